Source: an optimization exercise on an open RTL-to-GDS flow (aim: small area and a short achievable clock period). Production flows keep margins and buffers that such runs may drop.
At most, simulation tests tie the RTL to the original design; equivalence was not proved.
The runs stand in the order in which they began. Some may have run side by side, so a run need not build on the results above it, and the first need not be the original design.
Not every run is shown, and edits may drop behaviour that the tests do not exercise.
Only the layout flow was run in runs 1 to 3; the RTL was not checked for function there.
No activity file was given, so power comes from the tool's default toggle rates.

<file path="design/flow/run.sh">
#!/bin/bash
# synth_recipe.tcl (not shown) runs the flow's synth.tcl, then flattens the netlist and writes it again
# the make line also repeats each setting of config.mk as NAME=value (left out here)
make -C /OpenROAD-flow-scripts/flow DESIGN_CONFIG=/design/flow/config.mk WORK_HOME=/design/flow/orfs CLKGATE_MAP_FILE= SYNTH_SCRIPT=/design/flow/synth_recipe.tcl finish
</file>
<file path="design/flow/config.mk">
export PLATFORM = sky130hd
export DESIGN_NAME = top_level
export DESIGN_NICKNAME = top_level
export VERILOG_FILES = /design/flow/design.v
export SDC_FILE = /design/flow/constraint.sdc
export NUM_CORES = 4
export LEC_CHECK = 0
export CAP_MARGIN = 20
export CORE_MARGIN = 2
export CORE_UTILIZATION = 40
export SLEW_MARGIN = 20
</file>
<file path="design/flow/design.v">
module zero_cross 
						(input clk,
						input reset,
						input enable,
						input signed [11:0] x,
						output reg flag
						);
	reg signed [11:0] x_anterior, x_atual;
	always @ (posedge clk ) begin
		if (enable)begin 
			x_atual <= x;
			if((x_atual[11] == 1) &(x_anterior[11] == 0)) begin
				flag <= 1'b1;
			end else begin 
				flag <= 1'b0;
				end
			x_anterior <= x_atual;
		end else begin
					flag <= 1'b0;
					end
	end
endmodule
module top_level (input clk,
						input reset,
						input signed [11:0] entrada,
						input amostra_pronta,
						output flag,
						output reg ctrl,
						output reg [15:0] cnt,
						output reg [15:0] contagem_final,
						output [24:0] freq
						);
	zero_cross  cruza_zero     (.clk(clk),
										 .reset(reset),
										 .enable(amostra_pronta),
										 .x(entrada),
										 .flag(flag)
										);
	always @ (posedge clk) begin
	if(reset)begin
		if(flag) ctrl <= ~ctrl;
		if(ctrl) cnt <= cnt + 16'd1;
		else cnt <= 16'd0;
	end else  begin 
					ctrl <= 1'b0;
					cnt <= 16'd0; 
				end
	end
		always @ (posedge clk) begin
			if(reset) begin
				if(ctrl & flag) contagem_final <= cnt + 16'd1;
			end
			else contagem_final <= 16'd0;
		end
	wire [24:0] contagem_ext;
	assign contagem_ext = contagem_final;
	assign freq = (contagem_ext == 25'd0) ? (25'd1)  : (25'd2000000 / contagem_ext);	
endmodule
</file>
<file path="design/flow/constraint.sdc">
create_clock -name core_clock -period 90.0 [get_ports {clk}]
set_input_delay 18.0000 -clock core_clock [delete_from_list [all_inputs] [get_ports {clk}]]
set_output_delay 18.0000 -clock core_clock [all_outputs]
set_load 0.01 [all_outputs]
</file>
==> results of run 1 <==
[kinds of logic after synthesis]
logic type,after synthesis,synth area share [%]
multiplexers,112,7.35
XOR/XNOR,184,9.30
other,1,0.0217
adder cells (fa/ha/maj),256,18.5
buffers and inverters,144,3.37
flip-flops,36,4.28
AO/OA/AOI/OAI,816,32.3
AND/OR/NAND/NOR,886,24.9
[stage by stage]
stage | hold WS (ns) | util [%] | instance area [um2] | worst slack [ns]
after floorplan | 0.419 | - | 17300 | 19.99
final | 0.449 | 43.8 | 18800 | 10.17
after CTS | 0.456 | 43.8 | 18800 | 10.94
after global routing | 0.470 | 43.8 | 18800 | 4.86
after detailed placement | 0.444 | 43.4 | 18600 | 11.50
after global placement | 0.433 | 43.4 | 18600 | 12.10
[cells in the mapped netlist (all sizes together) (16+ instances only)]
cell      n  area [um2]
and2     21         131
o21bai   16         120
inv      76         285
and3     29         181
o21ai   160         801
buf      24         133
nand3    68         353
mux2     86        1010
nor2    258         973
a211oi   25         210
nor3     73         388
clkbuf   43         161
or2      20         125
o21a     63         473
xor2     58         508
o211a    21         210
nand2   226         851
or3      18         113
a21o     86         646
xnor2   126        1100
a21oi   198         995
o211ai   26         195
o31ai    31         248
mux2i    26         268
a31oi    31         200
ha      256        3200
nor2b    36         225
nand2b   52         325
nor4     22         153
dfxtp    34         681
nand4    22         138
[state kept, by name, summed over array words and instances, names as in the netlist]
| register | flops |
|---|---|
| cnt | 16 |
| contagem_final | 16 |
| cruza_zero.flag | 1 |
| cruza_zero.x_anterior | 1 |
| cruza_zero.x_atual | 1 |
| ctrl | 1 |
[critical path, delay by kind of cell, from the launching register on]
| family | cells | cell delay, ns |
|---|---|---|
| AO/OA/AOI/OAI | 138 | 34.82 |
| adder cells (fa/ha/maj) | 23 | 7.50 |
| buffers and inverters | 11 | 3.47 |
| flip-flops | 1 | 0.71 |
| multiplexers | 3 | 0.91 |
| AND/OR/NAND/NOR | 68 | 13.96 |
[how the worst max path moves through the flow]
stage                                   start  endpoint  slack, ns  cells after the start
2_1_floorplan  contagem_final[1]$_SDFFE_PN0P_   freq[0]      19.99                    259
3_3_place_gp   contagem_final[1]$_SDFFE_PN0P_   freq[0]      12.10                    244
3_5_place_dp   contagem_final[1]$_SDFFE_PN0P_   freq[0]      11.50                    244
4_1_cts        contagem_final[1]$_SDFFE_PN0P_   freq[0]      10.94                    244
5_1_grt        contagem_final[1]$_SDFFE_PN0P_   freq[0]       4.86                    246
6_report       contagem_final[1]$_SDFFE_PN0P_   freq[0]      10.17                    243
[area by class of cell]
| type | count | share of cell area [%] |
|---|---|---|
| flip-flops and latches | 36 | 3.95 |
| clock buffers | 6 | 0.686 |
| well taps | 585 | 3.90 |
| inverters | 77 | 1.54 |
| clock inverters | 2 | 0.186 |
| repair buffers | 93 | 4.53 |
| multi-input cells | 2256 | 85.2 |
[layer usage]
metal,vias up,GRT usage (%),share of wire (%)
met5,-,0,0
met4,0,5.78,2.2
met3,91,1.79,5.1
met2,455,41.1,45
met1,8628,33.2,47
li1,9226,-,-
==> flow_metrics.env, run 1 <==
export IMPL_outcome="no timing/DRC/antenna violations"
export IMPL_first_pass_iters=5
export IMPL_row_count=76
export IMPL_drv_slew=0
export IMPL_max_cap_violations=0
export IMPL_skew_ns=0.00610
export IMPL_synth_area_mm2=0.0173
export IMPL_place_gp_congestion=0.923
export IMPL_io_pin_count=74
export IMPL_min_path_type="flop to flop"
export IMPL_clkTransAtPathRegs_ns=0.06
export IMPL_final_hold_violation_count=0
export IMPL_cts_buffers=5
export IMPL_wirelength_mm=55.1
export IMPL_ys_flop_type="dfxtp_1"
export IMPL_drtIter0Drc=1175
export IMPL_final_setup_tns_ns=0
export IMPL_fillCellCount=4470
export IMPL_nNetsFinal=2740
export IMPL_antenna_cells=0
export IMPL_max_freq_mhz=12.5
export IMPL_arrival_ns=61.83
export IMPL_port_buffers=61
export IMPL_final_cell_mix="256 x nor2_1, 256 x ha_1, 225 x nand2_1"
export IMPL_stdcell_count=3055
export IMPL_coreArea_mm2=0.0429
export IMPL_synth_edf_count=2
export IMPL_vias=18400
export IMPL_clk_latency_ns=0.28
export IMPL_reg2reg_depth=9
export IMPL_crit_path_max_incr_delay_ns=0.94
export IMPL_ys_seq_area_share_pct=4.28
export IMPL_holdPathStages=0
export IMPL_die_h_um=212
export IMPL_cpMostUsedCell="o21ai_0"
export IMPL_postSynthAreaPerCell_um2=7.11
export IMPL_ant_nets=0
export IMPL_drc=0
export IMPL_synth_seq_cells=36
export IMPL_slew_headroom_pct=23.5
export IMPL_grtUsageTotal_pct=24.2
export IMPL_start_util_pct=40.4
export IMPL_worstSetupPathType="flop to primary output"
export IMPL_hold_buffers=0
export IMPL_crit_required_ns=72.00
export IMPL_die_w_um=212
export IMPL_post_cts_resized=0
export IMPL_rsz0062_at_grt="false"
export IMPL_vias_per_cell=6.02
export IMPL_r2r_slack_ns=87.96
export IMPL_areaGrowthSynthToFinish_pct=8.50
export IMPL_placed_cells=3047
export IMPL_setup_viol=0
export IMPL_worstMarginPinSlew_ns=1.15
export IMPL_cts_root_buf="clkbuf_16"
export IMPL_grt_max_degree=67
export IMPL_ys_async_sr_fraction_pct=0
export IMPL_finalCriticalPeriod_ns=79.83
export IMPL_start_kind="flop"
export IMPL_drive_above_1_share_pct=7.94
export IMPL_clockBufferDepth=2
export IMPL_hold_start="cruza_zero.x_atual[11]$_DFFE_PP_"
export IMPL_dpl_hpwl_mm=43.0
export IMPL_hold_end="cruza_zero.x_anterior[11]$_DFFE_PP_"
export IMPL_multi_input_area_mm2=0.0160
export IMPL_antenna_found_initial=0
export IMPL_grt_pass1_vias=17568
export IMPL_worstPathMaxFanout=28
export IMPL_clock_sinks=36
export IMPL_postCtsSetupRepairBufs=0
export IMPL_syn_inst=2435
export IMPL_die_area_mm2=0.0450
export IMPL_regArea_um2=742
export IMPL_r2r_end="contagem_final[14]$_SDFFE_PN0P_"
export IMPL_detail_route_wl_per_cell_um=18.0
export IMPL_cts_tree="built"
export IMPL_ys_types=112
export IMPL_grt_pass1_wl_mm=89.8
export IMPL_grt_overflow=0
export IMPL_cts_htree_levels=2
export IMPL_min_period_over_period_pct=88.7
export IMPL_yosys_warnings=2
export IMPL_cp_slowest_cell="a21oi_1"
export IMPL_worst_setup_path_end_kind="primary output"
export IMPL_timing_rr_start="cnt[0]$_SDFF_PN0_"
Power of run 1 is not shown: default switching activity piles up to over one toggle a cycle in this logic, so the estimate is an artifact.
==> inputs of run 2 (changes only) <==
==> design/flow/design.v (replaced) <==
module zero_cross 
						(input clk,
						input reset,
						input enable,
						input signed [11:0] x,
						output reg flag
						);
	reg s_anterior, s_atual;
	always @ (posedge clk) begin
		if (enable) begin
			s_atual    <= x[11];
			s_anterior <= s_atual;
			flag       <= s_atual & ~s_anterior;
		end else begin
			flag <= 1'b0;
		end
	end
endmodule
module top_level (input clk,
						input reset,
						input signed [11:0] entrada,
						input amostra_pronta,
						output flag,
						output reg ctrl,
						output reg [15:0] cnt,
						output reg [15:0] contagem_final,
						output [24:0] freq
						);
	zero_cross  cruza_zero     (.clk(clk),
										 .reset(reset),
										 .enable(amostra_pronta),
										 .x(entrada),
										 .flag(flag)
										);
	wire [15:0] cnt_inc = cnt + 16'd1;
	always @ (posedge clk) begin
		if (reset) begin
			if (flag) ctrl <= ~ctrl;
			if (ctrl) cnt <= cnt_inc;
			else cnt <= 16'd0;
		end else begin
			ctrl <= 1'b0;
			cnt <= 16'd0;
		end
	end
	always @ (posedge clk) begin
		if (reset) begin
			if (ctrl & flag) contagem_final <= cnt_inc;
		end
		else contagem_final <= 16'd0;
	end
	reg [15:0] Q, R;
	reg [9:0]  D;
	reg [10:0] S;
	reg [4:0]  E;
	reg [6:0]  T;
	wire [15:0] m1 = cnt + 16'd2;    
	wire [15:0] m2 = cnt + 16'd3;    
	wire [15:0] m3 = cnt + 16'd4;    
	wire        c1 = (R[15:11] == 5'd0) && (R[10:0] < S);
	wire [15:0] Qn = Q - {6'd0, D} - {15'd0, c1};
	wire [15:0] Rn = R - {5'd0, S} + (c1 ? m1 : 16'd0);
	wire signed [12:0] Y2  = $signed({2'b00, S}) - $signed({5'b00000, T, 1'b0}) - $signed({12'd0, c1});
	wire signed [12:0] Y2a = Y2 + $signed({4'd0, m2[8:0]});
	wire        c2a = Y2[12];
	wire        c2b = c2a && (m2[15:9] == 7'd0) && Y2a[12];
	wire [1:0]  c2  = {c2b, c2a & ~c2b};
	wire [10:0] S1  = Y2[10:0] + m2[10:0];
	wire [10:0] Sn  = c2b ? (S1 + m2[10:0]) : (c2a ? S1 : Y2[10:0]);
	wire [9:0]  Dn  = D - {4'd0, E, 1'b0} - {8'd0, c2};
	wire signed [8:0] Y3 = $signed({2'b00, T}) - $signed({4'd0, E}) - $signed({3'd0, E, 1'b0}) - $signed({7'd0, c2});
	wire        c3 = Y3[8];
	wire [4:0]  En = E - {4'd0, c3};
	wire [6:0]  Tn = c3 ? (Y3[6:0] + m3[6:0]) : Y3[6:0];
	always @ (posedge clk) begin
		if (cnt == 16'd42) begin
			Q <= 16'd45454; R <= 16'd24; D <= 10'd1010; S <= 11'd4; E <= 5'd21; T <= 7'd44;
		end else begin
			Q <= Qn; R <= Rn; D <= Dn; S <= Sn; E <= En; T <= Tn;
		end
	end
	wire        wrap = (cnt == 16'hffff);
	reg  [20:0] f_next;
	always @* begin
		f_next = wrap ? 21'd1 : {5'd0, Q};
		if (cnt[15:6] == 10'd0) begin
			case (cnt[5:0])
				6'd0: f_next = 21'd2000000;
				6'd1: f_next = 21'd1000000;
				6'd2: f_next = 21'd666666;
				6'd3: f_next = 21'd500000;
				6'd4: f_next = 21'd400000;
				6'd5: f_next = 21'd333333;
				6'd6: f_next = 21'd285714;
				6'd7: f_next = 21'd250000;
				6'd8: f_next = 21'd222222;
				6'd9: f_next = 21'd200000;
				6'd10: f_next = 21'd181818;
				6'd11: f_next = 21'd166666;
				6'd12: f_next = 21'd153846;
				6'd13: f_next = 21'd142857;
				6'd14: f_next = 21'd133333;
				6'd15: f_next = 21'd125000;
				6'd16: f_next = 21'd117647;
				6'd17: f_next = 21'd111111;
				6'd18: f_next = 21'd105263;
				6'd19: f_next = 21'd100000;
				6'd20: f_next = 21'd95238;
				6'd21: f_next = 21'd90909;
				6'd22: f_next = 21'd86956;
				6'd23: f_next = 21'd83333;
				6'd24: f_next = 21'd80000;
				6'd25: f_next = 21'd76923;
				6'd26: f_next = 21'd74074;
				6'd27: f_next = 21'd71428;
				6'd28: f_next = 21'd68965;
				6'd29: f_next = 21'd66666;
				6'd30: f_next = 21'd64516;
				6'd31: f_next = 21'd62500;
				6'd32: f_next = 21'd60606;
				6'd33: f_next = 21'd58823;
				6'd34: f_next = 21'd57142;
				6'd35: f_next = 21'd55555;
				6'd36: f_next = 21'd54054;
				6'd37: f_next = 21'd52631;
				6'd38: f_next = 21'd51282;
				6'd39: f_next = 21'd50000;
				6'd40: f_next = 21'd48780;
				6'd41: f_next = 21'd47619;
				6'd42: f_next = 21'd46511;
				default: ;
			endcase
		end
	end
	reg [20:0] freq_r;
	always @ (posedge clk) begin
		if (reset) begin
			if (ctrl & flag) freq_r <= f_next;
		end
		else freq_r <= 21'd1;
	end
	assign freq = {4'd0, freq_r};
endmodule
--- a/design/flow/config.mk
+++ b/design/flow/config.mk
@@ -5,6 +5,7 @@
 export SDC_FILE = /design/flow/constraint.sdc
 export NUM_CORES = 4
 export LEC_CHECK = 0
+export ABC_AREA = 1
 export CAP_MARGIN = 20
 export CORE_MARGIN = 2
 export CORE_UTILIZATION = 40
==> flow_metrics.env, run 2 <==
export IMPL_outcome="no timing/DRC/antenna violations"
export IMPL_worstPathCellList="clkdlybuf4s50_1"
export IMPL_slew_headroom_pct=29.3
export IMPL_skew_ns=0.0158
export IMPL_first_pass_iters=6
export IMPL_grtUsageTotal_pct=23.6
export IMPL_cts_tree="built"
export IMPL_layout_commonest_cell="nand2_1"
export IMPL_critPathLaunch="cnt[3]$_SDFF_PN0_"
export IMPL_die_w_um=171
export IMPL_antenna_found_initial=0
export IMPL_clockBufferDepth=2
export IMPL_holdPathStages=1
export IMPL_r2r_end="T[6]$_SDFF_PN0_"
export IMPL_wirelength_mm=33.4
export IMPL_ys_seq_area_share_pct=22.2
export IMPL_ys_async_sr_fraction_pct=0
export IMPL_post_cts_resized=0
export IMPL_min_period_over_period_pct=22.2
export IMPL_coreArea_mm2=0.0271
export IMPL_cts_htree_levels=4
export IMPL_synth_edf_count=2
export IMPL_ys_flop_type="dfxtp_1"
export IMPL_detail_route_wl_per_cell_um=16.1
export IMPL_synth_top_area_share_pct=21.6
export IMPL_start_kind="flop"
export IMPL_postCtsSetupRepairBufs=0
export IMPL_grt_overflow=0
export IMPL_cp_endpoint="cnt[3]"
export IMPL_clk_latency_ns=0.43
export IMPL_clock_sinks=122
export IMPL_timing_rr_start="S[6]$_SDFF_PN0_"
export IMPL_crit_path_max_incr_delay_ns=0.84
export IMPL_cp_num_cells=1
export IMPL_hold_buffers=0
export IMPL_syn_inst=1643
export IMPL_top_register="freq_r"
export IMPL_row_count=60
export IMPL_worstMarginPinSlew_ns=1.06
export IMPL_nNetsFinal=1858
export IMPL_max_freq_mhz=50.1
export IMPL_grt_max_degree=30
export IMPL_start_util_pct=40.9
export IMPL_post_route_util_pct=46.4
export IMPL_port_buffers=58
export IMPL_yosys_top_cells_area="dfxtp_1 22%, ha_1 14%, nand2_1 11%"
export IMPL_final_cell_mix="328 x nand2_1, 286 x inv_1, 150 x nor2_1"
export IMPL_grt_pass1_vias=10439
export IMPL_rsz0062_at_grt="false"
export IMPL_synth_common_cells="328 x nand2_1, 286 x inv_1, 152 x nor2_1"
export IMPL_final_setup_tns_ns=0
export IMPL_post_synth_top_count_cell="nand2_1"
export IMPL_synth_seq_cells=122
export IMPL_vias=10671
export IMPL_grt_pass1_wl_mm=53.8
export IMPL_largest_reg_flops=21
export IMPL_ys_types=60
export IMPL_yosys_warnings=2
export IMPL_arrival_ns=1.97
export IMPL_clkTransAtPathRegs_ns=0.07
export IMPL_reg2reg_depth=40
export IMPL_io_pin_count=74
export IMPL_min_path_type="flop to flop"
export IMPL_placed_cells=2049
export IMPL_antenna_cells=0
export IMPL_dpl_hpwl_mm=26.6
export IMPL_worstPathMaxFanout=13
export IMPL_final_hold_violation_count=0
export IMPL_die_h_um=171
export IMPL_yosys_area_top_type="dfxtp_1"
export IMPL_stdcell_count=2079
export IMPL_cts_buffers=17
export IMPL_vias_per_cell=5.13
export IMPL_hold_start="cruza_zero.s_anterior$_DFFE_PP_"
export IMPL_cp_slowest_cell="dfxtp_1"
export IMPL_crit_family="flip-flops"
export IMPL_drtIter0Drc=890
export IMPL_areaGrowthSynthToFinish_pct=13.3
export IMPL_place_gp_congestion=0.947
export IMPL_worstSetupPathType="flop to primary output"
export IMPL_max_cap_violations=0
export IMPL_drc=0
export IMPL_postSynthAreaPerCell_um2=6.75
export IMPL_setup_viol=0
export IMPL_drv_slew=0
export IMPL_ant_nets=0
export IMPL_die_area_mm2=0.0291
export IMPL_worst_setup_path_end_kind="primary output"
export IMPL_finalCriticalPeriod_ns=19.97
export IMPL_synth_area_mm2=0.0111
export IMPL_cts_root_buf="clkbuf_16"
export IMPL_r2r_slack_ns=81.74
export IMPL_drive_above_1_share_pct=6.56
export IMPL_path_buf_inv=1
export IMPL_crit_required_ns=72.00
## run 2: cell type report
cell class | instances | area (um2)
Clock buffer | 19 | 443
Clock inverter | 11 | 124
Fill cell | 2793 | 14500
Inverter | 298 | 1130
Multi-Input combinational cell | 1192 | 7320
Sequential cell | 122 | 2460
Tap cell | 372 | 465
Timing Repair Buffer | 65 | 633
## run 2: worst register-to-register path, delay by kind of cell, from the launching register on
kind	cells	cell delay, ns
simple gates	14	1.82
xor+xnor	3	0.87
fa+ha+maj	8	2.33
flops	1	0.45
buf+inv	7	1.26
compound gates	8	1.44
## run 2: worst min-delay path by stage
| stage | endpoint | slack [ns] |
|---|---|---|
| after global placement | cruza_zero.flag$_SDFF_PN0_ | 0.39 |
| after detailed placement | cruza_zero.flag$_SDFF_PN0_ | 0.40 |
| after global routing | cruza_zero.flag$_SDFF_PN0_ | 0.44 |
| final | cruza_zero.flag$_SDFF_PN0_ | 0.42 |
| after floorplan | cruza_zero.flag$_SDFF_PN0_ | 0.38 |
| after CTS | cruza_zero.flag$_SDFF_PN0_ | 0.42 |
## run 2: cells by family (layout without fill, tap and decap cells)
kind of cell	count (synthesis)	count (layout)	share of synthesized area, %
AO/OA/AOI/OAI	243	243	12.3
XOR/XNOR	69	69	5.51
adder cells (fa/ha/maj)	147	147	17.9
buffers and inverters	332	393	12.0
flip-flops	122	122	22.2
other	1	4	0.0338
AND/OR/NAND/NOR	729	729	30.0
## run 2: per-stage QoR
stage	hold slack [ns]	instance area, um2	setup slack [ns]
floorplan	0.383	11100	71.10
global placement	0.393	12000	69.99
detailed placement	0.395	12000	70.01
CTS	0.417	12600	70.02
global route	0.440	12600	69.98
finish	0.415	12600	70.03
## run 2: metal layers
metal	GRT usage, %	routed length (um)	vias to the layer above
met5	0	0	-
met4	8.40	896	0
met3	3.26	1420	57
met2	40.8	15800	289
met1	30.0	15300	4911
li1	-	-	5414
Power of run 2 is not shown: the default activity estimate is doubtful for this run.
==> inputs of run 3 (changes only) <==
--- a/design/flow/design.v
+++ b/design/flow/design.v
@@ -32,7 +32,34 @@
 										 .x(entrada),
 										 .flag(flag)
 										);
-	wire [15:0] cnt_inc = cnt + 16'd1;
+	function [16:0] add16;    
+		input [15:0] a;
+		input [15:0] b;
+		input        ci;
+		integer i;
+		reg c;
+		begin
+			c = ci;
+			for (i = 0; i < 16; i = i + 1) begin
+				add16[i] = a[i] ^ b[i] ^ c;
+				c = (a[i] & b[i]) | (c & (a[i] ^ b[i]));
+			end
+			add16[16] = c;
+		end
+	endfunction
+	function [15:0] inc16;    
+		input [15:0] a;
+		integer i;
+		reg c;
+		begin
+			c = 1'b1;
+			for (i = 0; i < 16; i = i + 1) begin
+				inc16[i] = a[i] ^ c;
+				c = c & a[i];
+			end
+		end
+	endfunction
+	wire [15:0] cnt_inc = inc16(cnt);
 	always @ (posedge clk) begin
 		if (reset) begin
 			if (flag) ctrl <= ~ctrl;
@@ -54,29 +81,30 @@
 	reg [10:0] S;
 	reg [4:0]  E;
 	reg [6:0]  T;
-	wire [15:0] m1 = cnt + 16'd2;    
-	wire [15:0] m2 = cnt + 16'd3;    
-	wire [15:0] m3 = cnt + 16'd4;    
-	wire        c1 = (R[15:11] == 5'd0) && (R[10:0] < S);
-	wire [15:0] Qn = Q - {6'd0, D} - {15'd0, c1};
-	wire [15:0] Rn = R - {5'd0, S} + (c1 ? m1 : 16'd0);
-	wire signed [12:0] Y2  = $signed({2'b00, S}) - $signed({5'b00000, T, 1'b0}) - $signed({12'd0, c1});
-	wire signed [12:0] Y2a = Y2 + $signed({4'd0, m2[8:0]});
-	wire        c2a = Y2[12];
-	wire        c2b = c2a && (m2[15:9] == 7'd0) && Y2a[12];
-	wire [1:0]  c2  = {c2b, c2a & ~c2b};
-	wire [10:0] S1  = Y2[10:0] + m2[10:0];
-	wire [10:0] Sn  = c2b ? (S1 + m2[10:0]) : (c2a ? S1 : Y2[10:0]);
-	wire [9:0]  Dn  = D - {4'd0, E, 1'b0} - {8'd0, c2};
-	wire signed [8:0] Y3 = $signed({2'b00, T}) - $signed({4'd0, E}) - $signed({3'd0, E, 1'b0}) - $signed({7'd0, c2});
-	wire        c3 = Y3[8];
-	wire [4:0]  En = E - {4'd0, c3};
-	wire [6:0]  Tn = c3 ? (Y3[6:0] + m3[6:0]) : Y3[6:0];
+	wire [15:0] m1 = inc16(cnt_inc);                             
+	wire [15:0] m2 = inc16(m1);                                  
+	wire [15:0] m3 = inc16(m2);                                  
+	wire [16:0] t1 = add16({5'd0, R[10:0]}, ~{5'd0, S}, 1'b1);    
+	wire        c1 = ~t1[16] & (R[15:11] == 5'd0);                
+	wire [15:0] Qn = add16(Q, ~{6'd0, D}, ~c1);                   
+	wire [15:0] Rn = add16(c1 ? m1 : {R[15:11], 11'd0}, {{4{~t1[16]}}, t1[11:0]}, 1'b0);
+	wire [16:0] y2 = add16({5'd0, S}, ~{8'd0, T, 1'b0}, ~c1);     
+	wire [15:0] s1 = add16(y2[15:0], m2, 1'b0);                    
+	wire        c2a = y2[15];
+	wire        c2b = c2a & s1[15] & (cnt[15:8] == 8'd0);
+	wire [15:0] s2 = add16(s1, m2, 1'b0);                          
+	wire [10:0] Sn = c2b ? s2[10:0] : (c2a ? s1[10:0] : y2[10:0]);
+	wire [15:0] Dn = add16({6'd0, D}, ~{10'd0, E, c2b}, ~c2a);    
+	wire [15:0] y3a = add16({9'd0, T}, ~{10'd0, E, c2b}, ~c2a);    
+	wire [15:0] y3  = add16(y3a, ~{11'd0, E}, 1'b1);              
+	wire        c3  = y3[15];
+	wire [15:0] En  = add16({11'd0, E}, 16'hffff, ~c3);           
+	wire [15:0] Tn  = add16(y3, c3 ? m3 : 16'd0, 1'b0);
 	always @ (posedge clk) begin
 		if (cnt == 16'd42) begin
 			Q <= 16'd45454; R <= 16'd24; D <= 10'd1010; S <= 11'd4; E <= 5'd21; T <= 7'd44;
 		end else begin
-			Q <= Qn; R <= Rn; D <= Dn; S <= Sn; E <= En; T <= Tn;
+			Q <= Qn; R <= Rn; D <= Dn[9:0]; S <= Sn; E <= En[4:0]; T <= Tn[6:0];
 		end
 	end
 	wire        wrap = (cnt == 16'hffff);
==> flow_metrics.env, run 3 <==
export IMPL_layout_commonest_cell="nand2_1"
export IMPL_ys_flop_type="dfxtp_1"
export IMPL_worstPathCellList="clkdlybuf4s50_1"
export IMPL_cts_buffers=17
export IMPL_synth_edf_count=2
export IMPL_finalCriticalPeriod_ns=19.83
export IMPL_yosys_warnings=2
export IMPL_ir_drop_v=0.0000258
export IMPL_worstSetupPathType="flop to primary output"
export IMPL_cts_root_buf="clkbuf_16"
export IMPL_hold_buffers=0
export IMPL_grt_pass1_wl_mm=37.2
export IMPL_cts_tree="built"
export IMPL_fillCellCount=2056
export IMPL_crit_path_max_incr_delay_ns=0.75
export IMPL_place_gp_congestion=0.963
export IMPL_ant_nets=0
export IMPL_yosys_top_cells_area="dfxtp_1 28%, fa_1 19%, ha_1 11%"
export IMPL_synth_area_mm2=0.00862
export IMPL_clk_latency_ns=0.42
export IMPL_max_cap_violations=0
export IMPL_ys_async_sr_fraction_pct=0
export IMPL_p_switching_w=0.000145
export IMPL_post_route_util_pct=47.6
export IMPL_regArea_mm2=0.00246
export IMPL_areaGrowthSynthToFinish_pct=16.5
export IMPL_drc=0
export IMPL_max_freq_mhz=50.4
export IMPL_grt_overflow=0
export IMPL_postCtsSetupRepairBufs=0
export IMPL_post_cts_resized=0
export IMPL_rsz0062_at_grt="false"
export IMPL_cts_htree_levels=4
export IMPL_synth_top_family_by_area="adder cells"
export IMPL_drive_above_1_share_pct=6.44
export IMPL_arrival_ns=1.83
export IMPL_wirelength_mm=22.6
export IMPL_crit_family="flip-flops"
export IMPL_nNetsFinal=1293
export IMPL_worstMarginPinSlew_ns=0.745
export IMPL_die_h_um=151
export IMPL_start_kind="flop"
export IMPL_min_path_type="flop to flop"
export IMPL_row_count=53
export IMPL_start_util_pct=40.9
export IMPL_final_setup_tns_ns=0
export IMPL_setup_viol=0
export IMPL_largest_reg_flops=21
export IMPL_worstPathMaxFanout=11
export IMPL_ys_types=43
export IMPL_io_pin_count=74
export IMPL_vias_per_cell=4.95
export IMPL_detail_route_wl_per_cell_um=16.0
export IMPL_skew_ns=0.00988
export IMPL_first_pass_iters=5
export IMPL_drtIter0Drc=469
export IMPL_grt_pass1_vias=7040
export IMPL_p_sw_share_pct=41.3
export IMPL_port_buffers=58
export IMPL_clockBufferDepth=2
export IMPL_die_w_um=151
export IMPL_synth_common_cells="234 x nand2_1, 158 x inv_1, 139 x nor2_1"
export IMPL_clock_sinks=122
export IMPL_grtUsageTotal_pct=21.5
export IMPL_path_buf_inv=1
export IMPL_vias=6976
export IMPL_syn_inst=1071
export IMPL_clkTransAtPathRegs_ns=0.06
export IMPL_coreArea_mm2=0.0211
export IMPL_combPwrFrac_pct=55.3
export IMPL_postSynthAreaPerCell_um2=8.05
export IMPL_die_area_mm2=0.0227
export IMPL_p_seq_share_pct=24.2
export IMPL_worst_setup_path_end_kind="primary output"
export IMPL_dpl_hpwl_mm=17.4
export IMPL_final_cell_mix="234 x nand2_1, 158 x inv_1, 138 x nor2_1"
export IMPL_synth_seq_cells=122
export IMPL_drv_slew=0
export IMPL_multi_input_area_mm2=0.00536
export IMPL_yosys_area_top_type="dfxtp_1"
export IMPL_muxShareOfSynthArea_pct=0.116
export IMPL_ys_seq_area_share_pct=28.6
export IMPL_antenna_cells=0
export IMPL_final_hold_violation_count=0
export IMPL_synth_top_area_share_pct=27.9
export IMPL_crit_required_ns=72.00
export IMPL_r2r_slack_ns=74.21
export IMPL_synth_compound_area_share_pct=4.20
export IMPL_leakage_nw=5.31
export IMPL_whs_ns=0.404
export IMPL_p_int_w=0.000207
export IMPL_cp_slowest_cell="dfxtp_1"
export IMPL_yosys_area_share_xor_xnor_pct=1.32
export IMPL_grt_max_degree=35
export IMPL_slew_headroom_pct=50.3
export IMPL_min_period_over_period_pct=22.0
export IMPL_synthSimpleGateAreaFrac_pct=26.4
export IMPL_outcome="no timing/DRC/antenna violations"
export IMPL_top_register="freq_r"
export IMPL_antenna_found_initial=0
export IMPL_post_synth_top_count_cell="nand2_1"
export IMPL_synth_fa_ha_area_share_pct=29.9
export IMPL_powerDensity_mw_per_mm2=35.1
export IMPL_clkPwrFrac_pct=20.5
export IMPL_total_power_w=0.000352
[run 3: cell types whose count changed after synthesis, moves of 17 or more]
| cell | change |
|---|---|
| nand3_1 | -20 |
| nand2_1 | -94 |
| o21ai_0 | -43 |
| ha_1 | -51 |
| xor2_1 | -45 |
| fa_1 | +61 |
| nor3_1 | -17 |
| inv_1 | -128 |
| a21oi_1 | -105 |
[run 3: stage by stage]
stage	instance area, um2	worst slack, ns	cells
global route	10000	70.06	1409
finish	10000	70.17	1409
CTS	10000	70.12	1409
global placement	9410	70.13	1376
detailed placement	9420	70.16	1377
floorplan	8630	71.10	1074
[run 3: power groups by stage]
stage / registers [W] / logic, W / clock network (W)
after detailed placement: 0.0000868 / 0.000196 / 0
after global routing: 0.0000878 / 0.000237 / 0.0000761
after global placement: 0.0000864 / 0.000190 / 0
after CTS: 0.0000857 / 0.000200 / 0.0000740
final: 0.0000852 / 0.000195 / 0.0000722
after floorplan: 0.0000842 / 0.000160 / 0
[run 3: per-layer routing]
| layer | track usage, % | wire length (um) |
|---|---|---|
| met1 | 29.2 | 10500 |
| met2 | 34.9 | 10600 |
| met3 | 3.61 | 832 |
| met4 | 7.38 | 604 |
| met5 | 0 | 0 |
[run 3: final cells by class]
cell class	instances	area share, %
Sequential cell	122	24.5
Clock inverter	15	1.89
Inverter	163	6.10
Multi-Input combinational cell	751	53.4
Clock buffer	17	4.24
Timing Repair Buffer	66	6.42
Tap cell	275	3.43
[run 3: path summary, 6_finish.rpt]
| check | from | end | depth (start not counted) |
|---|---|---|---|
| hold / removal | cruza_zero.s_anterior$_DFFE_PP_ | cruza_zero.flag$_SDFF_PN0_ | 1 |
| setup / recovery | cnt[0]$_SDFF_PN0_ | cnt[0] | 1 |
| hold reg to reg | cruza_zero.s_anterior$_DFFE_PP_ | cruza_zero.flag$_SDFF_PN0_ | 1 |
| setup reg to reg | S[0]$_SDFF_PN0_ | T[6]$_SDFF_PN0_ | 59 |
[run 3: cells by family (layout without fill, tap and decap cells)]
family | Yosys count | after routing
muxes | 1 | 1
xor gates and xnor gates | 13 | 13
adders and majority gates | 157 | 157
and+or+nand+nor | 523 | 523
DFF | 122 | 122
buffers and inverters | 201 | 261
AOI/OAI and AO/OA | 53 | 53
other | 1 | 4
==> inputs of run 4 (changes only) <==
--- a/design/flow/design.v
+++ b/design/flow/design.v
@@ -81,30 +81,28 @@
 	reg [10:0] S;
 	reg [4:0]  E;
 	reg [6:0]  T;
-	wire [15:0] m1 = inc16(cnt_inc);                             
-	wire [15:0] m2 = inc16(m1);                                  
-	wire [15:0] m3 = inc16(m2);                                  
-	wire [16:0] t1 = add16({5'd0, R[10:0]}, ~{5'd0, S}, 1'b1);    
-	wire        c1 = ~t1[16] & (R[15:11] == 5'd0);                
-	wire [15:0] Qn = add16(Q, ~{6'd0, D}, ~c1);                   
-	wire [15:0] Rn = add16(c1 ? m1 : {R[15:11], 11'd0}, {{4{~t1[16]}}, t1[11:0]}, 1'b0);
-	wire [16:0] y2 = add16({5'd0, S}, ~{8'd0, T, 1'b0}, ~c1);     
-	wire [15:0] s1 = add16(y2[15:0], m2, 1'b0);                    
-	wire        c2a = y2[15];
-	wire        c2b = c2a & s1[15] & (cnt[15:8] == 8'd0);
-	wire [15:0] s2 = add16(s1, m2, 1'b0);                          
-	wire [10:0] Sn = c2b ? s2[10:0] : (c2a ? s1[10:0] : y2[10:0]);
-	wire [15:0] Dn = add16({6'd0, D}, ~{10'd0, E, c2b}, ~c2a);    
-	wire [15:0] y3a = add16({9'd0, T}, ~{10'd0, E, c2b}, ~c2a);    
-	wire [15:0] y3  = add16(y3a, ~{11'd0, E}, 1'b1);              
-	wire        c3  = y3[15];
-	wire [15:0] En  = add16({11'd0, E}, 16'hffff, ~c3);           
-	wire [15:0] Tn  = add16(y3, c3 ? m3 : 16'd0, 1'b0);
+	wire [11:0] m2 = {inc16({5'd0, cnt_inc[11:1]}), cnt_inc[0]};
+	wire [16:0] t1 = add16({4'd0, 1'b0, R[10:0]}, {4'd0, ~{1'b0, S}}, 1'b1);   
+	wire        c1 = ~t1[12] & (R[15:11] == 5'd0);                            
+	wire [16:0] Qn = add16(Q, ~{6'd0, D}, ~c1);                                 
+	wire [16:0] Rn = add16(c1 ? cnt_inc : {R[15:11], 11'd0}, {{4{t1[11]}}, t1[11:0]}, c1);
+	wire [16:0] y2 = add16({5'd0, S}, {3'd0, ~{5'd0, T, 1'b0}}, ~c1);          
+	wire        c2a = y2[12];
+	wire [16:0] s1 = add16({4'd0, y2[11:0]}, {4'd0, m2}, 1'b0);                 
+	wire        c2b = c2a & s1[11] & (cnt[15:8] == 8'd0);
+	wire [16:0] s2 = add16({8'd0, s1[7:0]}, {8'd0, m2[7:0]}, 1'b0);             
+	wire [10:0] Sn = c2b ? {3'd0, s2[7:0]} : (c2a ? s1[10:0] : y2[10:0]);
+	wire [16:0] Dn = add16({6'd0, D}, {6'd0, ~{4'd0, E, c2b}}, ~c2a);          
+	wire [16:0] y3a = add16({9'd0, T}, {8'd0, ~{2'd0, E, c2b}}, ~c2a);         
+	wire [16:0] y3  = add16({8'd0, y3a[7:0]}, {8'd0, ~{3'd0, E}}, 1'b1);        
+	wire        c3  = y3[7];
+	wire [16:0] En  = add16({11'd0, E}, {11'd0, 5'h1f}, ~c3);                   
+	wire [16:0] Tn  = add16({9'd0, y3[6:0]}, {9'd0, c3 ? m2[6:0] : 7'd0}, c3);  
 	always @ (posedge clk) begin
 		if (cnt == 16'd42) begin
 			Q <= 16'd45454; R <= 16'd24; D <= 10'd1010; S <= 11'd4; E <= 5'd21; T <= 7'd44;
 		end else begin
-			Q <= Qn; R <= Rn; D <= Dn[9:0]; S <= Sn; E <= En[4:0]; T <= Tn[6:0];
+			Q <= Qn[15:0]; R <= Rn[15:0]; D <= Dn[9:0]; S <= Sn; E <= En[4:0]; T <= Tn[6:0];
 		end
 	end
 	wire        wrap = (cnt == 16'hffff);
--- a/design/flow/config.mk
+++ b/design/flow/config.mk
@@ -8,5 +8,5 @@
 export ABC_AREA = 1
 export CAP_MARGIN = 20
 export CORE_MARGIN = 2
-export CORE_UTILIZATION = 40
+export CORE_UTILIZATION = 70
 export SLEW_MARGIN = 20
==> flow_metrics.env, run 4 <==
export IMPL_vias_per_cell=6.60
export IMPL_largest_reg_flops=21
export IMPL_fin_ws_ns=70.00
export IMPL_ys_flop_type="dfxtp_1"
export IMPL_grt_pass1_wl_mm=45.0
export IMPL_arrival_ns=2.00
export IMPL_setup_viol=0
export IMPL_drtIter0Drc=1048
export IMPL_yosys_warnings=2
export IMPL_coreArea_mm2=0.0110
export IMPL_ys_async_sr_fraction_pct=0
export IMPL_synth_top_area_share_pct=30.1
export IMPL_max_freq_mhz=50.0
export IMPL_max_cap_violations=0
export IMPL_worstSetupPathType="flop to primary output"
export IMPL_outcome="no timing/DRC/antenna violations"
export IMPL_areaGrowthSynthToFinish_pct=15.2
export IMPL_die_w_um=111
export IMPL_first_pass_iters=8
export IMPL_final_hold_violation_count=0
export IMPL_path_buf_inv=1
export IMPL_row_count=38
export IMPL_final_cell_mix="200 x nand2_1, 159 x inv_1, 139 x nor2_1"
export IMPL_crit_required_ns=72.00
export IMPL_drv_slew=0
export IMPL_postSynthAreaPerCell_um2=8.08
export IMPL_die_area_mm2=0.0123
export IMPL_drc=0
export IMPL_cts_tree="built"
export IMPL_place_ws_ns=70.07
export IMPL_clk_latency_ns=0.44
export IMPL_grtUsageTotal_pct=48.3
export IMPL_slew_headroom_pct=32.6
export IMPL_post_cts_resized=0
export IMPL_io_pin_count=74
export IMPL_finalCriticalPeriod_ns=20.00
export IMPL_cts_htree_levels=4
export IMPL_final_setup_tns_ns=0
export IMPL_layout_commonest_cell="nand2_1"
export IMPL_crit_family="flip-flops"
export IMPL_ys_seq_area_share_pct=30.9
export IMPL_drive_above_1_share_pct=4.77
export IMPL_dpl_hpwl_mm=18.3
export IMPL_ant_nets=0
export IMPL_wirelength_mm=28.6
export IMPL_synth_area_mm2=0.00798
export IMPL_place_gp_congestion=1.05
export IMPL_antenna_cells=0
export IMPL_synth_edf_count=2
export IMPL_min_path_type="flop to flop"
export IMPL_postCtsSetupRepairBufs=0
export IMPL_grt_pass1_vias=8256
export IMPL_rsz0062_at_grt="false"
export IMPL_antenna_found_initial=0
export IMPL_top_register="freq_r"
export IMPL_clock_sinks=122
export IMPL_min_period_over_period_pct=22.2
export IMPL_hold_buffers=0
export IMPL_detail_route_wl_per_cell_um=24.1
export IMPL_synth_common_cells="200 x nand2_1, 159 x inv_1, 141 x nor2_1"
export IMPL_port_buffers=58
export IMPL_yosys_top_cells_area="dfxtp_1 30%, fa_1 20%, nand2_1 9.4%"
export IMPL_crit_path_max_incr_delay_ns=0.88
export IMPL_synth_seq_cells=122
export IMPL_clockBufferDepth=2
export IMPL_post_synth_top_count_cell="nand2_1"
export IMPL_clkTransAtPathRegs_ns=0.05
export IMPL_cp_slowest_cell="dfxtp_1"
export IMPL_worstMarginPinSlew_ns=1.01
export IMPL_grt_max_degree=32
export IMPL_start_kind="flop"
export IMPL_die_h_um=111
export IMPL_vias=7848
export IMPL_worstPathMaxFanout=17
export IMPL_yosys_area_top_type="dfxtp_1"
export IMPL_nNetsFinal=1180
export IMPL_syn_inst=988
export IMPL_start_util_pct=72.7
export IMPL_grt_overflow=0
export IMPL_cts_buffers=17
export IMPL_skew_ns=0.0131
export IMPL_worstPathCellList="clkdlybuf4s50_1"
export IMPL_ys_types=38
export IMPL_worst_setup_path_end_kind="primary output"
export IMPL_cts_root_buf="clkbuf_16"
-- run 4: cell count changes in the layout (fill, tap and decap cells not counted), sizes merged, moves of 3 or more --
| cell | previous run | this run |
|---|---|---|
| nand2 | 236 | 201 |
| inv | 168 | 164 |
| nor3 | 15 | 6 |
| a21oi | 8 | 11 |
| nand4 | 14 | 23 |
| o21ai | 18 | 13 |
| nor2 | 152 | 146 |
| buf | 8 | 4 |
| a311oi | 0 | 5 |
| nand3 | 94 | 85 |
| ha | 76 | 47 |
| o21a | 1 | 4 |
-- run 4: final timing paths --
kind	from	to	slack, ns	cells after the start
worst max-delay path	cruza_zero.flag$_SDFF_PN0_	flag	70.00	1
worst min-delay path	cruza_zero.s_anterior$_DFFE_PP_	cruza_zero.flag$_SDFF_PN0_	0.41	1
worst max register to register	S[0]$_SDFF_PN0_	T[6]$_SDFF_PN0_	72.84	58
worst min register to register	cruza_zero.s_anterior$_DFFE_PP_	cruza_zero.flag$_SDFF_PN0_	0.41	1
-- run 4: logic make-up after synthesis --
logic type,after synthesis,share of synthesized area [%]
DFF,122,30.9
xor gates and xnor gates,12,1.32
AOI/OAI and AO/OA,60,5.22
adders and majority gates,128,27.7
buffers and inverters,197,10.0
and+or+nand+nor,468,24.8
other,1,0.0470
-- run 4: metal layers --
layer	vias up	share of wire [%]	GRT usage, %
li1	3180	-	-
met1	3628	32	52.8
met2	745	47	78.7
met3	295	11	12.6
met4	0	11	40.5
met5	-	0	0
-- run 4: layout make-up --
type | instances | area (um2)
well taps | 140 | 175
multi-input cells | 672 | 4740
fillers | 573 | 1790
clock inverters | 13 | 171
clock buffers | 18 | 429
flip-flops and latches | 122 | 2460
inverters | 162 | 608
repair buffers | 62 | 611
-- run 4: metrics by stage --
stage          cell area, um2  utilization [%]  cells  hold WS (ns)
2_1_floorplan            7990                -    991         0.383
3_3_place_gp             8590             78.2   1158         0.395
3_5_place_dp             8590             78.2   1158         0.410
4_1_cts                  9190             83.7   1189         0.422
5_1_grt                  9200             83.7   1189         0.428
6_report                 9200             83.7   1189         0.414
Power of run 4 is not shown: the default activity estimate is doubtful for this run.
==> inputs of run 5 (changes only) <==
==> design/flow/flow/run.sh (new file) <==
#!/bin/bash
# The standard layout (standard.sh: standard synthesis, floorplan, place,
# CTS, route, finish) with one change: the port buffers that global placement
# inserts are sky130_fd_sc_hd__buf_1 instead of the tool's default choice.
set -euo pipefail
export BUFFER_PORTS_ARGS="-buffer_cell sky130_fd_sc_hd__buf_1"
bash standard.sh finish > flow_standard.log 2>&1
==> design/flow/standard.sh (new file) <==
#!/bin/bash
# synth_recipe.tcl (not shown) runs the flow's synth.tcl, then flattens the netlist and writes it again
# the make line also repeats each setting of config.mk as NAME=value (left out here)
make -C /OpenROAD-flow-scripts/flow DESIGN_CONFIG=/design/flow/config.mk WORK_HOME=/design/flow/orfs CLKGATE_MAP_FILE= SYNTH_SCRIPT=/design/flow/synth_recipe.tcl "${@:-finish}"
removed: design/flow/run.sh
==> flow_metrics.env, run 5 <==
export IMPL_antenna_cells=0
export IMPL_worstSetupPathType="flop to primary output"
export IMPL_synth_edf_count=2
export IMPL_synth_common_cells="200 x nand2_1, 159 x inv_1, 141 x nor2_1"
export IMPL_timing_rr_start="R[0]$_SDFF_PN0_"
export IMPL_postCtsSetupRepairBufs=0
export IMPL_drv_slew=0
export IMPL_synth_area_mm2=0.00798
export IMPL_reg2reg_depth=59
export IMPL_min_path_type="flop to flop"
export IMPL_ys_types=38
export IMPL_max_freq_mhz=51.4
export IMPL_vias_per_cell=6.34
export IMPL_die_area_mm2=0.0123
export IMPL_final_setup_tns_ns=0
export IMPL_clkTransAtPathRegs_ns=0.05
export IMPL_synth_top_area_share_pct=30.1
export IMPL_start_kind="flop"
export IMPL_cts_tree="built"
export IMPL_grt_max_degree=31
export IMPL_io_pin_count=74
export IMPL_grt_overflow=0
export IMPL_top_register="freq_r"
export IMPL_wirelength_mm=26.7
export IMPL_cts_buffers=17
export IMPL_crit_path_max_incr_delay_ns=0.80
export IMPL_r2r_slack_ns=72.85
export IMPL_row_count=38
export IMPL_coreArea_mm2=0.0110
export IMPL_syn_inst=988
export IMPL_place_gp_congestion=0.989
export IMPL_antenna_found_initial=0
export IMPL_worst_setup_path_end_kind="primary output"
export IMPL_slew_headroom_pct=49.6
export IMPL_grt_pass1_wl_mm=42.0
export IMPL_detail_route_wl_per_cell_um=22.5
export IMPL_cts_root_buf="clkbuf_16"
export IMPL_worstMarginPinSlew_ns=0.755
export IMPL_postSynthAreaPerCell_um2=8.08
export IMPL_worstPathMaxFanout=17
export IMPL_worstPathCellList="buf_1"
export IMPL_yosys_warnings=2
export IMPL_synth_seq_cells=122
export IMPL_cts_htree_levels=4
export IMPL_vias=7551
export IMPL_ys_flop_type="dfxtp_1"
export IMPL_finalCriticalPeriod_ns=19.44
export IMPL_min_period_over_period_pct=21.6
export IMPL_dpl_hpwl_mm=18.2
export IMPL_setup_viol=0
export IMPL_drive_above_1_share_pct=5.04
export IMPL_die_w_um=111
export IMPL_skew_ns=0.0165
export IMPL_clockBufferDepth=2
export IMPL_max_cap_violations=0
export IMPL_post_cts_resized=0
export IMPL_crit_family="flip-flops"
export IMPL_largest_reg_flops=21
export IMPL_cp_slowest_cell="dfxtp_1"
export IMPL_clock_sinks=122
export IMPL_r2r_end="T[6]$_SDFF_PN0_"
export IMPL_grtUsageTotal_pct=44.7
export IMPL_outcome="no timing/DRC/antenna violations"
export IMPL_final_hold_violation_count=0
export IMPL_ant_nets=0
export IMPL_ys_seq_area_share_pct=30.9
export IMPL_die_h_um=111
export IMPL_rsz0062_at_grt="false"
export IMPL_post_synth_top_count_cell="nand2_1"
export IMPL_final_cell_mix="200 x nand2_1, 159 x inv_1, 139 x nor2_1"
export IMPL_ys_async_sr_fraction_pct=0
export IMPL_hold_start="cruza_zero.s_anterior$_DFFE_PP_"
export IMPL_first_pass_iters=10
export IMPL_layout_commonest_cell="nand2_1"
export IMPL_hold_end="cruza_zero.flag$_SDFF_PN0_"
export IMPL_path_buf_inv=1
export IMPL_crit_required_ns=72.00
export IMPL_areaGrowthSynthToFinish_pct=10.6
export IMPL_yosys_top_cells_area="dfxtp_1 30%, fa_1 20%, nand2_1 9.4%"
export IMPL_grt_pass1_vias=7926
export IMPL_yosys_area_top_type="dfxtp_1"
export IMPL_clk_latency_ns=0.44
export IMPL_drtIter0Drc=950
export IMPL_arrival_ns=1.44
export IMPL_hold_buffers=0
export IMPL_port_buffers=58
export IMPL_drc=0
export IMPL_start_util_pct=72.7
export IMPL_nNetsFinal=1181
export IMPL_holdPathStages=1
[run 5: layout make-up]
class	count	area (um2)
clock buffer	18	439
tap	140	175
clock inverter	14	146
multi-input combinational	672	4740
fill	650	2160
timing repair buffer	63	255
sequential	122	2460
inverter	162	608
[run 5: cell families after synthesis]
family          share of synthesized area [%]
simple gates                             24.8
xor+xnor                                 1.32
buf+inv                                  10.0
flops                                    30.9
other cells                            0.0470
fa+ha+maj                                27.7
compound gates                           5.22
[run 5: worst max-delay path by stage]
stage	startpoint	endpoint	slack [ns]	cells past startpoint
final	cruza_zero.flag$_SDFF_PN0_	flag	70.56	1
after global routing	cruza_zero.flag$_SDFF_PN0_	flag	70.52	1
after CTS	cruza_zero.flag$_SDFF_PN0_	flag	70.60	1
after detailed placement	reset	freq_r[18]$_SDFFE_PN0P_	70.59	6
after global placement	reset	freq_r[19]$_SDFFE_PN0P_	70.66	5
after floorplan	reset	contagem_final[10]$_SDFFE_PN0P_	71.14	4
[run 5: metrics by stage]
stage | std cells | hold WS (ns) | setup slack [ns] | instance area, um2 | util, %
floorplan | 991 | 0.383 | 71.14 | 7990 | -
global placement | 1159 | 0.395 | 70.66 | 8230 | 75.0
detailed placement | 1159 | 0.405 | 70.59 | 8230 | 75.0
CTS | 1191 | 0.410 | 70.60 | 8820 | 80.3
global route | 1191 | 0.429 | 70.52 | 8820 | 80.3
finish | 1191 | 0.406 | 70.56 | 8820 | 80.3
[run 5: metal layers]
| metal | wire length (um) | GRT usage [%] |
|---|---|---|
| met3 | 2750 | 10.8 |
| met1 | 8810 | 50.1 |
| met5 | 0 | 0 |
| met4 | 2410 | 34.8 |
| met2 | 12800 | 73.1 |
Power of run 5 is not shown: the default activity estimate is doubtful for this run.
==> inputs of run 6 (changes only) <==
--- a/design/flow/config.mk
+++ b/design/flow/config.mk
@@ -9,4 +9,5 @@
 export CAP_MARGIN = 20
 export CORE_MARGIN = 2
 export CORE_UTILIZATION = 70
+export CTS_BUF_LIST = sky130_fd_sc_hd__clkbuf_2 sky130_fd_sc_hd__clkbuf_4 sky130_fd_sc_hd__clkbuf_8
 export SLEW_MARGIN = 20
==> flow_metrics.env, run 6 <==
export IMPL_outcome="no timing/DRC/antenna violations"
export IMPL_areaGrowthSynthToFinish_pct=8.18
export IMPL_min_period_over_period_pct=21.7
export IMPL_grtUsageTotal_pct=44.1
export IMPL_first_pass_iters=6
export IMPL_finalCriticalPeriod_ns=19.50
export IMPL_post_synth_top_count_cell="nand2_1"
export IMPL_crit_family="flip-flops"
export IMPL_crit_required_ns=72.00
export IMPL_antenna_cells=0
export IMPL_die_w_um=111
export IMPL_layout_commonest_cell="nand2_1"
export IMPL_final_hold_violation_count=0
export IMPL_final_cell_mix="200 x nand2_1, 159 x inv_1, 139 x nor2_1"
export IMPL_min_path_type="flop to flop"
export IMPL_synth_area_mm2=0.00798
export IMPL_clk_latency_ns=0.47
export IMPL_row_count=38
export IMPL_grt_pass1_vias=7692
export IMPL_syn_inst=988
export IMPL_cts_root_buf="clkbuf_8"
export IMPL_start_kind="flop"
export IMPL_drive_above_1_share_pct=5.04
export IMPL_worstPathCellList="buf_1"
export IMPL_cp_slowest_cell="dfxtp_1"
export IMPL_synth_top_area_share_pct=30.1
export IMPL_dpl_hpwl_mm=18.2
export IMPL_worstSetupPathType="flop to primary output"
export IMPL_postSynthAreaPerCell_um2=8.08
export IMPL_ant_nets=0
export IMPL_worstMarginPinSlew_ns=0.779
export IMPL_fillCellCount=698
export IMPL_synth_common_cells="200 x nand2_1, 159 x inv_1, 141 x nor2_1"
export IMPL_top_register="freq_r"
export IMPL_start_util_pct=72.7
export IMPL_slew_headroom_pct=48.0
export IMPL_clockBufferDepth=2
export IMPL_yosys_area_top_type="dfxtp_1"
export IMPL_grt_max_degree=31
export IMPL_setup_viol=0
export IMPL_drtIter0Drc=944
export IMPL_arrival_ns=1.50
export IMPL_place_gp_congestion=0.989
export IMPL_ys_flop_type="dfxtp_1"
export IMPL_postCtsSetupRepairBufs=0
export IMPL_vias_per_cell=6.27
export IMPL_cts_htree_levels=4
export IMPL_ys_async_sr_fraction_pct=0
export IMPL_ys_seq_area_share_pct=30.9
export IMPL_antenna_found_initial=0
export IMPL_largest_reg_flops=21
export IMPL_io_pin_count=74
export IMPL_detail_route_wl_per_cell_um=21.9
export IMPL_cts_buffers=17
export IMPL_clkTransAtPathRegs_ns=0.07
export IMPL_die_h_um=111
export IMPL_final_setup_tns_ns=0
export IMPL_worst_setup_path_end_kind="primary output"
export IMPL_grt_overflow=0
export IMPL_path_buf_inv=1
export IMPL_die_area_mm2=0.0123
export IMPL_drv_slew=0
export IMPL_clock_sinks=122
export IMPL_ys_types=38
export IMPL_crit_path_max_incr_delay_ns=0.83
export IMPL_worstPathMaxFanout=17
export IMPL_synth_edf_count=2
export IMPL_rsz0062_at_grt="false"
export IMPL_grt_pass1_wl_mm=41.0
export IMPL_cts_tree="built"
export IMPL_multi_input_area_mm2=0.00474
export IMPL_skew_ns=0.0168
export IMPL_port_buffers=58
export IMPL_regArea_mm2=0.00246
export IMPL_nNetsFinal=1181
export IMPL_yosys_warnings=2
export IMPL_wirelength_mm=26.0
export IMPL_synth_seq_cells=122
export IMPL_coreArea_mm2=0.0110
export IMPL_yosys_top_cells_area="dfxtp_1 30%, fa_1 20%, nand2_1 9.4%"
export IMPL_drc=0
export IMPL_vias=7472
export IMPL_max_freq_mhz=51.3
export IMPL_hold_buffers=0
export IMPL_max_cap_violations=0
export IMPL_post_cts_resized=0
run 6: cell count changes in the layout (fill, tap and decap cells not counted):
cell       before  now
clkbuf_8        1   18
clkbuf_16      17    0
run 6: cell families after synthesis:
logic type | synth area share [%]
simple gates | 24.8
compound gates | 5.22
fa+ha+maj | 27.7
other cells | 0.0470
xor+xnor | 1.32
flops | 30.9
buf+inv | 10.0
run 6: per-stage QoR:
step	worst slack, ns	instances	instance area (um2)	util (%)	hold WS (ns)
6_report	70.50	1191	8630	78.6	0.409
5_1_grt	70.46	1191	8630	78.6	0.432
4_1_cts	70.54	1191	8630	78.6	0.412
3_5_place_dp	70.59	1159	8230	75.0	0.405
3_3_place_gp	70.66	1159	8230	75.0	0.395
2_1_floorplan	71.14	991	7990	-	0.383
run 6: worst paths after layout:
| kind | start | to | slack, ns | cells past startpoint |
|---|---|---|---|---|
| min | cruza_zero.s_anterior$_DFFE_PP_ | cruza_zero.flag$_SDFF_PN0_ | 0.41 | 1 |
| max | cruza_zero.flag$_SDFF_PN0_ | flag | 70.50 | 1 |
| max reg2reg | S[0]$_SDFF_PN0_ | T[6]$_SDFF_PN0_ | 73.02 | 58 |
| min reg2reg | cruza_zero.s_anterior$_DFFE_PP_ | cruza_zero.flag$_SDFF_PN0_ | 0.41 | 1 |
run 6: area by class of cell:
cell class                      count  area share, %
Clock buffer                       18           2.87
Clock inverter                     14           1.70
Timing Repair Buffer               63           2.96
Sequential cell                   122           28.5
Multi-Input combinational cell    672           54.9
Tap cell                          140           2.03
Inverter                          162           7.04
run 6: layer usage:
layer	wire length (um)	part of all wire (%)	global-route usage, %
met5	0	0	0
met4	2290	8.8	30.2
met3	2460	9.5	10.6
met2	12500	48	74.0
met1	8800	34	49.7
Power of run 6 is not shown: the default activity estimate is doubtful for this run.
==> inputs of run 7 (changes only) <==
==> design/flow/flow/run.sh (replaced) <==
#!/bin/bash
# The standard layout (standard.sh) with two changes:
#  1. after the standard synthesis, its combinational logic is re-mapped by
#     flow/resyn.tcl (ABC's default liberty script, cell don't-use list kept);
#     every flip-flop keeps its instance name and cell type;
#  2. the port buffers that global placement inserts are buf_1 cells.
# Each tool's output goes to a log file of its own in this folder.
set -euo pipefail
export BUFFER_PORTS_ARGS="-buffer_cell sky130_fd_sc_hd__buf_1"
RES=orfs/results/sky130hd/top_level/base
bash standard.sh synth > flow_1_synth.log 2>&1
cp $RES/1_2_yosys.v std_netlist.v
export LIB=$FLOW_HOME/platforms/sky130hd/lib/sky130_fd_sc_hd__tt_025C_1v80.lib
export IN_NETLIST=std_netlist.v OUT_NETLIST=resyn_netlist.v OUT_STAT=resyn_stat.txt TOP=$FLOW_TOP
export DONT_USE_LIST="$(grep -m1 '^abc -script' orfs/logs/sky130hd/top_level/base/1_2_yosys.log | grep -o -- '-dont_use [^ ]*' | sed 's/-dont_use //' | tr '\n' ' ')"
yosys -c flow/resyn.tcl > flow_2_resyn.log 2>&1
diff <(grep -oE 'sky130_fd_sc_hd__[a-z]*df[a-z]*_[0-9]+ +[^ ]+' std_netlist.v | sort) \
     <(grep -oE 'sky130_fd_sc_hd__[a-z]*df[a-z]*_[0-9]+ +[^ ]+' resyn_netlist.v | sort) > flow_3_ffcheck.log 2>&1
cp resyn_netlist.v $RES/1_2_yosys.v
rm -f $RES/1_synth.odb $RES/1_synth.sdc
bash standard.sh finish > flow_4_finish.log 2>&1
==> design/flow/flow/resyn.tcl (new file) <==
# Re-maps the combinational logic of the standard synthesis netlist with ABC's
# default liberty script. Every flip-flop instance (name and cell type) is kept
# as the standard synthesis made it.
yosys -import
set lib $::env(LIB)
read_liberty -ignore_miss_func $lib
read_verilog $::env(IN_NETLIST)
hierarchy -top $::env(TOP)
foreach m {sky130_fd_sc_hd__dfxtp_1 sky130_fd_sc_hd__dfxtp_2 sky130_fd_sc_hd__dfxtp_4 sky130_fd_sc_hd__edfxtp_1 sky130_fd_sc_hd__dfxbp_1 sky130_fd_sc_hd__dfxbp_2 sky130_fd_sc_hd__dfrtp_1 sky130_fd_sc_hd__dfstp_1 sky130_fd_sc_hd__dfrtp_2 sky130_fd_sc_hd__dfrtp_4} { catch { blackbox $m } }
flatten
opt_clean
set dont_use {}
foreach c $::env(DONT_USE_LIST) { lappend dont_use -dont_use $c }
abc -liberty $lib {*}$dont_use
opt_clean -purge
hilomap -hicell sky130_fd_sc_hd__conb_1 HI -locell sky130_fd_sc_hd__conb_1 LO
splitnets
yosys rename -hide w:*.*
opt_clean -purge
tee -o $::env(OUT_STAT) stat -liberty $lib
write_verilog -noattr -nohex -nodec $::env(OUT_NETLIST)
--- a/design/flow/config.mk
+++ b/design/flow/config.mk
@@ -9,5 +9,4 @@
 export CAP_MARGIN = 20
 export CORE_MARGIN = 2
 export CORE_UTILIZATION = 70
-export CTS_BUF_LIST = sky130_fd_sc_hd__clkbuf_2 sky130_fd_sc_hd__clkbuf_4 sky130_fd_sc_hd__clkbuf_8
 export SLEW_MARGIN = 20
==> flow_metrics.env, run 7 <==
export IMPL_post_cts_resized=0
export IMPL_worstSetupPathType="flop to primary output"
export IMPL_final_cell_mix="145 x nor2_1, 123 x nand2_1, 120 x dfxtp_1"
export IMPL_grt_use_met2_pct=78.0
export IMPL_antenna_cells=0
export IMPL_start_kind="flop"
export IMPL_grt_pass1_wl_mm=44.4
export IMPL_clk_latency_ns=0.56
export IMPL_place_gp_congestion=1.10
export IMPL_areaGrowthSynthToFinish_pct=14.4
export IMPL_synth_area_mm2=0.00772
export IMPL_worstPathCellList="buf_1"
export IMPL_vias=9151
export IMPL_outcome="no timing/DRC/antenna violations"
export IMPL_largest_reg_flops=21
export IMPL_row_count=38
export IMPL_crit_required_ns=72.00
export IMPL_crit_path_max_incr_delay_ns=0.69
export IMPL_clockBufferDepth=2
export IMPL_max_cap_violations=0
export IMPL_nNetsFinal=1147
export IMPL_start_util_pct=71.5
export IMPL_path_buf_inv=1
export IMPL_min_period_over_period_pct=21.6
export IMPL_wirelength_mm=28.5
export IMPL_die_area_mm2=0.0119
export IMPL_antenna_found_initial=0
export IMPL_postSynthAreaPerCell_um2=7.40
export IMPL_setup_viol=0
export IMPL_cts_buffers=17
export IMPL_layout_commonest_cell="nor2_1"
export IMPL_coreArea_mm2=0.0108
export IMPL_arrival_ns=1.47
export IMPL_ant_nets=0
export IMPL_clkTransAtPathRegs_ns=0.06
export IMPL_top_register="freq_r"
export IMPL_dpl_hpwl_mm=17.8
export IMPL_die_h_um=109
export IMPL_drc=0
export IMPL_vias_per_cell=7.12
export IMPL_grt_overflow=0
export IMPL_holdPathStages=1
export IMPL_detail_route_wl_per_cell_um=22.2
export IMPL_cts_htree_levels=4
export IMPL_drtIter0Drc=1449
export IMPL_globalRoute_busiestLayer="met2"
export IMPL_first_pass_iters=8
export IMPL_worst_setup_path_end_kind="primary output"
export IMPL_syn_inst=1044
export IMPL_final_setup_tns_ns=0
export IMPL_max_freq_mhz=51.4
export IMPL_grt_max_degree=37
export IMPL_port_buffers=58
export IMPL_cts_root_buf="clkbuf_8"
export IMPL_skew_ns=0.00980
export IMPL_grtUsageTotal_pct=48.9
export IMPL_slew_headroom_pct=30.2
export IMPL_multi_input_area_mm2=0.00518
export IMPL_yosys_warnings=2
export IMPL_crit_family="flip-flops"
export IMPL_fillCellCount=601
export IMPL_grt_pass1_vias=8794
export IMPL_grt_met1_usage_pct=54.0
export IMPL_cp_num_cells=1
export IMPL_hold_buffers=0
export IMPL_drv_slew=0
export IMPL_grtUsageMet3_pct=14.8
export IMPL_die_w_um=109
export IMPL_postCtsSetupRepairBufs=0
export IMPL_rsz0062_at_grt="false"
export IMPL_finalCriticalPeriod_ns=19.47
export IMPL_worstPathMaxFanout=15
export IMPL_clock_sinks=122
export IMPL_drive_above_1_share_pct=3.76
export IMPL_final_hold_violation_count=0
export IMPL_min_path_type="flop to flop"
export IMPL_worstMarginPinSlew_ns=1.04
export IMPL_cts_tree="built"
export IMPL_cp_slowest_cell="dfxtp_1"
export IMPL_reg2reg_depth=30
export IMPL_io_pin_count=74
export IMPL_regArea_mm2=0.00246
export IMPL_whs_ns=0.414
[run 7: per-stage QoR]
step / std cells / cell area, um2 / setup WS, ns / utilization (%)
after CTS: 1285 / 8840 / 70.60 / 81.9
after detailed placement: 1253 / 8200 / 70.19 / 76.0
final: 1285 / 8840 / 70.53 / 81.9
after global placement: 1253 / 8200 / 70.23 / 76.0
after floorplan: 1044 / 7720 / 70.70 / -
after global routing: 1285 / 8840 / 70.53 / 81.9
[run 7: final timing paths]
path	start	endpoint	slack [ns]
max	cnt[2]$_SDFF_PN0_	cnt[2]	70.53
min	cruza_zero.s_anterior$_DFFE_PP_	cruza_zero.flag$_SDFF_PN0_	0.41
max reg2reg	S[0]$_SDFF_PN0_	T[6]$_SDFF_PN0_	78.61
min reg2reg	cruza_zero.s_anterior$_DFFE_PP_	cruza_zero.flag$_SDFF_PN0_	0.41
[run 7: final cells by class]
cell class              instances  area share (%)
multi-input cells             900            58.6
flip-flops and latches        122            27.9
clock buffers                  20            5.04
repair buffers                 69            3.40
clock inverters                12            2.14
well taps                     140            1.98
inverters                      22           0.935
[run 7: per-layer routing]
metal / vias to the layer above / routed length [um]
met5: - / 0
met4: 0 / 2610
met3: 302 / 3540
met2: 897 / 12800
met1: 4084 / 9600
li1: 3868 / -
[run 7: worst reg2reg max path, delay by kind of cell (launching register included)]
family	cells	cell delay, ns
AO/OA/AOI/OAI	20	7.16
XOR/XNOR	3	1.00
adder cells (fa/ha/maj)	4	1.73
flip-flops	1	0.51
AND/OR/NAND/NOR	3	0.90
Power of run 7 is not shown: the default activity estimate is doubtful for this run.
==> inputs of run 8 (changes only) <==
==> design/flow/flow/run.sh (replaced) <==
#!/bin/bash
# The standard layout (standard.sh: standard synthesis, floorplan, place,
# CTS, route, finish) with one change: the port buffers that global placement
# inserts are sky130_fd_sc_hd__buf_1 instead of the tool's default choice.
set -euo pipefail
export BUFFER_PORTS_ARGS="-buffer_cell sky130_fd_sc_hd__buf_1"
bash standard.sh finish > flow_standard.log 2>&1
--- a/design/flow/config.mk
+++ b/design/flow/config.mk
@@ -9,4 +9,7 @@
 export CAP_MARGIN = 20
 export CORE_MARGIN = 2
 export CORE_UTILIZATION = 70
+export CTS_BUF_LIST = sky130_fd_sc_hd__clkbuf_8
+export CTS_CLUSTER_DIAMETER = 80
+export CTS_CLUSTER_SIZE = 30
 export SLEW_MARGIN = 20
removed: design/flow/flow/resyn.tcl
==> flow_metrics.env, run 8 <==
export IMPL_synth_top_area_share_pct=30.1
export IMPL_port_buffers=58
export IMPL_slew_headroom_pct=48.0
export IMPL_ys_seq_area_share_pct=30.9
export IMPL_postCtsSetupRepairBufs=0
export IMPL_post_route_util_pct=78.6
export IMPL_post_synth_top_count_cell="nand2_1"
export IMPL_coreArea_mm2=0.0110
export IMPL_ys_flop_type="dfxtp_1"
export IMPL_yosys_warnings=2
export IMPL_cp_slowest_cell="dfxtp_1"
export IMPL_final_area_mm2=0.00863
export IMPL_grt_max_degree=31
export IMPL_finalCriticalPeriod_ns=19.50
export IMPL_final_setup_tns_ns=0
export IMPL_hold_buffers=0
export IMPL_die_w_um=111
export IMPL_top_register="freq_r"
export IMPL_cts_buffers=17
export IMPL_place_gp_congestion=0.989
export IMPL_synth_common_cells="200 x nand2_1, 159 x inv_1, 141 x nor2_1"
export IMPL_die_h_um=111
export IMPL_rsz0062_at_grt="false"
export IMPL_min_path_type="flop to flop"
export IMPL_antenna_cells=0
export IMPL_setup_viol=0
export IMPL_layout_commonest_cell="nand2_1"
export IMPL_clockBufferDepth=2
export IMPL_synth_seq_cells=122
export IMPL_start_kind="flop"
export IMPL_nNetsFinal=1181
export IMPL_worstSetupPathType="flop to primary output"
export IMPL_wirelength_mm=26.0
export IMPL_first_pass_iters=6
export IMPL_largest_reg_flops=21
export IMPL_post_cts_resized=0
export IMPL_clkTransAtPathRegs_ns=0.07
export IMPL_synth_edf_count=2
export IMPL_dpl_hpwl_mm=18.2
export IMPL_drtIter0Drc=944
export IMPL_max_freq_mhz=51.3
export IMPL_syn_inst=988
export IMPL_clock_sinks=122
export IMPL_grt_pass1_vias=7692
export IMPL_ant_nets=0
export IMPL_row_count=38
export IMPL_skew_ns=0.0168
export IMPL_crit_path_max_incr_delay_ns=0.83
export IMPL_areaGrowthSynthToFinish_pct=8.18
export IMPL_grt_overflow=0
export IMPL_io_pin_count=74
export IMPL_min_period_over_period_pct=21.7
export IMPL_max_cap_violations=0
export IMPL_final_hold_violation_count=0
export IMPL_stdcell_count=1191
export IMPL_crit_family="flip-flops"
export IMPL_drive_above_1_share_pct=5.04
export IMPL_cts_root_buf="clkbuf_8"
export IMPL_postSynthAreaPerCell_um2=8.08
export IMPL_placed_area_mm2=0.00823
export IMPL_drv_slew=0
export IMPL_ys_types=38
export IMPL_worstMarginPinSlew_ns=0.779
export IMPL_grt_pass1_wl_mm=41.0
export IMPL_synth_area_mm2=0.00798
export IMPL_worstPathMaxFanout=17
export IMPL_yosys_top_cells_area="dfxtp_1 30%, fa_1 20%, nand2_1 9.4%"
export IMPL_cts_htree_levels=4
export IMPL_antenna_found_initial=0
export IMPL_vias=7472
export IMPL_outcome="no timing/DRC/antenna violations"
export IMPL_crit_required_ns=72.00
export IMPL_drc=0
export IMPL_final_cell_mix="200 x nand2_1, 159 x inv_1, 139 x nor2_1"
export IMPL_vias_per_cell=6.27
export IMPL_grtUsageTotal_pct=44.1
export IMPL_ys_async_sr_fraction_pct=0
export IMPL_yosys_area_top_type="dfxtp_1"
export IMPL_path_buf_inv=1
export IMPL_cts_tree="built"
export IMPL_start_util_pct=72.7
export IMPL_worst_setup_path_end_kind="primary output"
export IMPL_detail_route_wl_per_cell_um=21.9
export IMPL_clk_latency_ns=0.47
export IMPL_placed_cells=1159
export IMPL_worstPathCellList="buf_1"
export IMPL_arrival_ns=1.50
export IMPL_die_area_mm2=0.0123
==> run 8: path summary, 6_finish.rpt <==
kind | cells past startpoint | slack [ns] | from | end
worst max-delay path | 1 | 70.50 | cruza_zero.flag$_SDFF_PN0_ | flag
worst min register to register | 1 | 0.41 | cruza_zero.s_anterior$_DFFE_PP_ | cruza_zero.flag$_SDFF_PN0_
worst min-delay path | 1 | 0.41 | cruza_zero.s_anterior$_DFFE_PP_ | cruza_zero.flag$_SDFF_PN0_
worst max register to register | 58 | 73.02 | S[0]$_SDFF_PN0_ | T[6]$_SDFF_PN0_
==> run 8: routing by layer <==
layer	share of wire (%)	routed length [um]	GRT usage, %	vias to the layer above
met5	0	0	0	-
met4	8.8	2290	30.2	0
met3	9.5	2460	10.6	216
met2	48	12500	74.0	630
met1	34	8800	49.7	3449
li1	-	-	-	3177
==> run 8: layout make-up <==
| class | instances | area, um2 |
|---|---|---|
| multi-input combinational | 672 | 4740 |
| sequential | 122 | 2460 |
| fill | 698 | 2350 |
| inverter | 162 | 608 |
| timing repair buffer | 63 | 255 |
| clock buffer | 18 | 248 |
| tap | 140 | 175 |
| clock inverter | 14 | 146 |
==> run 8: stage by stage <==
stage               hold WS (ns)  worst slack, ns
finish                     0.409            70.50
global route               0.432            70.46
detailed placement         0.405            70.59
floorplan                  0.383            71.14
CTS                        0.412            70.54
global placement           0.395            70.66
==> run 8: cells by family after synthesis <==
kind of cell / after synthesis / synth area share (%)
fa+ha+maj: 128 / 27.7
flops: 122 / 30.9
compound gates: 60 / 5.22
buf+inv: 197 / 10.0
simple gates: 468 / 24.8
other cells: 1 / 0.0470
xor+xnor: 12 / 1.32
Power of run 8 is not shown: the default activity estimate is doubtful for this run.
==> inputs of run 9 (changes only) <==
--- a/design/flow/design.v
+++ b/design/flow/design.v
@@ -3,18 +3,23 @@
 						input reset,
 						input enable,
 						input signed [11:0] x,
-						output reg flag
+						output reg flag,
+						output     flag_int    
 						);
 	reg s_anterior, s_atual;
+	reg flag_n;
 	always @ (posedge clk) begin
 		if (enable) begin
 			s_atual    <= x[11];
 			s_anterior <= s_atual;
 			flag       <= s_atual & ~s_anterior;
+			flag_n     <= ~(s_atual & ~s_anterior);
 		end else begin
-			flag <= 1'b0;
+			flag   <= 1'b0;
+			flag_n <= 1'b1;
 		end
 	end
+	assign flag_int = ~flag_n;
 endmodule
 module top_level (input clk,
 						input reset,
@@ -26,11 +31,13 @@
 						output reg [15:0] contagem_final,
 						output [24:0] freq
 						);
+	wire flag_i;    
 	zero_cross  cruza_zero     (.clk(clk),
 										 .reset(reset),
 										 .enable(amostra_pronta),
 										 .x(entrada),
-										 .flag(flag)
+										 .flag(flag),
+										 .flag_int(flag_i)
 										);
 	function [16:0] add16;    
 		input [15:0] a;
@@ -62,7 +69,7 @@
 	wire [15:0] cnt_inc = inc16(cnt);
 	always @ (posedge clk) begin
 		if (reset) begin
-			if (flag) ctrl <= ~ctrl;
+			if (flag_i) ctrl <= ~ctrl;
 			if (ctrl) cnt <= cnt_inc;
 			else cnt <= 16'd0;
 		end else begin
@@ -72,7 +79,7 @@
 	end
 	always @ (posedge clk) begin
 		if (reset) begin
-			if (ctrl & flag) contagem_final <= cnt_inc;
+			if (ctrl & flag_i) contagem_final <= cnt_inc;
 		end
 		else contagem_final <= 16'd0;
 	end
@@ -161,7 +168,7 @@
 	reg [20:0] freq_r;
 	always @ (posedge clk) begin
 		if (reset) begin
-			if (ctrl & flag) freq_r <= f_next;
+			if (ctrl & flag_i) freq_r <= f_next;
 		end
 		else freq_r <= 21'd1;
 	end
==> design/flow/flow/run.sh (replaced) <==
#!/bin/bash
# The standard layout (standard.sh) with two changes:
#  1. after the standard synthesis, its combinational logic is re-mapped by
#     flow/resyn.tcl (ABC script flow/area.abc, the platform's don't-use cells
#     kept out); every flip-flop keeps its instance name and cell type, which is
#     checked, and flow/equiv.ys proves the new netlist equivalent to the
#     standard one before the layout goes on;
#  2. the port buffers that global placement inserts are buf_1 cells.
# Each tool's output goes to a log file of its own in this folder.
set -euo pipefail
export BUFFER_PORTS_ARGS="-buffer_cell sky130_fd_sc_hd__buf_1"
RES=orfs/results/sky130hd/top_level/base
bash standard.sh synth > flow_1_synth.log 2>&1
cp $RES/1_2_yosys.v std_netlist.v
export LIB=$FLOW_HOME/platforms/sky130hd/lib/sky130_fd_sc_hd__tt_025C_1v80.lib
export IN_NETLIST=std_netlist.v OUT_NETLIST=resyn_netlist.v OUT_STAT=resyn_stat.txt TOP=$FLOW_TOP
export ABC_SCRIPT=flow/area.abc
export DONT_USE_LIST="$(grep -m1 '^abc -script' orfs/logs/sky130hd/top_level/base/1_2_yosys.log | grep -o -- '-dont_use [^ ]*' | sed 's/-dont_use //' | tr '\n' ' ')"
yosys -c flow/resyn.tcl > flow_2_resyn.log 2>&1
diff <(grep -oE 'sky130_fd_sc_hd__[a-z]*df[a-z]*_[0-9]+ +[^ ]+' std_netlist.v | sort) \
     <(grep -oE 'sky130_fd_sc_hd__[a-z]*df[a-z]*_[0-9]+ +[^ ]+' resyn_netlist.v | sort) > flow_3_ffcheck.log 2>&1
sed -e "s#LIBFILE#$LIB#" -e "s#TOPNAME#$FLOW_TOP#g" flow/equiv.ys > equiv_run.ys
yosys equiv_run.ys > flow_4_equiv.log 2>&1
cp resyn_netlist.v $RES/1_2_yosys.v
rm -f $RES/1_synth.odb $RES/1_synth.sdc
bash standard.sh finish > flow_5_finish.log 2>&1
==> design/flow/flow/area.abc (new file) <==
strash; dc2; dc2; strash; &get -n; &dch -f; &nf -R 1000; &put; strash; dc2; dc2; &get -n; &dch -f; &nf -R 1000; &put; topo; buffer -N 10; dnsize -c
==> design/flow/flow/equiv.ys (new file) <==
# Proves that the re-mapped netlist does what the standard synthesis netlist does
# (registers paired by instance name); fails the flow otherwise.
read_liberty -ignore_miss_func LIBFILE
read_verilog std_netlist.v
rename TOPNAME gold
read_verilog resyn_netlist.v
rename TOPNAME gate
flatten gold gate
rename -hide w:_*_.*
rename -hide w:_*_
opt_clean -purge
equiv_make gold gate eq
hierarchy -top eq
equiv_simple -seq 1
equiv_induct
equiv_status -assert
==> design/flow/flow/resyn.tcl (new file) <==
# Re-maps the combinational logic of the standard synthesis netlist with ABC
# (flow/area.abc: two rounds of dc2/dch/&nf area recovery, then fanout buffering). Every flip-flop instance (name and cell type) is kept
# as the standard synthesis made it.
yosys -import
set lib $::env(LIB)
read_liberty -ignore_miss_func $lib
read_verilog $::env(IN_NETLIST)
hierarchy -top $::env(TOP)
foreach m {sky130_fd_sc_hd__dfxtp_1 sky130_fd_sc_hd__dfxtp_2 sky130_fd_sc_hd__dfxtp_4 sky130_fd_sc_hd__edfxtp_1 sky130_fd_sc_hd__dfxbp_1 sky130_fd_sc_hd__dfxbp_2 sky130_fd_sc_hd__dfrtp_1 sky130_fd_sc_hd__dfstp_1 sky130_fd_sc_hd__dfrtp_2 sky130_fd_sc_hd__dfrtp_4} { catch { blackbox $m } }
flatten
yosys rename -hide w:_*_.*
opt_clean
set dont_use {}
foreach c $::env(DONT_USE_LIST) { lappend dont_use -dont_use $c }
abc -script $::env(ABC_SCRIPT) -liberty $lib {*}$dont_use
opt_clean -purge
hilomap -hicell sky130_fd_sc_hd__conb_1 HI -locell sky130_fd_sc_hd__conb_1 LO
splitnets
yosys rename -hide w:_*_.*
opt_clean -purge
tee -o $::env(OUT_STAT) stat -liberty $lib
write_verilog -noattr -nohex -nodec $::env(OUT_NETLIST)
--- a/design/flow/config.mk
+++ b/design/flow/config.mk
@@ -10,6 +10,4 @@
 export CORE_MARGIN = 2
 export CORE_UTILIZATION = 70
 export CTS_BUF_LIST = sky130_fd_sc_hd__clkbuf_8
-export CTS_CLUSTER_DIAMETER = 80
-export CTS_CLUSTER_SIZE = 30
 export SLEW_MARGIN = 20
==> flow_metrics.env, run 9 <==
export IMPL_clockBufferDepth=2
export IMPL_first_pass_iters=6
export IMPL_worstPathCellList="buf_1, nand2_1, or2_2, nor2_1, a221o_1"
export IMPL_top_register="freq_r"
export IMPL_placed_area_mm2=0.00782
export IMPL_ant_nets=0
export IMPL_postCtsSetupRepairBufs=0
export IMPL_start_kind="input pin"
export IMPL_die_h_um=107
export IMPL_detail_route_wl_per_cell_um=18.0
export IMPL_vias=7910
export IMPL_place_gp_congestion=1.13
export IMPL_worst_setup_path_end_kind="flop"
export IMPL_worstSetupPathType="input pin to flop"
export IMPL_grt_overflow=0
export IMPL_areaGrowthSynthToFinish_pct=10.3
export IMPL_cts_tree="built"
export IMPL_setup_viol=0
export IMPL_drtIter0Drc=822
export IMPL_r2r_end="T[6]$_SDFF_PN0_"
export IMPL_io_pin_count=74
export IMPL_syn_inst=1026
export IMPL_grt_met1_usage_pct=47.0
export IMPL_outcome="no timing/DRC/antenna violations"
export IMPL_start_util_pct=72.3
export IMPL_final_setup_tns_ns=0
export IMPL_layout_commonest_cell="nor2_1"
export IMPL_cts_buffers=17
export IMPL_grt_pass1_wl_mm=35.7
export IMPL_arrival_ns=20.21
export IMPL_finalCriticalPeriod_ns=19.81
export IMPL_coreArea_mm2=0.0103
export IMPL_vias_per_cell=6.40
export IMPL_max_freq_mhz=50.5
export IMPL_min_period_over_period_pct=22.0
export IMPL_crit_required_ns=90.39
export IMPL_hold_end="contagem_final[5]$_SDFFE_PN0P_"
export IMPL_yosys_warnings=2
export IMPL_largest_reg_flops=21
export IMPL_cts_root_buf="clkbuf_8"
export IMPL_post_route_util_pct=79.7
export IMPL_drv_slew=0
export IMPL_final_cell_mix="149 x nor2_1, 130 x nand2_1, 121 x dfxtp_1"
export IMPL_final_area_mm2=0.00823
export IMPL_whs_ns=0.454
export IMPL_final_hold_violation_count=0
export IMPL_port_buffers=58
export IMPL_die_area_mm2=0.0115
export IMPL_cp_slowest_cell="nor2_1"
export IMPL_grt_pass1_vias=7557
export IMPL_skew_ns=0.0139
export IMPL_clkTransAtPathRegs_ns=0.07
export IMPL_crit_path_max_incr_delay_ns=0.81
export IMPL_rsz0062_at_grt="false"
export IMPL_hold_buffers=0
export IMPL_drive_above_1_share_pct=4.19
export IMPL_post_cts_resized=0
export IMPL_holdPathStages=2
export IMPL_globalRoute_busiestLayer="met2"
export IMPL_nNetsFinal=1101
export IMPL_reg2reg_depth=59
export IMPL_clk_latency_ns=0.46
export IMPL_timing_rr_start="S[0]$_SDFF_PN0_"
export IMPL_r2r_slack_ns=75.62
export IMPL_synth_area_mm2=0.00746
export IMPL_dpl_hpwl_mm=16.0
export IMPL_hold_start="contagem_final[5]$_SDFFE_PN0P_"
export IMPL_postSynthAreaPerCell_um2=7.27
export IMPL_row_count=37
export IMPL_worstMarginPinSlew_ns=1.00
export IMPL_wirelength_mm=22.3
export IMPL_cts_htree_levels=4
export IMPL_grtUsageMet3_pct=6.93
export IMPL_grt_max_degree=32
export IMPL_max_cap_violations=0
export IMPL_antenna_found_initial=0
export IMPL_drc=0
export IMPL_die_w_um=107
export IMPL_clock_sinks=123
export IMPL_worstPathMaxFanout=18
export IMPL_min_path_type="flop to flop"
export IMPL_slew_headroom_pct=33.1
export IMPL_grtUsageTotal_pct=39.3
export IMPL_grt_use_met2_pct=67.6
## run 9: how the worst max path moves through the flow
| stage | startpoint | cells after the start | endpoint | slack [ns] |
|---|---|---|---|---|
| 2_1_floorplan | reset | 6 | freq_r[10]$_SDFFE_PN0P_ | 70.70 |
| 3_3_place_gp | reset | 5 | freq_r[1]$_SDFFE_PN0P_ | 69.82 |
| 3_5_place_dp | reset | 5 | freq_r[7]$_SDFFE_PN0P_ | 69.81 |
| 4_1_cts | reset | 5 | freq_r[7]$_SDFFE_PN0P_ | 70.26 |
| 5_1_grt | reset | 5 | freq_r[1]$_SDFFE_PN0P_ | 70.09 |
| 6_report | reset | 5 | freq_r[7]$_SDFFE_PN0P_ | 70.19 |
## run 9: stage by stage
step | cells | setup slack [ns]
2_1_floorplan | 1026 | 70.70
3_3_place_gp | 1203 | 69.82
3_5_place_dp | 1203 | 69.81
4_1_cts | 1235 | 70.26
5_1_grt | 1235 | 70.09
6_report | 1236 | 70.19
## run 9: critical path, delay by kind of cell
kind	cells	cell delay (ns)
AO/OA/AOI/OAI	1	0.29
AND/OR/NAND/NOR	3	1.76
buffers and inverters	1	0.15
## run 9: area by class of cell
class | instances | area, um2
Timing Repair Buffer | 65 | 270
Sequential cell | 123 | 2480
Tap cell | 136 | 170
Clock buffer | 20 | 275
Fill cell | 690 | 2100
Inverter | 41 | 154
Antenna cell | 1 | 2.50
Multi-Input combinational cell | 838 | 4740
Clock inverter | 12 | 133
## run 9: per-layer routing
metal	up-vias	share of wire [%]	wire [um]
met1	3614	38	8450
met5	-	0	0
met4	0	4.8	1080
met2	504	48	10600
li1	3677	-	-
met3	115	9.6	2130
Power of run 9 is not shown: the default activity estimate is doubtful for this run.
==> inputs of run 10 (changes only) <==
--- a/design/flow/flow/run.sh
+++ b/design/flow/flow/run.sh
@@ -5,10 +5,13 @@
 #     kept out); every flip-flop keeps its instance name and cell type, which is
 #     checked, and flow/equiv.ys proves the new netlist equivalent to the
 #     standard one before the layout goes on;
-#  2. the port buffers that global placement inserts are buf_1 cells.
+#  2. the port buffers that global placement inserts are buf_1 cells;
+#  3. repair_timing aims at 71 ns of setup slack (a 19 ns period) instead of 0,
+#     so that it also speeds up the paths from the inputs and to the outputs.
 # Each tool's output goes to a log file of its own in this folder.
 set -euo pipefail
 export BUFFER_PORTS_ARGS="-buffer_cell sky130_fd_sc_hd__buf_1"
+export SETUP_SLACK_MARGIN=71
 RES=orfs/results/sky130hd/top_level/base
 bash standard.sh synth > flow_1_synth.log 2>&1
 cp $RES/1_2_yosys.v std_netlist.v
==> flow_metrics.env, run 10 <==
export IMPL_slew_headroom_pct=37.2
export IMPL_clkTransAtPathRegs_ns=0.07
export IMPL_worstSetupPathType="flop to primary output"
export IMPL_row_count=37
export IMPL_die_h_um=107
export IMPL_rsz0062_at_grt="true"
export IMPL_layout_commonest_cell="nor2_1"
export IMPL_coreArea_mm2=0.0103
export IMPL_hold_buffers=0
export IMPL_min_path_type="flop to flop"
export IMPL_max_freq_mhz=52.6
export IMPL_grt_pass1_vias=7925
export IMPL_detail_route_wl_per_cell_um=19.7
export IMPL_worstPathMaxFanout=2
export IMPL_top_register="freq_r"
export IMPL_start_util_pct=72.3
export IMPL_fillCellCount=650
export IMPL_timing_rr_start="S[0]$_SDFF_PN0_"
export IMPL_min_period_over_period_pct=21.1
export IMPL_die_area_mm2=0.0115
export IMPL_grt_overflow=0
export IMPL_nNetsFinal=1110
export IMPL_wirelength_mm=24.5
export IMPL_cts_root_buf="clkbuf_8"
export IMPL_r2r_end="T[6]$_SDFF_PN0_"
export IMPL_reg2reg_depth=59
export IMPL_io_pin_count=74
export IMPL_ant_nets=0
export IMPL_final_hold_violation_count=0
export IMPL_largest_reg_flops=21
export IMPL_skew_ns=0.0244
export IMPL_clk_latency_ns=0.47
export IMPL_drc=0
export IMPL_hold_start="cruza_zero.s_anterior$_DFFE_PP_"
export IMPL_first_pass_iters=7
export IMPL_synth_area_mm2=0.00746
export IMPL_cts_buffers=17
export IMPL_r2r_slack_ns=75.04
export IMPL_antenna_found_initial=1
export IMPL_dpl_hpwl_mm=15.8
export IMPL_cts_tree="built"
export IMPL_critPathLaunch="cnt[2]$_SDFF_PN0_"
export IMPL_hold_end="cruza_zero.flag_n$_SDFF_PN1_"
export IMPL_worstMarginPinSlew_ns=0.933
export IMPL_drv_slew=0
export IMPL_cts_htree_levels=4
export IMPL_finalCriticalPeriod_ns=19.00
export IMPL_setup_viol=0
export IMPL_worst_setup_path_end_kind="primary output"
export IMPL_final_cell_mix="147 x nor2_1, 128 x nand2_1, 110 x o21ai_0"
export IMPL_drtIter0Drc=930
export IMPL_postSynthAreaPerCell_um2=7.27
export IMPL_arrival_ns=1.00
export IMPL_max_cap_violations=0
export IMPL_syn_inst=1026
export IMPL_place_gp_congestion=1.06
export IMPL_start_kind="flop"
export IMPL_grt_pass1_wl_mm=38.6
export IMPL_drive_above_1_share_pct=9.49
export IMPL_grt_max_degree=38
export IMPL_clockBufferDepth=2
export IMPL_grtUsageTotal_pct=42.8
export IMPL_die_w_um=107
export IMPL_crit_required_ns=72.00
export IMPL_areaGrowthSynthToFinish_pct=11.9
export IMPL_clock_sinks=123
export IMPL_port_buffers=58
export IMPL_vias_per_cell=6.68
export IMPL_holdPathStages=1
export IMPL_yosys_warnings=2
export IMPL_vias=8308
export IMPL_outcome="no timing/DRC/antenna violations"
export IMPL_antenna_cells=0
export IMPL_final_setup_tns_ns=0
-- run 10: cell types whose count changed in the layout (fill, tap and decap cells not counted), moves of 6 or more --
cell / delta
buf_1: -29
clkbuf_2: +17
buf_4: +6
buf_2: +10
dfxtp_4: +9
dfxtp_1: -16
dfxtp_2: +7
-- run 10: cell type report --
cell class / count / area (um2) / area share, %
Multi-Input combinational cell: 838 / 4760 / 57.0
Sequential cell: 123 / 2520 / 30.2
Timing Repair Buffer: 74 / 407 / 4.87
Clock buffer: 20 / 275 / 3.30
Tap cell: 136 / 170 / 2.04
Inverter: 41 / 154 / 1.84
Clock inverter: 11 / 56.3 / 0.674
-- run 10: worst max-delay path by stage --
stage,endpoint,slack (ns),cells past startpoint
5_1_grt,cnt[2],70.96,2
4_1_cts,cnt[2],70.99,2
6_report,cnt[2],71.00,2
3_3_place_gp,freq_r[8]$_SDFFE_PN0P_,70.40,6
2_1_floorplan,freq_r[4]$_SDFFE_PN0P_,71.00,7
3_5_place_dp,freq_r[8]$_SDFFE_PN0P_,70.44,6
-- run 10: through the flow --
step                worst slack, ns  util (%)  instances  cell area [um2]  hold slack, ns
detailed placement            70.44      75.8       1203             7830           0.438
finish                        71.00      80.9       1243             8350           0.449
global route                  70.96      80.9       1243             8350           0.474
floorplan                     71.00         -       1026             7490           0.420
CTS                           70.99      80.2       1240             8280           0.453
global placement              70.40      75.8       1203             7830           0.432
-- run 10: repair_timing --
item / CTS / global route
gates resized for setup: 35 / 27
setup endpoints to repair: 30 / 33
pin swaps: 1 / 0
setup buffers: 6 / 3
gates cloned: 0 / 0
-- run 10: worst max-delay path: stages (launching register included) --
cell and delay (ns):
dfxtp_2 0.32, buf_6 0.12, buf_6 0.11
-- run 10: per-layer routing --
layer  GRT usage [%]  vias to the layer above  routed length (um)  share of wire (%)
li1                -                     3690                   -                  -
met1            48.5                     3792                8800                 36
met2            71.0                      649               11500                 47
met3            12.4                      175                2770                 11
met4            25.6                        2                1420                5.8
met5               0                        -                  19              0.077
Power of run 10 is not shown: the default activity estimate is doubtful for this run.
==> inputs of run 11 (changes only) <==
--- a/design/flow/design.v
+++ b/design/flow/design.v
@@ -83,39 +83,40 @@
 		end
 		else contagem_final <= 16'd0;
 	end
-	reg [15:0] Q, R;
+	reg [15:0] Qb, R;
 	reg [9:0]  D;
-	reg [10:0] S;
-	reg [4:0]  E;
+	reg [10:0] Sb;
+	reg [4:0]  Eb;
 	reg [6:0]  T;
-	wire [11:0] m2 = {inc16({5'd0, cnt_inc[11:1]}), cnt_inc[0]};
-	wire [16:0] t1 = add16({4'd0, 1'b0, R[10:0]}, {4'd0, ~{1'b0, S}}, 1'b1);   
-	wire        c1 = ~t1[12] & (R[15:11] == 5'd0);                            
-	wire [16:0] Qn = add16(Q, ~{6'd0, D}, ~c1);                                 
-	wire [16:0] Rn = add16(c1 ? cnt_inc : {R[15:11], 11'd0}, {{4{t1[11]}}, t1[11:0]}, c1);
-	wire [16:0] y2 = add16({5'd0, S}, {3'd0, ~{5'd0, T, 1'b0}}, ~c1);          
-	wire        c2a = y2[12];
-	wire [16:0] s1 = add16({4'd0, y2[11:0]}, {4'd0, m2}, 1'b0);                 
-	wire        c2b = c2a & s1[11] & (cnt[15:8] == 8'd0);
-	wire [16:0] s2 = add16({8'd0, s1[7:0]}, {8'd0, m2[7:0]}, 1'b0);             
-	wire [10:0] Sn = c2b ? {3'd0, s2[7:0]} : (c2a ? s1[10:0] : y2[10:0]);
-	wire [16:0] Dn = add16({6'd0, D}, {6'd0, ~{4'd0, E, c2b}}, ~c2a);          
-	wire [16:0] y3a = add16({9'd0, T}, {8'd0, ~{2'd0, E, c2b}}, ~c2a);         
-	wire [16:0] y3  = add16({8'd0, y3a[7:0]}, {8'd0, ~{3'd0, E}}, 1'b1);        
+	wire [11:0] m2  = {inc16({5'd0, cnt_inc[11:1]}), cnt_inc[0]};
+	wire [11:0] m2n = ~m2;
+	wire [16:0] t1  = add16({5'd0, R[10:0]}, {4'd0, 1'b1, Sb}, 1'b1);           
+	wire        c1  = ~t1[12] & (R[15:11] == 5'd0);                             
+	wire [16:0] Qbn = add16(Qb, {6'd0, D}, c1);                                 
+	wire [16:0] Rn  = add16(c1 ? cnt_inc : {R[15:11], 11'd0}, {{4{t1[11]}}, t1[11:0]}, c1);
+	wire [16:0] y2b = add16({3'd0, 2'b11, Sb}, {5'd0, T, 1'b0}, c1);           
+	wire        c2a = ~y2b[12];
+	wire [16:0] s1b = add16({4'd0, y2b[11:0]}, {4'd0, m2n}, 1'b1);             
+	wire        c2b = c2a & ~s1b[11] & (cnt[15:8] == 8'd0);
+	wire [16:0] s2b = add16({8'd0, s1b[7:0]}, {8'd0, m2n[7:0]}, 1'b1);         
+	wire [10:0] Sbn = c2b ? {3'b111, s2b[7:0]} : (c2a ? s1b[10:0] : y2b[10:0]);
+	wire [16:0] Dn  = add16({6'd0, D}, {6'd0, 4'b1111, Eb, ~c2b}, ~c2a);       
+	wire [16:0] y3a = add16({9'd0, T}, {8'd0, 2'b11, Eb, ~c2b}, ~c2a);         
+	wire [16:0] y3  = add16({8'd0, y3a[7:0]}, {8'd0, 3'b111, Eb}, 1'b1);       
 	wire        c3  = y3[7];
-	wire [16:0] En  = add16({11'd0, E}, {11'd0, 5'h1f}, ~c3);                   
+	wire [16:0] Ebn = add16({11'd0, Eb}, 16'd0, c3);                            
 	wire [16:0] Tn  = add16({9'd0, y3[6:0]}, {9'd0, c3 ? m2[6:0] : 7'd0}, c3);  
 	always @ (posedge clk) begin
 		if (cnt == 16'd42) begin
-			Q <= 16'd45454; R <= 16'd24; D <= 10'd1010; S <= 11'd4; E <= 5'd21; T <= 7'd44;
+			Qb <= ~16'd45454; R <= 16'd24; D <= 10'd1010; Sb <= ~11'd4; Eb <= ~5'd21; T <= 7'd44;
 		end else begin
-			Q <= Qn[15:0]; R <= Rn[15:0]; D <= Dn[9:0]; S <= Sn; E <= En[4:0]; T <= Tn[6:0];
+			Qb <= Qbn[15:0]; R <= Rn[15:0]; D <= Dn[9:0]; Sb <= Sbn; Eb <= Ebn[4:0]; T <= Tn[6:0];
 		end
 	end
 	wire        wrap = (cnt == 16'hffff);
 	reg  [20:0] f_next;
 	always @* begin
-		f_next = wrap ? 21'd1 : {5'd0, Q};
+		f_next = wrap ? 21'd1 : {5'd0, ~Qb};
 		if (cnt[15:6] == 10'd0) begin
 			case (cnt[5:0])
 				6'd0: f_next = 21'd2000000;
==> design/flow/flow/run.sh (replaced) <==
#!/bin/bash
# The standard layout (standard.sh) with three changes:
#  1. after the standard synthesis, its combinational logic is re-mapped by
#     flow/resyn.tcl with each ABC script in flow/abc/ (with and without the
#     standard netlist's adder cells kept), and the smallest result is used.
#     Every flip-flop keeps its instance name and cell type, which is checked,
#     and flow/equiv.ys proves the chosen netlist equivalent to the standard one
#     before the layout goes on;
#  2. the port buffers that global placement inserts are buf_1 cells;
#  3. repair_timing aims at 71 ns of setup slack (a 19 ns period) instead of 0,
#     so that it also speeds up the paths from the inputs and to the outputs.
# Each tool's output goes to a log file of its own in this folder.
set -euo pipefail
export BUFFER_PORTS_ARGS="-buffer_cell sky130_fd_sc_hd__buf_1"
export SETUP_SLACK_MARGIN=71
RES=orfs/results/sky130hd/top_level/base
bash standard.sh synth > flow_1_synth.log 2>&1
cp $RES/1_2_yosys.v std_netlist.v
export LIB=$FLOW_HOME/platforms/sky130hd/lib/sky130_fd_sc_hd__tt_025C_1v80.lib
export IN_NETLIST=std_netlist.v TOP=$FLOW_TOP
export DONT_USE_LIST="$(grep -m1 '^abc -script' orfs/logs/sky130hd/top_level/base/1_2_yosys.log | grep -o -- '-dont_use [^ ]*' | sed 's/-dont_use //' | tr '\n' ' ')"
ffs() { grep -oE 'sky130_fd_sc_hd__[a-z]*df[a-z]*_[0-9]+ +[^ ]+' "$1" | sort; }
ffs std_netlist.v > std_ffs.txt
: > resyn_areas.txt
for s in flow/abc/*.abc; do
  for k in 0 1; do
    n=resyn_$(basename $s .abc)_k$k
    if ABC_SCRIPT=$s KEEP_ADDERS=$k OUT_NETLIST=$n.v OUT_STAT=$n.stat yosys -c flow/resyn.tcl > flow_2_$n.log 2>&1 \
       && ffs $n.v | cmp -s - std_ffs.txt; then
      echo "$(grep 'Chip area' $n.stat | awk '{print $NF}') $n" >> resyn_areas.txt
    fi
  done
done
sort -g resyn_areas.txt > resyn_ranked.txt
chosen=""
while read -r area n; do
  sed -e "s#LIBFILE#$LIB#" -e "s#TOPNAME#$FLOW_TOP#g" -e "s#resyn_netlist.v#$n.v#" flow/equiv.ys > equiv_$n.ys
  if yosys equiv_$n.ys > flow_3_equiv_$n.log 2>&1; then chosen=$n; break; fi
done < resyn_ranked.txt
echo "chosen: ${chosen:-standard netlist}" > flow_4_choice.log
if [[ -n "$chosen" ]]; then
  cp $chosen.v $RES/1_2_yosys.v
  rm -f $RES/1_synth.odb $RES/1_synth.sdc
fi
bash standard.sh finish > flow_5_finish.log 2>&1
==> design/flow/flow/abc/s1.abc (new file) <==
strash; dc2; dc2; strash; &get -n; &dch -f; &nf -R 1000; &put; strash; dc2; dc2; &get -n; &dch -f; &nf -R 1000; &put; topo; buffer -N 10; dnsize -c
==> design/flow/flow/abc/s2.abc (new file) <==
strash; dc2; dc2; strash; &get -n; &dch -f; &nf -R 1000; &put; strash; dc2; dc2; &get -n; &dch -f; &nf -R 1000; &put; strash; dc2; dc2; &get -n; &dch -f; &nf -R 1000; &put; topo; buffer -N 10; dnsize -c
==> design/flow/flow/abc/s3.abc (new file) <==
strash; &get -n; &fraig -x; &put; scorr; dc2; dretime; strash; &get -n; &dch -f; &nf -R 1000; &put; strash; dc2; &get -n; &dch -f; &nf -R 1000; &put; topo; buffer -N 10; dnsize -c
==> design/flow/flow/abc/s4.abc (new file) <==
strash; dc2; dc2; strash; &get -n; &dch -f; &nf -R 1000 -F 4 -A 4; &put; strash; dc2; dc2; &get -n; &dch -f; &nf -R 1000 -F 4 -A 4; &put; topo; buffer -N 10; dnsize -c
==> design/flow/flow/abc/s5.abc (new file) <==
strash; dc2; dc2; strash; &get -n; &dch -f; &nf -R 2000; &put; strash; &get -n; &dch -f; &nf -R 2000; &put; topo; buffer -N 10; dnsize -c
==> design/flow/flow/resyn.tcl (replaced) <==
# Re-maps the combinational logic of the standard synthesis netlist with the
# ABC script $ABC_SCRIPT. Every flip-flop instance (name and cell type) is kept
# as the standard synthesis made it; with KEEP_ADDERS=1 its full and half
# adder cells are kept too.
yosys -import
set lib $::env(LIB)
read_liberty -ignore_miss_func $lib
read_verilog $::env(IN_NETLIST)
hierarchy -top $::env(TOP)
set keep {sky130_fd_sc_hd__dfxtp_1 sky130_fd_sc_hd__dfxtp_2 sky130_fd_sc_hd__dfxtp_4 sky130_fd_sc_hd__edfxtp_1 sky130_fd_sc_hd__dfxbp_1 sky130_fd_sc_hd__dfxbp_2 sky130_fd_sc_hd__dfrtp_1 sky130_fd_sc_hd__dfstp_1 sky130_fd_sc_hd__dfrtp_2 sky130_fd_sc_hd__dfrtp_4}
if { $::env(KEEP_ADDERS) } { lappend keep sky130_fd_sc_hd__fa_1 sky130_fd_sc_hd__ha_1 }
foreach m $keep { catch { blackbox $m } }
flatten
yosys rename -hide w:_*_.*
opt_clean
set dont_use {}
foreach c $::env(DONT_USE_LIST) { lappend dont_use -dont_use $c }
abc -script $::env(ABC_SCRIPT) -liberty $lib {*}$dont_use
opt_clean -purge
hilomap -hicell sky130_fd_sc_hd__conb_1 HI -locell sky130_fd_sc_hd__conb_1 LO
splitnets
yosys rename -hide w:_*_.*
opt_clean -purge
tee -o $::env(OUT_STAT) stat -liberty $lib
write_verilog -noattr -nohex -nodec $::env(OUT_NETLIST)
removed: design/flow/flow/area.abc
==> flow_metrics.env, run 11 <==
export IMPL_outcome="no timing/DRC/antenna violations"
export IMPL_grtUsageTotal_pct=41.0
export IMPL_slew_headroom_pct=47.8
export IMPL_nNetsFinal=1076
export IMPL_worstSetupPathType="flop to primary output"
export IMPL_largest_reg_flops=21
export IMPL_min_path_type="flop to flop"
export IMPL_worst_setup_path_end_kind="primary output"
export IMPL_vias=7931
export IMPL_grt_overflow=0
export IMPL_port_buffers=58
export IMPL_drv_slew=0
export IMPL_dpl_hpwl_mm=16.1
export IMPL_vias_per_cell=6.55
export IMPL_clock_sinks=123
export IMPL_die_area_mm2=0.0112
export IMPL_drive_above_1_share_pct=12.0
export IMPL_hold_buffers=0
export IMPL_drtIter0Drc=1130
export IMPL_layout_commonest_cell="nor2_1"
export IMPL_grt_pass1_vias=7247
export IMPL_multi_input_area_mm2=0.00469
export IMPL_syn_inst=981
export IMPL_worstPathMaxFanout=2
export IMPL_io_pin_count=74
export IMPL_rsz0062_at_grt="true"
export IMPL_arrival_ns=1.03
export IMPL_skew_ns=0.0189
export IMPL_cts_htree_levels=4
export IMPL_antenna_cells=0
export IMPL_top_register="freq_r"
export IMPL_synth_area_mm2=0.00728
export IMPL_grt_max_degree=38
export IMPL_max_cap_violations=0
export IMPL_areaGrowthSynthToFinish_pct=15.2
export IMPL_worstMarginPinSlew_ns=0.777
export IMPL_final_setup_tns_ns=0
export IMPL_ant_nets=0
export IMPL_yosys_warnings=2
export IMPL_clk_latency_ns=0.47
export IMPL_cp_endpoint="cnt[0]"
export IMPL_timing_rr_start="Sb[0]$_SDFF_PN1_"
export IMPL_post_route_util_pct=82.3
export IMPL_grt_pass1_wl_mm=35.9
export IMPL_place_gp_congestion=1.10
export IMPL_die_w_um=106
export IMPL_drc=0
export IMPL_coreArea_mm2=0.0102
export IMPL_die_h_um=106
export IMPL_fillCellCount=625
export IMPL_r2r_end="T[6]$_SDFF_PN0_"
export IMPL_finalCriticalPeriod_ns=19.03
export IMPL_cts_tree="built"
export IMPL_wirelength_mm=23.8
export IMPL_start_kind="flop"
export IMPL_crit_required_ns=72.00
export IMPL_postSynthAreaPerCell_um2=7.42
export IMPL_start_util_pct=71.4
export IMPL_first_pass_iters=12
export IMPL_cts_buffers=17
export IMPL_antenna_found_initial=0
export IMPL_detail_route_wl_per_cell_um=19.7
export IMPL_clkTransAtPathRegs_ns=0.08
export IMPL_critPathLaunch="cnt[0]$_SDFF_PN0_"
export IMPL_row_count=37
export IMPL_clockBufferDepth=2
export IMPL_regArea_mm2=0.00254
export IMPL_r2r_slack_ns=76.37
export IMPL_reg2reg_depth=58
export IMPL_cts_root_buf="clkbuf_8"
export IMPL_setup_viol=0
export IMPL_min_period_over_period_pct=21.1
export IMPL_final_cell_mix="139 x nor2_1, 126 x nand2_1, 102 x dfxtp_1"
export IMPL_final_hold_violation_count=0
export IMPL_max_freq_mhz=52.5
-- run 11: layer usage --
| layer | global-route usage [%] | wire length [um] |
|---|---|---|
| met1 | 49.8 | 9110 |
| met3 | 9.32 | 2470 |
| met2 | 67.9 | 10900 |
| met4 | 21.2 | 1300 |
| met5 | 0 | 0 |
-- run 11: worst max-delay path: stages, from the launching register on --
cell     delay, ns
dfxtp_4       0.35
buf_12        0.12
buf_6         0.11
-- run 11: layout make-up --
cell class	instances	area share, %
tap	136	2.03
timing repair buffer	84	5.97
multi-input combinational	821	56.0
sequential	123	30.3
clock inverter	15	2.25
inverter	14	0.627
clock buffer	17	2.79
-- run 11: through the flow --
stage | cells | worst slack, ns | area, um2 | hold slack, ns
floorplan | 981 | 71.08 | 7290 | 0.420
detailed placement | 1161 | 70.26 | 7660 | 0.435
global placement | 1161 | 70.30 | 7660 | 0.424
finish | 1210 | 70.97 | 8380 | 0.442
CTS | 1202 | 70.91 | 8270 | 0.446
global route | 1210 | 70.95 | 8380 | 0.461
-- run 11: how the worst min path moves through the flow --
stage                                    startpoint  depth (start not counted)                            to
floorplan           cruza_zero.s_anterior$_DFFE_PP_                          1  cruza_zero.flag_n$_SDFF_PN1_
global placement             freq_r[5]$_SDFFE_PN0P_                          2        freq_r[5]$_SDFFE_PN0P_
detailed placement          freq_r[16]$_SDFFE_PN0P_                          2       freq_r[16]$_SDFFE_PN0P_
CTS                         freq_r[16]$_SDFFE_PN0P_                          2       freq_r[16]$_SDFFE_PN0P_
global route                freq_r[16]$_SDFFE_PN0P_                          2       freq_r[16]$_SDFFE_PN0P_
finish                      freq_r[16]$_SDFFE_PN0P_                          2       freq_r[16]$_SDFFE_PN0P_
-- run 11: timing repair --
item	CTS	global route
gates cloned	1	0
endpoints found under the setup margin	33	35
buffers inserted	8	8
pin swaps	1	0
gates resized for setup	46	22
Power of run 11 is not shown: the default activity estimate is doubtful for this run.
==> inputs of run 12 (changes only) <==
--- a/design/flow/flow/run.sh
+++ b/design/flow/flow/run.sh
@@ -8,11 +8,13 @@
 #     before the layout goes on;
 #  2. the port buffers that global placement inserts are buf_1 cells;
 #  3. repair_timing aims at 71 ns of setup slack (a 19 ns period) instead of 0,
-#     so that it also speeds up the paths from the inputs and to the outputs.
+#     so that it also speeds up the paths from the inputs and to the outputs,
+#     by resizing cells and swapping pins only.
 # Each tool's output goes to a log file of its own in this folder.
 set -euo pipefail
 export BUFFER_PORTS_ARGS="-buffer_cell sky130_fd_sc_hd__buf_1"
 export SETUP_SLACK_MARGIN=71
+export SETUP_MOVE_SEQUENCE="sizeup,swap"
 RES=orfs/results/sky130hd/top_level/base
 bash standard.sh synth > flow_1_synth.log 2>&1
 cp $RES/1_2_yosys.v std_netlist.v
==> flow_metrics.env, run 12 <==
export IMPL_outcome="no timing/DRC/antenna violations"
export IMPL_clock_sinks=123
export IMPL_min_path_type="flop to flop"
export IMPL_skew_ns=0.0148
export IMPL_nNetsFinal=1059
export IMPL_rsz0062_at_grt="true"
export IMPL_drc=0
export IMPL_worst_setup_path_end_kind="primary output"
export IMPL_top_register="freq_r"
export IMPL_port_buffers=58
export IMPL_min_period_over_period_pct=21.2
export IMPL_max_cap_violations=0
export IMPL_ant_nets=0
export IMPL_cts_root_buf="clkbuf_8"
export IMPL_drv_slew=0
export IMPL_largest_reg_flops=21
export IMPL_antenna_cells=0
export IMPL_syn_inst=981
export IMPL_worstPathMaxFanout=25
export IMPL_grt_pass1_vias=7213
export IMPL_clkTransAtPathRegs_ns=0.08
export IMPL_clk_latency_ns=0.46
export IMPL_r2r_slack_ns=76.44
export IMPL_place_gp_congestion=1.10
export IMPL_detail_route_wl_per_cell_um=19.4
export IMPL_layout_commonest_cell="nor2_1"
export IMPL_critPathLaunch="cnt[0]$_SDFF_PN0_"
export IMPL_cts_htree_levels=4
export IMPL_start_kind="flop"
export IMPL_highest_layer="met4"
export IMPL_vias=7862
export IMPL_wirelength_mm=23.1
export IMPL_dpl_hpwl_mm=16.1
export IMPL_grt_max_degree=38
export IMPL_timing_rr_start="Sb[0]$_SDFF_PN1_"
export IMPL_arrival_ns=1.09
export IMPL_grt_pass1_wl_mm=35.5
export IMPL_drive_above_1_share_pct=11.1
export IMPL_row_count=37
export IMPL_cts_tree="built"
export IMPL_grtUsageTotal_pct=40.3
export IMPL_yosys_warnings=2
export IMPL_vias_per_cell=6.59
export IMPL_max_freq_mhz=52.4
export IMPL_hold_start="freq_r[16]$_SDFFE_PN0P_"
export IMPL_areaGrowthSynthToFinish_pct=13.6
export IMPL_antenna_found_initial=0
export IMPL_crit_required_ns=72.00
export IMPL_first_pass_iters=9
export IMPL_finalCriticalPeriod_ns=19.09
export IMPL_cts_buffers=17
export IMPL_postSynthAreaPerCell_um2=7.42
export IMPL_start_util_pct=71.4
export IMPL_coreArea_mm2=0.0102
export IMPL_final_cell_mix="139 x nor2_1, 126 x nand2_1, 102 x dfxtp_1"
export IMPL_worstSetupPathType="flop to primary output"
export IMPL_drtIter0Drc=1016
export IMPL_met3_wirelength_mm=2.27
export IMPL_slew_headroom_pct=46.7
export IMPL_m1WireLength_mm=8.98
export IMPL_final_hold_violation_count=0
export IMPL_die_area_mm2=0.0112
export IMPL_synth_area_mm2=0.00728
export IMPL_setup_viol=0
export IMPL_final_setup_tns_ns=0
export IMPL_clockBufferDepth=2
export IMPL_met2_length_mm=10.8
export IMPL_io_pin_count=74
export IMPL_postCtsSetupRepairBufs=0
export IMPL_die_h_um=106
export IMPL_worstMarginPinSlew_ns=0.794
export IMPL_die_w_um=106
export IMPL_grt_overflow=0
run 12: final cells by class:
class                      instances  area, um2
tap                              136        170
multi-input combinational        821       4690
clock buffer                      17        234
sequential                       123       2540
timing repair buffer              67        390
inverter                          14       52.6
clock inverter                    15        189
fill                             637       1920
run 12: metrics by stage:
step / area (um2) / util, % / std cells / hold slack, ns / setup slack, ns
3_5_place_dp: 7660 / 75.2 / 1161 / 0.435 / 70.26
4_1_cts: 8200 / 80.5 / 1193 / 0.446 / 70.91
6_report: 8270 / 81.2 / 1193 / 0.442 / 70.91
3_3_place_gp: 7660 / 75.2 / 1161 / 0.424 / 70.30
5_1_grt: 8270 / 81.2 / 1193 / 0.461 / 70.88
2_1_floorplan: 7290 / - / 981 / 0.420 / 71.08
run 12: path summary, 6_finish.rpt:
| path | endpoint | depth (start not counted) |
|---|---|---|
| setup / recovery | cnt[0] | 2 |
| hold reg to reg | freq_r[16]$_SDFFE_PN0P_ | 2 |
| hold / removal | freq_r[16]$_SDFFE_PN0P_ | 2 |
| setup reg to reg | T[6]$_SDFF_PN0_ | 58 |
run 12: per-layer routing:
metal  vias to the layer above  GRT usage, %
met5                         -             0
met4                         0          18.9
met3                       135          9.93
met2                       526          67.2
met1                      3637          48.9
li1                       3564             -
run 12: what timing repair did:
item,4_1_cts,5_1_grt
pin swaps,1,3
hold endpoints to repair,0,0
hold buffers,0,0
resized for setup,52,31
setup endpoints to repair,33,37
run 12: worst max-delay path: stages (launching register included):
cell and delay [ns]:
dfxtp_2 0.34, buf_12 0.17, buf_6 0.12
Power of run 12 is not shown: the default activity estimate is doubtful for this run.
==> inputs of run 13 (changes only) <==
--- a/design/flow/flow/run.sh
+++ b/design/flow/flow/run.sh
@@ -9,12 +9,14 @@
 #  2. the port buffers that global placement inserts are buf_1 cells;
 #  3. repair_timing aims at 71 ns of setup slack (a 19 ns period) instead of 0,
 #     so that it also speeds up the paths from the inputs and to the outputs,
-#     by resizing cells and swapping pins only.
+#     by resizing cells and swapping pins only;
+#  4. clock tree synthesis inserts no dummy load cells.
 # Each tool's output goes to a log file of its own in this folder.
 set -euo pipefail
 export BUFFER_PORTS_ARGS="-buffer_cell sky130_fd_sc_hd__buf_1"
 export SETUP_SLACK_MARGIN=71
 export SETUP_MOVE_SEQUENCE="sizeup,swap"
+export CTS_ARGS="-sink_clustering_enable -repair_clock_nets -buf_list sky130_fd_sc_hd__clkbuf_8 -dont_use_dummy_load"
 RES=orfs/results/sky130hd/top_level/base
 bash standard.sh synth > flow_1_synth.log 2>&1
 cp $RES/1_2_yosys.v std_netlist.v
--- a/design/flow/config.mk
+++ b/design/flow/config.mk
@@ -8,6 +8,6 @@
 export ABC_AREA = 1
 export CAP_MARGIN = 20
 export CORE_MARGIN = 2
-export CORE_UTILIZATION = 70
+export CORE_UTILIZATION = 55
 export CTS_BUF_LIST = sky130_fd_sc_hd__clkbuf_8
 export SLEW_MARGIN = 20
==> flow_metrics.env, run 13 <==
export IMPL_clockBufferDepth=2
export IMPL_max_cap_violations=0
export IMPL_skew_ns=0.0166
export IMPL_clk_latency_ns=0.44
export IMPL_fillCellCount=1243
export IMPL_wirelength_mm=20.4
export IMPL_outcome="no timing/DRC/antenna violations"
export IMPL_drive_above_1_share_pct=8.72
export IMPL_crit_path_max_incr_delay_ns=0.45
export IMPL_min_period_over_period_pct=21.1
export IMPL_top_register="freq_r"
export IMPL_start_util_pct=55.6
export IMPL_place_gp_congestion=0.990
export IMPL_slew_headroom_pct=54.4
export IMPL_drv_slew=0
export IMPL_cts_buffers=17
export IMPL_path_buf_inv=1
export IMPL_row_count=42
export IMPL_crit_family="flip-flops"
export IMPL_die_h_um=119
export IMPL_grt_overflow=0
export IMPL_nNetsFinal=1060
export IMPL_worst_setup_path_end_kind="primary output"
export IMPL_synth_area_mm2=0.00728
export IMPL_syn_inst=981
export IMPL_layout_commonest_cell="nor2_1"
export IMPL_setup_viol=0
export IMPL_cts_tree="built"
export IMPL_drtIter0Drc=584
export IMPL_drc=0
export IMPL_powerDensity_mw_per_mm2=43.3
export IMPL_max_freq_mhz=52.6
export IMPL_die_w_um=119
export IMPL_grt_max_degree=32
export IMPL_final_hold_violation_count=0
export IMPL_postSynthAreaPerCell_um2=7.42
export IMPL_leakage_nw=3.20
export IMPL_rsz0062_at_grt="true"
export IMPL_worstPathMaxFanout=15
export IMPL_areaGrowthSynthToFinish_pct=11.2
export IMPL_arrival_ns=1.02
export IMPL_cts_htree_levels=4
export IMPL_finalCriticalPeriod_ns=19.02
export IMPL_ant_nets=0
export IMPL_coreArea_mm2=0.0131
export IMPL_grt_pass1_vias=6541
export IMPL_vias_per_cell=5.87
export IMPL_vias=7152
export IMPL_cp_slowest_cell="dfxtp_4"
export IMPL_post_route_util_pct=61.8
export IMPL_dpl_hpwl_mm=15.2
export IMPL_detail_route_wl_per_cell_um=16.7
export IMPL_final_setup_tns_ns=0
export IMPL_largest_reg_flops=21
export IMPL_worstPathCellList="buf_6"
export IMPL_port_buffers=58
export IMPL_ir_drop_v=0.0000379
export IMPL_clock_sinks=123
export IMPL_postCtsSetupRepairBufs=0
export IMPL_yosys_warnings=2
export IMPL_antenna_cells=0
export IMPL_die_area_mm2=0.0142
export IMPL_antenna_found_initial=0
export IMPL_crit_required_ns=72.00
export IMPL_start_kind="flop"
export IMPL_grtUsageTotal_pct=29.2
export IMPL_clkTransAtPathRegs_ns=0.06
export IMPL_cts_root_buf="clkbuf_8"
export IMPL_first_pass_iters=6
export IMPL_grt_pass1_wl_mm=32.7
export IMPL_worstMarginPinSlew_ns=0.678
export IMPL_io_pin_count=74
export IMPL_hold_buffers=0
export IMPL_min_path_type="flop to flop"
export IMPL_final_cell_mix="139 x nor2_1, 126 x nand2_1, 104 x dfxtp_1"
export IMPL_worstSetupPathType="flop to primary output"
## run 13: area by class of cell
cell class                      count  area, um2  area share (%)
Tap cell                          176        220            2.72
Sequential cell                   123       2530            31.3
Clock buffer                       17        234            2.89
Timing Repair Buffer               68        353            4.36
Multi-Input combinational cell    821       4700            58.1
Inverter                           14       52.6           0.650
## run 13: what timing repair did
action / CTS / global route
cloned: 0 / 0
gates resized for setup: 41 / 20
setup endpoints to repair: 30 / 33
pin swaps: 0 / 3
## run 13: final timing paths
check	slack (ns)	depth (start not counted)	start	end
hold / removal	0.43	2	freq_r[7]$_SDFFE_PN0P_	freq_r[7]$_SDFFE_PN0P_
hold reg to reg	0.43	2	freq_r[7]$_SDFFE_PN0P_	freq_r[7]$_SDFFE_PN0P_
setup / recovery	70.98	1	cnt[1]$_SDFF_PN0_	cnt[1]
setup reg to reg	76.80	58	Sb[0]$_SDFF_PN1_	T[6]$_SDFF_PN0_
## run 13: stage by stage
step / setup slack (ns) / power, W / std cells / hold slack (ns) / cell area, um2
CTS: 70.84 / 0.000351 / 1219 / 0.438 / 8040
floorplan: 71.08 / 0.000279 / 981 / 0.420 / 7290
finish: 70.98 / 0.000350 / 1219 / 0.433 / 8090
global route: 70.94 / 0.000388 / 1219 / 0.472 / 8090
global placement: 70.30 / 0.000306 / 1202 / 0.423 / 7720
detailed placement: 70.32 / 0.000314 / 1202 / 0.429 / 7720
## run 13: per-layer routing
metal / vias to the layer above / routed length, um / GRT usage [%]
met1: 3253 / 9080 / 38.6
li1: 3553 / - / -
met3: 44 / 1570 / 6.37
met2: 302 / 9200 / 46.7
met5: - / 0 / 0
met4: 0 / 544 / 10.8
## run 13: report_power, final
group          leakage (nW)  total [W]  switching, W  internal (W)
combinational          2.04   0.000221      0.000120      0.000101
clock                 0.122  0.0000352     0.0000187     0.0000166
sequential             1.03  0.0000936     0.0000198     0.0000738
==> inputs of run 14 (changes only) <==
--- a/design/flow/flow/run.sh
+++ b/design/flow/flow/run.sh
@@ -1,5 +1,5 @@
 #!/bin/bash
-# The standard layout (standard.sh) with three changes:
+# The standard layout (standard.sh) with four changes:
 #  1. after the standard synthesis, its combinational logic is re-mapped by
 #     flow/resyn.tcl with each ABC script in flow/abc/ (with and without the
 #     standard netlist's adder cells kept), and the smallest result is used.
==> flow_metrics.env, run 14 <==
export IMPL_die_h_um=119
export IMPL_arrival_ns=1.02
export IMPL_cts_buffers=17
export IMPL_worstSetupPathType="flop to primary output"
export IMPL_wirelength_mm=20.4
export IMPL_hold_buffers=0
export IMPL_yosys_warnings=2
export IMPL_vias_per_cell=5.87
export IMPL_layout_commonest_cell="nor2_1"
export IMPL_postCtsSetupRepairBufs=0
export IMPL_total_power_w=0.000350
export IMPL_nNetsFinal=1060
export IMPL_grt_overflow=0
export IMPL_start_kind="flop"
export IMPL_post_route_util_pct=61.8
export IMPL_synth_area_mm2=0.00728
export IMPL_slew_headroom_pct=54.4
export IMPL_grt_max_degree=32
export IMPL_hold_end="freq_r[7]$_SDFFE_PN0P_"
export IMPL_timing_rr_start="Sb[0]$_SDFF_PN1_"
export IMPL_setup_viol=0
export IMPL_areaGrowthSynthToFinish_pct=11.2
export IMPL_crit_path_max_incr_delay_ns=0.45
export IMPL_cts_htree_levels=4
export IMPL_final_cell_mix="139 x nor2_1, 126 x nand2_1, 104 x dfxtp_1"
export IMPL_cp_slowest_cell="dfxtp_4"
export IMPL_worstMarginPinSlew_ns=0.678
export IMPL_skew_ns=0.0166
export IMPL_largest_reg_flops=21
export IMPL_powerDensity_mw_per_mm2=43.3
export IMPL_finalCriticalPeriod_ns=19.02
export IMPL_max_freq_mhz=52.6
export IMPL_hold_start="freq_r[7]$_SDFFE_PN0P_"
export IMPL_rsz0062_at_grt="true"
export IMPL_io_pin_count=74
export IMPL_min_period_over_period_pct=21.1
export IMPL_port_buffers=58
export IMPL_die_w_um=119
export IMPL_grtUsageTotal_pct=29.2
export IMPL_postSynthAreaPerCell_um2=7.42
export IMPL_clock_sinks=123
export IMPL_final_setup_tns_ns=0
export IMPL_worst_setup_path_end_kind="primary output"
export IMPL_placed_cells=1202
export IMPL_crit_required_ns=72.00
export IMPL_ir_drop_v=0.0000379
export IMPL_place_gp_congestion=0.990
export IMPL_worstPathCellList="buf_6"
export IMPL_path_buf_inv=1
export IMPL_crit_family="flip-flops"
export IMPL_ant_nets=0
export IMPL_drtIter0Drc=584
export IMPL_leakage_nw=3.20
export IMPL_clockBufferDepth=2
export IMPL_drc=0
export IMPL_final_hold_violation_count=0
export IMPL_reg2reg_depth=58
export IMPL_stdcell_count=1219
export IMPL_start_util_pct=55.6
export IMPL_clkTransAtPathRegs_ns=0.06
export IMPL_clk_latency_ns=0.44
export IMPL_dpl_hpwl_mm=15.2
export IMPL_antenna_found_initial=0
export IMPL_antenna_cells=0
export IMPL_drive_above_1_share_pct=8.72
export IMPL_coreArea_mm2=0.0131
export IMPL_max_cap_violations=0
export IMPL_r2r_end="T[6]$_SDFF_PN0_"
export IMPL_grt_pass1_vias=6541
export IMPL_die_area_mm2=0.0142
export IMPL_r2r_slack_ns=76.80
export IMPL_cts_tree="built"
export IMPL_top_register="freq_r"
export IMPL_row_count=42
export IMPL_syn_inst=981
export IMPL_min_path_type="flop to flop"
export IMPL_detail_route_wl_per_cell_um=16.7
export IMPL_cts_root_buf="clkbuf_8"
export IMPL_first_pass_iters=6
export IMPL_drv_slew=0
export IMPL_worstPathMaxFanout=15
export IMPL_outcome="no timing/DRC/antenna violations"
export IMPL_holdPathStages=2
export IMPL_vias=7152
export IMPL_grt_pass1_wl_mm=32.7
[run 14: worst max-delay path by stage]
stage	startpoint	end	cells past startpoint
floorplan	reset	freq_r[1]$_SDFFE_PN0P_	6
global placement	reset	freq_r[1]$_SDFFE_PN0P_	7
detailed placement	reset	freq_r[1]$_SDFFE_PN0P_	7
CTS	cnt[2]$_SDFF_PN0_	cnt[2]	1
global route	cnt[2]$_SDFF_PN0_	cnt[2]	1
finish	cnt[1]$_SDFF_PN0_	cnt[1]	1
[run 14: power breakdown]
part / leakage [nW] / switching, W / internal [W]
logic: 2.04 / 0.000120 / 0.000101
clock network: 0.122 / 0.0000187 / 0.0000166
registers: 1.03 / 0.0000198 / 0.0000738
[run 14: timing repair]
| item | 4_1_cts | 5_1_grt |
|---|---|---|
| pin swaps | 0 | 3 |
| endpoints found under the setup margin | 30 | 33 |
| resized for setup | 41 | 20 |
[run 14: cell type report]
| cell class | instances | area, um2 |
|---|---|---|
| sequential | 123 | 2530 |
| multi-input combinational | 821 | 4700 |
| fill | 1243 | 4990 |
| tap | 176 | 220 |
| inverter | 14 | 52.6 |
| timing repair buffer | 68 | 353 |
| clock buffer | 17 | 234 |
[run 14: routing by layer]
layer | part of all wire (%) | GRT usage [%] | vias to the layer above
li1 | - | - | 3553
met1 | 45 | 38.6 | 3253
met2 | 45 | 46.7 | 302
met3 | 7.7 | 6.37 | 44
met4 | 2.7 | 10.8 | 0
met5 | 0 | 0 | -
[run 14: per-stage QoR]
stage / hold WS (ns) / area [um2] / setup slack, ns
floorplan: 0.420 / 7290 / 71.08
global placement: 0.423 / 7720 / 70.30
detailed placement: 0.429 / 7720 / 70.32
CTS: 0.438 / 8040 / 70.84
global route: 0.472 / 8090 / 70.94
finish: 0.433 / 8090 / 70.98
==> inputs of run 15 (changes only) <==
--- a/design/flow/flow/run.sh
+++ b/design/flow/flow/run.sh
@@ -7,14 +7,14 @@
 #     and flow/equiv.ys proves the chosen netlist equivalent to the standard one
 #     before the layout goes on;
 #  2. the port buffers that global placement inserts are buf_1 cells;
-#  3. repair_timing aims at 71 ns of setup slack (a 19 ns period) instead of 0,
+#  3. repair_timing aims at 71.2 ns of setup slack (an 18.8 ns period) instead of 0,
 #     so that it also speeds up the paths from the inputs and to the outputs,
 #     by resizing cells and swapping pins only;
 #  4. clock tree synthesis inserts no dummy load cells.
 # Each tool's output goes to a log file of its own in this folder.
 set -euo pipefail
 export BUFFER_PORTS_ARGS="-buffer_cell sky130_fd_sc_hd__buf_1"
-export SETUP_SLACK_MARGIN=71
+export SETUP_SLACK_MARGIN=71.2
 export SETUP_MOVE_SEQUENCE="sizeup,swap"
 export CTS_ARGS="-sink_clustering_enable -repair_clock_nets -buf_list sky130_fd_sc_hd__clkbuf_8 -dont_use_dummy_load"
 RES=orfs/results/sky130hd/top_level/base
==> flow_metrics.env, run 15 <==
export IMPL_detail_route_wl_per_cell_um=16.9
export IMPL_worstMarginPinSlew_ns=0.910
export IMPL_drv_slew=0
export IMPL_die_area_mm2=0.0142
export IMPL_cts_htree_levels=4
export IMPL_final_cell_mix="139 x nor2_1, 126 x nand2_1, 93 x o21ai_0"
export IMPL_syn_inst=981
export IMPL_worstPathCellList="buf_6"
export IMPL_row_count=42
export IMPL_arrival_ns=1.04
export IMPL_grt_overflow=0
export IMPL_antenna_found_initial=0
export IMPL_holdPathStages=2
export IMPL_nNetsFinal=1058
export IMPL_final_hold_violation_count=0
export IMPL_reg2reg_depth=58
export IMPL_synth_area_mm2=0.00728
export IMPL_r2r_slack_ns=76.61
export IMPL_port_buffers=58
export IMPL_start_kind="flop"
export IMPL_antenna_cells=0
export IMPL_postCtsSetupRepairBufs=0
export IMPL_drtIter0Drc=600
export IMPL_clockBufferDepth=2
export IMPL_wirelength_mm=20.6
export IMPL_grt_pass1_wl_mm=32.8
export IMPL_first_pass_iters=7
export IMPL_die_h_um=119
export IMPL_crit_path_max_incr_delay_ns=0.46
export IMPL_worstPathMaxFanout=16
export IMPL_skew_ns=0.0277
export IMPL_rsz0062_at_grt="true"
export IMPL_clkTransAtPathRegs_ns=0.06
export IMPL_cts_root_buf="clkbuf_8"
export IMPL_crit_family="flip-flops"
export IMPL_areaGrowthSynthToFinish_pct=17.6
export IMPL_max_cap_violations=0
export IMPL_min_period_over_period_pct=21.2
export IMPL_grt_pass1_vias=6606
export IMPL_finalCriticalPeriod_ns=19.04
export IMPL_ant_nets=0
export IMPL_cts_tree="built"
export IMPL_drc=0
export IMPL_clock_sinks=123
export IMPL_hold_end="freq_r[7]$_SDFFE_PN0P_"
export IMPL_io_pin_count=74
export IMPL_r2r_end="T[6]$_SDFF_PN0_"
export IMPL_final_setup_tns_ns=0
export IMPL_powerDensity_mw_per_mm2=40.6
export IMPL_die_w_um=119
export IMPL_cp_slowest_cell="dfxtp_4"
export IMPL_postSynthAreaPerCell_um2=7.42
export IMPL_largest_reg_flops=21
export IMPL_hold_buffers=0
export IMPL_drive_above_1_share_pct=16.5
export IMPL_worst_setup_path_end_kind="primary output"
export IMPL_total_power_w=0.000348
export IMPL_hold_start="freq_r[7]$_SDFFE_PN0P_"
export IMPL_cts_buffers=17
export IMPL_path_buf_inv=1
export IMPL_slew_headroom_pct=38.7
export IMPL_grtUsageTotal_pct=29.2
export IMPL_grt_max_degree=38
export IMPL_layout_commonest_cell="nor2_1"
export IMPL_crit_required_ns=72.00
export IMPL_outcome="no timing/DRC/antenna violations"
export IMPL_start_util_pct=55.6
export IMPL_ir_drop_v=0.0000403
export IMPL_yosys_warnings=2
export IMPL_fin_ws_ns=70.96
export IMPL_dpl_hpwl_mm=14.6
export IMPL_worstSetupPathType="flop to primary output"
export IMPL_vias_per_cell=5.92
export IMPL_place_gp_congestion=1.03
export IMPL_min_path_type="flop to flop"
export IMPL_place_ws_ns=70.35
export IMPL_setup_viol=0
export IMPL_timing_rr_start="Sb[0]$_SDFF_PN1_"
export IMPL_max_freq_mhz=52.5
export IMPL_leakage_nw=3.40
export IMPL_whs_ns=0.445
export IMPL_top_register="freq_r"
export IMPL_vias=7203
export IMPL_post_route_util_pct=65.4
export IMPL_clk_latency_ns=0.46
export IMPL_coreArea_mm2=0.0131
-- run 15: how the worst max path moves through the flow --
| stage | startpoint | endpoint | depth (start not counted) |
|---|---|---|---|
| 5_1_grt | cnt[2]$_SDFF_PN0_ | cnt[2] | 1 |
| 4_1_cts | cnt[2]$_SDFF_PN0_ | cnt[2] | 1 |
| 3_5_place_dp | reset | freq_r[13]$_SDFFE_PN0P_ | 6 |
| 2_1_floorplan | reset | freq_r[6]$_SDFFE_PN0P_ | 6 |
| 3_3_place_gp | reset | freq_r[13]$_SDFFE_PN0P_ | 6 |
| 6_report | cnt[2]$_SDFF_PN0_ | cnt[2] | 1 |
-- run 15: stage by stage --
stage,instance area (um2),cells
floorplan,7330,981
global placement,7720,1200
detailed placement,7720,1200
CTS,8550,1217
global route,8560,1217
finish,8560,1217
-- run 15: per-layer routing --
layer / up-vias / global-route usage (%) / routed length (um)
li1: 3543 / - / -
met1: 3272 / 37.7 / 9050
met2: 313 / 45.9 / 9160
met3: 75 / 7.95 / 1590
met4: 0 / 12.6 / 786
met5: - / 0 / 0
-- run 15: cell type report --
type | instances | area [um2]
Multi-Input combinational cell | 821 | 4760
Fill cell | 1168 | 4530
Sequential cell | 123 | 2590
Timing Repair Buffer | 66 | 696
Clock buffer | 17 | 234
Tap cell | 176 | 220
Inverter | 14 | 52.6
-- run 15: tightest hold or removal path, cell delays in order, from the launching register on --
cell and delay [ns]:
dfxtp_2 0.32, nand2_1 0.05, nand2_1 0.04
-- run 15: repair_timing --
action / in CTS / in global routing
setup endpoints to repair: 75 / 70
endpoints found under the hold margin: 0 / 0
gates resized for setup: 197 / 3
pin swaps: 8 / 4
-- run 15: where the power goes --
part,switching (W),total (W),internal (W)
clock,0.0000191,0.0000357,0.0000166
combinational,0.000118,0.000220,0.000101
sequential,0.0000189,0.0000925,0.0000736
total,0.000156,0.000348,0.000191
==> inputs of run 16 (changes only) <==
--- a/design/flow/flow/run.sh
+++ b/design/flow/flow/run.sh
@@ -7,14 +7,14 @@
 #     and flow/equiv.ys proves the chosen netlist equivalent to the standard one
 #     before the layout goes on;
 #  2. the port buffers that global placement inserts are buf_1 cells;
-#  3. repair_timing aims at 71.2 ns of setup slack (an 18.8 ns period) instead of 0,
+#  3. repair_timing aims at 70.8 ns of setup slack (a 19.2 ns period) instead of 0,
 #     so that it also speeds up the paths from the inputs and to the outputs,
 #     by resizing cells and swapping pins only;
 #  4. clock tree synthesis inserts no dummy load cells.
 # Each tool's output goes to a log file of its own in this folder.
 set -euo pipefail
 export BUFFER_PORTS_ARGS="-buffer_cell sky130_fd_sc_hd__buf_1"
-export SETUP_SLACK_MARGIN=71.2
+export SETUP_SLACK_MARGIN=70.8
 export SETUP_MOVE_SEQUENCE="sizeup,swap"
 export CTS_ARGS="-sink_clustering_enable -repair_clock_nets -buf_list sky130_fd_sc_hd__clkbuf_8 -dont_use_dummy_load"
 RES=orfs/results/sky130hd/top_level/base
==> flow_metrics.env, run 16 <==
export IMPL_drc=0
export IMPL_cts_root_buf="clkbuf_8"
export IMPL_r2r_end="T[6]$_SDFF_PN0_"
export IMPL_cts_buffers=17
export IMPL_cp_slowest_cell="dfxtp_1"
export IMPL_start_kind="flop"
export IMPL_postSynthAreaPerCell_um2=7.42
export IMPL_outcome="no timing/DRC/antenna violations"
export IMPL_grt_max_degree=38
export IMPL_slew_headroom_pct=55.3
export IMPL_clk_latency_ns=0.44
export IMPL_multi_input_area_mm2=0.00468
export IMPL_clkTransAtPathRegs_ns=0.06
export IMPL_worstSetupPathType="flop to primary output"
export IMPL_grt_overflow=0
export IMPL_layout_commonest_cell="nor2_1"
export IMPL_vias_per_cell=5.92
export IMPL_dpl_hpwl_mm=14.4
export IMPL_top_register="freq_r"
export IMPL_place_ws_ns=69.52
export IMPL_fin_ws_ns=70.86
export IMPL_areaGrowthSynthToFinish_pct=9.66
export IMPL_cts_tree="built"
export IMPL_first_pass_iters=8
export IMPL_grtUsageTotal_pct=28.3
export IMPL_clockBufferDepth=2
export IMPL_ant_nets=0
export IMPL_start_util_pct=55.6
export IMPL_die_h_um=119
export IMPL_worstPathMaxFanout=25
export IMPL_worstMarginPinSlew_ns=0.669
export IMPL_p_sw_share_pct=44.8
export IMPL_crit_path_max_incr_delay_ns=0.34
export IMPL_place_gp_congestion=1.03
export IMPL_drv_slew=0
export IMPL_timing_rr_start="Sb[0]$_SDFF_PN1_"
export IMPL_holdPathStages=2
export IMPL_min_path_type="flop to flop"
export IMPL_drive_above_1_share_pct=5.56
export IMPL_antenna_cells=0
export IMPL_grt_pass1_vias=6476
export IMPL_p_switching_w=0.000156
export IMPL_p_seq_share_pct=26.8
export IMPL_detail_route_wl_per_cell_um=16.3
export IMPL_wirelength_mm=19.8
export IMPL_antenna_found_initial=0
export IMPL_final_cell_mix="139 x nor2_1, 126 x nand2_1, 117 x dfxtp_1"
export IMPL_cts_htree_levels=4
export IMPL_arrival_ns=1.14
export IMPL_rsz0062_at_grt="false"
export IMPL_synth_area_mm2=0.00728
export IMPL_max_freq_mhz=52.3
export IMPL_die_area_mm2=0.0142
export IMPL_finalCriticalPeriod_ns=19.14
export IMPL_coreArea_mm2=0.0131
export IMPL_regArea_mm2=0.00249
export IMPL_min_period_over_period_pct=21.3
export IMPL_drtIter0Drc=648
export IMPL_final_hold_violation_count=0
export IMPL_critPathLaunch="cnt[0]$_SDFF_PN0_"
export IMPL_port_buffers=58
export IMPL_skew_ns=0.0266
export IMPL_reg2reg_depth=58
export IMPL_io_pin_count=74
export IMPL_postCtsSetupRepairBufs=0
export IMPL_p_int_w=0.000192
export IMPL_powerDensity_mw_per_mm2=43.5
export IMPL_yosys_warnings=2
export IMPL_clkPwrFrac_pct=10.2
export IMPL_setup_viol=0
export IMPL_combPwrFrac_pct=63.1
export IMPL_nNetsFinal=1060
export IMPL_r2r_slack_ns=76.96
export IMPL_crit_required_ns=72.00
export IMPL_fillCellCount=1224
export IMPL_hold_buffers=0
export IMPL_largest_reg_flops=21
export IMPL_die_w_um=119
export IMPL_worstPathCellList="buf_8, buf_1"
export IMPL_grt_pass1_wl_mm=32.0
export IMPL_row_count=42
export IMPL_clock_sinks=123
export IMPL_ir_drop_v=0.0000390
export IMPL_leakage_nw=3.11
export IMPL_cp_endpoint="cnt[0]"
export IMPL_max_cap_violations=0
export IMPL_final_setup_tns_ns=0
export IMPL_worst_setup_path_end_kind="primary output"
export IMPL_syn_inst=981
export IMPL_vias=7221
==> run 16: layout make-up <==
cell class	instances	area share [%]
multi-input cells	821	58.7
flip-flops and latches	123	31.2
repair buffers	68	3.76
clock buffers	17	2.93
well taps	176	2.76
inverters	14	0.659
==> run 16: critical path: cells and delay by family (launching register included) <==
kind                   cells  cell delay (ns)
DFF                        1             0.34
buffers and inverters      2             0.37
==> run 16: power groups by stage <==
stage	clock [W]	combinational, W	sequential (W)
after CTS	0.0000358	0.000218	0.0000930
after global routing	0.0000382	0.000252	0.0000960
after detailed placement	0	0.000216	0.0000941
after floorplan	0	0.000190	0.0000891
final	0.0000353	0.000219	0.0000930
after global placement	0	0.000211	0.0000931
==> run 16: metal layers <==
layer	GRT usage (%)	part of all wire [%]	up-vias
met5	0	0	-
met4	11.3	3.5	0
met1	37.4	45	3271
met2	43.8	43	327
li1	-	-	3542
met3	7.90	8.5	81
==> run 16: worst min-delay path by stage <==
stage	start	endpoint	slack [ns]
4_1_cts	freq_r[16]$_SDFFE_PN0P_	freq_r[16]$_SDFFE_PN0P_	0.44
3_5_place_dp	freq_r[16]$_SDFFE_PN0P_	freq_r[16]$_SDFFE_PN0P_	0.43
6_report	freq_r[7]$_SDFFE_PN0P_	freq_r[7]$_SDFFE_PN0P_	0.44
2_1_floorplan	cruza_zero.s_anterior$_DFFE_PP_	cruza_zero.flag_n$_SDFF_PN1_	0.42
5_1_grt	freq_r[5]$_SDFFE_PN0P_	freq_r[5]$_SDFFE_PN0P_	0.47
3_3_place_gp	freq_r[7]$_SDFFE_PN0P_	freq_r[7]$_SDFFE_PN0P_	0.42
==> run 16: what timing repair did <==
action                                 in CTS  in global routing
pin swaps                                   1                  1
endpoints found under the hold margin       0                  0
resized for setup                          11                  3
setup endpoints to repair                  25                 13
==> run 16: stage by stage <==
stage                     util [%]  hold WS (ns)  instances  total power (W)  instance area (um2)
after floorplan                  -         0.420        981         0.000279                 7280
after global placement        58.9         0.425       1202         0.000304                 7700
after detailed placement      58.9         0.429       1202         0.000311                 7700
after CTS                     60.9         0.440       1219         0.000347                 7970
after global routing          61.0         0.466       1219         0.000386                 7980
final                         61.0         0.435       1219         0.000347                 7980
==> inputs of run 17 (changes only) <==
--- a/design/flow/flow/run.sh
+++ b/design/flow/flow/run.sh
@@ -7,14 +7,14 @@
 #     and flow/equiv.ys proves the chosen netlist equivalent to the standard one
 #     before the layout goes on;
 #  2. the port buffers that global placement inserts are buf_1 cells;
-#  3. repair_timing aims at 70.8 ns of setup slack (a 19.2 ns period) instead of 0,
+#  3. repair_timing aims at 70.5 ns of setup slack (a 19.5 ns period) instead of 0,
 #     so that it also speeds up the paths from the inputs and to the outputs,
 #     by resizing cells and swapping pins only;
 #  4. clock tree synthesis inserts no dummy load cells.
 # Each tool's output goes to a log file of its own in this folder.
 set -euo pipefail
 export BUFFER_PORTS_ARGS="-buffer_cell sky130_fd_sc_hd__buf_1"
-export SETUP_SLACK_MARGIN=70.8
+export SETUP_SLACK_MARGIN=70.5
 export SETUP_MOVE_SEQUENCE="sizeup,swap"
 export CTS_ARGS="-sink_clustering_enable -repair_clock_nets -buf_list sky130_fd_sc_hd__clkbuf_8 -dont_use_dummy_load"
 RES=orfs/results/sky130hd/top_level/base
==> flow_metrics.env, run 17 <==
export IMPL_wirelength_mm=20.0
export IMPL_multi_input_area_mm2=0.00467
export IMPL_cts_tree="built"
export IMPL_whs_ns=0.434
export IMPL_p_sw_share_pct=44.9
export IMPL_synth_area_mm2=0.00728
export IMPL_p_int_w=0.000192
export IMPL_final_setup_tns_ns=0
export IMPL_combPwrFrac_pct=63.1
export IMPL_detail_route_wl_per_cell_um=16.4
export IMPL_final_hold_violation_count=0
export IMPL_worstPathMaxFanout=18
export IMPL_die_h_um=119
export IMPL_place_gp_congestion=1.02
export IMPL_die_w_um=119
export IMPL_cts_htree_levels=4
export IMPL_cts_root_buf="clkbuf_8"
export IMPL_grtUsageTotal_pct=28.8
export IMPL_clockBufferDepth=2
export IMPL_path_buf_inv=1
export IMPL_start_kind="input pin"
export IMPL_worstSetupPathType="input pin to flop"
export IMPL_worstMarginPinSlew_ns=0.668
export IMPL_postSynthAreaPerCell_um2=7.42
export IMPL_drc=0
export IMPL_io_pin_count=74
export IMPL_grt_max_degree=38
export IMPL_outcome="no timing/DRC/antenna violations"
export IMPL_slew_headroom_pct=55.2
export IMPL_nNetsFinal=1061
export IMPL_largest_reg_flops=21
export IMPL_row_count=42
export IMPL_hold_buffers=0
export IMPL_powerDensity_mw_per_mm2=43.7
export IMPL_start_util_pct=55.6
export IMPL_arrival_ns=19.74
export IMPL_leakage_nw=3.11
export IMPL_grt_overflow=0
export IMPL_vias=7268
export IMPL_coreArea_mm2=0.0131
export IMPL_cts_buffers=17
export IMPL_dpl_hpwl_mm=14.9
export IMPL_syn_inst=981
export IMPL_worst_setup_path_end_kind="flop"
export IMPL_final_cell_mix="140 x nor2_1, 126 x nand2_1, 121 x dfxtp_1"
export IMPL_max_cap_violations=0
export IMPL_rsz0062_at_grt="false"
export IMPL_port_buffers=58
export IMPL_antenna_cells=0
export IMPL_grt_pass1_vias=6599
export IMPL_finalCriticalPeriod_ns=19.40
export IMPL_stdcell_count=1220
export IMPL_skew_ns=0.0299
export IMPL_min_path_type="flop to flop"
export IMPL_min_period_over_period_pct=21.6
export IMPL_layout_commonest_cell="nor2_1"
export IMPL_areaGrowthSynthToFinish_pct=9.39
export IMPL_clkTransAtPathRegs_ns=0.06
export IMPL_drtIter0Drc=513
export IMPL_max_freq_mhz=51.6
export IMPL_cp_slowest_cell="or2_2"
export IMPL_worstPathCellList="buf_1, nand2_2, or2_2, nor2_1, o21ai_0, o211ai_1"
export IMPL_ant_nets=0
export IMPL_postCtsSetupRepairBufs=0
export IMPL_top_register="freq_r"
export IMPL_fillCellCount=1243
export IMPL_placed_cells=1203
export IMPL_setup_viol=0
export IMPL_first_pass_iters=5
export IMPL_yosys_warnings=2
export IMPL_die_area_mm2=0.0142
export IMPL_clock_sinks=123
export IMPL_crit_required_ns=90.35
export IMPL_drive_above_1_share_pct=5.08
export IMPL_crit_path_max_incr_delay_ns=0.50
export IMPL_vias_per_cell=5.96
export IMPL_regArea_mm2=0.00248
export IMPL_p_seq_share_pct=26.8
export IMPL_clk_latency_ns=0.45
export IMPL_antenna_found_initial=0
export IMPL_ir_drop_v=0.0000424
export IMPL_clkPwrFrac_pct=10.2
export IMPL_crit_family="simple AND/OR/NAND/NOR gates"
export IMPL_drv_slew=0
export IMPL_grt_pass1_wl_mm=32.5
export IMPL_p_switching_w=0.000156
==> run 17: changes by cell type in the layout (fill, tap and decap cells not counted) <==
cell     before  now
buf_4         9   11
buf_8         1    0
dfxtp_1     117  121
dfxtp_2       4    0
nand2_2       0    1
nand2_4       1    0
nand3_1      31   32
nand3_2       1    0
nor2_1      139  140
nor2_2        3    2
or2_2        19   20
or2_4         1    0
==> run 17: cell type report <==
| class | instances | area share, % |
|---|---|---|
| Multi-Input combinational cell | 821 | 58.7 |
| Sequential cell | 123 | 31.2 |
| Timing Repair Buffer | 69 | 3.77 |
| Clock buffer | 17 | 2.94 |
| Tap cell | 176 | 2.77 |
| Inverter | 14 | 0.660 |
==> run 17: routing by layer <==
layer / global-route usage (%) / part of all wire, % / up-vias
met5: 0 / 0 / -
met4: 11.2 / 3.0 / 0
met1: 38.4 / 45 / 3365
li1: - / - / 3552
met2: 45.2 / 44 / 299
met3: 6.51 / 7.3 / 52
==> run 17: through the flow <==
stage | power [W] | area (um2) | setup WS [ns] | utilization (%)
after floorplan | 0.000279 | 7280 | 70.76 | -
after global placement | 0.000305 | 7710 | 69.40 | 58.9
after detailed placement | 0.000312 | 7710 | 69.53 | 58.9
after CTS | 0.000348 | 7960 | 70.63 | 60.8
after global routing | 0.000388 | 7960 | 70.57 | 60.8
final | 0.000348 | 7960 | 70.60 | 60.8
==> run 17: worst min-delay path, cell delays in order (launching register included) <==
cell	delay [ns]
dfxtp_1	0.31
nand2_1	0.05
nand2_1	0.04
==> run 17: repair_timing <==
action,CTS,global route
setup endpoints to repair,18,0
hold endpoints to repair,0,0
resized for setup,4,0
==> run 17: worst paths after layout <==
check	slack, ns	cells after the start	from	end
hold reg to reg	0.43	2	freq_r[5]$_SDFFE_PN0P_	freq_r[5]$_SDFFE_PN0P_
setup / recovery	70.60	6	reset	freq_r[9]$_SDFFE_PN0P_
hold / removal	0.43	2	freq_r[5]$_SDFFE_PN0P_	freq_r[5]$_SDFFE_PN0P_
setup reg to reg	76.84	58	Sb[0]$_SDFF_PN1_	T[6]$_SDFF_PN0_
==> run 17: power groups by stage <==
stage | Sequential [W] | Clock (W) | Combinational [W]
floorplan | 0.0000891 | 0 | 0.000190
global placement | 0.0000932 | 0 | 0.000211
detailed placement | 0.0000943 | 0 | 0.000217
CTS | 0.0000931 | 0.0000365 | 0.000219
global route | 0.0000962 | 0.0000383 | 0.000253
finish | 0.0000931 | 0.0000354 | 0.000219
==> inputs of run 18 (changes only) <==
--- a/design/flow/flow/run.sh
+++ b/design/flow/flow/run.sh
@@ -7,14 +7,14 @@
 #     and flow/equiv.ys proves the chosen netlist equivalent to the standard one
 #     before the layout goes on;
 #  2. the port buffers that global placement inserts are buf_1 cells;
-#  3. repair_timing aims at 70.5 ns of setup slack (a 19.5 ns period) instead of 0,
+#  3. repair_timing aims at 70 ns of setup slack (a 20 ns period) instead of 0,
 #     so that it also speeds up the paths from the inputs and to the outputs,
 #     by resizing cells and swapping pins only;
 #  4. clock tree synthesis inserts no dummy load cells.
 # Each tool's output goes to a log file of its own in this folder.
 set -euo pipefail
 export BUFFER_PORTS_ARGS="-buffer_cell sky130_fd_sc_hd__buf_1"
-export SETUP_SLACK_MARGIN=70.5
+export SETUP_SLACK_MARGIN=70
 export SETUP_MOVE_SEQUENCE="sizeup,swap"
 export CTS_ARGS="-sink_clustering_enable -repair_clock_nets -buf_list sky130_fd_sc_hd__clkbuf_8 -dont_use_dummy_load"
 RES=orfs/results/sky130hd/top_level/base
==> flow_metrics.env, run 18 <==
export IMPL_outcome="no timing/DRC/antenna violations"
export IMPL_synth_area_mm2=0.00728
export IMPL_detail_route_wl_per_cell_um=16.4
export IMPL_p_switching_w=0.000156
export IMPL_final_cell_mix="141 x nor2_1, 127 x nand2_1, 121 x dfxtp_1"
export IMPL_arrival_ns=20.06
export IMPL_grt_max_degree=38
export IMPL_die_h_um=119
export IMPL_crit_path_max_incr_delay_ns=0.58
export IMPL_wirelength_mm=20.0
export IMPL_r2r_slack_ns=76.85
export IMPL_clockBufferDepth=2
export IMPL_cts_root_buf="clkbuf_8"
export IMPL_final_hold_violation_count=0
export IMPL_drv_slew=0
export IMPL_vias=7270
export IMPL_post_route_util_pct=60.7
export IMPL_vias_per_cell=5.96
export IMPL_yosys_warnings=2
export IMPL_grt_pass1_wl_mm=32.6
export IMPL_slew_headroom_pct=56.3
export IMPL_cp_slowest_cell="or2_2"
export IMPL_p_seq_share_pct=26.8
export IMPL_io_pin_count=74
export IMPL_finalCriticalPeriod_ns=19.71
export IMPL_cts_buffers=17
export IMPL_crit_required_ns=90.35
export IMPL_postCtsSetupRepairBufs=0
export IMPL_areaGrowthSynthToFinish_pct=9.25
export IMPL_worstSetupPathType="input pin to flop"
export IMPL_final_setup_tns_ns=0
export IMPL_antenna_found_initial=0
export IMPL_worstMarginPinSlew_ns=0.650
export IMPL_die_w_um=119
export IMPL_clkTransAtPathRegs_ns=0.07
export IMPL_drive_above_1_share_pct=4.89
export IMPL_largest_reg_flops=21
export IMPL_setup_viol=0
export IMPL_port_buffers=58
export IMPL_final_area_mm2=0.00795
export IMPL_grtUsageTotal_pct=28.8
export IMPL_place_gp_congestion=1.02
export IMPL_drtIter0Drc=557
export IMPL_max_freq_mhz=50.7
export IMPL_cts_tree="built"
export IMPL_worst_setup_path_end_kind="flop"
export IMPL_drc=0
export IMPL_start_kind="input pin"
export IMPL_ant_nets=0
export IMPL_r2r_end="T[6]$_SDFF_PN0_"
export IMPL_combPwrFrac_pct=63.1
export IMPL_min_path_type="flop to flop"
export IMPL_postSynthAreaPerCell_um2=7.42
export IMPL_grt_pass1_vias=6595
export IMPL_clock_sinks=123
export IMPL_holdPathStages=2
export IMPL_worstPathMaxFanout=18
export IMPL_hold_end="freq_r[5]$_SDFFE_PN0P_"
export IMPL_skew_ns=0.0274
export IMPL_nNetsFinal=1061
export IMPL_worstPathCellList="buf_1, nand2_1, or2_2, nor2_2, o21ai_0, o211ai_1"
export IMPL_coreArea_mm2=0.0131
export IMPL_hold_start="freq_r[5]$_SDFFE_PN0P_"
export IMPL_syn_inst=981
export IMPL_min_period_over_period_pct=21.9
export IMPL_hold_buffers=0
export IMPL_clk_latency_ns=0.44
export IMPL_placed_area_mm2=0.00771
export IMPL_start_util_pct=55.6
export IMPL_antenna_cells=0
export IMPL_first_pass_iters=5
export IMPL_p_int_w=0.000192
export IMPL_p_sw_share_pct=44.9
export IMPL_rsz0062_at_grt="false"
export IMPL_cts_htree_levels=4
export IMPL_reg2reg_depth=58
export IMPL_row_count=42
export IMPL_leakage_nw=3.11
export IMPL_timing_rr_start="Sb[0]$_SDFF_PN1_"
export IMPL_max_cap_violations=0
export IMPL_ir_drop_v=0.0000424
export IMPL_die_area_mm2=0.0142
export IMPL_top_register="freq_r"
export IMPL_layout_commonest_cell="nor2_1"
export IMPL_powerDensity_mw_per_mm2=43.8
export IMPL_dpl_hpwl_mm=14.9
export IMPL_grt_overflow=0
export IMPL_clkPwrFrac_pct=10.1
==> run 18: cell count changes in the layout (fill, tap and decap cells not counted) <==
cell	previous run	this run
nor2_1	140	141
nand2_1	126	127
nand2_2	1	0
nor2_4	1	0
==> run 18: worst max path at each step <==
stage	cells after the start	to	start	slack [ns]
3_3_place_gp	6	freq_r[10]$_SDFFE_PN0P_	reset	69.40
5_1_grt	6	freq_r[12]$_SDFFE_PN0P_	reset	70.16
6_report	6	freq_r[10]$_SDFFE_PN0P_	reset	70.29
3_5_place_dp	6	freq_r[10]$_SDFFE_PN0P_	reset	69.53
4_1_cts	6	freq_r[10]$_SDFFE_PN0P_	reset	70.31
2_1_floorplan	6	freq_r[10]$_SDFFE_PN0P_	reset	70.76
==> run 18: layout make-up <==
cell class | count | area (um2)
fillers | 1242 | 5140
multi-input cells | 821 | 4660
flip-flops and latches | 123 | 2480
repair buffers | 69 | 300
clock buffers | 17 | 234
well taps | 176 | 220
inverters | 14 | 52.6
==> run 18: through the flow <==
stage	hold slack, ns	power [W]	instances	setup slack (ns)
after detailed placement	0.431	0.000312	1203	69.53
final	0.434	0.000348	1220	70.29
after floorplan	0.420	0.000279	981	70.76
after global routing	0.468	0.000388	1220	70.16
after global placement	0.422	0.000305	1203	69.40
after CTS	0.440	0.000348	1220	70.31
==> run 18: power groups by stage <==
stage	combinational [W]	sequential, W	clock [W]
floorplan	0.000190	0.0000891	0
global placement	0.000211	0.0000932	0
detailed placement	0.000217	0.0000943	0
CTS	0.000219	0.0000931	0.0000365
global route	0.000253	0.0000962	0.0000383
finish	0.000219	0.0000931	0.0000353
==> run 18: routing by layer <==
metal	vias to the layer above	GRT usage [%]	routed length (um)
met5	-	0	0
met4	0	11.2	627
met3	65	6.37	1380
met2	302	45.3	8900
met1	3349	38.5	9050
li1	3554	-	-
==> run 18: critical path, delay by kind of cell <==
| kind | cells | cell delay, ns |
|---|---|---|
| AOI/OAI and AO/OA | 2 | 0.43 |
| and+or+nand+nor | 3 | 1.51 |
| buffers and inverters | 1 | 0.10 |
==> run 18: repair_timing <==
item / CTS / global route
setup endpoints to repair: 3 / 0
endpoints found under the hold margin: 0 / 0
gates resized for setup: 1 / 0
==> inputs of run 19 (changes only) <==
--- a/design/flow/flow/run.sh
+++ b/design/flow/flow/run.sh
@@ -7,14 +7,14 @@
 #     and flow/equiv.ys proves the chosen netlist equivalent to the standard one
 #     before the layout goes on;
 #  2. the port buffers that global placement inserts are buf_1 cells;
-#  3. repair_timing aims at 70 ns of setup slack (a 20 ns period) instead of 0,
+#  3. repair_timing aims at 70.8 ns of setup slack (a 19.2 ns period) instead of 0,
 #     so that it also speeds up the paths from the inputs and to the outputs,
 #     by resizing cells and swapping pins only;
 #  4. clock tree synthesis inserts no dummy load cells.
 # Each tool's output goes to a log file of its own in this folder.
 set -euo pipefail
 export BUFFER_PORTS_ARGS="-buffer_cell sky130_fd_sc_hd__buf_1"
-export SETUP_SLACK_MARGIN=70
+export SETUP_SLACK_MARGIN=70.8
 export SETUP_MOVE_SEQUENCE="sizeup,swap"
 export CTS_ARGS="-sink_clustering_enable -repair_clock_nets -buf_list sky130_fd_sc_hd__clkbuf_8 -dont_use_dummy_load"
 RES=orfs/results/sky130hd/top_level/base
==> design/flow/flow/abc/s6.abc (new file) <==
strash; &get -n; &deepsyn -T 60; &put; strash; &get -n; &dch -f; &nf -R 1000; &put; strash; dc2; &get -n; &dch -f; &nf -R 1000; &put; topo; buffer -N 10; dnsize -c
==> design/flow/flow/abc/s7.abc (new file) <==
strash; dc2; &get -n; &deepsyn -T 20 -S 2; &put; strash; &get -n; &dch -f; &nf -R 1000; &put; topo; buffer -N 10; dnsize -c
==> flow_metrics.env, run 19 <==
export IMPL_yosys_warnings=2
export IMPL_total_power_w=0.000328
export IMPL_outcome="no timing/DRC/antenna violations"
export IMPL_p_seq_share_pct=28.4
export IMPL_min_path_type="flop to flop"
export IMPL_setup_viol=0
export IMPL_io_pin_count=74
export IMPL_cts_root_buf="clkbuf_8"
export IMPL_dpl_hpwl_mm=15.0
export IMPL_max_freq_mhz=52.2
export IMPL_drive_above_1_share_pct=5.21
export IMPL_drc=0
export IMPL_clkTransAtPathRegs_ns=0.07
export IMPL_reg2reg_depth=41
export IMPL_worst_setup_path_end_kind="primary output"
export IMPL_cts_htree_levels=4
export IMPL_largest_reg_flops=21
export IMPL_start_kind="flop"
export IMPL_placed_area_mm2=0.00745
export IMPL_final_area_mm2=0.00775
export IMPL_hold_buffers=0
export IMPL_slew_headroom_pct=41.6
export IMPL_worstPathCellList="buf_6, buf_1"
export IMPL_areaGrowthSynthToFinish_pct=10.7
export IMPL_skew_ns=0.0227
export IMPL_final_cell_mix="118 x dfxtp_1, 110 x nand2_1, 107 x o21ai_0"
export IMPL_grt_pass1_vias=6482
export IMPL_place_gp_congestion=0.942
export IMPL_cp_num_cells=2
export IMPL_holdPathStages=1
export IMPL_drtIter0Drc=576
export IMPL_port_buffers=58
export IMPL_cts_tree="built"
export IMPL_layout_commonest_cell="dfxtp_1"
export IMPL_detail_route_wl_per_cell_um=17.7
export IMPL_grt_pass1_wl_mm=32.0
export IMPL_ir_drop_v=0.0000442
export IMPL_finalCriticalPeriod_ns=19.16
export IMPL_start_util_pct=55.9
export IMPL_clkPwrFrac_pct=10.8
export IMPL_powerDensity_mw_per_mm2=42.4
export IMPL_syn_inst=918
export IMPL_clk_latency_ns=0.45
export IMPL_combPwrFrac_pct=60.8
export IMPL_row_count=41
export IMPL_r2r_slack_ns=78.03
export IMPL_p_switching_w=0.000149
export IMPL_synth_area_mm2=0.00700
export IMPL_grt_overflow=0
export IMPL_grt_max_degree=32
export IMPL_p_int_w=0.000179
export IMPL_crit_path_max_incr_delay_ns=0.35
export IMPL_postCtsSetupRepairBufs=0
export IMPL_coreArea_mm2=0.0125
export IMPL_clockBufferDepth=2
export IMPL_worstSetupPathType="flop to primary output"
export IMPL_final_hold_violation_count=0
export IMPL_postSynthAreaPerCell_um2=7.63
export IMPL_p_sw_share_pct=45.4
export IMPL_nNetsFinal=995
export IMPL_leakage_nw=2.87
export IMPL_cts_buffers=17
export IMPL_final_setup_tns_ns=0
export IMPL_ant_nets=0
export IMPL_drv_slew=0
export IMPL_path_buf_inv=2
export IMPL_wirelength_mm=20.3
export IMPL_die_h_um=117
export IMPL_arrival_ns=1.16
export IMPL_worstPathMaxFanout=18
export IMPL_clock_sinks=123
export IMPL_worstMarginPinSlew_ns=0.875
export IMPL_crit_family="buffers and inverters"
export IMPL_cp_slowest_cell="dfxtp_1"
export IMPL_post_route_util_pct=61.9
export IMPL_top_register="freq_r"
export IMPL_first_pass_iters=5
export IMPL_die_w_um=117
export IMPL_antenna_cells=0
export IMPL_vias_per_cell=6.09
export IMPL_die_area_mm2=0.0136
export IMPL_min_period_over_period_pct=21.3
export IMPL_max_cap_violations=0
export IMPL_vias=7006
export IMPL_antenna_found_initial=0
export IMPL_grtUsageTotal_pct=30.4
export IMPL_crit_required_ns=72.00
export IMPL_rsz0062_at_grt="false"
==> run 19: power groups by stage <==
stage	clock network, W	logic [W]	registers [W]
after global placement	0	0.000184	0.0000928
final	0.0000354	0.000200	0.0000931
after floorplan	0	0.000166	0.0000883
after detailed placement	0	0.000195	0.0000942
after global routing	0.0000388	0.000225	0.0000953
after CTS	0.0000360	0.000197	0.0000931
==> run 19: what timing repair did <==
item,CTS,global route
endpoints found under the hold margin,0,0
pin swaps,0,3
gates resized for setup,14,15
setup endpoints to repair,29,20
==> run 19: path summary, 6_finish.rpt <==
path / start / end
setup / recovery: cnt[3]$_SDFF_PN0_ / cnt[3]
hold / removal: cruza_zero.s_anterior$_DFFE_PP_ / cruza_zero.flag_n$_SDFF_PN1_
setup reg to reg: Sb[0]$_SDFF_PN1_ / T[5]$_SDFF_PN1_
hold reg to reg: cruza_zero.s_anterior$_DFFE_PP_ / cruza_zero.flag_n$_SDFF_PN1_
==> run 19: area by class of cell <==
cell class,instances,area (um2)
sequential,123,2490
tap,172,215
timing repair buffer,68,334
inverter,20,75.1
fill,1156,4770
multi-input combinational,750,4400
clock buffer,17,234
==> run 19: metal layers <==
| layer | GRT usage [%] | wire [um] | vias up |
|---|---|---|---|
| li1 | - | - | 3369 |
| met1 | 39.7 | 8710 | 3280 |
| met2 | 49.9 | 9610 | 318 |
| met3 | 7.00 | 1590 | 39 |
| met4 | 10.4 | 421 | 0 |
| met5 | 0 | 0 | - |
==> run 19: stage by stage <==
stage	worst slack (ns)	hold slack, ns	std cells
after floorplan	70.68	0.420	918
after global placement	69.70	0.434	1133
after detailed placement	69.60	0.439	1133
after CTS	70.80	0.457	1150
after global routing	70.79	0.479	1150
final	70.84	0.451	1150
==> inputs of run 20 (changes only) <==
--- a/design/flow/flow/run.sh
+++ b/design/flow/flow/run.sh
@@ -7,14 +7,14 @@
 #     and flow/equiv.ys proves the chosen netlist equivalent to the standard one
 #     before the layout goes on;
 #  2. the port buffers that global placement inserts are buf_1 cells;
-#  3. repair_timing aims at 70.8 ns of setup slack (a 19.2 ns period) instead of 0,
+#  3. repair_timing aims at 70.6 ns of setup slack (a 19.4 ns period) instead of 0,
 #     so that it also speeds up the paths from the inputs and to the outputs,
 #     by resizing cells and swapping pins only;
 #  4. clock tree synthesis inserts no dummy load cells.
 # Each tool's output goes to a log file of its own in this folder.
 set -euo pipefail
 export BUFFER_PORTS_ARGS="-buffer_cell sky130_fd_sc_hd__buf_1"
-export SETUP_SLACK_MARGIN=70.8
+export SETUP_SLACK_MARGIN=70.6
 export SETUP_MOVE_SEQUENCE="sizeup,swap"
 export CTS_ARGS="-sink_clustering_enable -repair_clock_nets -buf_list sky130_fd_sc_hd__clkbuf_8 -dont_use_dummy_load"
 RES=orfs/results/sky130hd/top_level/base
==> flow_metrics.env, run 20 <==
export IMPL_outcome="no timing/DRC/antenna violations"
export IMPL_drtIter0Drc=533
export IMPL_clock_sinks=123
export IMPL_setup_viol=0
export IMPL_wirelength_mm=21.4
export IMPL_worstPathMaxFanout=18
export IMPL_final_cell_mix="120 x dfxtp_1, 113 x o21ai_0, 110 x nand2_1"
export IMPL_layout_commonest_cell="dfxtp_1"
export IMPL_vias=7073
export IMPL_cts_tree="built"
export IMPL_regArea_mm2=0.00248
export IMPL_hold_start="freq_r[18]$_SDFFE_PN0P_"
export IMPL_largest_reg_flops=21
export IMPL_skew_ns=0.0282
export IMPL_reg2reg_depth=44
export IMPL_areaGrowthSynthToFinish_pct=10.0
export IMPL_drv_slew=0
export IMPL_grt_pass1_vias=6470
export IMPL_start_util_pct=55.9
export IMPL_hold_buffers=0
export IMPL_cts_buffers=17
export IMPL_drc=0
export IMPL_die_h_um=117
export IMPL_antenna_cells=0
export IMPL_total_power_w=0.000329
export IMPL_worstSetupPathType="input pin to flop"
export IMPL_finalCriticalPeriod_ns=19.27
export IMPL_p_seq_share_pct=28.4
export IMPL_first_pass_iters=5
export IMPL_synth_area_mm2=0.00700
export IMPL_arrival_ns=19.57
export IMPL_postSynthAreaPerCell_um2=7.63
export IMPL_grt_overflow=0
export IMPL_min_period_over_period_pct=21.4
export IMPL_r2r_end="T[5]$_SDFF_PN1_"
export IMPL_cts_root_buf="clkbuf_8"
export IMPL_nNetsFinal=996
export IMPL_coreArea_mm2=0.0125
export IMPL_highest_layer="met4"
export IMPL_p_sw_share_pct=45.5
export IMPL_clk_latency_ns=0.45
export IMPL_min_path_type="flop to flop"
export IMPL_rsz0062_at_grt="false"
export IMPL_worstMarginPinSlew_ns=0.871
export IMPL_final_area_mm2=0.00770
export IMPL_m1WireLength_mm=9.15
export IMPL_multi_input_area_mm2=0.00439
export IMPL_row_count=41
export IMPL_die_area_mm2=0.0136
export IMPL_placed_area_mm2=0.00744
export IMPL_top_register="freq_r"
export IMPL_worst_setup_path_end_kind="flop"
export IMPL_slew_headroom_pct=41.7
export IMPL_clockBufferDepth=2
export IMPL_p_int_w=0.000179
export IMPL_postCtsSetupRepairBufs=0
export IMPL_yosys_warnings=2
export IMPL_io_pin_count=74
export IMPL_p_switching_w=0.000150
export IMPL_grt_max_degree=37
export IMPL_met2_length_mm=9.99
export IMPL_final_setup_tns_ns=0
export IMPL_clkPwrFrac_pct=10.8
export IMPL_place_gp_congestion=0.967
export IMPL_grtUsageTotal_pct=32.0
export IMPL_vias_per_cell=6.15
export IMPL_clkTransAtPathRegs_ns=0.05
export IMPL_final_hold_violation_count=0
export IMPL_antenna_found_initial=0
export IMPL_max_cap_violations=0
export IMPL_fillCellCount=1154
export IMPL_crit_required_ns=90.30
export IMPL_holdPathStages=2
export IMPL_max_freq_mhz=51.9
export IMPL_combPwrFrac_pct=60.8
export IMPL_met3_wirelength_mm=1.46
export IMPL_grt_pass1_wl_mm=33.1
export IMPL_dpl_hpwl_mm=15.8
export IMPL_hold_end="freq_r[18]$_SDFFE_PN0P_"
export IMPL_leakage_nw=2.86
export IMPL_timing_rr_start="Sb[0]$_SDFF_PN1_"
export IMPL_ir_drop_v=0.0000403
export IMPL_cts_htree_levels=4
export IMPL_syn_inst=918
export IMPL_start_kind="input pin"
export IMPL_detail_route_wl_per_cell_um=18.6
export IMPL_powerDensity_mw_per_mm2=42.7
export IMPL_ant_nets=0
export IMPL_r2r_slack_ns=78.10
export IMPL_drive_above_1_share_pct=4.80
export IMPL_die_w_um=117
export IMPL_port_buffers=58
==> run 20: worst max-delay path by stage <==
stage | startpoint | to | slack (ns) | depth (start not counted)
after floorplan | reset | freq_r[10]$_SDFFE_PN0P_ | 70.63 | 9
after global placement | reset | freq_r[0]$_SDFFE_PN1P_ | 69.55 | 8
after detailed placement | reset | freq_r[5]$_SDFFE_PN0P_ | 69.48 | 7
after CTS | reset | freq_r[5]$_SDFFE_PN0P_ | 70.59 | 7
after global routing | reset | freq_r[5]$_SDFFE_PN0P_ | 70.64 | 7
final | reset | freq_r[5]$_SDFFE_PN0P_ | 70.73 | 7
==> run 20: timing repair <==
| action | CTS | global route |
|---|---|---|
| gates resized for setup | 5 | 2 |
| pin swaps | 0 | 4 |
| setup endpoints to repair | 18 | 16 |
==> run 20: final cells by class <==
cell class	instances	area share [%]
multi-input cells	750	57.0
repair buffers	69	3.92
inverters	20	0.975
clock buffers	17	3.04
well taps	172	2.79
flip-flops and latches	123	32.3
==> run 20: power groups by stage <==
stage          sequential (W)  clock (W)  combinational [W]
3_3_place_gp        0.0000926          0           0.000183
6_report            0.0000936  0.0000354           0.000200
4_1_cts             0.0000932  0.0000355           0.000196
5_1_grt             0.0000959  0.0000379           0.000223
2_1_floorplan       0.0000882          0           0.000166
3_5_place_dp        0.0000943          0           0.000194
==> run 20: critical path, cell delays in order <==
cell	delay, ns
clkbuf_2	0.12
nand2_4	0.16
or2_4	0.39
nor2_4	0.15
o311a_4	0.38
a211o_4	0.24
o21ai_0	0.11
==> run 20: through the flow <==
step	cells	util [%]	hold WS [ns]	setup slack [ns]
global placement	1134	59.4	0.433	69.55
finish	1151	61.5	0.449	70.73
global route	1151	61.5	0.478	70.64
detailed placement	1134	59.4	0.443	69.48
floorplan	918	-	0.420	70.63
CTS	1151	61.5	0.457	70.59
==> run 20: layer usage <==
| layer | up-vias | track usage (%) |
|---|---|---|
| li1 | 3382 | - |
| met1 | 3320 | 41.0 |
| met2 | 317 | 52.9 |
| met3 | 54 | 5.51 |
| met4 | 0 | 14.2 |
| met5 | - | 0 |
==> inputs of run 21 (changes only) <==
--- a/design/flow/flow/run.sh
+++ b/design/flow/flow/run.sh
@@ -7,14 +7,14 @@
 #     and flow/equiv.ys proves the chosen netlist equivalent to the standard one
 #     before the layout goes on;
 #  2. the port buffers that global placement inserts are buf_1 cells;
-#  3. repair_timing aims at 70.6 ns of setup slack (a 19.4 ns period) instead of 0,
+#  3. repair_timing aims at 71 ns of setup slack (a 19 ns period) instead of 0,
 #     so that it also speeds up the paths from the inputs and to the outputs,
 #     by resizing cells and swapping pins only;
 #  4. clock tree synthesis inserts no dummy load cells.
 # Each tool's output goes to a log file of its own in this folder.
 set -euo pipefail
 export BUFFER_PORTS_ARGS="-buffer_cell sky130_fd_sc_hd__buf_1"
-export SETUP_SLACK_MARGIN=70.6
+export SETUP_SLACK_MARGIN=71
 export SETUP_MOVE_SEQUENCE="sizeup,swap"
 export CTS_ARGS="-sink_clustering_enable -repair_clock_nets -buf_list sky130_fd_sc_hd__clkbuf_8 -dont_use_dummy_load"
 RES=orfs/results/sky130hd/top_level/base
==> flow_metrics.env, run 21 <==
export IMPL_worstSetupPathType="flop to primary output"
export IMPL_worstPathMaxFanout=29
export IMPL_row_count=41
export IMPL_clock_sinks=123
export IMPL_grt_max_degree=37
export IMPL_postSynthAreaPerCell_um2=7.63
export IMPL_start_util_pct=55.9
export IMPL_layout_commonest_cell="nand2_1"
export IMPL_drv_slew=0
export IMPL_antenna_found_initial=0
export IMPL_grtUsageTotal_pct=30.1
export IMPL_drc=0
export IMPL_synth_area_mm2=0.00700
export IMPL_outcome="no timing/DRC/antenna violations"
export IMPL_ir_drop_v=0.0000402
export IMPL_top_register="freq_r"
export IMPL_rsz0062_at_grt="true"
export IMPL_die_h_um=117
export IMPL_powerDensity_mw_per_mm2=41.6
export IMPL_min_period_over_period_pct=21.2
export IMPL_worst_setup_path_end_kind="primary output"
export IMPL_cts_root_buf="clkbuf_8"
export IMPL_detail_route_wl_per_cell_um=17.8
export IMPL_grt_pass1_wl_mm=31.8
export IMPL_wirelength_mm=20.4
export IMPL_clockBufferDepth=2
export IMPL_crit_path_max_incr_delay_ns=0.35
export IMPL_hold_start="freq_r[20]$_SDFFE_PN0P_"
export IMPL_place_ws_ns=69.65
export IMPL_final_cell_mix="110 x nand2_1, 104 x dfxtp_1, 98 x o21ai_0"
export IMPL_first_pass_iters=5
export IMPL_vias=6989
export IMPL_nNetsFinal=995
export IMPL_setup_viol=0
export IMPL_areaGrowthSynthToFinish_pct=13.0
export IMPL_clk_latency_ns=0.44
export IMPL_grt_pass1_vias=6315
export IMPL_crit_required_ns=72.00
export IMPL_hold_end="freq_r[20]$_SDFFE_PN0P_"
export IMPL_r2r_slack_ns=77.99
export IMPL_finalCriticalPeriod_ns=19.10
export IMPL_final_hold_violation_count=0
export IMPL_max_cap_violations=0
export IMPL_fillCellCount=1174
export IMPL_final_setup_tns_ns=0
export IMPL_clkTransAtPathRegs_ns=0.07
export IMPL_largest_reg_flops=21
export IMPL_grt_overflow=0
export IMPL_cts_buffers=17
export IMPL_yosys_warnings=2
export IMPL_reg2reg_depth=43
export IMPL_worstPathCellList="buf_12, buf_6"
export IMPL_coreArea_mm2=0.0125
export IMPL_fin_ws_ns=70.90
export IMPL_dpl_hpwl_mm=14.9
export IMPL_timing_rr_start="Sb[0]$_SDFF_PN1_"
export IMPL_start_kind="flop"
export IMPL_holdPathStages=2
export IMPL_multi_input_area_mm2=0.00440
export IMPL_leakage_nw=2.98
export IMPL_skew_ns=0.0284
export IMPL_min_path_type="flop to flop"
export IMPL_hold_buffers=0
export IMPL_post_route_util_pct=63.2
export IMPL_max_freq_mhz=52.4
export IMPL_port_buffers=58
export IMPL_crit_family="flip-flops"
export IMPL_drive_above_1_share_pct=9.20
export IMPL_total_power_w=0.000329
export IMPL_drtIter0Drc=494
export IMPL_r2r_end="T[5]$_SDFF_PN1_"
export IMPL_syn_inst=918
export IMPL_cts_tree="built"
export IMPL_path_buf_inv=2
export IMPL_worstMarginPinSlew_ns=0.786
export IMPL_cp_slowest_cell="dfxtp_2"
export IMPL_arrival_ns=1.10
export IMPL_antenna_cells=0
export IMPL_die_area_mm2=0.0136
export IMPL_die_w_um=117
export IMPL_ant_nets=0
export IMPL_regArea_mm2=0.00252
export IMPL_vias_per_cell=6.08
export IMPL_cts_htree_levels=4
export IMPL_place_gp_congestion=0.960
export IMPL_slew_headroom_pct=47.6
export IMPL_io_pin_count=74
## run 21: worst max-delay path by stage
stage,startpoint,to,slack (ns),depth (start not counted)
4_1_cts,cnt[0]$_SDFF_PN0_,cnt[0],70.90,2
6_report,cnt[0]$_SDFF_PN0_,cnt[0],70.90,2
5_1_grt,reset,freq_r[0]$_SDFFE_PN1P_,70.83,8
3_5_place_dp,reset,freq_r[15]$_SDFFE_PN0P_,69.65,7
2_1_floorplan,reset,freq_r[10]$_SDFFE_PN0P_,70.68,9
3_3_place_gp,reset,freq_r[12]$_SDFFE_PN0P_,69.69,7
## run 21: final cells by class
cell class / instances / share of cell area (%)
flip-flops and latches: 123 / 31.9
repair buffers: 68 / 5.84
well taps: 172 / 2.72
multi-input cells: 750 / 55.7
clock buffers: 17 / 2.96
inverters: 20 / 0.949
## run 21: through the flow
step           hold WS (ns)  instances  area, um2
6_report              0.453       1150       7910
5_1_grt               0.476       1150       7910
4_1_cts               0.456       1150       7870
3_5_place_dp          0.442       1133       7450
3_3_place_gp          0.434       1133       7450
2_1_floorplan         0.420        918       7100
## run 21: repair_timing
item | CTS | global route
buffers inserted | 0 | 0
endpoints found under the setup margin | 53 | 42
pin swaps | 5 | 6
resized for setup | 78 | 23
## run 21: layer usage
metal  share of wire, %  global-route usage [%]
met5                  0                       0
met4                2.3                    11.0
met3                6.7                    6.33
met2                 46                    47.7
met1                 45                    40.6
## run 21: tightest hold or removal path: cells and delay by family, from the launching register on
kind | cells | cell delay [ns]
AOI/OAI and AO/OA | 1 | 0.05
DFF | 1 | 0.32
and+or+nand+nor | 1 | 0.05
## run 21: report_power, final
part / internal, W / leakage, nW / switching (W)
Sequential: 0.0000736 / 1.03 / 0.0000197
Clock: 0.0000165 / 0.122 / 0.0000187
Combinational: 0.0000891 / 1.83 / 0.000111
Total: 0.000179 / 2.98 / 0.000150
==> inputs of run 22 (changes only) <==
--- a/design/flow/flow/run.sh
+++ b/design/flow/flow/run.sh
@@ -7,14 +7,14 @@
 #     and flow/equiv.ys proves the chosen netlist equivalent to the standard one
 #     before the layout goes on;
 #  2. the port buffers that global placement inserts are buf_1 cells;
-#  3. repair_timing aims at 71 ns of setup slack (a 19 ns period) instead of 0,
+#  3. repair_timing aims at 70.8 ns of setup slack (a 19.2 ns period) instead of 0,
 #     so that it also speeds up the paths from the inputs and to the outputs,
 #     by resizing cells and swapping pins only;
 #  4. clock tree synthesis inserts no dummy load cells.
 # Each tool's output goes to a log file of its own in this folder.
 set -euo pipefail
 export BUFFER_PORTS_ARGS="-buffer_cell sky130_fd_sc_hd__buf_1"
-export SETUP_SLACK_MARGIN=71
+export SETUP_SLACK_MARGIN=70.8
 export SETUP_MOVE_SEQUENCE="sizeup,swap"
 export CTS_ARGS="-sink_clustering_enable -repair_clock_nets -buf_list sky130_fd_sc_hd__clkbuf_8 -dont_use_dummy_load"
 RES=orfs/results/sky130hd/top_level/base
--- a/design/flow/config.mk
+++ b/design/flow/config.mk
@@ -8,6 +8,6 @@
 export ABC_AREA = 1
 export CAP_MARGIN = 20
 export CORE_MARGIN = 2
-export CORE_UTILIZATION = 55
+export CORE_UTILIZATION = 45
 export CTS_BUF_LIST = sky130_fd_sc_hd__clkbuf_8
 export SLEW_MARGIN = 20
==> flow_metrics.env, run 22 <==
export IMPL_holdPathStages=2
export IMPL_vias=6821
export IMPL_antenna_found_initial=0
export IMPL_placed_area_mm2=0.00747
export IMPL_worst_setup_path_end_kind="flop"
export IMPL_vias_per_cell=5.84
export IMPL_hold_end="freq_r[19]$_SDFFE_PN0P_"
export IMPL_areaGrowthSynthToFinish_pct=11.3
export IMPL_r2r_end="T[6]$_SDFF_PN0_"
export IMPL_hold_start="freq_r[19]$_SDFFE_PN0P_"
export IMPL_grt_max_degree=32
export IMPL_worstSetupPathType="input pin to flop"
export IMPL_syn_inst=918
export IMPL_outcome="no timing/DRC/antenna violations"
export IMPL_postCtsSetupRepairBufs=0
export IMPL_die_w_um=129
export IMPL_hold_buffers=0
export IMPL_final_area_mm2=0.00779
export IMPL_place_gp_congestion=0.957
export IMPL_drtIter0Drc=602
export IMPL_finalCriticalPeriod_ns=19.25
export IMPL_first_pass_iters=6
export IMPL_reg2reg_depth=43
export IMPL_synth_area_mm2=0.00700
export IMPL_clockBufferDepth=2
export IMPL_port_buffers=58
export IMPL_worstMarginPinSlew_ns=0.872
export IMPL_grt_pass1_vias=6112
export IMPL_clk_latency_ns=0.44
export IMPL_io_pin_count=74
export IMPL_final_hold_violation_count=0
export IMPL_max_freq_mhz=52.0
export IMPL_crit_required_ns=90.36
export IMPL_die_area_mm2=0.0166
export IMPL_cts_root_buf="clkbuf_8"
export IMPL_ant_nets=0
export IMPL_start_util_pct=46.0
export IMPL_ir_drop_v=0.0000318
export IMPL_min_period_over_period_pct=21.4
export IMPL_r2r_slack_ns=78.09
export IMPL_wirelength_mm=20.8
export IMPL_detail_route_wl_per_cell_um=17.9
export IMPL_grt_overflow=0
export IMPL_max_cap_violations=0
export IMPL_whs_ns=0.449
export IMPL_coreArea_mm2=0.0152
export IMPL_yosys_warnings=2
export IMPL_drv_slew=0
export IMPL_cts_buffers=17
export IMPL_drc=0
export IMPL_row_count=45
export IMPL_grtUsageTotal_pct=25.8
export IMPL_powerDensity_mw_per_mm2=41.6
export IMPL_regArea_mm2=0.00249
export IMPL_final_setup_tns_ns=0
export IMPL_dpl_hpwl_mm=14.9
export IMPL_final_cell_mix="117 x dfxtp_1, 110 x nand2_1, 106 x o21ai_0"
export IMPL_rsz0062_at_grt="true"
export IMPL_postSynthAreaPerCell_um2=7.63
export IMPL_grt_pass1_wl_mm=33.1
export IMPL_nNetsFinal=996
export IMPL_timing_rr_start="Sb[0]$_SDFF_PN1_"
export IMPL_fillCellCount=1521
export IMPL_drive_above_1_share_pct=5.41
export IMPL_worstPathMaxFanout=18
export IMPL_antenna_cells=0
export IMPL_top_register="freq_r"
export IMPL_layout_commonest_cell="dfxtp_1"
export IMPL_multi_input_area_mm2=0.00440
export IMPL_min_path_type="flop to flop"
export IMPL_leakage_nw=2.88
export IMPL_die_h_um=129
export IMPL_setup_viol=0
export IMPL_arrival_ns=19.61
export IMPL_start_kind="input pin"
export IMPL_skew_ns=0.0318
export IMPL_clkTransAtPathRegs_ns=0.07
export IMPL_clock_sinks=123
export IMPL_largest_reg_flops=21
export IMPL_cts_tree="built"
export IMPL_cts_htree_levels=4
export IMPL_slew_headroom_pct=41.8
==> run 22: layout make-up <==
type	count	share of cell area, %
Multi-Input combinational cell	750	56.5
Sequential cell	123	32.0
Timing Repair Buffer	69	4.55
Tap cell	188	3.02
Clock buffer	17	3.00
Inverter	20	0.964
==> run 22: report_power, final <==
group,internal (W),total (W),switching (W)
Combinational,0.0000891,0.000197,0.000108
Clock,0.0000166,0.0000359,0.0000193
Sequential,0.0000737,0.0000918,0.0000181
==> run 22: critical path, stage by stage <==
cell and delay [ns]:
buf_8 0.11, nand2_8 0.16, or2_4 0.33, nor2_4 0.06, o311a_1 0.16, buf_12 0.17
a211o_4 0.40, o21ai_1 0.20
==> run 22: through the flow <==
step                std cells  worst slack, ns  util, %  power, W
floorplan                 918            70.68        -  0.000255
global placement         1150            69.89     49.2  0.000283
detailed placement       1150            69.88     49.2  0.000286
CTS                      1167            70.80     50.9  0.000324
global route             1167            70.73     51.2  0.000358
finish                   1167            70.75     51.2  0.000324
==> run 22: how the worst max path moves through the flow <==
stage                      startpoint                 endpoint  slack, ns
CTS                 cnt[6]$_SDFF_PN0_                   cnt[6]      70.80
detailed placement              reset   freq_r[6]$_SDFFE_PN0P_      69.88
global route                    reset   freq_r[0]$_SDFFE_PN1P_      70.73
finish                          reset   freq_r[4]$_SDFFE_PN0P_      70.75
global placement                reset   freq_r[9]$_SDFFE_PN0P_      69.89
floorplan                       reset  freq_r[10]$_SDFFE_PN0P_      70.68
==> run 22: timing repair <==
action / 4_1_cts / 5_1_grt
pin swaps: 3 / 5
setup endpoints to repair: 29 / 23
resized for setup: 16 / 17
==> run 22: routing by layer <==
layer,global-route usage (%),up-vias,share of wire (%)
met5,0,-,0
met1,36.1,3146,48
li1,-,3372,-
met4,8.63,0,2.6
met3,5.36,42,5.9
met2,39.8,261,43
==> inputs of run 23 (changes only) <==
--- a/design/flow/config.mk
+++ b/design/flow/config.mk
@@ -8,6 +8,6 @@
 export ABC_AREA = 1
 export CAP_MARGIN = 20
 export CORE_MARGIN = 2
-export CORE_UTILIZATION = 45
+export CORE_UTILIZATION = 65
 export CTS_BUF_LIST = sky130_fd_sc_hd__clkbuf_8
 export SLEW_MARGIN = 20
==> flow_metrics.env, run 23 <==
export IMPL_outcome="no timing/DRC/antenna violations"
export IMPL_hold_start="freq_r[20]$_SDFFE_PN0P_"
export IMPL_clockBufferDepth=2
export IMPL_ant_nets=0
export IMPL_leakage_nw=2.87
export IMPL_clock_sinks=123
export IMPL_cts_buffers=17
export IMPL_skew_ns=0.0259
export IMPL_timing_rr_start="Sb[0]$_SDFF_PN1_"
export IMPL_postSynthAreaPerCell_um2=7.63
export IMPL_hold_buffers=0
export IMPL_areaGrowthSynthToFinish_pct=10.2
export IMPL_crit_path_max_incr_delay_ns=0.37
export IMPL_powerDensity_mw_per_mm2=43.3
export IMPL_wirelength_mm=21.2
export IMPL_cts_root_buf="clkbuf_8"
export IMPL_min_period_over_period_pct=21.3
export IMPL_final_hold_violation_count=0
export IMPL_detail_route_wl_per_cell_um=19.0
export IMPL_row_count=37
export IMPL_cts_tree="built"
export IMPL_die_area_mm2=0.0116
export IMPL_finalCriticalPeriod_ns=19.17
export IMPL_drtIter0Drc=1149
export IMPL_max_cap_violations=0
export IMPL_syn_inst=918
export IMPL_port_buffers=58
export IMPL_place_gp_congestion=0.991
export IMPL_die_w_um=108
export IMPL_fin_ws_ns=70.83
export IMPL_grtUsageTotal_pct=37.1
export IMPL_worstPathMaxFanout=18
export IMPL_dpl_hpwl_mm=15.1
export IMPL_nNetsFinal=994
export IMPL_ir_drop_v=0.0000454
export IMPL_coreArea_mm2=0.0104
export IMPL_die_h_um=108
export IMPL_final_cell_mix="118 x dfxtp_1, 110 x nand2_1, 102 x o21ai_0"
export IMPL_crit_required_ns=90.38
export IMPL_arrival_ns=19.55
export IMPL_largest_reg_flops=21
export IMPL_yosys_warnings=2
export IMPL_vias_per_cell=6.55
export IMPL_clkTransAtPathRegs_ns=0.06
export IMPL_synth_area_mm2=0.00700
export IMPL_critPathLaunch="reset"
export IMPL_rsz0062_at_grt="true"
export IMPL_antenna_cells=0
export IMPL_setup_viol=0
export IMPL_top_register="freq_r"
export IMPL_slew_headroom_pct=32.7
export IMPL_final_setup_tns_ns=0
export IMPL_io_pin_count=74
export IMPL_first_pass_iters=6
export IMPL_start_kind="input pin"
export IMPL_worstSetupPathType="input pin to flop"
export IMPL_worstPathCellList="buf_4, nand2_8, or2_4, nor2_4, o311a_4, a211o_4, inv_2, a21oi_2"
export IMPL_cp_slowest_cell="or2_4"
export IMPL_place_ws_ns=69.56
export IMPL_worst_setup_path_end_kind="flop"
export IMPL_clk_latency_ns=0.46
export IMPL_grt_max_degree=32
export IMPL_grt_overflow=0
export IMPL_drc=0
export IMPL_grt_pass1_vias=6859
export IMPL_drv_slew=0
export IMPL_antenna_found_initial=0
export IMPL_worstMarginPinSlew_ns=1.00
export IMPL_layout_commonest_cell="dfxtp_1"
export IMPL_drive_above_1_share_pct=5.42
export IMPL_min_path_type="flop to flop"
export IMPL_cts_htree_levels=4
export IMPL_max_freq_mhz=52.2
export IMPL_vias=7288
export IMPL_start_util_pct=67.5
export IMPL_grt_pass1_wl_mm=33.8
## run 23: cell type report
type                            count  area, um2
Multi-Input combinational cell    750       4410
Fill cell                         762       2660
Inverter                           20       75.1
Clock buffer                       17        234
Tap cell                          136        170
Timing Repair Buffer               67        340
Sequential cell                   123       2490
## run 23: power by group
group / total (W) / leakage (nW) / switching (W) / internal [W]
clock: 0.0000353 / 0.122 / 0.0000187 / 0.0000165
sequential: 0.0000937 / 1.02 / 0.0000200 / 0.0000738
combinational: 0.000205 / 1.72 / 0.000116 / 0.0000890
## run 23: what timing repair did
item	CTS	global route
endpoints found under the hold margin	0	0
resized for setup	13	25
endpoints found under the setup margin	29	17
pin swaps	0	3
setup buffers	0	0
## run 23: stage by stage
| step | hold WS, ns | std cells | power [W] | util (%) | instance area [um2] |
|---|---|---|---|---|---|
| after floorplan | 0.420 | 918 | 0.000255 | - | 7080 |
| after global placement | 0.432 | 1096 | 0.000273 | 71.3 | 7390 |
| after detailed placement | 0.442 | 1096 | 0.000291 | 71.3 | 7390 |
| after CTS | 0.456 | 1113 | 0.000328 | 74.0 | 7670 |
| after global routing | 0.477 | 1113 | 0.000361 | 74.4 | 7710 |
| final | 0.450 | 1113 | 0.000334 | 74.4 | 7710 |
## run 23: metal layers
| layer | track usage [%] | part of all wire [%] | routed length, um | up-vias |
|---|---|---|---|---|
| li1 | - | - | - | 3374 |
| met1 | 44.9 | 40 | 8500 | 3351 |
| met2 | 62.7 | 47 | 10000 | 469 |
| met3 | 7.81 | 8.6 | 1820 | 94 |
| met4 | 17.6 | 4.0 | 852 | 0 |
| met5 | 0 | 0 | 0 | - |
## run 23: worst paths after layout
kind | to | slack (ns) | depth (start not counted)
max | freq_r[0]$_SDFFE_PN1P_ | 70.83 | 8
min | freq_r[20]$_SDFFE_PN0P_ | 0.45 | 2
max reg2reg | T[6]$_SDFF_PN0_ | 77.43 | 42
min reg2reg | freq_r[20]$_SDFFE_PN0P_ | 0.45 | 2
## run 23: worst max-delay path: cells and delay by family
family / cells / cell delay (ns)
buffers and inverters: 2 / 0.18
and+or+nand+nor: 3 / 0.63
AOI/OAI and AO/OA: 3 / 0.71

-- what the ideal ports hide --
In the flow no input, the clock included, has a driving cell. The finished layouts below were timed again as built, in two steps. Step 1: set_driving_cell puts a clkbuf_16 on clk and a buf_2 on each other input, an assumption about the parent block. Step 2 also shifts input and output timing later by t, the mid clock arrival at the registers, as if the neighbouring blocks saw the same clock. Slacks: no drivers / after step 1 / after step 2; pairs: no drivers / after step 1.
| run | t, ns | setup WS [ns] | pins driven straight from the clock port |
|---|---|---|---|
| run 1 | 0.306 | 10.175 / 10.144 / 10.450 | 1 |
| run 2 | 0.476 | 70.030 / 69.979 / 70.014 | 1 |
| run 3 | 0.458 | 70.171 / 70.126 / 70.171 | 1 |
| run 4 | 0.485 | 69.995 / 69.944 / 69.961 | 1 |
| run 5 | 0.469 | 70.562 / 70.519 / 70.479 | 1 |
| run 6 | 0.502 | 70.499 / 70.462 / 70.488 | 1 |
| run 7 | 0.600 | 70.529 / 70.489 / 70.132 | 1 |
| run 8 | 0.502 | 70.499 / 70.462 / 70.488 | 1 |
| run 9 | 0.489 | 70.188 / 70.200 / 69.711 | 1 |
| run 10 | 0.490 | 71.002 / 70.966 / 70.618 | 1 |
| run 11 | 0.493 | 70.966 / 70.932 / 70.622 | 1 |
| run 12 | 0.490 | 70.910 / 70.874 / 70.566 | 1 |
| run 13 | 0.472 | 70.978 / 70.941 / 70.612 | 1 |
| run 14 | 0.472 | 70.978 / 70.941 / 70.612 | 1 |
| run 15 | 0.485 | 70.959 / 70.920 / 70.568 | 1 |
| run 16 | 0.462 | 70.862 / 70.824 / 70.522 | 1 |
| run 17 | 0.470 | 70.604 / 70.587 / 70.149 | 1 |
| run 18 | 0.465 | 70.293 / 70.307 / 69.843 | 1 |
| run 19 | 0.476 | 70.837 / 70.798 / 70.373 | 1 |
| run 20 | 0.471 | 70.735 / 70.730 / 70.278 | 1 |
| run 21 | 0.461 | 70.904 / 70.864 / 70.434 | 1 |
| run 22 | 0.466 | 70.751 / 70.748 / 70.282 | 1 |
| run 23 | 0.483 | 70.834 / 70.802 / 70.363 | 1 |
After both steps setup and hold are still met in every run listed. For run 9, which loses most, drivers alone change the setup slack by +0.012 ns; drivers and shift together by -0.477 ns.
